What follows belongs to an exercise in optimizing a design on an open flow for small area; a production flow would make more cautious choices.
Only simulation tests tie the RTL to the original design; equivalence was not proved.
The runs stand in the order in which they began. Some may have run side by side, so a run need not build on the results above it, and the first need not be the original design.
The series may have gaps, and a smaller design here may also do less where the tests do not look.
The clock port is modelled as an ideal driver, which makes a skipped or thinned clock tree look cheaper than it is; a real chip needs a root buffer or a tree.
No activity file was given, so power comes from the tool's default toggle rates.

`flow/run.sh`:
```
#!/bin/bash
# synth_recipe.tcl (not shown) runs the flow's synth.tcl, then flattens the netlist and writes it again
# the make line also repeats each setting of config.mk as NAME=value (left out here)
make -C /OpenROAD-flow-scripts/flow DESIGN_CONFIG=/design/flow/config.mk WORK_HOME=/design/flow/orfs CLKGATE_MAP_FILE= SYNTH_SCRIPT=/design/flow/synth_recipe.tcl finish
```
`flow/config.mk`:
```
export PLATFORM = sky130hd
export DESIGN_NAME = pintest
export DESIGN_NICKNAME = pintest
export VERILOG_FILES = /design/flow/design.v
export SDC_FILE = /design/flow/constraint.sdc
export NUM_CORES = 4
export LEC_CHECK = 0
export CAP_MARGIN = 20
export CORE_MARGIN = 2
export CORE_UTILIZATION = 40
export SLEW_MARGIN = 20
```
`flow/constraint.sdc`:
```
create_clock -name core_clock -period 10.0 [get_ports {CLK100_P}]
set_input_delay 2.0000 -clock core_clock [delete_from_list [all_inputs] [get_ports {CLK100_P}]]
set_output_delay 2.0000 -clock core_clock [all_outputs]
set_load 0.01 [all_outputs]
```
`flow/design.v`:
```
module pintest 
(
	input wire			CLK100_P,
	input wire			rst,  
	output wire[8:0]	D2IO_n,
	output wire[8:0]	D2IO_p,
	output wire[4:0]	D2I_n,
	output wire[4:0]	D2I_p,
	output wire[5:0]	D3IO_n,
	input wire			TestClock,
	output wire			D3IO_n7,  
	output wire[7:0]	D3IO_p,
	output wire[7:0]	D3I_n,
	output wire[7:0]	D3I_p,
	output wire[7:0]	D6IO_n,
	output wire[7:0]	D6IO_p,
	output wire[7:0]	D6I_n,
	output wire[7:0]	D6I_p,
	output wire[3:0]	LED,
	output wire[7:0]	S0,
	output wire[11:0]	S1,
	output wire[6:0]	S8,
	output wire[0:0]	S6
);
localparam PINCOUNT = 128;
localparam PINMAX = PINCOUNT - 1;
localparam RESETBITS = 20;  
localparam LEDBITS = 19;    
reg [PINMAX:0] shiftreg;
reg [PINMAX:0] shiftreg_r;
wire clk;
reg [5:0] porcount;
wire por_reset;
wire reset;
reg last_testclk;
reg [2:0] sync_testclk;
always @(posedge CLK100_P)
begin
	if (rst)
	begin
		porcount <= 6'b0;
	end
	else if (~&porcount)
	begin
		porcount <= porcount + 1'b1;
	end
end
assign por_reset = ~&porcount;
assign clk = CLK100_P;
reg[RESETBITS-1:0] resetcount;
always @(posedge clk or posedge por_reset)
begin
	if (por_reset) begin
		resetcount <= 'b0;
		sync_testclk <= 'b0;
		shiftreg <= 'b0;
	end else begin
		shiftreg <= shiftreg_r;
		sync_testclk <= {TestClock, sync_testclk[2:1]};
		if (sync_testclk[0] == 1'b1 ) begin
			resetcount <= 'b0;
		end else begin
			if (~&resetcount) begin
				resetcount <= resetcount + 1'b1;
			end 
		end
	end
end
assign reset = por_reset | &resetcount;
reg[LEDBITS-1:0] ledCount;
always @(posedge clk or posedge por_reset)
begin
	if (por_reset) begin
		ledCount <= 'b0;
	end else begin
		ledCount <= ledCount + 1'b1;
	end
end
reg flip;
assign LED[0] = por_reset;
assign LED[1] = ledCount[LEDBITS-1];
assign LED[2] = ~reset;
assign LED[3] = flip;
always @(posedge clk)
begin
	if (~reset) begin
		last_testclk <= sync_testclk[0];
	end
end
always @(posedge clk or posedge reset)
begin
	if (reset) begin
		shiftreg_r[PINMAX:1] <= {PINMAX{1'b0}};
		shiftreg_r[0] <= 1'b1;
		flip <= 1'b0;
	end else begin
		if (sync_testclk[0] == 1'b1 && last_testclk == 1'b0) begin
			shiftreg_r <={shiftreg_r[PINMAX-1:0], shiftreg_r[PINMAX]};
			flip <= ~flip;
		end
	end
end
assign S0[5]    = shiftreg[0];  
assign S1[3]    = shiftreg[1];  
assign S8[6]    = shiftreg[2];  
assign D6I_n[0]    = shiftreg[3];  
assign S1[4]    = shiftreg[4];  
assign S8[4]    = shiftreg[5];  
assign S6[0]    = shiftreg[6];  
assign D6I_p[3]    = shiftreg[7];  
assign D6I_p[2]    = shiftreg[8];  
assign D6I_p[5]    = shiftreg[9];  
assign D6I_p[0]    = shiftreg[10];  
assign D6I_n[3]    = shiftreg[11];  
assign D6I_n[5]    = shiftreg[12];  
assign D6I_n[2]    = shiftreg[13];  
assign D6I_n[1]    = shiftreg[14];  
assign D6I_p[1]    = shiftreg[15];  
assign S8[3]    = shiftreg[16];  
assign S1[5]    = shiftreg[17];  
assign S1[9]    = shiftreg[18];  
assign S1[0]    = shiftreg[19];  
assign S1[11]    = shiftreg[20];  
assign S8[5]    = shiftreg[21];  
assign S8[1]    = shiftreg[22];  
assign S0[7]    = shiftreg[24];  
assign S0[2]    = shiftreg[25];  
assign S0[0]    = shiftreg[26];  
assign S1[7]    = shiftreg[27];  
assign S0[1]    = shiftreg[28];  
assign S0[4]    = shiftreg[29];  
assign S0[6]    = shiftreg[30];  
assign S0[3]    = shiftreg[31];  
assign D6IO_n[6]    = shiftreg[32];  
assign D6IO_p[7]    = shiftreg[33];  
assign D6IO_n[7]    = shiftreg[34];  
assign D6I_n[6]    = shiftreg[35];  
assign D6I_p[6]    = shiftreg[36];  
assign D6I_p[7]    = shiftreg[37];  
assign D6I_p[4]    = shiftreg[38];  
assign D6I_n[7]    = shiftreg[39];  
assign S1[1]    = shiftreg[40];  
assign S1[2]    = shiftreg[41];  
assign D6I_n[4]    = shiftreg[42];  
assign S1[8]    = shiftreg[43];  
assign S8[0]    = shiftreg[44];  
assign S1[6]    = shiftreg[45];  
assign S1[10]    = shiftreg[46];  
assign S8[2]    = shiftreg[47];  
assign D6IO_n[3]    = shiftreg[50];  
assign D6IO_p[3]    = shiftreg[51];  
assign D6IO_p[0]    = shiftreg[52];  
assign D6IO_n[0]    = shiftreg[53];  
assign D6IO_p[1]    = shiftreg[54];  
assign D6IO_n[1]    = shiftreg[55];  
assign D6IO_p[4]    = shiftreg[56];  
assign D6IO_n[5]    = shiftreg[57];  
assign D6IO_p[5]    = shiftreg[58];  
assign D6IO_n[4]    = shiftreg[60];  
assign D6IO_p[2]    = shiftreg[61];  
assign D6IO_n[2]    = shiftreg[62];  
assign D6IO_p[6]    = shiftreg[63];  
assign D3IO_n[0]    = shiftreg[64];  
assign D3IO_p[0]    = shiftreg[65];  
assign D3I_n[3]    = shiftreg[66];  
assign D3I_p[3]    = shiftreg[67];  
assign D3I_n[4]    = shiftreg[68];  
assign D3I_p[4]    = shiftreg[69];  
assign D2IO_p[7]    = shiftreg[70];  
assign D2IO_n[7]    = shiftreg[71];  
assign D2IO_n[6]    = shiftreg[72];  
assign D2IO_p[6]    = shiftreg[73];  
assign D2IO_n[4]    = shiftreg[74];  
assign D2IO_p[4]    = shiftreg[75];  
assign D2I_n[1]    = shiftreg[76];  
assign D2I_p[1]    = shiftreg[77];  
assign D2I_n[0]    = shiftreg[78];  
assign D2I_p[0]    = shiftreg[79];  
assign D3IO_p[6]    = shiftreg[80];  
assign D3IO_n7    = shiftreg[81];  
assign D3IO_n[2]    = shiftreg[82];  
assign D3IO_p[2]    = shiftreg[83];  
assign D2IO_n[8]    = shiftreg[84];  
assign D2IO_p[8]    = shiftreg[85];  
assign D2IO_n[1]    = shiftreg[86];  
assign D2IO_n[2]    = shiftreg[87];  
assign D2IO_p[2]    = shiftreg[88];  
assign D2IO_n[0]    = shiftreg[89];  
assign D2IO_p[1]    = shiftreg[90];  
assign D3IO_n[4]    = shiftreg[91];  
assign D2IO_p[0]    = shiftreg[92];  
assign D3IO_p[4]    = shiftreg[93];  
assign D3IO_p[5]    = shiftreg[98];  
assign D3IO_n[5]    = shiftreg[99];  
assign D2IO_p[3]    = shiftreg[100];  
assign D2IO_n[3]    = shiftreg[101];  
assign D2IO_p[5]    = shiftreg[102];  
assign D3IO_p[1]    = shiftreg[104];  
assign D2IO_n[5]    = shiftreg[105];  
assign D3IO_n[1]    = shiftreg[106];  
assign D3IO_p[3]    = shiftreg[107];  
assign D3I_p[7]    = shiftreg[108];  
assign D3IO_p[7]    = shiftreg[109];  
assign D3IO_n[3]    = shiftreg[110];  
assign D3I_n[7]    = shiftreg[111];  
assign D2I_p[2]    = shiftreg[112];  
assign D2I_p[3]    = shiftreg[113];  
assign D3I_p[1]    = shiftreg[114];  
assign D2I_p[4]    = shiftreg[115];  
assign D2I_n[2]    = shiftreg[116];  
assign D2I_n[3]    = shiftreg[117];  
assign D3I_n[1]    = shiftreg[118];  
assign D2I_n[4]    = shiftreg[119];  
assign D3I_p[0]    = shiftreg[120];  
assign D3I_p[2]    = shiftreg[121];  
assign D3I_p[5]    = shiftreg[122];  
assign D3I_p[6]    = shiftreg[123];  
assign D3I_n[6]    = shiftreg[124];  
assign D3I_n[5]    = shiftreg[125];  
assign D3I_n[2]    = shiftreg[126];  
assign D3I_n[0]    = shiftreg[127];  
endmodule
```
==> run notes, run 1 <==
ROUTE
----------------------------------------------------------------------------------------
Count of routing violations after the opening detailed-route iteration               164
Post-detailed-route wirelength per cell                                         15.85 um
Final WL                                                                        17710 um
Remaining antenna violation count after routing                                        0
DR DRC count                                                                           0
Total iterations of the first detailed-routing run                                     4
Routed via count                                                                    5334
Per-cell via count in the routed design                                            4.775

GLOBAL ROUTING
----------------------------------------------------------------------------------------
Total overflow reported by the global router                                           0
Largest net degree at the start of global routing                                     93
Number of global-route vias before repair                                           5867
Antenna violations before repair                                                       0
Global-route wire length before repair                                          30060 um
Total global-route track usage                                                    13.85%

SETUP PATH
----------------------------------------------------------------------------------------
Kind of start point of the critical path                                        register
Startpoint-to-endpoint class of the critical path                                reg2out
Critical path peak fanout                                                             14
Critical path required time                                                      8.00 ns
Arrival time of data at the critical path endpoint                               2.67 ns
Worst Setup End Kind                                                        primary output

CTS
----------------------------------------------------------------------------------------
Insertion delay of the later-clocked pin in the worst-skew pair                  0.56 ns
Total of cells resized after clock tree synthesis                                      0
TritonCTS Buffers                                                                     31
Worst-case clock buffer depth                                                          3
H-tree depth                                                                           1
CTS tree                                                                            done
Clock Root Buffer                                                           sky130_fd_sc_hd__clkbuf_16
Post-CTS Setup Inserts                                                                 0
Worst-path clk slew                                                              0.06 ns
Quantity of hold-fixing buffers added after cts                                        0
Clock sink count                                                                     297

PLACEMENT
----------------------------------------------------------------------------------------
Weighted congestion at the end of routability-driven global placement             0.7283
Total half-perimeter wirelength after legalization and detailed placement       10750 um
Post-placement worst setup slack                                                5.936 ns
Port Buffers                                                                         125

HOLD PATH
----------------------------------------------------------------------------------------
Hold WC Path Type                                                                reg2reg

TIMING
----------------------------------------------------------------------------------------
Top achievable clock speed                                                     214.2 MHz
Setup repair after global routing missed its margin                                false
Hold WS                                                                        0.3604 ns
Sum Neg Setup Slack                                                                 0 ns
Clock period minus final worst setup slack                                      4.670 ns
Final Hold Violating Endpoints                                                         0
Worst setup skew after layout                                                0.009130 ns
Final setup fails                                                                      0
Final worst slack                                                               5.330 ns
Final worst-path cycle share                                                      46.70%
Tightest slew margin relative to the limit                                        35.98%
Slew @ Worst Pin                                                               0.9603 ns
Final count of pins violating max slew                                                 0

LOGIC SYNTHESIS
----------------------------------------------------------------------------------------
Syn Nets                                                                             628
Synthesized area                                                               10130 um2
Post-Syn Area per Cell                                                         16.28 um2
Number of warnings issued by yosys                                                     1
Share of the yosys chip area belonging to registers                               73.14%
Mapped Cells                                                                         622
Unique cell type count in the Yosys netlist                                           50
#FFs+latches synth                                                                   297

DIE
----------------------------------------------------------------------------------------
Core area                                                                      25040 um2
Row count                                                                             58
Die Span X                                                                      163.1 um
Number of top-level pins                                                             126
Initial Utilization                                                               40.45%
Die height                                                                      163.1 um
Floorplan die area                                                             26610 um2

POWER AND IR DROP
----------------------------------------------------------------------------------------
Power per cell area                                                         188.7 nW/um2
Maximum vdd ir drop                                                             121.0 uV
Total leakage power                                                             6.172 nW

FINAL LAYOUT
----------------------------------------------------------------------------------------
Area overhead of the layout relative to synthesis                                 26.45%
Antenna Diode Count                                                                    0
Proportion of layout cells with a drive suffix above 1                            25.54%
Final net count                                                                      768

OUTCOME
----------------------------------------------------------------------------------------
Result of the run                                                           finished clean

FLOW RUN
----------------------------------------------------------------------------------------
Maximum Capacitance Violations                                                         0

==> state kept, by name, summed over array words and instances, names as in the netlist <==
| register | flops |
|---|---|
| ledCount | 19 |
| porcount | 6 |
| shiftreg | 119 |
| last_testclk | 1 |
| resetcount | 20 |
| sync_testclk | 3 |
| shiftreg_r | 128 |
| flip | 1 |
==> final timing paths <==
kind / from / to / slack (ns) / cells after the start
worst max-delay path: resetcount[0]$_DFFE_PN0P_ / LED[2] / 5.33 / 5
worst min-delay path: sync_testclk[1]$_DFF_PN0_ / sync_testclk[0]$_DFF_PN0_ / 0.36 / 0
worst max register to register: sync_testclk[0]$_DFF_PN0_ / shiftreg_r[90]$_DFFE_PP0P_ / 7.23 / 4
worst min register to register: sync_testclk[1]$_DFF_PN0_ / sync_testclk[0]$_DFF_PN0_ / 0.36 / 0
max in group asynchronous: porcount[0]$_SDFFE_PP0N_ / sync_testclk[0]$_DFF_PN0_ / 7.34 / 5
min in group asynchronous: resetcount[7]$_DFFE_PN0P_ / shiftreg_r[57]$_DFFE_PP0P_ / 0.67 / 3
==> layer usage <==
| metal | vias up | wire length (um) | track usage [%] | part of all wire (%) |
|---|---|---|---|---|
| met3 | 33 | 1388 | 5.130 | 7.8 |
| met4 | 0 | 354 | 3.580 | 2.0 |
| li1 | 2441 | - | - | - |
| met5 | - | 0 | 0 | 0 |
| met2 | 109 | 8582 | 22.73 | 48 |
| met1 | 2751 | 7380 | 17.44 | 42 |
==> cells by family after synthesis <==
family          Yosys count  synth area share [%]
compound gates           36                 2.174
flops                   297                 73.14
fa+ha+maj                 3                0.3706
buf+inv                  28                 1.458
mux                     135                 15.03
xor+xnor                 21                 1.816
simple gates            102                 6.004
==> synth_stat cells, drive strengths merged <==
master  number  area (um2)
o21bai       1       7.510
o31ai        4       30.03
a211oi       1       7.510
dfrtp      289        7232
a21boi       1       7.510
nor3b        1       7.510
and4         3       28.78
nand3       24       142.6
o21ai        3       15.01
a21oi       17       88.84
or2          1       6.260
inv          5       18.77
edfxtp       1       30.03
buf         18       110.1
nand2b       1       6.260
and3         5       32.53
xor2        10       87.58
or4b         2       20.02
nor4         3       33.78
nor2        20       75.07
nor3        12       82.58
a31oi        6       37.54
mux2i        1       10.01
dfstp        1       26.28
xnor2       11       96.34
mux2       134        1513
nand4        7       56.30
o31a         1       8.760
nor2b        6       37.54
o21ba        1       10.01
or4          2       15.01
dfxtp        6       120.1
or3          3       18.77
o21a         1       7.510
ha           3       37.54
clkbuf       5       18.77
nand2       12       45.04
==> stage by stage <==
step,utilization [%],power (mW),area [um2],std cells
floorplan,-,1.253,10130,622
global placement,46.83,1.258,11730,1059
detailed placement,46.83,1.259,11730,1059
CTS,51.14,2.452,12800,1117
global route,51.15,2.510,12810,1117
finish,51.15,2.417,12810,1117
==> layout by cell type (no fill, tap or decap), types with 6 or more instances in the layout <==
| master | netlist | final |
|---|---|---|
| sky130_fd_sc_hd__nand2_1 | 12 | 12 |
| sky130_fd_sc_hd__clkbuf_8 | 0 | 6 |
| sky130_fd_sc_hd__dfrtp_1 | 289 | 289 |
| sky130_fd_sc_hd__a21oi_1 | 16 | 15 |
| sky130_fd_sc_hd__nor3_1 | 10 | 10 |
| sky130_fd_sc_hd__clkbuf_1 | 5 | 9 |
| sky130_fd_sc_hd__mux2_2 | 128 | 128 |
| sky130_fd_sc_hd__xnor2_1 | 11 | 11 |
| sky130_fd_sc_hd__clkdlybuf4s50_1 | 0 | 125 |
| sky130_fd_sc_hd__a31oi_1 | 6 | 6 |
| sky130_fd_sc_hd__nor2_1 | 20 | 20 |
| sky130_fd_sc_hd__xor2_1 | 10 | 10 |
| sky130_fd_sc_hd__nor2b_1 | 6 | 6 |
| sky130_fd_sc_hd__nand3_1 | 21 | 21 |
| sky130_fd_sc_hd__clkbuf_16 | 0 | 31 |
| sky130_fd_sc_hd__dfxtp_1 | 6 | 6 |
==> power breakdown <==
group | internal, mW | switching, mW | total (mW)
Sequential | 1.21 | 0.00625 | 1.21
Clock | 0.722 | 0.458 | 1.18
Combinational | 0.0125 | 0.0102 | 0.0226
Total | 1.94 | 0.474 | 2.42
==> worst max-delay path: stages, from the launching register on <==
cell and delay [ns]:
sky130_fd_sc_hd__dfrtp_1 0.43, sky130_fd_sc_hd__ha_1 0.25, sky130_fd_sc_hd__nand3_2 0.20, sky130_fd_sc_hd__nor3_4 0.55, sky130_fd_sc_hd__a21oi_1 0.17, sky130_fd_sc_hd__clkdlybuf4s50_1 0.52
==> final cells by class <==
type	count	area [um2]
clock buffer	46	892.1
inverter	5	23.77
sequential	297	7408
tap	330	412.9
fill	2086	12230
timing repair buffer	130	1292
clock inverter	12	186.4
multi-input combinational	297	2591
==> run 2: changes to the inputs <==
==> flow/design.v (replaced) <==
module pintest 
(
	input wire			CLK100_P,
	input wire			rst,  
	output wire[8:0]	D2IO_n,
	output wire[8:0]	D2IO_p,
	output wire[4:0]	D2I_n,
	output wire[4:0]	D2I_p,
	output wire[5:0]	D3IO_n,
	input wire			TestClock,
	output wire			D3IO_n7,  
	output wire[7:0]	D3IO_p,
	output wire[7:0]	D3I_n,
	output wire[7:0]	D3I_p,
	output wire[7:0]	D6IO_n,
	output wire[7:0]	D6IO_p,
	output wire[7:0]	D6I_n,
	output wire[7:0]	D6I_p,
	output wire[3:0]	LED,
	output wire[7:0]	S0,
	output wire[11:0]	S1,
	output wire[6:0]	S8,
	output wire[0:0]	S6
);
localparam GND = 7'd23;  
reg [6:0]  pos_out;      
reg        inc;          
reg [2:0]  sync_testclk;
reg        last_testclk;
reg        por;          
reg [19:0] tmo;          
reg [17:0] blink;        
reg        led1;
wire tmo_mid  = &tmo[18:1];
wire tmo_ones = tmo_mid & tmo[0];
wire timeout  = tmo_ones & tmo[19];
wire reset    = por | timeout;
wire clr      = rst | por;             
wire edge_tc  = sync_testclk[0] & ~last_testclk;
wire por_end  = tmo_mid & tmo[19] & ~tmo[0] & ~last_testclk;
wire [6:0] pos = (reset | por_end) ? 7'd0 : pos_out + {6'd0, inc};
always @(posedge CLK100_P)
begin
	por <= rst | (por & ~tmo_ones);
	if (rst)
		tmo <= 20'hDB6FF;              
	else if (sync_testclk[0])
		tmo <= 20'hFFFFE;              
	else
		tmo <= {tmo[18:0], ~(tmo[19] ^ tmo[2]) | (tmo_ones & ~por)};
	sync_testclk <= clr ? 3'b0 : {TestClock, sync_testclk[2:1]};
	last_testclk <= sync_testclk[0] & ~timeout;
	inc     <= edge_tc & ~reset;
	pos_out <= clr ? GND : pos;
	if (clr) begin
		blink <= 18'h3FFFE;
		led1  <= 1'b0;
	end else begin
		blink <= {blink[16:0], ~(blink[17] ^ blink[10]) ^ (&blink[16:0])};
		led1  <= led1 ^ (&blink);
	end
end
assign LED[0] = por;
assign LED[1] = led1;
assign LED[2] = ~reset;
assign LED[3] = pos[0];
wire [127:0] pins = 128'd1 << pos_out;
assign S0[5]    = pins[0];  
assign S1[3]    = pins[1];  
assign S8[6]    = pins[2];  
assign D6I_n[0]    = pins[3];  
assign S1[4]    = pins[4];  
assign S8[4]    = pins[5];  
assign S6[0]    = pins[6];  
assign D6I_p[3]    = pins[7];  
assign D6I_p[2]    = pins[8];  
assign D6I_p[5]    = pins[9];  
assign D6I_p[0]    = pins[10];  
assign D6I_n[3]    = pins[11];  
assign D6I_n[5]    = pins[12];  
assign D6I_n[2]    = pins[13];  
assign D6I_n[1]    = pins[14];  
assign D6I_p[1]    = pins[15];  
assign S8[3]    = pins[16];  
assign S1[5]    = pins[17];  
assign S1[9]    = pins[18];  
assign S1[0]    = pins[19];  
assign S1[11]    = pins[20];  
assign S8[5]    = pins[21];  
assign S8[1]    = pins[22];  
assign S0[7]    = pins[24];  
assign S0[2]    = pins[25];  
assign S0[0]    = pins[26];  
assign S1[7]    = pins[27];  
assign S0[1]    = pins[28];  
assign S0[4]    = pins[29];  
assign S0[6]    = pins[30];  
assign S0[3]    = pins[31];  
assign D6IO_n[6]    = pins[32];  
assign D6IO_p[7]    = pins[33];  
assign D6IO_n[7]    = pins[34];  
assign D6I_n[6]    = pins[35];  
assign D6I_p[6]    = pins[36];  
assign D6I_p[7]    = pins[37];  
assign D6I_p[4]    = pins[38];  
assign D6I_n[7]    = pins[39];  
assign S1[1]    = pins[40];  
assign S1[2]    = pins[41];  
assign D6I_n[4]    = pins[42];  
assign S1[8]    = pins[43];  
assign S8[0]    = pins[44];  
assign S1[6]    = pins[45];  
assign S1[10]    = pins[46];  
assign S8[2]    = pins[47];  
assign D6IO_n[3]    = pins[50];  
assign D6IO_p[3]    = pins[51];  
assign D6IO_p[0]    = pins[52];  
assign D6IO_n[0]    = pins[53];  
assign D6IO_p[1]    = pins[54];  
assign D6IO_n[1]    = pins[55];  
assign D6IO_p[4]    = pins[56];  
assign D6IO_n[5]    = pins[57];  
assign D6IO_p[5]    = pins[58];  
assign D6IO_n[4]    = pins[60];  
assign D6IO_p[2]    = pins[61];  
assign D6IO_n[2]    = pins[62];  
assign D6IO_p[6]    = pins[63];  
assign D3IO_n[0]    = pins[64];  
assign D3IO_p[0]    = pins[65];  
assign D3I_n[3]    = pins[66];  
assign D3I_p[3]    = pins[67];  
assign D3I_n[4]    = pins[68];  
assign D3I_p[4]    = pins[69];  
assign D2IO_p[7]    = pins[70];  
assign D2IO_n[7]    = pins[71];  
assign D2IO_n[6]    = pins[72];  
assign D2IO_p[6]    = pins[73];  
assign D2IO_n[4]    = pins[74];  
assign D2IO_p[4]    = pins[75];  
assign D2I_n[1]    = pins[76];  
assign D2I_p[1]    = pins[77];  
assign D2I_n[0]    = pins[78];  
assign D2I_p[0]    = pins[79];  
assign D3IO_p[6]    = pins[80];  
assign D3IO_n7    = pins[81];  
assign D3IO_n[2]    = pins[82];  
assign D3IO_p[2]    = pins[83];  
assign D2IO_n[8]    = pins[84];  
assign D2IO_p[8]    = pins[85];  
assign D2IO_n[1]    = pins[86];  
assign D2IO_n[2]    = pins[87];  
assign D2IO_p[2]    = pins[88];  
assign D2IO_n[0]    = pins[89];  
assign D2IO_p[1]    = pins[90];  
assign D3IO_n[4]    = pins[91];  
assign D2IO_p[0]    = pins[92];  
assign D3IO_p[4]    = pins[93];  
assign D3IO_p[5]    = pins[98];  
assign D3IO_n[5]    = pins[99];  
assign D2IO_p[3]    = pins[100];  
assign D2IO_n[3]    = pins[101];  
assign D2IO_p[5]    = pins[102];  
assign D3IO_p[1]    = pins[104];  
assign D2IO_n[5]    = pins[105];  
assign D3IO_n[1]    = pins[106];  
assign D3IO_p[3]    = pins[107];  
assign D3I_p[7]    = pins[108];  
assign D3IO_p[7]    = pins[109];  
assign D3IO_n[3]    = pins[110];  
assign D3I_n[7]    = pins[111];  
assign D2I_p[2]    = pins[112];  
assign D2I_p[3]    = pins[113];  
assign D3I_p[1]    = pins[114];  
assign D2I_p[4]    = pins[115];  
assign D2I_n[2]    = pins[116];  
assign D2I_n[3]    = pins[117];  
assign D3I_n[1]    = pins[118];  
assign D2I_n[4]    = pins[119];  
assign D3I_p[0]    = pins[120];  
assign D3I_p[2]    = pins[121];  
assign D3I_p[5]    = pins[122];  
assign D3I_p[6]    = pins[123];  
assign D3I_n[6]    = pins[124];  
assign D3I_n[5]    = pins[125];  
assign D3I_n[2]    = pins[126];  
assign D3I_n[0]    = pins[127];  
endmodule
==> run notes, run 2 <==
OUTCOME
----------------------------------------------------------------------------------------
Result of the run                                                           finished clean   unchanged

TIMING
----------------------------------------------------------------------------------------
Final count of pins violating max slew                                                 0   unchanged
Sum Neg Setup Slack                                                                 0 ns   unchanged
Clock period minus final worst setup slack                                      4.245 ns   was 4.670 ns
Tightest slew margin relative to the limit                                        26.54%   was 35.98%
Slew @ Worst Pin                                                                1.102 ns   was 0.9603 ns
Final setup fails                                                                      0   unchanged
Top achievable clock speed                                                     235.6 MHz   was 214.2 MHz
Final worst-path cycle share                                                      42.45%   was 46.70%
Worst setup skew after layout                                                0.003379 ns   was 0.009130 ns
Setup repair after global routing missed its margin                                false   unchanged
Final Hold Violating Endpoints                                                         0   unchanged

LOGIC SYNTHESIS
----------------------------------------------------------------------------------------
#FFs+latches synth                                                                    52   was 297
Top-area cell type share of the netlist area                                      42.64%   was 71.40%
Unique cell type count in the Yosys netlist                                           32   was 50
Top post-synthesis cells by area                                            sky130_fd_sc_hd__dfxtp_1 (43%), sky130_fd_sc_hd__nor2_1 (20%), sky130_fd_sc_hd__or3_1 (8.2%)   was sky130_fd_sc_hd__dfrtp_1 (71%), sky130_fd_sc_hd__mux2_2 (14%), sky130_fd_sc_hd__dfxtp_1 (1.2%)
Main flop type after synthesis                                              sky130_fd_sc_hd__dfxtp_1   was sky130_fd_sc_hd__dfrtp_1
Leading cell type by number of instances after synthesis                    sky130_fd_sc_hd__nor2_1   was sky130_fd_sc_hd__dfrtp_1
Post-Syn Area per Cell                                                         7.015 um2   was 16.28 um2
Async S/R FF share, synth                                                             0%   was 97.64%
Most frequent cells after synthesis                                         sky130_fd_sc_hd__nor2_1 (131), sky130_fd_sc_hd__dfxtp_1 (52), sky130_fd_sc_hd__nand2_1 (37), sky130_fd_sc_hd__or3_1 (32), sky130_fd_sc_hd__clkbuf_1 (23)   was sky130_fd_sc_hd__dfrtp_1 (289), sky130_fd_sc_hd__mux2_2 (128), sky130_fd_sc_hd__nand3_1 (21), sky130_fd_sc_hd__nor2_1 (20), sky130_fd_sc_hd__a21oi_1 (16)
Mapped Cells                                                                         348   was 622
Synthesized area                                                                2441 um2   was 10130 um2
Share of the yosys chip area belonging to registers                               42.64%   was 73.14%
Number of synthesized flops with an enable pin                                         0   was 1
Number of warnings issued by yosys                                                     1   unchanged
Yosys top cell by area                                                      sky130_fd_sc_hd__dfxtp_1   was sky130_fd_sc_hd__dfrtp_1
Syn Nets                                                                             353   was 628

DIE
----------------------------------------------------------------------------------------
Core area                                                                       5921 um2   was 25040 um2
Initial Utilization                                                               41.23%   was 40.45%
Die height                                                                      82.12 um   was 163.1 um
Floorplan die area                                                              6744 um2   was 26610 um2
Number of top-level pins                                                             126   unchanged
Row count                                                                             28   was 58
Die Span X                                                                      82.12 um   was 163.1 um

FINAL LAYOUT
----------------------------------------------------------------------------------------
# fillers                                                                            571   was 2086
Most common cell after layout, fill and taps aside                          sky130_fd_sc_hd__nor2_1   was sky130_fd_sc_hd__dfrtp_1
Proportion of layout cells with a drive suffix above 1                            2.655%   was 25.54%
Largest reg by FF count                                                              tmo   was shiftreg_r
Area overhead of the layout relative to synthesis                                 54.13%   was 26.45%
Area of the multi-input gates                                                   1267 um2   was 2591 um2
Final net count                                                                      456   was 768
Most used cells in the layout excluding fill and tap cells                  sky130_fd_sc_hd__nor2_1 (131), sky130_fd_sc_hd__clkdlybuf4s50_1 (125), sky130_fd_sc_hd__dfxtp_1 (52), sky130_fd_sc_hd__nand2_1 (37), sky130_fd_sc_hd__or3_1 (32)   was sky130_fd_sc_hd__dfrtp_1 (289), sky130_fd_sc_hd__mux2_2 (128), sky130_fd_sc_hd__clkdlybuf4s50_1 (125), sky130_fd_sc_hd__clkbuf_16 (31), sky130_fd_sc_hd__nand3_1 (21)
Largest registers                                                           tmo (20), blink (18), pos_out (7)   was shiftreg_r (128), shiftreg (119), resetcount (20)
Antenna Diode Count                                                                    0   unchanged
Largest register FFs                                                                  20   was 128
Sequential standard cell area                                                   1041 um2   was 7408 um2

ROUTE
----------------------------------------------------------------------------------------
Final WL                                                                         7461 um   was 17710 um
Remaining antenna violation count after routing                                        0   unchanged
DR DRC count                                                                           0   unchanged
Routed via count                                                                    2595   was 5334
Post-detailed-route wirelength per cell                                         14.16 um   was 15.85 um
Count of routing violations after the opening detailed-route iteration               102   was 164
Per-cell via count in the routed design                                            4.924   was 4.775
Total iterations of the first detailed-routing run                                     4   unchanged

CTS
----------------------------------------------------------------------------------------
Post-CTS Setup Inserts                                                                 0   unchanged
Total of cells resized after clock tree synthesis                                      0   unchanged
Quantity of hold-fixing buffers added after cts                                        0   unchanged
H-tree depth                                                                           2   was 1
Clock sink count                                                                      52   was 297
Clock Root Buffer                                                           sky130_fd_sc_hd__clkbuf_8   was sky130_fd_sc_hd__clkbuf_16
TritonCTS Buffers                                                                      5   was 31
Worst-case clock buffer depth                                                          2   was 3
CTS tree                                                                            done   unchanged
Insertion delay of the later-clocked pin in the worst-skew pair                  0.30 ns   was 0.56 ns
Worst-path clk slew                                                              0.08 ns   was 0.06 ns

SETUP PATH
----------------------------------------------------------------------------------------
Arrival time of data at the critical path endpoint                               2.25 ns   was 2.67 ns
Critical path required time                                                      8.00 ns   about the same
Worst Setup End Kind                                                        primary output   unchanged
Startpoint-to-endpoint class of the critical path                                reg2out   unchanged
Critical path peak fanout                                                             29   was 14
Kind of start point of the critical path                                        register   unchanged
Cells traversed along the worst timing path                                 nand2b_1 > nor2_1 > clkdlybuf4s50_1   was ha_1 > nand3_2 > nor3_4 > a21oi_1 > clkdlybuf4s50_1
Slowest library cell on the worst path                                      sky130_fd_sc_hd__nand2b_1   was sky130_fd_sc_hd__nor3_4
Setup slack of the worst register-to-register path                               8.37 ns   was 7.23 ns
Max incr delay on CP                                                             0.87 ns   was 0.55 ns

HOLD PATH
----------------------------------------------------------------------------------------
Hold WC Path Type                                                                reg2reg   unchanged

GLOBAL ROUTING
----------------------------------------------------------------------------------------
Antenna violations before repair                                                       0   unchanged
Global-route wire length before repair                                          11500 um   was 30060 um
Largest net degree at the start of global routing                                     41   was 93
Total global-route track usage                                                    22.04%   was 13.85%
Number of global-route vias before repair                                           2208   was 5867
Total overflow reported by the global router                                           0   unchanged

PLACEMENT
----------------------------------------------------------------------------------------
Port Buffers                                                                         125   unchanged
Weighted congestion at the end of routability-driven global placement             0.8123   was 0.7283
Total half-perimeter wirelength after legalization and detailed placement        5604 um   was 10750 um

FLOW RUN
----------------------------------------------------------------------------------------
Maximum Capacitance Violations                                                         0   unchanged

## run 2: cell types whose count changed in the layout (fill, tap and decap cells not counted), sizes merged, moves of 25 or more
cell,delta
dfxtp,+46
or3,+30
dfrtp,-289
mux2,-134
clkbuf,-39
nor2,+111
nand2,+25
## run 2: kinds of logic (layout without fill, tap and decap cells)
kind of cell    count (synthesis)  after routing  share of synthesized area, %
flops                          52             52                         42.64
xor+xnor                        7              7                         2.512
buf+inv                        33            137                         5.535
compound gates                 11             11                         2.973
fa+ha+maj                       2              2                         1.025
simple gates                  243            243                         45.31
## run 2: area by class of cell
class	count	share of cell area (%)
well taps	75	2.494
repair buffers	125	33.26
multi-input cells	263	33.69
flip-flops and latches	52	27.67
clock buffers	7	2.295
inverters	4	0.3991
clock inverters	1	0.1995
## run 2: final timing paths
path | depth (start not counted) | start | to
worst max register to register | 4 | blink[10]$_SDFF_PP1_ | led1$_SDFF_PP0_
worst min register to register | 1 | tmo[6]$_SDFF_PP1_ | tmo[7]$_SDFF_PP1_
worst min-delay path | 1 | tmo[6]$_SDFF_PP1_ | tmo[7]$_SDFF_PP1_
worst max-delay path | 3 | pos_out[6]$_SDFF_PP0_ | D6I_n[7]
## run 2: metrics by stage
stage               hold slack (ns)  area (um2)  setup slack, ns  utilization (%)  instances
finish                       0.4453        3762            5.755            63.55        527
global route                 0.4644        3762            5.503            63.55        527
CTS                          0.4467        3760            5.688            63.50        527
detailed placement           0.4236        3666            5.830            61.92        519
global placement             0.4112        3666            5.837            61.92        519
floorplan                    0.4057        2441            6.738                -        348
## run 2: critical path: cells and delay by family, from the launching register on
kind / cells / cell delay (ns)
buf+inv: 1 / 0.56
simple gates: 2 / 0.98
flops: 1 / 0.41
## run 2: per-layer routing
metal | GRT usage, % | share of wire (%)
met1 | 27.17 | 43
met2 | 37.40 | 48
met3 | 5.543 | 7.6
met4 | 7.667 | 1.7
met5 | 0 | 0
Power of run 2 is not shown: the default activity estimate is doubtful for this run.
==> run 3: changes to the inputs <==
==> flow/flow/run.sh (new file) <==
#!/bin/bash
set -euo pipefail
export BUFFER_PORTS_ARGS="-buffer_cell sky130_fd_sc_hd__buf_1"
export CTS_ARGS="-sink_clustering_enable -repair_clock_nets -dont_use_dummy_load -buf_list {sky130_fd_sc_hd__clkbuf_4 sky130_fd_sc_hd__clkbuf_8} -root_buf sky130_fd_sc_hd__clkbuf_8 -sink_clustering_size 30"
bash standard.sh > flow.log 2>&1
==> flow/standard.sh (new file) <==
#!/bin/bash
# synth_recipe.tcl (not shown) runs the flow's synth.tcl, then flattens the netlist and writes it again
# the make line also repeats each setting of config.mk as NAME=value (left out here)
make -C /OpenROAD-flow-scripts/flow DESIGN_CONFIG=/design/flow/config.mk WORK_HOME=/design/flow/orfs CLKGATE_MAP_FILE= SYNTH_SCRIPT=/design/flow/synth_recipe.tcl "${@:-finish}"
removed: flow/run.sh
==> run notes, run 3 <==
LOGIC SYNTHESIS
----------------------------------------------------------------------------------------
Mapped Cells                                                                         348   unchanged
Top-area cell type share of the netlist area                                      42.64%   unchanged
Number of warnings issued by yosys                                                     1   unchanged
Most frequent cells after synthesis                                         sky130_fd_sc_hd__nor2_1 (131), sky130_fd_sc_hd__dfxtp_1 (52), sky130_fd_sc_hd__nand2_1 (37), sky130_fd_sc_hd__or3_1 (32), sky130_fd_sc_hd__clkbuf_1 (23)   unchanged
Post-Syn Area per Cell                                                         7.015 um2   unchanged
Async S/R FF share, synth                                                             0%   unchanged
Share of the yosys chip area belonging to registers                               42.64%   unchanged
Leading cell type by number of instances after synthesis                    sky130_fd_sc_hd__nor2_1   unchanged
Yosys top cell by area                                                      sky130_fd_sc_hd__dfxtp_1   unchanged
Number of synthesized flops with an enable pin                                         0   unchanged
Main flop type after synthesis                                              sky130_fd_sc_hd__dfxtp_1   unchanged
#FFs+latches synth                                                                    52   unchanged
Syn Nets                                                                             353   unchanged
Synthesized area                                                                2441 um2   unchanged
Unique cell type count in the Yosys netlist                                           32   unchanged
Top post-synthesis cells by area                                            sky130_fd_sc_hd__dfxtp_1 (43%), sky130_fd_sc_hd__nor2_1 (20%), sky130_fd_sc_hd__or3_1 (8.2%)   unchanged

CTS
----------------------------------------------------------------------------------------
Insertion delay of the later-clocked pin in the worst-skew pair                  0.30 ns   about the same
TritonCTS Buffers                                                                      5   unchanged
Quantity of hold-fixing buffers added after cts                                        0   unchanged
CTS tree                                                                            done   unchanged
H-tree depth                                                                           2   unchanged
Clock sink count                                                                      52   unchanged
Clock Root Buffer                                                           sky130_fd_sc_hd__clkbuf_8   unchanged
Total of cells resized after clock tree synthesis                                      0   unchanged
Worst-case clock buffer depth                                                          2   unchanged
Worst-path clk slew                                                              0.09 ns   was 0.08 ns
Post-CTS Setup Inserts                                                                 0   unchanged

FINAL LAYOUT
----------------------------------------------------------------------------------------
Sequential standard cell area                                                   1041 um2   unchanged
Proportion of layout cells with a drive suffix above 1                            2.661%   was 2.655%
Share of the core filled with cells                                               50.23%   was 63.55%
Most used cells in the layout excluding fill and tap cells                  sky130_fd_sc_hd__nor2_1 (131), sky130_fd_sc_hd__buf_1 (125), sky130_fd_sc_hd__dfxtp_1 (52), sky130_fd_sc_hd__nand2_1 (37), sky130_fd_sc_hd__or3_1 (32)   was sky130_fd_sc_hd__nor2_1 (131), sky130_fd_sc_hd__clkdlybuf4s50_1 (125), sky130_fd_sc_hd__dfxtp_1 (52), sky130_fd_sc_hd__nand2_1 (37), sky130_fd_sc_hd__or3_1 (32)
Final Instance Area                                                             2974 um2   was 3762 um2
Largest register FFs                                                                  20   unchanged
Most common cell after layout, fill and taps aside                          sky130_fd_sc_hd__nor2_1   unchanged
Largest registers                                                           tmo (20), blink (18), pos_out (7)   unchanged
Area of the multi-input gates                                                   1267 um2   unchanged
Largest reg by FF count                                                              tmo   unchanged
Final net count                                                                      458   was 456
Area overhead of the layout relative to synthesis                                 21.83%   was 54.13%
Antenna Diode Count                                                                    0   unchanged
# fillers                                                                            625   was 571

ROUTE
----------------------------------------------------------------------------------------
DR DRC count                                                                           0   unchanged
Remaining antenna violation count after routing                                        0   unchanged
Routed via count                                                                    2552   was 2595
Count of routing violations after the opening detailed-route iteration               103   was 102
Final WL                                                                         6601 um   was 7461 um
Post-detailed-route wirelength per cell                                         12.55 um   was 14.16 um
Per-cell via count in the routed design                                            4.852   was 4.924
Total iterations of the first detailed-routing run                                     4   unchanged

SETUP PATH
----------------------------------------------------------------------------------------
Critical path required time                                                      8.00 ns   about the same
Worst Setup End Kind                                                        primary output   unchanged
Startpoint-to-endpoint class of the critical path                                reg2out   unchanged
Max incr delay on CP                                                             0.51 ns   was 0.87 ns
Launch point of the worst path                                              pos_out[1]$_SDFF_PP1_   was pos_out[6]$_SDFF_PP0_
FF-to-FF Start                                                              blink[10]$_SDFF_PP1_   unchanged
Cells traversed along the worst timing path                                 nor3b_1 > nand2_1 > nor2_1 > buf_1   was nand2b_1 > nor2_1 > clkdlybuf4s50_1
Arrival time of data at the critical path endpoint                               1.87 ns   was 2.25 ns
Kind of start point of the critical path                                        register   unchanged
Slowest library cell on the worst path                                      sky130_fd_sc_hd__dfxtp_1   was sky130_fd_sc_hd__nand2b_1
Critical path peak fanout                                                             11   was 29

DIE
----------------------------------------------------------------------------------------
Die Span X                                                                      82.12 um   unchanged
Die height                                                                      82.12 um   unchanged
Row count                                                                             28   unchanged
Floorplan die area                                                              6744 um2   unchanged
Initial Utilization                                                               41.23%   unchanged
Core area                                                                       5921 um2   unchanged
Number of top-level pins                                                             126   unchanged

PLACEMENT
----------------------------------------------------------------------------------------
Port Buffers                                                                         125   unchanged
Total cell area at the placement stage                                          2892 um2   was 3666 um2
Total half-perimeter wirelength after legalization and detailed placement        4755 um   was 5604 um
Weighted congestion at the end of routability-driven global placement             0.7275   was 0.8123

TIMING
----------------------------------------------------------------------------------------
Setup repair after global routing missed its margin                                false   unchanged
Slew @ Worst Pin                                                               0.9284 ns   was 1.102 ns
Final count of pins violating max slew                                                 0   unchanged
Top achievable clock speed                                                     258.4 MHz   was 235.6 MHz
Final worst-path cycle share                                                      38.70%   was 42.45%
Worst setup skew after layout                                                 0.01877 ns   was 0.003379 ns
Final Hold Violating Endpoints                                                         0   unchanged
Clock period minus final worst setup slack                                      3.870 ns   was 4.245 ns
Hold WS                                                                        0.4193 ns   was 0.4453 ns
Tightest slew margin relative to the limit                                        37.95%   was 26.54%
Sum Neg Setup Slack                                                                 0 ns   unchanged
Final setup fails                                                                      0   unchanged

GLOBAL ROUTING
----------------------------------------------------------------------------------------
Antenna violations before repair                                                       0   unchanged
Total overflow reported by the global router                                           0   unchanged
Largest net degree at the start of global routing                                     41   unchanged
Total global-route track usage                                                    18.60%   was 22.04%
Number of global-route vias before repair                                           1991   was 2208
Global-route wire length before repair                                           9729 um   was 11500 um

FLOW RUN
----------------------------------------------------------------------------------------
Maximum Capacitance Violations                                                         0   unchanged

HOLD PATH
----------------------------------------------------------------------------------------
Hold Startpoint                                                             sync_testclk[1]$_SDFF_PP0_   was tmo[6]$_SDFF_PP1_
Hold WC Path Type                                                                reg2reg   unchanged

OUTCOME
----------------------------------------------------------------------------------------
Result of the run                                                           finished clean   unchanged

[run 3: cell counts after synthesis]
Identical to the previous run, type by type.
[run 3: stage by stage]
stage                     setup WS (ns)  instances
after global routing              5.886        526
after global placement            6.441        520
after floorplan                   6.738        348
final                             6.130        526
after CTS                         6.061        525
after detailed placement          6.389        520
[run 3: routing by layer]
| metal | GRT usage, % | part of all wire, % | vias up |
|---|---|---|---|
| met5 | 0 | 0 | - |
| met1 | 22.39 | 44 | 1133 |
| met4 | 4.500 | 0.92 | 0 |
| li1 | - | - | 1320 |
| met2 | 34.15 | 48 | 92 |
| met3 | 3.370 | 6.4 | 7 |
[run 3: final cells by class]
type | count | area share [%]
repair buffers | 127 | 16.41
inverters | 4 | 0.5048
well taps | 75 | 3.155
flip-flops and latches | 52 | 35.00
multi-input cells | 263 | 42.62
clock buffers | 5 | 2.314
[run 3: path summary, 6_finish.rpt]
kind | to | slack, ns | cells after the start
setup / recovery | S0[0] | 6.13 | 4
hold / removal | sync_testclk[0]$_SDFF_PP0_ | 0.42 | 1
hold reg to reg | sync_testclk[0]$_SDFF_PP0_ | 0.42 | 1
setup reg to reg | led1$_SDFF_PP0_ | 8.37 | 4
[run 3: logic make-up (layout without fill, tap and decap cells)]
kind of cell / count (synthesis) / in the layout / synth area share (%)
XOR/XNOR: 7 / 7 / 2.512
AND/OR/NAND/NOR: 243 / 243 / 45.31
flip-flops: 52 / 52 / 42.64
adder cells (fa/ha/maj): 2 / 2 / 1.025
AO/OA/AOI/OAI: 11 / 11 / 2.973
buffers and inverters: 33 / 136 / 5.535
[run 3: worst max-delay path: cells and delay by family (launching register included)]
kind          cells  cell delay (ns)
buf+inv           1             0.17
flops             1             0.51
simple gates      3             0.90
Power of run 3 is not shown: the default activity estimate is doubtful for this run.
==> run 4: changes to the inputs <==
--- a/flow/design.v
+++ b/flow/design.v
@@ -23,14 +23,20 @@
 	output wire[0:0]	S6
 );
 localparam GND = 7'd23;  
+localparam [19:0] TMO_INV   = 20'h55555;
+localparam [17:0] BLINK_INV = 18'h15555;
+localparam [2:0]  SYNC_INV  = 3'b010;
 reg [6:0]  pos_out;      
 reg        inc;          
-reg [2:0]  sync_testclk;
+reg [2:0]  sync_q;
 reg        last_testclk;
 reg        por;          
-reg [19:0] tmo;          
-reg [17:0] blink;        
+reg [19:0] tmo_q;        
+reg [17:0] blink_q;      
 reg        led1;
+wire [2:0]  sync_testclk = sync_q ^ SYNC_INV;
+wire [19:0] tmo   = tmo_q ^ TMO_INV;
+wire [17:0] blink = blink_q ^ BLINK_INV;
 wire tmo_mid  = &tmo[18:1];
 wire tmo_ones = tmo_mid & tmo[0];
 wire timeout  = tmo_ones & tmo[19];
@@ -39,26 +45,26 @@
 wire edge_tc  = sync_testclk[0] & ~last_testclk;
 wire por_end  = tmo_mid & tmo[19] & ~tmo[0] & ~last_testclk;
 wire [6:0] pos = (reset | por_end) ? 7'd0 : pos_out + {6'd0, inc};
+reg [19:0] tmo_next;
+always @*
+begin
+	if (rst)
+		tmo_next = 20'hDB6FF;          
+	else if (sync_testclk[0])
+		tmo_next = 20'hFFFFE;          
+	else
+		tmo_next = {tmo[18:0], ~(tmo[19] ^ tmo[2]) | (tmo_ones & ~por)};
+end
 always @(posedge CLK100_P)
 begin
 	por <= rst | (por & ~tmo_ones);
-	if (rst)
-		tmo <= 20'hDB6FF;              
-	else if (sync_testclk[0])
-		tmo <= 20'hFFFFE;              
-	else
-		tmo <= {tmo[18:0], ~(tmo[19] ^ tmo[2]) | (tmo_ones & ~por)};
-	sync_testclk <= clr ? 3'b0 : {TestClock, sync_testclk[2:1]};
+	tmo_q <= tmo_next ^ TMO_INV;
+	sync_q <= (clr ? 3'b0 : {TestClock, sync_testclk[2:1]}) ^ SYNC_INV;
 	last_testclk <= sync_testclk[0] & ~timeout;
 	inc     <= edge_tc & ~reset;
 	pos_out <= clr ? GND : pos;
-	if (clr) begin
-		blink <= 18'h3FFFE;
-		led1  <= 1'b0;
-	end else begin
-		blink <= {blink[16:0], ~(blink[17] ^ blink[10]) ^ (&blink[16:0])};
-		led1  <= led1 ^ (&blink);
-	end
+	blink_q <= (clr ? 18'h3FFFE : {blink[16:0], ~(blink[17] ^ blink[10]) ^ (&blink[16:0])}) ^ BLINK_INV;
+	led1    <= ~clr & (led1 ^ (&blink));
 end
 assign LED[0] = por;
 assign LED[1] = led1;
==> run notes, run 4 <==
LOGIC SYNTHESIS
----------------------------------------------------------------------------------------
Leading cell type by number of instances after synthesis                    sky130_fd_sc_hd__nor2_1   unchanged
Number of warnings issued by yosys                                                     1   unchanged
Top post-synthesis cells by area                                            sky130_fd_sc_hd__dfxtp_1 (44%), sky130_fd_sc_hd__nor2_1 (22%), sky130_fd_sc_hd__nand2_1 (8.9%)   was sky130_fd_sc_hd__dfxtp_1 (43%), sky130_fd_sc_hd__nor2_1 (20%), sky130_fd_sc_hd__or3_1 (8.2%)
Top-area cell type share of the netlist area                                      44.23%   was 42.64%
Post-Syn Area per Cell                                                         6.862 um2   was 7.015 um2
Share of the yosys chip area belonging to registers                               44.23%   was 42.64%
Number of synthesized flops with an enable pin                                         0   unchanged
Most frequent cells after synthesis                                         sky130_fd_sc_hd__nor2_1 (141), sky130_fd_sc_hd__nand2_1 (56), sky130_fd_sc_hd__dfxtp_1 (52), sky130_fd_sc_hd__clkbuf_1 (18), sky130_fd_sc_hd__a21oi_1 (7)   was sky130_fd_sc_hd__nor2_1 (131), sky130_fd_sc_hd__dfxtp_1 (52), sky130_fd_sc_hd__nand2_1 (37), sky130_fd_sc_hd__or3_1 (32), sky130_fd_sc_hd__clkbuf_1 (23)
Yosys top cell by area                                                      sky130_fd_sc_hd__dfxtp_1   unchanged
Mapped Cells                                                                         343   was 348
Async S/R FF share, synth                                                             0%   unchanged
Main flop type after synthesis                                              sky130_fd_sc_hd__dfxtp_1   unchanged
Synthesized area                                                                2354 um2   was 2441 um2
Syn Nets                                                                             348   was 353
Unique cell type count in the Yosys netlist                                           34   was 32
#FFs+latches synth                                                                    52   unchanged

PLACEMENT
----------------------------------------------------------------------------------------
Total half-perimeter wirelength after legalization and detailed placement        4811 um   was 4755 um
Weighted congestion at the end of routability-driven global placement             0.7636   was 0.7275
Total cell area at the placement stage                                          2808 um2   was 2892 um2
Port Buffers                                                                         125   unchanged

TIMING
----------------------------------------------------------------------------------------
Hold WS                                                                        0.3821 ns   was 0.4193 ns
Final worst-path cycle share                                                      42.93%   was 38.70%
Slew @ Worst Pin                                                                1.089 ns   was 0.9284 ns
Final Hold Violating Endpoints                                                         0   unchanged
Tightest slew margin relative to the limit                                        27.43%   was 37.95%
Worst setup skew after layout                                                0.008953 ns   was 0.01877 ns
Final count of pins violating max slew                                                 0   unchanged
Setup repair after global routing missed its margin                                false   unchanged
Top achievable clock speed                                                     232.9 MHz   was 258.4 MHz
Sum Neg Setup Slack                                                                 0 ns   unchanged
Final setup fails                                                                      0   unchanged
Clock period minus final worst setup slack                                      4.293 ns   was 3.870 ns

CTS
----------------------------------------------------------------------------------------
Quantity of hold-fixing buffers added after cts                                        0   unchanged
Total of cells resized after clock tree synthesis                                      0   unchanged
H-tree depth                                                                           2   unchanged
CTS tree                                                                            done   unchanged
Worst-case clock buffer depth                                                          2   unchanged
Insertion delay of the later-clocked pin in the worst-skew pair                  0.30 ns   about the same
Clock Root Buffer                                                           sky130_fd_sc_hd__clkbuf_8   unchanged
Worst-path clk slew                                                              0.09 ns   about the same
Clock sink count                                                                      52   unchanged
TritonCTS Buffers                                                                      5   unchanged
Post-CTS Setup Inserts                                                                 0   unchanged

ROUTE
----------------------------------------------------------------------------------------
DR DRC count                                                                           0   unchanged
Count of routing violations after the opening detailed-route iteration                85   was 103
Routed via count                                                                    2492   was 2552
Remaining antenna violation count after routing                                        0   unchanged
Post-detailed-route wirelength per cell                                         12.53 um   was 12.55 um
Total iterations of the first detailed-routing run                                     4   unchanged
Final WL                                                                         6513 um   was 6601 um
Per-cell via count in the routed design                                            4.792   was 4.852

SETUP PATH
----------------------------------------------------------------------------------------
Kind of start point of the critical path                                        register   unchanged
Slowest library cell on the worst path                                      sky130_fd_sc_hd__or4_4   was sky130_fd_sc_hd__dfxtp_1
Startpoint-to-endpoint class of the critical path                                reg2out   unchanged
Max incr delay on CP                                                             0.53 ns   was 0.51 ns
Arrival time of data at the critical path endpoint                               2.29 ns   was 1.87 ns
Worst Setup End Kind                                                        primary output   unchanged
Critical path required time                                                      8.00 ns   about the same
Cells traversed along the worst timing path                                 or4_1 > or4_4 > nor3_1 > a21oi_1 > buf_1   was nor3b_1 > nand2_1 > nor2_1 > buf_1
Critical path peak fanout                                                              4   was 11

DIE
----------------------------------------------------------------------------------------
Core area                                                                       5608 um2   was 5921 um2
Initial Utilization                                                               41.97%   was 41.23%
Row count                                                                             27   was 28
Number of top-level pins                                                             126   unchanged
Floorplan die area                                                              6513 um2   was 6744 um2
Die height                                                                      80.71 um   was 82.12 um
Die Span X                                                                      80.71 um   was 82.12 um

HOLD PATH
----------------------------------------------------------------------------------------
Hold WC Path Type                                                                reg2reg   unchanged

FINAL LAYOUT
----------------------------------------------------------------------------------------
Largest reg by FF count                                                            tmo_q   was tmo
Final Instance Area                                                             2879 um2   was 2974 um2
Largest register FFs                                                                  20   unchanged
Largest registers                                                           tmo_q (20), blink_q (18), pos_out (7)   was tmo (20), blink (18), pos_out (7)
Most used cells in the layout excluding fill and tap cells                  sky130_fd_sc_hd__nor2_1 (141), sky130_fd_sc_hd__buf_1 (125), sky130_fd_sc_hd__nand2_1 (56), sky130_fd_sc_hd__dfxtp_1 (52), sky130_fd_sc_hd__a21oi_1 (7)   was sky130_fd_sc_hd__nor2_1 (131), sky130_fd_sc_hd__buf_1 (125), sky130_fd_sc_hd__dfxtp_1 (52), sky130_fd_sc_hd__nand2_1 (37), sky130_fd_sc_hd__or3_1 (32)
Area overhead of the layout relative to synthesis                                 22.33%   was 21.83%
Most common cell after layout, fill and taps aside                          sky130_fd_sc_hd__nor2_1   unchanged
Proportion of layout cells with a drive suffix above 1                            2.679%   was 2.661%
Antenna Diode Count                                                                    0   unchanged
Final net count                                                                      455   was 458

GLOBAL ROUTING
----------------------------------------------------------------------------------------
Number of global-route vias before repair                                           2020   was 1991
Total overflow reported by the global router                                           0   unchanged
Global-route wire length before repair                                           9791 um   was 9729 um
Total global-route track usage                                                    18.95%   was 18.60%
Antenna violations before repair                                                       0   unchanged
Largest net degree at the start of global routing                                     32   was 41

FLOW RUN
----------------------------------------------------------------------------------------
Maximum Capacitance Violations                                                         0   unchanged

OUTCOME
----------------------------------------------------------------------------------------
Result of the run                                                           finished clean   unchanged

==> run 4: changes by cell type in the layout (fill, tap and decap cells not counted), sizes merged, moves of 4 or more <==
| cell | change |
|---|---|
| or3 | -31 |
| nand2 | +19 |
| nor2 | +10 |
| nand4 | -8 |
| a21oi | +6 |
| and2 | -4 |
==> run 4: area by class of cell <==
class	count	area, um2
multi-input combinational	262	1195
inverter	4	15.01
fill	586	2729
tap	72	90.09
timing repair buffer	125	469.2
clock buffer	5	68.82
sequential	52	1041
==> run 4: critical path: cells and delay by family (launching register included) <==
family	cells	cell delay (ns)
AO/OA/AOI/OAI	1	0.12
AND/OR/NAND/NOR	3	1.41
flip-flops	1	0.32
buffers and inverters	1	0.14
==> run 4: logic make-up (layout without fill, tap and decap cells) <==
kind of cell	Yosys count	after routing	synth area share, %
adders and majority gates	2	2	1.063
DFF	52	52	44.23
AOI/OAI and AO/OA	17	17	4.200
buffers and inverters	29	134	5.103
and+or+nand+nor	236	236	42.80
xor gates and xnor gates	7	7	2.605
==> run 4: metal layers <==
| metal | wire, um | track usage (%) |
|---|---|---|
| met1 | 2832 | 23.08 |
| met2 | 3140 | 33.25 |
| met3 | 449 | 3.933 |
| met4 | 91 | 6.271 |
| met5 | 0 | 0 |
==> run 4: per-stage QoR <==
| stage | instances | setup WS [ns] | utilization [%] |
|---|---|---|---|
| floorplan | 343 | 6.233 | - |
| global placement | 515 | 6.087 | 50.07 |
| detailed placement | 515 | 6.052 | 50.07 |
| CTS | 520 | 5.705 | 51.29 |
| global route | 520 | 5.579 | 51.34 |
| finish | 520 | 5.707 | 51.34 |
==> run 4: final timing paths <==
kind,from,end,slack [ns],cells past startpoint
worst min-delay path,sync_q[2]$_SDFF_PN0_,sync_q[1]$_DFF_P_,0.38,1
worst max register to register,tmo_q[8]$_DFF_P_,inc$_DFF_P_,8.01,4
worst min register to register,sync_q[2]$_SDFF_PN0_,sync_q[1]$_DFF_P_,0.38,1
worst max-delay path,tmo_q[8]$_DFF_P_,LED[2],5.71,5
Power of run 4 is not shown: the default activity estimate is doubtful for this run.
==> run 5: changes to the inputs <==
==> flow/flow/run.sh (replaced) <==
#!/bin/bash
set -euo pipefail
here=$(pwd)
export BUFFER_PORTS_ARGS="-buffer_cell sky130_fd_sc_hd__buf_1"
export CTS_ARGS="-sink_clustering_enable -repair_clock_nets -dont_use_dummy_load -buf_list {sky130_fd_sc_hd__clkbuf_4} -root_buf sky130_fd_sc_hd__clkbuf_4"
export POST_CTS_TCL="$here/flow/post_cts.tcl"
bash standard.sh > flow.log 2>&1
==> flow/flow/post_cts.tcl (new file) <==
set block [ord::get_db_block]
set root [$block findInst clkbuf_0_CLK100_P]
set innet [[$root findITerm A] getNet]
set rootnet [[$root findITerm X] getNet]
set loads {}
foreach it [$rootnet getITerms] {
  if { [$it getInst] != $root } { lappend loads $it }
}
if { [llength $loads] <= 4 } {
  foreach it $loads { $it disconnect; $it connect $innet }
  [$root findITerm A] disconnect
  [$root findITerm X] disconnect
  odb::dbInst_destroy $root
  odb::dbNet_destroy $rootnet
  puts "post_cts: removed root clock buffer, port drives [llength $loads] buffers"
} else {
  puts "post_cts: root clock buffer kept, it drives [llength $loads] pins"
}
--- a/flow/config.mk
+++ b/flow/config.mk
@@ -7,5 +7,5 @@
 export LEC_CHECK = 0
 export CAP_MARGIN = 20
 export CORE_MARGIN = 2
-export CORE_UTILIZATION = 40
+export CORE_UTILIZATION = 75
 export SLEW_MARGIN = 20
==> run notes, run 5 <==
LOGIC SYNTHESIS
-----------------------------------------------------------------------
Unique cell type count in the Yosys netlist                          34   unchanged
Yosys top cell by area                                     sky130_fd_sc_hd__dfxtp_1   unchanged
Top post-synthesis cells by area                           sky130_fd_sc_hd__dfxtp_1 (44%), sky130_fd_sc_hd__nor2_1 (22%), sky130_fd_sc_hd__nand2_1 (8.9%)   unchanged
Syn Nets                                                            348   unchanged
Top-area cell type share of the netlist area                     44.23%   unchanged
Post-Syn Area per Cell                                        6.862 um2   unchanged
Async S/R FF share, synth                                            0%   unchanged
Share of the yosys chip area belonging to registers              44.23%   unchanged
#FFs+latches synth                                                   52   unchanged
Mapped Cells                                                        343   unchanged
Number of synthesized flops with an enable pin                        0   unchanged
Leading cell type by number of instances after synthesis   sky130_fd_sc_hd__nor2_1   unchanged
Synthesized area                                               2354 um2   unchanged
Main flop type after synthesis                             sky130_fd_sc_hd__dfxtp_1   unchanged
Most frequent cells after synthesis                        sky130_fd_sc_hd__nor2_1 (141), sky130_fd_sc_hd__nand2_1 (56), sky130_fd_sc_hd__dfxtp_1 (52), sky130_fd_sc_hd__clkbuf_1 (18), sky130_fd_sc_hd__a21oi_1 (7)   unchanged
Number of warnings issued by yosys                                    1   unchanged

DIE
-----------------------------------------------------------------------
Initial Utilization                                              77.73%   was 41.97%
Row count                                                            20   was 27
Die height                                                     60.02 um   was 80.71 um
Die Span X                                                     60.02 um   was 80.71 um
Number of top-level pins                                            126   unchanged

OUTCOME
-----------------------------------------------------------------------
First error                                                [ERROR GPL-0301] Utilization 101.823 % exceeds 100%.
Stage where the run ended                                  3_3_place_gp
Result of the run                                          stopped before the end   was finished clean

PLACEMENT
-----------------------------------------------------------------------
Port Buffers                                                        125   unchanged

==> run 5: cell families after synthesis <==
| logic type | Yosys count | synth area share, % |
|---|---|---|
| compound gates | 17 | 4.200 |
| xor+xnor | 7 | 2.605 |
| fa+ha+maj | 2 | 1.063 |
| buf+inv | 29 | 5.103 |
| flops | 52 | 44.23 |
| simple gates | 236 | 42.80 |
==> run 6: changes to the inputs <==
==> flow/flow/run.sh (replaced) <==
#!/bin/bash
set -euo pipefail
here=$(pwd)
export BUFFER_PORTS_ARGS="-buffer_cell sky130_fd_sc_hd__buf_1"
export CTS_ARGS="-sink_clustering_enable -repair_clock_nets -dont_use_dummy_load -buf_list {sky130_fd_sc_hd__clkbuf_4} -root_buf sky130_fd_sc_hd__clkbuf_4"
export POST_CTS_TCL="$here/flow/post_cts.tcl"
export POST_CTS_SLEW=0.100
bash standard.sh > flow.log 2>&1
--- a/flow/flow/post_cts.tcl
+++ b/flow/flow/post_cts.tcl
@@ -16,3 +16,24 @@
 } else {
   puts "post_cts: root clock buffer kept, it drives [llength $loads] pins"
 }
+
+estimate_parasitics -placement
+foreach it [$innet getITerms] {
+  set inst [$it getInst]
+  if { ![string match "sky130_fd_sc_hd__clkbuf_*" [[$inst getMaster] getName]] } { continue }
+  set leafnet [[$inst findITerm X] getNet]
+  set worst 0
+  foreach sink [$leafnet getITerms] {
+    if { [$sink getInst] == $inst } { continue }
+    set pin [get_pins [[$sink getInst] getName]/[[$sink getMTerm] getName]]
+    foreach rf {rise fall} {
+      set s [get_property $pin slew_max_$rf]
+      if { $s > $worst } { set worst $s }
+    }
+  }
+  puts "post_cts: [$inst getName] [[$inst getMaster] getName] worst sink slew $worst"
+  if { $worst > $::env(POST_CTS_SLEW) } {
+    $inst swapMaster [[ord::get_db] findMaster sky130_fd_sc_hd__clkbuf_8]
+    puts "post_cts: [$inst getName] upsized to clkbuf_8"
+  }
+}
--- a/flow/config.mk
+++ b/flow/config.mk
@@ -7,5 +7,5 @@
 export LEC_CHECK = 0
 export CAP_MARGIN = 20
 export CORE_MARGIN = 2
-export CORE_UTILIZATION = 75
+export CORE_UTILIZATION = 65
 export SLEW_MARGIN = 20
==> run notes, run 6 <==
DIE
----------------------------------------------------------------------------------------
Die Span X                                                                      64.17 um   was 60.02 um
Die height                                                                      64.17 um   was 60.02 um
Core area                                                                       3416 um2
Floorplan die area                                                              4118 um2
Initial Utilization                                                               68.90%   was 77.73%
Number of top-level pins                                                             126   unchanged
Row count                                                                             21   was 20

ROUTE
----------------------------------------------------------------------------------------
Routed via count                                                                    2550
Post-detailed-route wirelength per cell                                         12.62 um
Total iterations of the first detailed-routing run                                     4
Final WL                                                                         6220 um
Count of routing violations after the opening detailed-route iteration               204
Per-cell via count in the routed design                                            5.172
DR DRC count                                                                           0
Remaining antenna violation count after routing                                        0

SETUP PATH
----------------------------------------------------------------------------------------
Kind of start point of the critical path                                        register
Critical path required time                                                      8.00 ns
Slowest library cell on the worst path                                      sky130_fd_sc_hd__or4_4
Startpoint-to-endpoint class of the critical path                                reg2out
Critical path peak fanout                                                              4
Arrival time of data at the critical path endpoint                               2.08 ns
Worst Setup End Kind                                                        primary output
Max incr delay on CP                                                             0.52 ns
Cells traversed along the worst timing path                                 or4_1 > or4_4 > nor3_1 > a21oi_1 > buf_1

FINAL LAYOUT
----------------------------------------------------------------------------------------
Most common cell after layout, fill and taps aside                          sky130_fd_sc_hd__nor2_1
Largest reg by FF count                                                            tmo_q
Area overhead of the layout relative to synthesis                                 20.36%
Largest registers                                                           tmo_q (20), blink_q (18), pos_out (7)
Sequential standard cell area                                                   1041 um2
Proportion of layout cells with a drive suffix above 1                            2.461%
Antenna Diode Count                                                                    0
Area of the multi-input gates                                                   1195 um2
Share of the core filled with cells                                               82.93%
Final net count                                                                      454
Most used cells in the layout excluding fill and tap cells                  sky130_fd_sc_hd__nor2_1 (141), sky130_fd_sc_hd__buf_1 (125), sky130_fd_sc_hd__nand2_1 (56), sky130_fd_sc_hd__dfxtp_1 (52), sky130_fd_sc_hd__a21oi_1 (7)
Largest register FFs                                                                  20
# fillers                                                                            244

LOGIC SYNTHESIS
----------------------------------------------------------------------------------------
Number of synthesized flops with an enable pin                                         0   unchanged
Post-Syn Area per Cell                                                         6.862 um2   unchanged
Share of the yosys chip area belonging to registers                               44.23%   unchanged
Synthesized area                                                                2354 um2   unchanged
Top-area cell type share of the netlist area                                      44.23%   unchanged
Mapped Cells                                                                         343   unchanged
Syn Nets                                                                             348   unchanged
Async S/R FF share, synth                                                             0%   unchanged
Most frequent cells after synthesis                                         sky130_fd_sc_hd__nor2_1 (141), sky130_fd_sc_hd__nand2_1 (56), sky130_fd_sc_hd__dfxtp_1 (52), sky130_fd_sc_hd__clkbuf_1 (18), sky130_fd_sc_hd__a21oi_1 (7)   unchanged
#FFs+latches synth                                                                    52   unchanged
Leading cell type by number of instances after synthesis                    sky130_fd_sc_hd__nor2_1   unchanged
Main flop type after synthesis                                              sky130_fd_sc_hd__dfxtp_1   unchanged
Top post-synthesis cells by area                                            sky130_fd_sc_hd__dfxtp_1 (44%), sky130_fd_sc_hd__nor2_1 (22%), sky130_fd_sc_hd__nand2_1 (8.9%)   unchanged
Unique cell type count in the Yosys netlist                                           34   unchanged
Yosys top cell by area                                                      sky130_fd_sc_hd__dfxtp_1   unchanged
Number of warnings issued by yosys                                                     1   unchanged

PLACEMENT
----------------------------------------------------------------------------------------
Weighted congestion at the end of routability-driven global placement             0.7983
Port Buffers                                                                         125   unchanged
Total half-perimeter wirelength after legalization and detailed placement        4655 um

TIMING
----------------------------------------------------------------------------------------
Slew @ Worst Pin                                                                1.086 ns
Final worst-path cycle share                                                      40.77%
Setup repair after global routing missed its margin                                false
Clock period minus final worst setup slack                                      4.077 ns
Final setup fails                                                                      0
Final Hold Violating Endpoints                                                         0
Tightest slew margin relative to the limit                                        27.62%
Sum Neg Setup Slack                                                                 0 ns
Hold WS                                                                        0.3859 ns
Top achievable clock speed                                                     245.3 MHz
Worst setup skew after layout                                                0.008519 ns
Final count of pins violating max slew                                                 0

GLOBAL ROUTING
----------------------------------------------------------------------------------------
Number of global-route vias before repair                                           2161
Total overflow reported by the global router                                           0
Largest net degree at the start of global routing                                     32
Antenna violations before repair                                                       0
Total global-route track usage                                                    28.88%
Global-route wire length before repair                                           9515 um

CTS
----------------------------------------------------------------------------------------
Insertion delay of the later-clocked pin in the worst-skew pair                  0.14 ns
Clock sink count                                                                      52
Worst-path clk slew                                                              0.08 ns

FLOW RUN
----------------------------------------------------------------------------------------
Maximum Capacitance Violations                                                         0

HOLD PATH
----------------------------------------------------------------------------------------
Hold WC Path Type                                                                reg2reg

OUTCOME
----------------------------------------------------------------------------------------
Result of the run                                                           finished clean   was stopped before the end

==> run 6: logic make-up after synthesis <==
logic type	share of synthesized area, %
XOR/XNOR	2.605
AO/OA/AOI/OAI	4.200
flip-flops	44.23
AND/OR/NAND/NOR	42.80
adder cells (fa/ha/maj)	1.063
buffers and inverters	5.103
==> run 6: metal layers <==
layer  GRT usage [%]  share of wire (%)
met1           32.17                 40
met2           54.43                 52
met3           5.458                5.8
met4           9.840                1.8
met5               0                  0
==> run 6: cell type report <==
type | instances | area share [%]
multi-input combinational | 262 | 42.18
sequential | 52 | 36.75
timing repair buffer | 125 | 16.56
tap | 46 | 2.032
clock buffer | 4 | 1.943
inverter | 4 | 0.5300
==> run 6: through the flow <==
step	instance area, um2	setup WS (ns)	std cells
6_report	2833	5.923	493
5_1_grt	2833	5.800	493
3_5_place_dp	2775	6.098	489
3_3_place_gp	2775	6.098	489
2_1_floorplan	2354	6.233	343
==> run 6: worst max-delay path, delay by kind of cell (launching register included) <==
family,cells,cell delay [ns]
AO/OA/AOI/OAI,1,0.12
buffers and inverters,1,0.14
AND/OR/NAND/NOR,3,1.36
flip-flops,1,0.31
==> run 6: path summary, 6_finish.rpt <==
| check | from | end | slack (ns) | cells after the start |
|---|---|---|---|---|
| min reg2reg | blink_q[14]$_DFF_P_ | blink_q[15]$_SDFF_PN1_ | 0.39 | 1 |
| max reg2reg | tmo_q[8]$_DFF_P_ | pos_out[2]$_SDFF_PN1_ | 8.03 | 4 |
| min | blink_q[14]$_DFF_P_ | blink_q[15]$_SDFF_PN1_ | 0.39 | 1 |
| max | tmo_q[8]$_DFF_P_ | LED[2] | 5.92 | 5 |
Power of run 6 is not shown: the default activity estimate is doubtful for this run.
==> run 7: changes to the inputs <==
==> flow/flow/run.sh (replaced) <==
#!/bin/bash
set -euo pipefail
here=$(pwd)
cat > "$here/flow_synth.tcl" <<EOF
proc abc {args} {
  set i [lsearch -exact \$args -script]
  if { \$i >= 0 } { set args [lreplace \$args [expr {\$i + 1}] [expr {\$i + 1}] $here/flow/abc_area.script] }
  yosys abc {*}\$args
}
source $here/synth_recipe.tcl
EOF
sed "s|SYNTH_SCRIPT=[^ ]*|SYNTH_SCRIPT=$here/flow_synth.tcl|" standard.sh > flow_standard.sh
export BUFFER_PORTS_ARGS="-buffer_cell sky130_fd_sc_hd__buf_1"
export CTS_ARGS="-sink_clustering_enable -repair_clock_nets -dont_use_dummy_load -buf_list {sky130_fd_sc_hd__clkbuf_4} -root_buf sky130_fd_sc_hd__clkbuf_4"
export POST_CTS_TCL="$here/flow/post_cts.tcl"
export POST_CTS_SLEW=0.100
bash flow_standard.sh > flow.log 2>&1
==> flow/flow/abc_area.script (new file) <==
&get -n
&deepsyn -I 4 -J 50
&put
map -a
topo
==> run notes, run 7 <==
PLACEMENT
----------------------------------------------------------------------------------------
Post-placement worst setup slack                                                6.148 ns   was 6.098 ns
Port Buffers                                                                         125   unchanged
Weighted congestion at the end of routability-driven global placement             0.9062   was 0.7983
Total half-perimeter wirelength after legalization and detailed placement        5402 um   was 4655 um

LOGIC SYNTHESIS
----------------------------------------------------------------------------------------
Most frequent cells after synthesis                                         sky130_fd_sc_hd__nor2_1 (158), sky130_fd_sc_hd__dfxtp_1 (52), sky130_fd_sc_hd__nand2_1 (37), sky130_fd_sc_hd__clkinv_1 (18), sky130_fd_sc_hd__nand3_1 (17)   was sky130_fd_sc_hd__nor2_1 (141), sky130_fd_sc_hd__nand2_1 (56), sky130_fd_sc_hd__dfxtp_1 (52), sky130_fd_sc_hd__clkbuf_1 (18), sky130_fd_sc_hd__a21oi_1 (7)
Synthesized area                                                                2172 um2   was 2354 um2
Mapped Cells                                                                         319   was 343
#FFs+latches synth                                                                    52   unchanged
Number of warnings issued by yosys                                                     1   unchanged
Number of synthesized flops with an enable pin                                         0   unchanged
Syn Nets                                                                             324   was 348
Main flop type after synthesis                                              sky130_fd_sc_hd__dfxtp_1   unchanged
Leading cell type by number of instances after synthesis                    sky130_fd_sc_hd__nor2_1   unchanged
Yosys top cell by area                                                      sky130_fd_sc_hd__dfxtp_1   unchanged
Top-area cell type share of the netlist area                                      47.93%   was 44.23%
Async S/R FF share, synth                                                             0%   unchanged
Top post-synthesis cells by area                                            sky130_fd_sc_hd__dfxtp_1 (48%), sky130_fd_sc_hd__nor2_1 (27%), sky130_fd_sc_hd__nand2_1 (6.4%)   was sky130_fd_sc_hd__dfxtp_1 (44%), sky130_fd_sc_hd__nor2_1 (22%), sky130_fd_sc_hd__nand2_1 (8.9%)
Share of the yosys chip area belonging to registers                               47.93%   was 44.23%
Unique cell type count in the Yosys netlist                                           19   was 34
Post-Syn Area per Cell                                                         6.809 um2   was 6.862 um2

TIMING
----------------------------------------------------------------------------------------
Final setup fails                                                                      0   unchanged
Tightest slew margin relative to the limit                                        32.54%   was 27.62%
Final Hold Violating Endpoints                                                         0   unchanged
Worst setup skew after layout                                                0.002957 ns   was 0.008519 ns
Top achievable clock speed                                                     260.8 MHz   was 245.3 MHz
Clock period minus final worst setup slack                                      3.835 ns   was 4.077 ns
Final count of pins violating max slew                                                 0   unchanged
Setup repair after global routing missed its margin                                false   unchanged
Sum Neg Setup Slack                                                                 0 ns   unchanged
Final worst slack                                                               6.165 ns   was 5.923 ns
Final worst-path cycle share                                                      38.35%   was 40.77%
Hold WS                                                                        0.3972 ns   was 0.3859 ns
Slew @ Worst Pin                                                                1.008 ns   was 1.086 ns

ROUTE
----------------------------------------------------------------------------------------
Count of routing violations after the opening detailed-route iteration               281   was 204
Total iterations of the first detailed-routing run                                     6   was 4
Per-cell via count in the routed design                                            5.489   was 5.172
Final WL                                                                         7399 um   was 6220 um
Routed via count                                                                    2684   was 2550
Remaining antenna violation count after routing                                        0   unchanged
DR DRC count                                                                           0   unchanged
Post-detailed-route wirelength per cell                                         15.13 um   was 12.62 um

FLOW RUN
----------------------------------------------------------------------------------------
Maximum Capacitance Violations                                                         0   unchanged

DIE
----------------------------------------------------------------------------------------
Core area                                                                       3128 um2   was 3416 um2
Number of top-level pins                                                             126   unchanged
Row count                                                                             20   was 21
Floorplan die area                                                              3820 um2   was 4118 um2
Die height                                                                      61.81 um   was 64.17 um
Initial Utilization                                                               69.44%   was 68.90%
Die Span X                                                                      61.81 um   was 64.17 um

GLOBAL ROUTING
----------------------------------------------------------------------------------------
Number of global-route vias before repair                                           2017   was 2161
Total global-route track usage                                                    35.21%   was 28.88%
Met2 GRT Util                                                                     60.75%   was 54.43%
Most congested layer reported by global routing                                     met2   unchanged
Met1 GRT Util                                                                     44.01%   was 32.17%
Largest net degree at the start of global routing                                     17   was 32
Total overflow reported by the global router                                           0   unchanged
Met3 Use GR                                                                       4.348%   was 5.458%
Antenna violations before repair                                                       0   unchanged
Global-route wire length before repair                                           9777 um   was 9515 um

HOLD PATH
----------------------------------------------------------------------------------------
Hold Startpoint                                                             sync_q[1]$_DFF_P_   was blink_q[14]$_DFF_P_
Hold WC Path Type                                                                reg2reg   unchanged

SETUP PATH
----------------------------------------------------------------------------------------
Reg2reg path depth                                                                     4   unchanged
FF-to-FF Start                                                               por$_DFF_P_   was tmo_q[8]$_DFF_P_
Critical path required time                                                      8.00 ns   about the same
Launch point of the worst path                                              tmo_q[15]$_SDFF_PP1_   was tmo_q[8]$_DFF_P_
Kind of start point of the critical path                                        register   unchanged
Critical path peak fanout                                                              4   unchanged
Worst setup path end                                                              LED[3]   was LED[2]
Arrival time of data at the critical path endpoint                               1.83 ns   was 2.08 ns
Worst R2R End                                                               blink_q[0]$_DFF_P_   was pos_out[2]$_SDFF_PN1_
Setup slack of the worst register-to-register path                               7.87 ns   was 8.03 ns
Worst Setup End Kind                                                        primary output   unchanged
Startpoint-to-endpoint class of the critical path                                reg2out   unchanged

FINAL LAYOUT
----------------------------------------------------------------------------------------
Antenna Diode Count                                                                    0   unchanged
Most common cell after layout, fill and taps aside                          sky130_fd_sc_hd__nor2_1   unchanged
Most used cells in the layout excluding fill and tap cells                  sky130_fd_sc_hd__nor2_1 (158), sky130_fd_sc_hd__buf_1 (125), sky130_fd_sc_hd__dfxtp_1 (52), sky130_fd_sc_hd__nand2_1 (37), sky130_fd_sc_hd__clkinv_1 (18)   was sky130_fd_sc_hd__nor2_1 (141), sky130_fd_sc_hd__buf_1 (125), sky130_fd_sc_hd__nand2_1 (56), sky130_fd_sc_hd__dfxtp_1 (52), sky130_fd_sc_hd__a21oi_1 (7)
Area of the multi-input gates                                                   1041 um2   was 1195 um2
Largest registers                                                           tmo_q (20), blink_q (18), pos_out (7)   unchanged
Share of the core filled with cells                                               87.24%   was 82.93%
Area overhead of the layout relative to synthesis                                 25.63%   was 20.36%
Sequential standard cell area                                                   1041 um2   unchanged
Largest reg by FF count                                                            tmo_q   unchanged
Proportion of layout cells with a drive suffix above 1                            1.573%   was 2.461%
# fillers                                                                            197   was 244
Final net count                                                                      452   was 454
Largest register FFs                                                                  20   unchanged

OUTCOME
----------------------------------------------------------------------------------------
Result of the run                                                           finished clean   unchanged

CTS
----------------------------------------------------------------------------------------
Clock sink count                                                                      52   unchanged
Insertion delay of the later-clocked pin in the worst-skew pair                  0.14 ns   about the same
Worst-path clk slew                                                              0.08 ns   about the same

## run 7: final cells by class
cell class / instances / share of cell area (%)
inverters: 18 / 2.476
flip-flops and latches: 52 / 38.15
repair buffers: 125 / 17.19
multi-input cells: 246 / 38.15
well taps: 44 / 2.017
clock buffers: 4 / 2.017
## run 7: worst min-delay path by stage
| stage | cells past startpoint | end |
|---|---|---|
| 2_1_floorplan | 1 | sync_q[1]$_DFF_P_ |
| 3_3_place_gp | 1 | sync_q[0]$_SDFF_PN0_ |
| 3_5_place_dp | 1 | blink_q[9]$_SDFF_PN1_ |
| 5_1_grt | 1 | sync_q[0]$_SDFF_PN0_ |
| 6_report | 1 | sync_q[0]$_SDFF_PN0_ |
## run 7: logic make-up after synthesis
logic type               count (synthesis)  synth area share, %
flip-flops                              52                47.93
AND/OR/NAND/NOR                        226                41.59
adder cells (fa/ha/maj)                  2                1.152
buffers and inverters                   21                4.147
AO/OA/AOI/OAI                           14                3.572
XOR/XNOR                                 4                1.613
## run 7: routing by layer
layer | wire length (um) | up-vias
met4 | 208 | 0
met3 | 648 | 28
met5 | 0 | -
met2 | 3781 | 182
li1 | - | 1264
met1 | 2760 | 1210
## run 7: worst max-delay path, stage by stage, from the launching register on
cell,delay [ns]
sky130_fd_sc_hd__dfxtp_1,0.35
sky130_fd_sc_hd__nand4_1,0.11
sky130_fd_sc_hd__nor4_1,0.23
sky130_fd_sc_hd__nand3_1,0.12
sky130_fd_sc_hd__nor2_1,0.12
sky130_fd_sc_hd__clkinv_1,0.10
sky130_fd_sc_hd__nor2_1,0.20
sky130_fd_sc_hd__nor2_1,0.12
sky130_fd_sc_hd__nand2_1,0.14
sky130_fd_sc_hd__nor2_1,0.07
sky130_fd_sc_hd__buf_1,0.13
## run 7: stage by stage
step,instances,instance area (um2)
5_1_grt,489,2729
6_report,489,2729
2_1_floorplan,319,2172
3_3_place_gp,485,2674
3_5_place_dp,485,2674
Power of run 7 is not shown: the default activity estimate is doubtful for this run.
==> run 8: changes to the inputs <==
--- a/flow/design.v
+++ b/flow/design.v
@@ -22,21 +22,21 @@
 	output wire[6:0]	S8,
 	output wire[0:0]	S6
 );
-localparam GND = 7'd23;  
+localparam GND = 7'd96;  
 localparam [19:0] TMO_INV   = 20'h55555;
-localparam [17:0] BLINK_INV = 18'h15555;
+localparam [17:0] BLINK_INV = 18'h00000;
 localparam [2:0]  SYNC_INV  = 3'b010;
 reg [6:0]  pos_out;      
 reg        inc;          
 reg [2:0]  sync_q;
 reg        last_testclk;
-reg        por;          
 reg [19:0] tmo_q;        
 reg [17:0] blink_q;      
 reg        led1;
 wire [2:0]  sync_testclk = sync_q ^ SYNC_INV;
 wire [19:0] tmo   = tmo_q ^ TMO_INV;
 wire [17:0] blink = blink_q ^ BLINK_INV;
+wire por      = inc & ~last_testclk;
 wire tmo_mid  = &tmo[18:1];
 wire tmo_ones = tmo_mid & tmo[0];
 wire timeout  = tmo_ones & tmo[19];
@@ -57,14 +57,13 @@
 end
 always @(posedge CLK100_P)
 begin
-	por <= rst | (por & ~tmo_ones);
 	tmo_q <= tmo_next ^ TMO_INV;
 	sync_q <= (clr ? 3'b0 : {TestClock, sync_testclk[2:1]}) ^ SYNC_INV;
-	last_testclk <= sync_testclk[0] & ~timeout;
-	inc     <= edge_tc & ~reset;
+	last_testclk <= ~rst & sync_testclk[0] & ~timeout;
+	inc     <= rst | (por & ~tmo_ones) | (edge_tc & ~reset);
 	pos_out <= clr ? GND : pos;
-	blink_q <= (clr ? 18'h3FFFE : {blink[16:0], ~(blink[17] ^ blink[10]) ^ (&blink[16:0])}) ^ BLINK_INV;
-	led1    <= ~clr & (led1 ^ (&blink));
+	blink_q <= {blink[16:0], clr | (~(blink[17] ^ blink[10]) ^ (&blink[16:0]))} ^ BLINK_INV;
+	led1    <= ~clr & (led1 ^ (~blink[17] & (&blink[16:0])));
 end
 assign LED[0] = por;
 assign LED[1] = led1;
==> run notes, run 8 <==
OUTCOME
-----------------------------------------------------------------------------------------------------
Result of the run                                                                        finished clean   unchanged

TIMING
-----------------------------------------------------------------------------------------------------
Final worst slack                                                                            6.176 ns   was 6.165 ns
Worst setup skew after layout                                                             0.007723 ns   was 0.002957 ns
Final count of pins violating max slew                                                              0   unchanged
Slew @ Worst Pin                                                                            0.7767 ns   was 1.008 ns
Top achievable clock speed                                                                  261.5 MHz   was 260.8 MHz
Final worst-path cycle share                                                                   38.24%   was 38.35%
Final Hold Violating Endpoints                                                                      0   unchanged
Hold WS                                                                                     0.3608 ns   was 0.3972 ns
Final setup fails                                                                                   0   unchanged
Tightest slew margin relative to the limit                                                     48.07%   was 32.54%
Clock period minus final worst setup slack                                                   3.824 ns   was 3.835 ns
Setup repair after global routing missed its margin                                             false   unchanged
Sum Neg Setup Slack                                                                              0 ns   unchanged

ROUTE
-----------------------------------------------------------------------------------------------------
Final WL                                                                                      8327 um   was 7399 um
DR DRC count                                                                                        0   unchanged
Total iterations of the first detailed-routing run                                                 10   was 6
Routed via count                                                                                 2716   was 2684
Count of routing violations after the opening detailed-route iteration                            371   was 281
Per-cell via count in the routed design                                                         5.754   was 5.489
Post-detailed-route wirelength per cell                                                      17.64 um   was 15.13 um
Remaining antenna violation count after routing                                                     0   unchanged

LOGIC SYNTHESIS
-----------------------------------------------------------------------------------------------------
Fraction of synthesized cell area in xor and xnor cells                                        2.098%   was 1.613%
Dominant combinational cell family by area after synthesis                               simple AND/OR/NAND/NOR gates   unchanged
Async S/R FF share, synth                                                                          0%   unchanged
Unique cell type count in the Yosys netlist                                                        20   was 19
Yosys top cell by area                                                                   sky130_fd_sc_hd__dfxtp_1   unchanged
Share of the synthesized area in compound gates (AO/OA/AOI/OAI)                                3.477%   was 3.571%
Leading cell type by number of instances after synthesis                                 sky130_fd_sc_hd__nor2_1   unchanged
Post-Syn Area per Cell                                                                      6.911 um2   was 6.809 um2
#FFs+latches synth                                                                                 51   was 52
Top post-synthesis cells by area                                                         sky130_fd_sc_hd__dfxtp_1 (49%), sky130_fd_sc_hd__nor2_1 (28%), sky130_fd_sc_hd__nand2_1 (5.8%)   was sky130_fd_sc_hd__dfxtp_1 (48%), sky130_fd_sc_hd__nor2_1 (27%), sky130_fd_sc_hd__nand2_1 (6.4%)
Share of the yosys chip area belonging to registers                                            48.92%   was 47.93%
Share of synthesized area spent on multiplexers                                                    0%   unchanged
Top-area cell type share of the netlist area                                                   48.92%   was 47.93%
Most frequent cells after synthesis                                                      sky130_fd_sc_hd__nor2_1 (153), sky130_fd_sc_hd__dfxtp_1 (51), sky130_fd_sc_hd__nand2_1 (32), sky130_fd_sc_hd__clkinv_1 (19), sky130_fd_sc_hd__nand3_1 (12)   was sky130_fd_sc_hd__nor2_1 (158), sky130_fd_sc_hd__dfxtp_1 (52), sky130_fd_sc_hd__nand2_1 (37), sky130_fd_sc_hd__clkinv_1 (18), sky130_fd_sc_hd__nand3_1 (17)
Fraction of the mapped netlist area in simple logic gates                                      39.81%   was 41.59%
Main flop type after synthesis                                                           sky130_fd_sc_hd__dfxtp_1   unchanged
Synthesized area                                                                             2087 um2   was 2172 um2
Number of synthesized flops with an enable pin                                                      0   unchanged
Syn Nets                                                                                          307   was 324
Mapped Cells                                                                                      302   was 319
Number of warnings issued by yosys                                                                  1   unchanged
Post-synthesis share of cell area spent on full adders, half adders and majority gates         1.199%   was 1.152%

GLOBAL ROUTING
-----------------------------------------------------------------------------------------------------
Met3 Use GR                                                                                    13.01%   was 4.348%
Met1 GRT Util                                                                                  46.65%   was 44.01%
Most congested layer reported by global routing                                                  met2   unchanged
Number of global-route vias before repair                                                        2193   was 2017
Total overflow reported by the global router                                                        0   unchanged
Met2 GRT Util                                                                                  63.90%   was 60.75%
Global-route wire length before repair                                                       10560 um   was 9777 um
Largest net degree at the start of global routing                                                  17   unchanged
Total global-route track usage                                                                 40.04%   was 35.21%
Antenna violations before repair                                                                    0   unchanged

SETUP PATH
-----------------------------------------------------------------------------------------------------
Critical path peak fanout                                                                           4   unchanged
Setup slack of the worst register-to-register path                                            8.27 ns   was 7.87 ns
Kind of start point of the critical path                                                     register   unchanged
Startpoint-to-endpoint class of the critical path                                             reg2out   unchanged
Worst Setup End Kind                                                                     primary output   unchanged
Arrival time of data at the critical path endpoint                                            1.82 ns   was 1.83 ns
Critical path required time                                                                   8.00 ns   about the same

FINAL LAYOUT
-----------------------------------------------------------------------------------------------------
Most used cells in the layout excluding fill and tap cells                               sky130_fd_sc_hd__nor2_1 (153), sky130_fd_sc_hd__buf_1 (125), sky130_fd_sc_hd__dfxtp_1 (51), sky130_fd_sc_hd__nand2_1 (32), sky130_fd_sc_hd__clkinv_1 (19)   was sky130_fd_sc_hd__nor2_1 (158), sky130_fd_sc_hd__buf_1 (125), sky130_fd_sc_hd__dfxtp_1 (52), sky130_fd_sc_hd__nand2_1 (37), sky130_fd_sc_hd__clkinv_1 (18)
Area overhead of the layout relative to synthesis                                              26.68%   was 25.63%
Final non-filler cell total                                                                       472   was 489
Most common cell after layout, fill and taps aside                                       sky130_fd_sc_hd__nor2_1   unchanged
Largest reg by FF count                                                                         tmo_q   unchanged
Largest registers                                                                        tmo_q (20), blink_q (18), pos_out (7)   unchanged
Largest register FFs                                                                               20   unchanged
Final net count                                                                                   435   was 452
# fillers                                                                                         203   was 197
Antenna Diode Count                                                                                 0   unchanged
Area of the multi-input gates                                                               972.2 um2   was 1041 um2
Proportion of layout cells with a drive suffix above 1                                         1.402%   was 1.573%
Sequential standard cell area                                                                1021 um2   was 1041 um2

CTS
-----------------------------------------------------------------------------------------------------
Worst-path clk slew                                                                           0.09 ns   was 0.08 ns
Insertion delay of the later-clocked pin in the worst-skew pair                               0.15 ns   was 0.14 ns
Clock sink count                                                                                   51   was 52

PLACEMENT
-----------------------------------------------------------------------------------------------------
Weighted congestion at the end of routability-driven global placement                          0.8895   was 0.9062
Port Buffers                                                                                      125   unchanged
Total half-perimeter wirelength after legalization and detailed placement                     4962 um   was 5402 um
Number of cells after detailed placement                                                          468   was 485
Post-placement worst setup slack                                                             6.464 ns   was 6.148 ns

DIE
-----------------------------------------------------------------------------------------------------
Initial Utilization                                                                            68.36%   was 69.44%
Die height                                                                                   60.67 um   was 61.81 um
Number of top-level pins                                                                          126   unchanged
Core area                                                                                    3053 um2   was 3128 um2
Floorplan die area                                                                           3680 um2   was 3820 um2
Row count                                                                                          20   unchanged
Die Span X                                                                                   60.67 um   was 61.81 um

POWER AND IR DROP
-----------------------------------------------------------------------------------------------------
Net switching fraction of the power                                                            19.10%
Clk network pwr share                                                                           28.6%
Switching power summed over all nets                                                       0.05798 mW
Combinational Power Share                                                                        2.4%
Total leakage power                                                                         0.9076 nW
Power share of the sequential group                                                             68.9%
Internal power component                                                                    0.2456 mW
Maximum vdd ir drop                                                                          131.3 uV
Power per cell area                                                                      114.8 nW/um2

FLOW RUN
-----------------------------------------------------------------------------------------------------
Maximum Capacitance Violations                                                                      0   unchanged

HOLD PATH
-----------------------------------------------------------------------------------------------------
Hold WC Path Type                                                                             reg2reg   unchanged

run 8: cell count changes in the layout (fill, tap and decap cells not counted), moves of 2 or more:
cell,change
sky130_fd_sc_hd__nand2_1,-5
sky130_fd_sc_hd__nand3_1,-5
sky130_fd_sc_hd__nor2_1,-5
sky130_fd_sc_hd__nor3_1,-3
sky130_fd_sc_hd__nand4_1,+2
sky130_fd_sc_hd__xnor2_1,+2
run 8: worst paths after layout:
kind	from	endpoint	depth (start not counted)
worst max-delay path	tmo_q[8]$_DFF_P_	LED[3]	6
worst min-delay path	blink_q[8]$_DFF_P_	blink_q[9]$_DFF_P_	0
worst max register to register	tmo_q[8]$_DFF_P_	pos_out[5]$_SDFF_PP1_	5
worst min register to register	blink_q[8]$_DFF_P_	blink_q[9]$_DFF_P_	0
run 8: cells by family (layout without fill, tap and decap cells):
family	count (synthesis)	after routing
fa+ha+maj	2	2
simple gates	209	209
xor+xnor	5	5
compound gates	13	13
flops	51	51
buf+inv	22	148
run 8: area by class of cell:
class	count	area share (%)
Tap cell	44	2.082
Clock buffer	4	2.082
Multi-Input combinational cell	229	36.77
Timing Repair Buffer	125	17.75
Inverter	19	2.698
Sequential cell	51	38.62
run 8: critical path, cell delays in order, from the launching register on:
cell	delay (ns)
sky130_fd_sc_hd__dfxtp_1	0.33
sky130_fd_sc_hd__nor4_1	0.37
sky130_fd_sc_hd__nand3_1	0.17
sky130_fd_sc_hd__or3_2	0.45
sky130_fd_sc_hd__nand2_1	0.15
sky130_fd_sc_hd__nor2_1	0.08
sky130_fd_sc_hd__buf_1	0.13
run 8: metrics by stage:
step                area [um2]  power [mW]  util [%]
floorplan                 2087      0.2175         -
global placement          2589      0.2197     84.80
detailed placement        2589      0.2202     84.80
global route              2644      0.3095     86.60
finish                    2644      0.3036     86.60
run 8: metal layers:
| layer | share of wire (%) | up-vias |
|---|---|---|
| met5 | 0 | - |
| met4 | 7.7 | 0 |
| met3 | 12 | 72 |
| met2 | 47 | 257 |
| met1 | 34 | 1188 |
| li1 | - | 1199 |
run 8: power groups by stage:
| stage | Sequential (mW) | Clock [mW] | Combinational [mW] |
|---|---|---|---|
| 2_1_floorplan | 0.213 | 0 | 0.00486 |
| 3_3_place_gp | 0.213 | 0 | 0.00661 |
| 3_5_place_dp | 0.213 | 0 | 0.00677 |
| 5_1_grt | 0.209 | 0.0921 | 0.00811 |
| 6_report | 0.209 | 0.0870 | 0.00740 |
==> run 9: changes to the inputs <==
--- a/flow/flow/run.sh
+++ b/flow/flow/run.sh
@@ -13,5 +13,5 @@
 export BUFFER_PORTS_ARGS="-buffer_cell sky130_fd_sc_hd__buf_1"
 export CTS_ARGS="-sink_clustering_enable -repair_clock_nets -dont_use_dummy_load -buf_list {sky130_fd_sc_hd__clkbuf_4} -root_buf sky130_fd_sc_hd__clkbuf_4"
 export POST_CTS_TCL="$here/flow/post_cts.tcl"
-export POST_CTS_SLEW=0.100
+export POST_CTS_SLEW=0.105
 bash flow_standard.sh > flow.log 2>&1
==> flow/flow/post_cts.tcl (replaced) <==
# Runs at the end of ORFS's CTS step (POST_CTS_TCL).
set block [ord::get_db_block]
set root [$block findInst clkbuf_0_CLK100_P]
set innet [[$root findITerm A] getNet]
set rootnet [[$root findITerm X] getNet]
set loads {}
foreach it [$rootnet getITerms] {
  if { [$it getInst] != $root } { lappend loads $it }
}
if { [llength $loads] <= 4 } {
  foreach it $loads { $it disconnect; $it connect $innet }
  [$root findITerm A] disconnect
  [$root findITerm X] disconnect
  odb::dbInst_destroy $root
  odb::dbNet_destroy $rootnet
  puts "post_cts: removed root clock buffer, port drives [llength $loads] buffers"
} else {
  puts "post_cts: root clock buffer kept, it drives [llength $loads] pins"
  return
}

proc leaf_worst_slew { inst } {
  set worst 0
  set leafnet [[$inst findITerm X] getNet]
  foreach sink [$leafnet getITerms] {
    if { [$sink getInst] == $inst } { continue }
    set pin [get_pins [[$sink getInst] getName]/[[$sink getMTerm] getName]]
    foreach rf {rise fall} {
      set s [get_property $pin slew_max_$rf]
      if { $s > $worst } { set worst $s }
    }
  }
  return $worst
}

set leaves {}
foreach it [$innet getITerms] {
  set inst [$it getInst]
  if { [string match "sky130_fd_sc_hd__*buf_*" [[$inst getMaster] getName]] } { lappend leaves $inst }
}
foreach inst $leaves { $inst swapMaster [[ord::get_db] findMaster sky130_fd_sc_hd__buf_4] }
estimate_parasitics -placement
foreach inst $leaves {
  set w [leaf_worst_slew $inst]
  if { $w > $::env(POST_CTS_SLEW) } {
    $inst swapMaster [[ord::get_db] findMaster sky130_fd_sc_hd__buf_6]
  }
  puts "post_cts: [$inst getName] estimated sink slew with buf_4 $w, now [[$inst getMaster] getName]"
}
estimate_parasitics -placement
foreach inst $leaves {
  puts "post_cts: [$inst getName] [[$inst getMaster] getName] estimated sink slew [leaf_worst_slew $inst]"
}
==> run notes, run 9 <==
OUTCOME
----------------------------------------------------------------------------------------
Result of the run                                                           finished clean   unchanged

LOGIC SYNTHESIS
----------------------------------------------------------------------------------------
Synthesized area                                                                2087 um2   unchanged
Share of the yosys chip area belonging to registers                               48.92%   unchanged
Mapped Cells                                                                         302   unchanged
Post-Syn Area per Cell                                                         6.911 um2   unchanged
Async S/R FF share, synth                                                             0%   unchanged
Top post-synthesis cells by area                                            sky130_fd_sc_hd__dfxtp_1 (49%), sky130_fd_sc_hd__nor2_1 (28%), sky130_fd_sc_hd__nand2_1 (5.8%)   unchanged
Unique cell type count in the Yosys netlist                                           20   unchanged
Leading cell type by number of instances after synthesis                    sky130_fd_sc_hd__nor2_1   unchanged
Number of warnings issued by yosys                                                     1   unchanged
Most frequent cells after synthesis                                         sky130_fd_sc_hd__nor2_1 (153), sky130_fd_sc_hd__dfxtp_1 (51), sky130_fd_sc_hd__nand2_1 (32), sky130_fd_sc_hd__clkinv_1 (19), sky130_fd_sc_hd__nand3_1 (12)   unchanged
Syn Nets                                                                             307   unchanged
Top-area cell type share of the netlist area                                      48.92%   unchanged
Yosys top cell by area                                                      sky130_fd_sc_hd__dfxtp_1   unchanged
Number of synthesized flops with an enable pin                                         0   unchanged
#FFs+latches synth                                                                    51   unchanged
Main flop type after synthesis                                              sky130_fd_sc_hd__dfxtp_1   unchanged

SETUP PATH
----------------------------------------------------------------------------------------
Kind of start point of the critical path                                        register   unchanged
Cells traversed along the worst timing path                                 nand3_1 > nor2_1 > buf_1   was nor4_1 > nand3_1 > or3_2 > nand2_1 > nor2_1 > buf_1
Slowest library cell on the worst path                                      sky130_fd_sc_hd__nand3_1   was sky130_fd_sc_hd__or3_2
Critical path peak fanout                                                             16   was 4
Critical path required time                                                      8.00 ns   about the same
Number of buffers and inverters on the critical path                                   1   unchanged
Arrival time of data at the critical path endpoint                               1.78 ns   was 1.82 ns
Startpoint-to-endpoint class of the critical path                                reg2out   unchanged
Crit path max-delay family                                                  simple AND/OR/NAND/NOR gates   unchanged
Worst Setup End Kind                                                        primary output   unchanged
Max incr delay on CP                                                             0.58 ns   was 0.45 ns

DIE
----------------------------------------------------------------------------------------
Core area                                                                       3053 um2   unchanged
Die height                                                                      60.67 um   unchanged
Die Span X                                                                      60.67 um   unchanged
Number of top-level pins                                                             126   unchanged
Row count                                                                             20   unchanged
Floorplan die area                                                              3680 um2   unchanged
Initial Utilization                                                               68.36%   unchanged

GLOBAL ROUTING
----------------------------------------------------------------------------------------
Global-route wire length before repair                                          10560 um   unchanged
Largest net degree at the start of global routing                                     17   unchanged
Number of global-route vias before repair                                           2193   unchanged
Total global-route track usage                                                    40.04%   unchanged
Total overflow reported by the global router                                           0   unchanged
Antenna violations before repair                                                       0   unchanged

ROUTE
----------------------------------------------------------------------------------------
Per-cell via count in the routed design                                            5.625   was 5.754
Total iterations of the first detailed-routing run                                     6   was 10
Remaining antenna violation count after routing                                        0   unchanged
Count of routing violations after the opening detailed-route iteration               401   was 371
Routed via count                                                                    2655   was 2716
Final WL                                                                         7909 um   was 8327 um
Post-detailed-route wirelength per cell                                         16.76 um   was 17.64 um
DR DRC count                                                                           0   unchanged

FINAL LAYOUT
----------------------------------------------------------------------------------------
Largest registers                                                           tmo_q (20), blink_q (18), pos_out (7)   unchanged
Most common cell after layout, fill and taps aside                          sky130_fd_sc_hd__nor2_1   unchanged
Largest reg by FF count                                                            tmo_q   unchanged
Most used cells in the layout excluding fill and tap cells                  sky130_fd_sc_hd__nor2_1 (153), sky130_fd_sc_hd__buf_1 (125), sky130_fd_sc_hd__dfxtp_1 (51), sky130_fd_sc_hd__nand2_1 (32), sky130_fd_sc_hd__clkinv_1 (19)   unchanged
Final non-filler cell total                                                          472   unchanged
Area overhead of the layout relative to synthesis                                 26.02%   was 26.68%
# fillers                                                                            207   was 203
Antenna Diode Count                                                                    0   unchanged
Largest register FFs                                                                  20   unchanged
Final net count                                                                      435   unchanged
Proportion of layout cells with a drive suffix above 1                            1.402%   unchanged

POWER AND IR DROP
----------------------------------------------------------------------------------------
Maximum vdd ir drop                                                             136.5 uV   was 131.3 uV
Total leakage power                                                            0.9018 nW   was 0.9076 nW
Power per cell area                                                         112.4 nW/um2   was 114.8 nW/um2

TIMING
----------------------------------------------------------------------------------------
Final count of pins violating max slew                                                 0   unchanged
Setup repair after global routing missed its margin                                false   unchanged
Top achievable clock speed                                                     264.4 MHz   was 261.5 MHz
Tightest slew margin relative to the limit                                        49.16%   was 48.07%
Hold WS                                                                        0.3536 ns   was 0.3608 ns
Slew @ Worst Pin                                                               0.7605 ns   was 0.7767 ns
Final setup fails                                                                      0   unchanged
Final worst-path cycle share                                                      37.82%   was 38.24%
Sum Neg Setup Slack                                                                 0 ns   unchanged
Final Hold Violating Endpoints                                                         0   unchanged
Clock period minus final worst setup slack                                      3.782 ns   was 3.824 ns
Worst setup skew after layout                                                 0.02956 ns   was 0.007723 ns

PLACEMENT
----------------------------------------------------------------------------------------
Port Buffers                                                                         125   unchanged
Number of cells after detailed placement                                             468   unchanged
Total half-perimeter wirelength after legalization and detailed placement        4962 um   unchanged
Weighted congestion at the end of routability-driven global placement             0.8895   unchanged

CTS
----------------------------------------------------------------------------------------
Insertion delay of the later-clocked pin in the worst-skew pair                  0.14 ns   was 0.15 ns
Clock sink count                                                                      51   unchanged
Worst-path clk slew                                                              0.11 ns   was 0.09 ns

FLOW RUN
----------------------------------------------------------------------------------------
Maximum Capacitance Violations                                                         0   unchanged

HOLD PATH
----------------------------------------------------------------------------------------
Hold WC Path Type                                                                reg2reg   unchanged

-- run 9: cell counts after synthesis --
No cell type changed its count.
-- run 9: area by class of cell --
type	instances	area, um2	area share, %
inverters	19	71.32	2.712
flip-flops and latches	51	1021	38.82
repair buffers	125	469.2	17.84
multi-input cells	229	972.2	36.96
well taps	44	55.05	2.093
clock buffers	4	41.29	1.570
-- run 9: worst paths after layout --
check / slack [ns] / start / endpoint / cells past startpoint
setup / recovery: 6.22 / pos_out[2]$_SDFF_PP0_ / S1[6] / 3
hold / removal: 0.35 / blink_q[7]$_DFF_P_ / blink_q[8]$_DFF_P_ / 0
setup reg to reg: 8.35 / tmo_q[8]$_DFF_P_ / pos_out[5]$_SDFF_PP1_ / 5
hold reg to reg: 0.35 / blink_q[7]$_DFF_P_ / blink_q[8]$_DFF_P_ / 0
-- run 9: kinds of logic (layout without fill, tap and decap cells) --
| family | count (synthesis) | after routing | synth area share (%) |
|---|---|---|---|
| compound gates | 13 | 13 | 3.477 |
| xor+xnor | 5 | 5 | 2.099 |
| fa+ha+maj | 2 | 2 | 1.199 |
| buf+inv | 22 | 148 | 4.496 |
| flops | 51 | 51 | 48.92 |
| simple gates | 209 | 209 | 39.81 |
-- run 9: routing by layer --
metal / share of wire (%) / vias up / GRT usage, % / wire (um)
met5: 0 / - / 0 / 0
met4: 4.7 / 0 / 24.84 / 368
met3: 11 / 56 / 13.01 / 856
met2: 50 / 234 / 63.90 / 3952
met1: 35 / 1168 / 46.65 / 2732
li1: - / 1197 / - / -
-- run 9: power by group --
part	total, mW	switching (mW)	leakage (nW)	internal (mW)
Combinational	0.00721	0.00478	0.463	0.00243
Sequential	0.209	0.00249	0.416	0.207
Clock	0.0791	0.0498	0.0230	0.0293
-- run 9: worst register-to-register path: stages (launching register included) --
cell and delay (ns):
sky130_fd_sc_hd__dfxtp_1 0.33, sky130_fd_sc_hd__nor4_1 0.36, sky130_fd_sc_hd__nand3_1 0.16, sky130_fd_sc_hd__or3_2 0.45, sky130_fd_sc_hd__nand2_1 0.14, sky130_fd_sc_hd__o21ai_0 0.12
-- run 9: metrics by stage --
stage / cell area, um2 / util, % / power (mW) / setup slack, ns
global route: 2630 / 86.15 / 0.3021 / 6.048
global placement: 2589 / 84.80 / 0.2197 / 6.517
finish: 2630 / 86.15 / 0.2956 / 6.218
floorplan: 2087 / - / 0.2175 / 6.586
detailed placement: 2589 / 84.80 / 0.2202 / 6.464
==> run 10: changes to the inputs <==
--- a/flow/design.v
+++ b/flow/design.v
@@ -25,15 +25,19 @@
 localparam GND = 7'd96;  
 localparam [19:0] TMO_INV   = 20'h55555;
 localparam [17:0] BLINK_INV = 18'h00000;
-localparam [2:0]  SYNC_INV  = 3'b010;
+localparam [2:0]  SYNC_INV  = 3'b111;
+localparam        INC_INV   = 1'b0;
+localparam        LAST_INV  = 1'b0;
 reg [6:0]  pos_out;      
-reg        inc;          
+reg        inc_q;        
 reg [2:0]  sync_q;
-reg        last_testclk;
+reg        last_q;
 reg [19:0] tmo_q;        
 reg [17:0] blink_q;      
 reg        led1;
 wire [2:0]  sync_testclk = sync_q ^ SYNC_INV;
+wire        inc          = inc_q ^ INC_INV;
+wire        last_testclk = last_q ^ LAST_INV;
 wire [19:0] tmo   = tmo_q ^ TMO_INV;
 wire [17:0] blink = blink_q ^ BLINK_INV;
 wire por      = inc & ~last_testclk;
@@ -50,7 +54,7 @@
 begin
 	if (rst)
 		tmo_next = 20'hDB6FF;          
-	else if (sync_testclk[0])
+	else if (sync_testclk[0] & ~por)
 		tmo_next = 20'hFFFFE;          
 	else
 		tmo_next = {tmo[18:0], ~(tmo[19] ^ tmo[2]) | (tmo_ones & ~por)};
@@ -58,9 +62,9 @@
 always @(posedge CLK100_P)
 begin
 	tmo_q <= tmo_next ^ TMO_INV;
-	sync_q <= (clr ? 3'b0 : {TestClock, sync_testclk[2:1]}) ^ SYNC_INV;
-	last_testclk <= ~rst & sync_testclk[0] & ~timeout;
-	inc     <= rst | (por & ~tmo_ones) | (edge_tc & ~reset);
+	sync_q <= {~clr & TestClock, sync_testclk[2:1]} ^ SYNC_INV;
+	last_q <= (~clr & sync_testclk[0] & ~timeout) ^ LAST_INV;
+	inc_q  <= (rst | (por & ~tmo_ones) | (edge_tc & ~reset)) ^ INC_INV;
 	pos_out <= clr ? GND : pos;
 	blink_q <= {blink[16:0], clr | (~(blink[17] ^ blink[10]) ^ (&blink[16:0]))} ^ BLINK_INV;
 	led1    <= ~clr & (led1 ^ (~blink[17] & (&blink[16:0])));
==> run notes, run 10 <==
GLOBAL ROUTING
----------------------------------------------------------------------------------------
Number of global-route vias before repair                                           1921   was 2193
Antenna violations before repair                                                       0   unchanged
Met1 GRT Util                                                                     41.79%   was 46.65%
Global-route wire length before repair                                           9121 um   was 10560 um
Total overflow reported by the global router                                           0   unchanged
Total global-route track usage                                                    33.41%   was 40.04%
Most congested layer reported by global routing                                     met2   unchanged
Met2 GRT Util                                                                     59.32%   was 63.90%
Met3 Use GR                                                                       4.051%   was 13.01%
Largest net degree at the start of global routing                                     17   unchanged

ROUTE
----------------------------------------------------------------------------------------
Post-detailed-route wirelength per cell                                         13.90 um   was 16.76 um
Remaining antenna violation count after routing                                        0   unchanged
DR DRC count                                                                           0   unchanged
Count of routing violations after the opening detailed-route iteration               250   was 401
Final WL                                                                         6507 um   was 7909 um
Per-cell via count in the routed design                                            5.372   was 5.625
Total iterations of the first detailed-routing run                                     5   was 6
Routed via count                                                                    2514   was 2655

SETUP PATH
----------------------------------------------------------------------------------------
FF-to-FF Start                                                              tmo_q[15]$_SDFF_PP1_   was tmo_q[8]$_DFF_P_
Kind of start point of the critical path                                        register   unchanged
Critical path required time                                                      8.00 ns   about the same
Critical path peak fanout                                                              4   was 16
Reg2reg path depth                                                                     6   was 5
Setup slack of the worst register-to-register path                               8.12 ns   was 8.35 ns
Worst Setup End Kind                                                        primary output   unchanged
Worst R2R End                                                               pos_out[4]$_SDFF_PP0_   was pos_out[5]$_SDFF_PP1_
Arrival time of data at the critical path endpoint                               1.92 ns   was 1.78 ns
Startpoint-to-endpoint class of the critical path                                reg2out   unchanged

OUTCOME
----------------------------------------------------------------------------------------
Result of the run                                                           finished clean   unchanged

DIE
----------------------------------------------------------------------------------------
Number of top-level pins                                                             126   unchanged
Core area                                                                       3053 um2   unchanged
Floorplan die area                                                              3661 um2   was 3680 um2
Row count                                                                             20   unchanged
Die height                                                                      60.51 um   was 60.67 um
Die Span X                                                                      60.51 um   was 60.67 um
Initial Utilization                                                               67.99%   was 68.36%

TIMING
----------------------------------------------------------------------------------------
Final setup fails                                                                      0   unchanged
Top achievable clock speed                                                     255.2 MHz   was 264.4 MHz
Setup repair after global routing missed its margin                                false   unchanged
Clock period minus final worst setup slack                                      3.919 ns   was 3.782 ns
Tightest slew margin relative to the limit                                        51.00%   was 49.16%
Final Hold Violating Endpoints                                                         0   unchanged
Final worst-path cycle share                                                      39.19%   was 37.82%
Worst setup skew after layout                                                 0.02322 ns   was 0.02956 ns
Slew @ Worst Pin                                                               0.7330 ns   was 0.7605 ns
Hold WS                                                                        0.3368 ns   was 0.3536 ns
Sum Neg Setup Slack                                                                 0 ns   unchanged
Final count of pins violating max slew                                                 0   unchanged

LOGIC SYNTHESIS
----------------------------------------------------------------------------------------
Number of warnings issued by yosys                                                     1   unchanged
Number of synthesized flops with an enable pin                                         0   unchanged
Main flop type after synthesis                                              sky130_fd_sc_hd__dfxtp_1   unchanged
Async S/R FF share, synth                                                             0%   unchanged
Top post-synthesis cells by area                                            sky130_fd_sc_hd__dfxtp_1 (49%), sky130_fd_sc_hd__nor2_1 (27%), sky130_fd_sc_hd__nand2_1 (6.1%)   was sky130_fd_sc_hd__dfxtp_1 (49%), sky130_fd_sc_hd__nor2_1 (28%), sky130_fd_sc_hd__nand2_1 (5.8%)
Leading cell type by number of instances after synthesis                    sky130_fd_sc_hd__nor2_1   unchanged
Mapped Cells                                                                         298   was 302
Top-area cell type share of the netlist area                                      49.19%   was 48.92%
#FFs+latches synth                                                                    51   unchanged
Most frequent cells after synthesis                                         sky130_fd_sc_hd__nor2_1 (149), sky130_fd_sc_hd__dfxtp_1 (51), sky130_fd_sc_hd__nand2_1 (34), sky130_fd_sc_hd__clkinv_1 (15), sky130_fd_sc_hd__nand3_1 (12)   was sky130_fd_sc_hd__nor2_1 (153), sky130_fd_sc_hd__dfxtp_1 (51), sky130_fd_sc_hd__nand2_1 (32), sky130_fd_sc_hd__clkinv_1 (19), sky130_fd_sc_hd__nand3_1 (12)
Share of the yosys chip area belonging to registers                               49.19%   was 48.92%
Synthesized area                                                                2076 um2   was 2087 um2
Unique cell type count in the Yosys netlist                                           20   unchanged
Yosys top cell by area                                                      sky130_fd_sc_hd__dfxtp_1   unchanged
Post-Syn Area per Cell                                                         6.966 um2   was 6.911 um2
Syn Nets                                                                             303   was 307

FLOW RUN
----------------------------------------------------------------------------------------
Maximum Capacitance Violations                                                         0   unchanged

FINAL LAYOUT
----------------------------------------------------------------------------------------
Largest register FFs                                                                  20   unchanged
Area overhead of the layout relative to synthesis                                 26.16%   was 26.02%
Proportion of layout cells with a drive suffix above 1                            1.651%   was 1.402%
Most used cells in the layout excluding fill and tap cells                  sky130_fd_sc_hd__nor2_1 (149), sky130_fd_sc_hd__buf_1 (125), sky130_fd_sc_hd__dfxtp_1 (51), sky130_fd_sc_hd__nand2_1 (34), sky130_fd_sc_hd__clkinv_1 (15)   was sky130_fd_sc_hd__nor2_1 (153), sky130_fd_sc_hd__buf_1 (125), sky130_fd_sc_hd__dfxtp_1 (51), sky130_fd_sc_hd__nand2_1 (32), sky130_fd_sc_hd__clkinv_1 (19)
Antenna Diode Count                                                                    0   unchanged
Largest reg by FF count                                                            tmo_q   unchanged
Final net count                                                                      431   was 435
Final Instance Area                                                             2619 um2   was 2630 um2
Most common cell after layout, fill and taps aside                          sky130_fd_sc_hd__nor2_1   unchanged
# fillers                                                                            218   was 207
Largest registers                                                           tmo_q (20), blink_q (18), pos_out (7)   unchanged

PLACEMENT
----------------------------------------------------------------------------------------
Port Buffers                                                                         125   unchanged
Total cell area at the placement stage                                          2577 um2   was 2589 um2
Total half-perimeter wirelength after legalization and detailed placement        4833 um   was 4962 um
Weighted congestion at the end of routability-driven global placement             0.9167   was 0.8895

CTS
----------------------------------------------------------------------------------------
Worst-path clk slew                                                              0.10 ns   was 0.11 ns
Insertion delay of the later-clocked pin in the worst-skew pair                  0.14 ns   about the same
Clock sink count                                                                      51   unchanged

POWER AND IR DROP
----------------------------------------------------------------------------------------
Power per cell area                                                         112.0 nW/um2   was 112.4 nW/um2
Switching power summed over all nets                                          0.05475 mW   was 0.05709 mW
Net switching fraction of the power                                               18.66%   was 19.31%
Combinational Power Share                                                           2.6%   was 2.4%
Maximum vdd ir drop                                                             139.7 uV   was 136.5 uV
Total chip power                                                               0.2934 mW   was 0.2956 mW
Power share of the sequential group                                                71.3%   was 70.8%
Clk network pwr share                                                              26.1%   was 26.8%
Total leakage power                                                            0.9059 nW   was 0.9018 nW
Internal power component                                                       0.2387 mW   was 0.2385 mW

HOLD PATH
----------------------------------------------------------------------------------------
Hold Startpoint                                                             sync_q[1]$_DFF_P_   was blink_q[7]$_DFF_P_
Hold-critical path endpoint                                                 sync_q[0]$_DFF_P_   was blink_q[8]$_DFF_P_
Cells on Worst Hold Path                                                               0   unchanged
Hold WC Path Type                                                                reg2reg   unchanged

[run 10: cell types whose count changed in the layout (fill, tap and decap cells not counted), sizes merged]
cell / delta
nor2: -4
a21oi: +2
o21ai: -1
or2: +1
o22ai: -1
or3b: +1
nor3: +1
or3: -1
nand2: +2
clkinv: -4
[run 10: metal layers]
metal	vias up	part of all wire, %	routed length (um)
met3	18	8.3	539
li1	1195	-	-
met2	159	50	3249
met5	-	0	0
met4	0	2.4	159
met1	1142	39	2559
[run 10: final cells by class]
cell class	count	area (um2)	share of cell area, %
Sequential cell	51	1021	38.99
Tap cell	44	55.05	2.102
Multi-Input combinational cell	229	975.9	37.27
Timing Repair Buffer	125	469.2	17.92
Inverter	15	56.30	2.150
Clock buffer	4	41.29	1.577
[run 10: worst max path at each step]
stage | start | endpoint | slack (ns) | depth (start not counted)
6_report | tmo_q[15]$_SDFF_PP1_ | LED[3] | 6.08 | 7
5_1_grt | tmo_q[15]$_SDFF_PP1_ | LED[3] | 5.98 | 7
3_5_place_dp | tmo_q[15]$_SDFF_PP1_ | LED[3] | 6.28 | 7
3_3_place_gp | tmo_q[15]$_SDFF_PP1_ | LED[3] | 6.42 | 7
2_1_floorplan | tmo_q[15]$_SDFF_PP1_ | LED[3] | 6.53 | 7
[run 10: logic make-up (layout without fill, tap and decap cells)]
| family | Yosys count | after routing | share of synthesized area (%) |
|---|---|---|---|
| DFF | 51 | 51 | 49.19 |
| buffers and inverters | 18 | 144 | 3.797 |
| adders and majority gates | 2 | 2 | 1.205 |
| AOI/OAI and AO/OA | 13 | 13 | 3.436 |
| xor gates and xnor gates | 5 | 5 | 2.110 |
| and+or+nand+nor | 209 | 209 | 40.27 |
[run 10: power by group through the flow]
stage / registers (mW) / clock network, mW / logic (mW)
finish: 0.209 / 0.0767 / 0.00760
global route: 0.209 / 0.0853 / 0.00841
detailed placement: 0.213 / 0 / 0.00743
global placement: 0.213 / 0 / 0.00721
floorplan: 0.213 / 0 / 0.00519
[run 10: critical path, cell delays in order (launching register included)]
cell,delay (ns)
sky130_fd_sc_hd__dfxtp_1,0.38
sky130_fd_sc_hd__nand4_1,0.12
sky130_fd_sc_hd__nor4_1,0.29
sky130_fd_sc_hd__nand3_1,0.18
sky130_fd_sc_hd__or3b_2,0.50
sky130_fd_sc_hd__nand2_1,0.13
sky130_fd_sc_hd__nor2_1,0.05
sky130_fd_sc_hd__buf_1,0.12
[run 10: through the flow]
step	instances	setup slack, ns	util [%]
2_1_floorplan	298	6.534	-
3_3_place_gp	464	6.424	84.43
3_5_place_dp	464	6.275	84.43
5_1_grt	468	5.979	85.78
6_report	468	6.081	85.78
==> run 11: changes to the inputs <==
--- a/flow/config.mk
+++ b/flow/config.mk
@@ -7,5 +7,5 @@
 export LEC_CHECK = 0
 export CAP_MARGIN = 20
 export CORE_MARGIN = 2
-export CORE_UTILIZATION = 65
+export CORE_UTILIZATION = 75
 export SLEW_MARGIN = 20
==> run notes, run 11 <==
OUTCOME
-----------------------------------------------------------------------
Result of the run                                          stopped before the end   was finished clean
Stage where the run ended                                  3_3_place_gp
First error                                                [ERROR GPL-0301] Utilization 105.922 % exceeds 100%.

PLACEMENT
-----------------------------------------------------------------------
Port Buffers                                                        125   unchanged

LOGIC SYNTHESIS
-----------------------------------------------------------------------
Leading cell type by number of instances after synthesis   sky130_fd_sc_hd__nor2_1   unchanged
#FFs+latches synth                                                   51   unchanged
Async S/R FF share, synth                                            0%   unchanged
Post-Syn Area per Cell                                        6.966 um2   unchanged
Unique cell type count in the Yosys netlist                          20   unchanged
Mapped Cells                                                        298   unchanged
Synthesized area                                               2076 um2   unchanged
Syn Nets                                                            303   unchanged
Share of the yosys chip area belonging to registers              49.19%   unchanged
Most frequent cells after synthesis                        sky130_fd_sc_hd__nor2_1 (149), sky130_fd_sc_hd__dfxtp_1 (51), sky130_fd_sc_hd__nand2_1 (34), sky130_fd_sc_hd__clkinv_1 (15), sky130_fd_sc_hd__nand3_1 (12)   unchanged
Top post-synthesis cells by area                           sky130_fd_sc_hd__dfxtp_1 (49%), sky130_fd_sc_hd__nor2_1 (27%), sky130_fd_sc_hd__nand2_1 (6.1%)   unchanged
Main flop type after synthesis                             sky130_fd_sc_hd__dfxtp_1   unchanged
Top-area cell type share of the netlist area                     49.19%   unchanged
Number of warnings issued by yosys                                    1   unchanged
Yosys top cell by area                                     sky130_fd_sc_hd__dfxtp_1   unchanged
Number of synthesized flops with an enable pin                        0   unchanged

DIE
-----------------------------------------------------------------------
Initial Utilization                                              77.27%   was 67.99%
Row count                                                            19   was 20
Number of top-level pins                                            126   unchanged
Die height                                                     56.61 um   was 60.51 um
Die Span X                                                     56.61 um   was 60.51 um

-- run 11: cells by family after synthesis --
kind of cell / share of synthesized area [%]
buffers and inverters: 3.797
DFF: 49.19
adders and majority gates: 1.205
xor gates and xnor gates: 2.110
and+or+nand+nor: 40.27
AOI/OAI and AO/OA: 3.436
==> run 12: changes to the inputs <==
--- a/flow/config.mk
+++ b/flow/config.mk
@@ -7,5 +7,5 @@
 export LEC_CHECK = 0
 export CAP_MARGIN = 20
 export CORE_MARGIN = 2
-export CORE_UTILIZATION = 75
+export CORE_UTILIZATION = 82
 export SLEW_MARGIN = 20
==> run notes, run 12 <==
LOGIC SYNTHESIS
-----------------------------------------------------------------------
Synthesized area                                               2076 um2   unchanged
Number of warnings issued by yosys                                    1   unchanged
Top-area cell type share of the netlist area                     49.19%   unchanged
Number of synthesized flops with an enable pin                        0   unchanged
Share of the yosys chip area belonging to registers              49.19%   unchanged
Yosys top cell by area                                     sky130_fd_sc_hd__dfxtp_1   unchanged
Post-Syn Area per Cell                                        6.966 um2   unchanged
Syn Nets                                                            303   unchanged
Most frequent cells after synthesis                        sky130_fd_sc_hd__nor2_1 (149), sky130_fd_sc_hd__dfxtp_1 (51), sky130_fd_sc_hd__nand2_1 (34), sky130_fd_sc_hd__clkinv_1 (15), sky130_fd_sc_hd__nand3_1 (12)   unchanged
Mapped Cells                                                        298   unchanged
Unique cell type count in the Yosys netlist                          20   unchanged
Main flop type after synthesis                             sky130_fd_sc_hd__dfxtp_1   unchanged
#FFs+latches synth                                                   51   unchanged
Async S/R FF share, synth                                            0%   unchanged
Leading cell type by number of instances after synthesis   sky130_fd_sc_hd__nor2_1   unchanged
Top post-synthesis cells by area                           sky130_fd_sc_hd__dfxtp_1 (49%), sky130_fd_sc_hd__nor2_1 (27%), sky130_fd_sc_hd__nand2_1 (6.1%)   unchanged

DIE
-----------------------------------------------------------------------
Die Span X                                                     54.31 um   was 56.61 um
Row count                                                            18   was 19
Number of top-level pins                                            126   unchanged
Die height                                                     54.31 um   was 56.61 um
Initial Utilization                                              85.34%   was 77.27%

OUTCOME
-----------------------------------------------------------------------
Result of the run                                          stopped before the end   unchanged
Stage where the run ended                                  3_3_place_gp   unchanged
First error                                                [ERROR GPL-0301] Utilization 117.101 % exceeds 100%.   was [ERROR GPL-0301] Utilization 105.922 % exceeds 100%.

PLACEMENT
-----------------------------------------------------------------------
Port Buffers                                                        125   unchanged

run 12: kinds of logic after synthesis:
kind of cell / Yosys count / synth area share, %
AO/OA/AOI/OAI: 13 / 3.436
XOR/XNOR: 5 / 2.110
adder cells (fa/ha/maj): 2 / 1.205
buffers and inverters: 18 / 3.797
flip-flops: 51 / 49.19
AND/OR/NAND/NOR: 209 / 40.27
==> run 13: changes to the inputs <==
--- a/flow/config.mk
+++ b/flow/config.mk
@@ -6,6 +6,9 @@
 export NUM_CORES = 4
 export LEC_CHECK = 0
 export CAP_MARGIN = 20
+export CELL_PAD_IN_SITES_DETAIL_PLACEMENT = 0
+export CELL_PAD_IN_SITES_GLOBAL_PLACEMENT = 1
 export CORE_MARGIN = 2
-export CORE_UTILIZATION = 82
+export CORE_UTILIZATION = 65
+export PLACE_DENSITY = 0.9
 export SLEW_MARGIN = 20
==> run notes, run 13 <==
LOGIC SYNTHESIS
-----------------------------------------------------------------------------------------------------
Number of synthesized flops with an enable pin                                                      0   unchanged
Main flop type after synthesis                                                           sky130_fd_sc_hd__dfxtp_1   unchanged
Async S/R FF share, synth                                                                          0%   unchanged
Synthesized area                                                                             2076 um2   unchanged
Dominant combinational cell family by area after synthesis                               simple AND/OR/NAND/NOR gates   unchanged
Most frequent cells after synthesis                                                      sky130_fd_sc_hd__nor2_1 (149), sky130_fd_sc_hd__dfxtp_1 (51), sky130_fd_sc_hd__nand2_1 (34), sky130_fd_sc_hd__clkinv_1 (15), sky130_fd_sc_hd__nand3_1 (12)   unchanged
Yosys top cell by area                                                                   sky130_fd_sc_hd__dfxtp_1   unchanged
Post-synthesis share of cell area spent on full adders, half adders and majority gates         1.206%   unchanged
Leading cell type by number of instances after synthesis                                 sky130_fd_sc_hd__nor2_1   unchanged
Number of warnings issued by yosys                                                                  1   unchanged
Top-area cell type share of the netlist area                                                   49.19%   unchanged
Syn Nets                                                                                          303   unchanged
Share of the yosys chip area belonging to registers                                            49.19%   unchanged
Share of the synthesized area in compound gates (AO/OA/AOI/OAI)                                3.436%   unchanged
Fraction of the mapped netlist area in simple logic gates                                      40.27%   unchanged
Top post-synthesis cells by area                                                         sky130_fd_sc_hd__dfxtp_1 (49%), sky130_fd_sc_hd__nor2_1 (27%), sky130_fd_sc_hd__nand2_1 (6.1%)   unchanged
#FFs+latches synth                                                                                 51   unchanged
Mapped Cells                                                                                      298   unchanged
Unique cell type count in the Yosys netlist                                                        20   unchanged
Post-Syn Area per Cell                                                                      6.966 um2   unchanged
Share of synthesized area spent on multiplexers                                                    0%   unchanged
Fraction of synthesized cell area in xor and xnor cells                                        2.110%   unchanged

OUTCOME
-----------------------------------------------------------------------------------------------------
Result of the run                                                                        stopped before the end   unchanged
First error                                                                              [ERROR GPL-0301] Utilization 111.166 % exceeds 100%.   was [ERROR GPL-0301] Utilization 117.101 % exceeds 100%.
Stage where the run ended                                                                3_1_place_gp_skip_io   was 3_3_place_gp

DIE
-----------------------------------------------------------------------------------------------------
Die height                                                                                   60.51 um   was 54.31 um
Initial Utilization                                                                            67.99%   was 85.34%
Row count                                                                                          20   was 18
Die Span X                                                                                   60.51 um   was 54.31 um

-- run 13: cell counts after synthesis --
No cell type changed its count.
-- run 13: logic make-up after synthesis --
group                    count (synthesis)
flip-flops                              51
buffers and inverters                   18
XOR/XNOR                                 5
AO/OA/AOI/OAI                           13
AND/OR/NAND/NOR                        209
adder cells (fa/ha/maj)                  2
==> run 14: changes to the inputs <==
--- a/flow/config.mk
+++ b/flow/config.mk
@@ -9,6 +9,5 @@
 export CELL_PAD_IN_SITES_DETAIL_PLACEMENT = 0
 export CELL_PAD_IN_SITES_GLOBAL_PLACEMENT = 1
 export CORE_MARGIN = 2
-export CORE_UTILIZATION = 65
-export PLACE_DENSITY = 0.9
+export CORE_UTILIZATION = 75
 export SLEW_MARGIN = 20
==> run notes, run 14 <==
OUTCOME
-----------------------------------------------------------------------------------------------------
Result of the run                                                                        stopped before the end   unchanged
Stage where the run ended                                                                3_1_place_gp_skip_io   unchanged
First error                                                                              [ERROR GPL-0301] Utilization 125.876 % exceeds 100%.   was [ERROR GPL-0301] Utilization 111.166 % exceeds 100%.

DIE
-----------------------------------------------------------------------------------------------------
Die Span X                                                                                   56.61 um   was 60.51 um
Initial Utilization                                                                            77.27%   was 67.99%
Row count                                                                                          19   was 20
Die height                                                                                   56.61 um   was 60.51 um

LOGIC SYNTHESIS
-----------------------------------------------------------------------------------------------------
Top-area cell type share of the netlist area                                                   49.19%   unchanged
Main flop type after synthesis                                                           sky130_fd_sc_hd__dfxtp_1   unchanged
Async S/R FF share, synth                                                                          0%   unchanged
Number of warnings issued by yosys                                                                  1   unchanged
Synthesized area                                                                             2076 um2   unchanged
Share of the yosys chip area belonging to registers                                            49.19%   unchanged
Fraction of the mapped netlist area in simple logic gates                                      40.27%   unchanged
Unique cell type count in the Yosys netlist                                                        20   unchanged
#FFs+latches synth                                                                                 51   unchanged
Share of the synthesized area in compound gates (AO/OA/AOI/OAI)                                3.436%   unchanged
Syn Nets                                                                                          303   unchanged
Number of synthesized flops with an enable pin                                                      0   unchanged
Top post-synthesis cells by area                                                         sky130_fd_sc_hd__dfxtp_1 (49%), sky130_fd_sc_hd__nor2_1 (27%), sky130_fd_sc_hd__nand2_1 (6.1%)   unchanged
Mapped Cells                                                                                      298   unchanged
Share of synthesized area spent on multiplexers                                                    0%   unchanged
Dominant combinational cell family by area after synthesis                               simple AND/OR/NAND/NOR gates   unchanged
Most frequent cells after synthesis                                                      sky130_fd_sc_hd__nor2_1 (149), sky130_fd_sc_hd__dfxtp_1 (51), sky130_fd_sc_hd__nand2_1 (34), sky130_fd_sc_hd__clkinv_1 (15), sky130_fd_sc_hd__nand3_1 (12)   unchanged
Leading cell type by number of instances after synthesis                                 sky130_fd_sc_hd__nor2_1   unchanged
Post-Syn Area per Cell                                                                      6.966 um2   unchanged
Fraction of synthesized cell area in xor and xnor cells                                        2.110%   unchanged
Yosys top cell by area                                                                   sky130_fd_sc_hd__dfxtp_1   unchanged
Post-synthesis share of cell area spent on full adders, half adders and majority gates         1.206%   unchanged

## run 14: cell counts after synthesis
Identical to the previous run, type by type.
## run 14: cells by family after synthesis
group,after synthesis
fa+ha+maj,2
compound gates,13
buf+inv,18
xor+xnor,5
flops,51
simple gates,209
==> run 15: changes to the inputs <==
--- a/flow/flow/run.sh
+++ b/flow/flow/run.sh
@@ -13,5 +13,5 @@
 export BUFFER_PORTS_ARGS="-buffer_cell sky130_fd_sc_hd__buf_1"
 export CTS_ARGS="-sink_clustering_enable -repair_clock_nets -dont_use_dummy_load -buf_list {sky130_fd_sc_hd__clkbuf_4} -root_buf sky130_fd_sc_hd__clkbuf_4"
 export POST_CTS_TCL="$here/flow/post_cts.tcl"
-export POST_CTS_SLEW=0.105
+export POST_CTS_SLEW=0.110
 bash flow_standard.sh > flow.log 2>&1
==> flow/config.mk (replaced) <==
export PLATFORM = sky130hd
export DESIGN_NAME = pintest
export DESIGN_NICKNAME = pintest
export VERILOG_FILES = /design/flow/design.v
export SDC_FILE = /design/flow/constraint.sdc
export NUM_CORES = 4
export LEC_CHECK = 0
export CAP_MARGIN = 20
export CORE_MARGIN = 2
export CORE_UTILIZATION = 65
export SLEW_MARGIN = 20
==> run notes, run 15 <==
OUTCOME
-----------------------------------------------------------------------------------------------------
Result of the run                                                                        finished clean   was stopped before the end

POWER AND IR DROP
-----------------------------------------------------------------------------------------------------
Clk network pwr share                                                                           25.5%
Internal power component                                                                    0.2359 mW
Power per cell area                                                                      111.2 nW/um2
Total leakage power                                                                         0.9047 nW
Net switching fraction of the power                                                            18.86%
Maximum vdd ir drop                                                                          139.4 uV
Combinational Power Share                                                                        2.6%
Power share of the sequential group                                                             71.9%
Switching power summed over all nets                                                       0.05483 mW
Total chip power                                                                            0.2907 mW

LOGIC SYNTHESIS
-----------------------------------------------------------------------------------------------------
Post-synthesis share of cell area spent on full adders, half adders and majority gates         1.206%   unchanged
Synthesized area                                                                             2076 um2   unchanged
Number of warnings issued by yosys                                                                  1   unchanged
Post-Syn Area per Cell                                                                      6.966 um2   unchanged
#FFs+latches synth                                                                                 51   unchanged
Fraction of the mapped netlist area in simple logic gates                                      40.27%   unchanged
Fraction of synthesized cell area in xor and xnor cells                                        2.110%   unchanged
Top-area cell type share of the netlist area                                                   49.19%   unchanged
Mapped Cells                                                                                      298   unchanged
Main flop type after synthesis                                                           sky130_fd_sc_hd__dfxtp_1   unchanged
Unique cell type count in the Yosys netlist                                                        20   unchanged
Top post-synthesis cells by area                                                         sky130_fd_sc_hd__dfxtp_1 (49%), sky130_fd_sc_hd__nor2_1 (27%), sky130_fd_sc_hd__nand2_1 (6.1%)   unchanged
Number of synthesized flops with an enable pin                                                      0   unchanged
Leading cell type by number of instances after synthesis                                 sky130_fd_sc_hd__nor2_1   unchanged
Share of the synthesized area in compound gates (AO/OA/AOI/OAI)                                3.436%   unchanged
Most frequent cells after synthesis                                                      sky130_fd_sc_hd__nor2_1 (149), sky130_fd_sc_hd__dfxtp_1 (51), sky130_fd_sc_hd__nand2_1 (34), sky130_fd_sc_hd__clkinv_1 (15), sky130_fd_sc_hd__nand3_1 (12)   unchanged
Syn Nets                                                                                          303   unchanged
Share of synthesized area spent on multiplexers                                                    0%   unchanged
Dominant combinational cell family by area after synthesis                               simple AND/OR/NAND/NOR gates   unchanged
Async S/R FF share, synth                                                                          0%   unchanged
Yosys top cell by area                                                                   sky130_fd_sc_hd__dfxtp_1   unchanged
Share of the yosys chip area belonging to registers                                            49.19%   unchanged

TIMING
-----------------------------------------------------------------------------------------------------
Final Hold Violating Endpoints                                                                      0
Tightest slew margin relative to the limit                                                     52.39%
Final worst-path cycle share                                                                   39.22%
Clock period minus final worst setup slack                                                   3.922 ns
Worst setup skew after layout                                                              0.03279 ns
Final count of pins violating max slew                                                              0
Slew @ Worst Pin                                                                            0.7122 ns
Final setup fails                                                                                   0
Setup repair after global routing missed its margin                                             false
Final worst slack                                                                            6.078 ns
Top achievable clock speed                                                                  255.0 MHz
Hold WS                                                                                     0.3177 ns
Sum Neg Setup Slack                                                                              0 ns

ROUTE
-----------------------------------------------------------------------------------------------------
Per-cell via count in the routed design                                                         5.400
Post-detailed-route wirelength per cell                                                      13.90 um
Total iterations of the first detailed-routing run                                                  5
Routed via count                                                                                 2527
Remaining antenna violation count after routing                                                     0
Final WL                                                                                      6504 um
DR DRC count                                                                                        0
Count of routing violations after the opening detailed-route iteration                            273

DIE
-----------------------------------------------------------------------------------------------------
Floorplan die area                                                                           3661 um2
Die Span X                                                                                   60.51 um   was 56.61 um
Core area                                                                                    3053 um2
Initial Utilization                                                                            67.99%   was 77.27%
Die height                                                                                   60.51 um   was 56.61 um
Number of top-level pins                                                                          126
Row count                                                                                          20   was 19

PLACEMENT
-----------------------------------------------------------------------------------------------------
Number of cells after detailed placement                                                          464
Post-placement worst setup slack                                                             6.275 ns
Total half-perimeter wirelength after legalization and detailed placement                     4833 um
Total cell area at the placement stage                                                       2577 um2
Weighted congestion at the end of routability-driven global placement                          0.9167
Port Buffers                                                                                      125

FINAL LAYOUT
-----------------------------------------------------------------------------------------------------
Largest register FFs                                                                               20
Area overhead of the layout relative to synthesis                                              25.98%
Largest registers                                                                        tmo_q (20), blink_q (18), pos_out (7)
Final Instance Area                                                                          2615 um2
Antenna Diode Count                                                                                 0
Share of the core filled with cells                                                            85.66%
Most used cells in the layout excluding fill and tap cells                               sky130_fd_sc_hd__nor2_1 (149), sky130_fd_sc_hd__buf_1 (125), sky130_fd_sc_hd__dfxtp_1 (51), sky130_fd_sc_hd__nand2_1 (34), sky130_fd_sc_hd__clkinv_1 (15)
Most common cell after layout, fill and taps aside                                       sky130_fd_sc_hd__nor2_1
# fillers                                                                                         220
Final net count                                                                                   431
Final non-filler cell total                                                                       468
Proportion of layout cells with a drive suffix above 1                                         1.651%
Largest reg by FF count                                                                         tmo_q

SETUP PATH
-----------------------------------------------------------------------------------------------------
Kind of start point of the critical path                                                     register
Critical path peak fanout                                                                           4
Cells traversed along the worst timing path                                              nand4_1 > nor4_1 > nand3_1 > or3b_2 > nand2_1 > nor2_1 > buf_1
Worst Setup End Kind                                                                     primary output
Startpoint-to-endpoint class of the critical path                                             reg2out
Arrival time of data at the critical path endpoint                                            1.92 ns
Max incr delay on CP                                                                          0.50 ns
Critical path required time                                                                   8.00 ns
Slowest library cell on the worst path                                                   sky130_fd_sc_hd__or3b_2

GLOBAL ROUTING
-----------------------------------------------------------------------------------------------------
Number of global-route vias before repair                                                        1917
Largest net degree at the start of global routing                                                  17
Total overflow reported by the global router                                                        0
Antenna violations before repair                                                                    0
Global-route wire length before repair                                                        9135 um
Total global-route track usage                                                                 33.41%

CTS
-----------------------------------------------------------------------------------------------------
Clock sink count                                                                                   51
Worst-path clk slew                                                                           0.11 ns
Insertion delay of the later-clocked pin in the worst-skew pair                               0.15 ns

FLOW RUN
-----------------------------------------------------------------------------------------------------
Maximum Capacitance Violations                                                                      0

HOLD PATH
-----------------------------------------------------------------------------------------------------
Hold WC Path Type                                                                             reg2reg

-- run 15: cell counts after synthesis --
Identical to the previous run, type by type.
-- run 15: critical path: cells and delay by family (launching register included) --
| kind | cells | cell delay (ns) |
|---|---|---|
| buffers and inverters | 1 | 0.12 |
| flip-flops | 1 | 0.38 |
| AND/OR/NAND/NOR | 6 | 1.28 |
-- run 15: path summary, 6_finish.rpt --
| kind | start | endpoint | slack (ns) | depth (start not counted) |
|---|---|---|---|---|
| worst max-delay path | tmo_q[15]$_SDFF_PP1_ | LED[3] | 6.08 | 7 |
| worst min-delay path | sync_q[2]$_DFF_P_ | sync_q[1]$_DFF_P_ | 0.32 | 0 |
| worst max register to register | tmo_q[15]$_SDFF_PP1_ | pos_out[5]$_SDFF_PP1_ | 8.16 | 6 |
| worst min register to register | sync_q[2]$_DFF_P_ | sync_q[1]$_DFF_P_ | 0.32 | 0 |
-- run 15: cells by family after synthesis --
group | count (synthesis)
and+or+nand+nor | 209
DFF | 51
buffers and inverters | 18
AOI/OAI and AO/OA | 13
xor gates and xnor gates | 5
adders and majority gates | 2
-- run 15: routing by layer --
layer | global-route usage (%) | part of all wire, % | up-vias
li1 | - | - | 1199
met1 | 41.79 | 38 | 1136
met2 | 59.32 | 50 | 172
met3 | 4.051 | 8.8 | 20
met4 | 12.42 | 2.8 | 0
met5 | 0 | 0 | -
-- run 15: area by class of cell --
| cell class | count | area (um2) | share of cell area (%) |
|---|---|---|---|
| Multi-Input combinational cell | 229 | 975.9 | 37.32 |
| Timing Repair Buffer | 125 | 469.2 | 17.94 |
| Clock buffer | 4 | 37.54 | 1.435 |
| Inverter | 15 | 56.30 | 2.153 |
| Sequential cell | 51 | 1021 | 39.04 |
| Tap cell | 44 | 55.05 | 2.105 |
-- run 15: power groups by stage --
stage / Sequential [mW] / Combinational [mW] / Clock (mW)
floorplan: 0.213 / 0.00519 / 0
detailed placement: 0.213 / 0.00743 / 0
global placement: 0.213 / 0.00721 / 0
global route: 0.209 / 0.00841 / 0.0825
finish: 0.209 / 0.00756 / 0.0741
==> run 16: changes to the inputs <==
--- a/flow/design.v
+++ b/flow/design.v
@@ -48,7 +48,9 @@
 wire clr      = rst | por;             
 wire edge_tc  = sync_testclk[0] & ~last_testclk;
 wire por_end  = tmo_mid & tmo[19] & ~tmo[0] & ~last_testclk;
-wire [6:0] pos = (reset | por_end) ? 7'd0 : pos_out + {6'd0, inc};
+wire [6:0] carry = {inc & (&pos_out[5:0]), inc & (&pos_out[4:0]), inc & (&pos_out[3:0]),
+                    inc & (&pos_out[2:0]), inc & (&pos_out[1:0]), inc & pos_out[0], inc};
+wire [6:0] pos = (reset | por_end) ? 7'd0 : pos_out ^ carry;
 reg [19:0] tmo_next;
 always @*
 begin
--- a/flow/flow/run.sh
+++ b/flow/flow/run.sh
@@ -9,7 +9,7 @@
 }
 source $here/synth_recipe.tcl
 EOF
-sed "s|SYNTH_SCRIPT=[^ ]*|SYNTH_SCRIPT=$here/flow_synth.tcl|" standard.sh > flow_standard.sh
+sed "s|SYNTH_SCRIPT=[^ ]*|SYNTH_SCRIPT=$here/flow_synth.tcl ADDER_MAP_FILE=|" standard.sh > flow_standard.sh
 export BUFFER_PORTS_ARGS="-buffer_cell sky130_fd_sc_hd__buf_1"
 export CTS_ARGS="-sink_clustering_enable -repair_clock_nets -dont_use_dummy_load -buf_list {sky130_fd_sc_hd__clkbuf_4} -root_buf sky130_fd_sc_hd__clkbuf_4"
 export POST_CTS_TCL="$here/flow/post_cts.tcl"
==> run notes, run 16 <==
FINAL LAYOUT
-----------------------------------------------------------------------------------------------------
Final non-filler cell total                                                                       473   was 468
Final net count                                                                                   434   was 431
Largest reg by FF count                                                                         tmo_q   unchanged
Most used cells in the layout excluding fill and tap cells                               sky130_fd_sc_hd__nor2_1 (149), sky130_fd_sc_hd__buf_1 (125), sky130_fd_sc_hd__dfxtp_1 (51), sky130_fd_sc_hd__nand2_1 (31), sky130_fd_sc_hd__clkinv_1 (20)   was sky130_fd_sc_hd__nor2_1 (149), sky130_fd_sc_hd__buf_1 (125), sky130_fd_sc_hd__dfxtp_1 (51), sky130_fd_sc_hd__nand2_1 (34), sky130_fd_sc_hd__clkinv_1 (15)
# fillers                                                                                         203   was 220
Proportion of layout cells with a drive suffix above 1                                         1.865%   was 1.651%
Area overhead of the layout relative to synthesis                                              25.85%   was 25.98%
Largest register FFs                                                                               20   unchanged
Most common cell after layout, fill and taps aside                                       sky130_fd_sc_hd__nor2_1   unchanged
Antenna Diode Count                                                                                 0   unchanged
Final Instance Area                                                                          2608 um2   was 2615 um2
Largest registers                                                                        tmo_q (20), blink_q (18), pos_out (7)   unchanged

DIE
-----------------------------------------------------------------------------------------------------
Row count                                                                                          20   unchanged
Number of top-level pins                                                                          126   unchanged
Initial Utilization                                                                            67.87%   was 67.99%
Die height                                                                                   60.46 um   was 60.51 um
Floorplan die area                                                                           3655 um2   was 3661 um2
Die Span X                                                                                   60.46 um   was 60.51 um
Core area                                                                                    3053 um2   unchanged

SETUP PATH
-----------------------------------------------------------------------------------------------------
Worst R2R End                                                                            pos_out[6]$_SDFF_PP1_   was pos_out[5]$_SDFF_PP1_
Slowest library cell on the worst path                                                   sky130_fd_sc_hd__dfxtp_1   was sky130_fd_sc_hd__or3b_2
Max incr delay on CP                                                                          0.41 ns   was 0.50 ns
Reg2reg path depth                                                                                 11   was 6
Launch point of the worst path                                                           pos_out[1]$_SDFF_PP0_   was tmo_q[15]$_SDFF_PP1_
Number of cells on the critical path                                                                5   was 7
Cells traversed along the worst timing path                                              clkinv_1 > nor3_1 > clkinv_1 > nor2_1 > buf_1   was nand4_1 > nor4_1 > nand3_1 > or3b_2 > nand2_1 > nor2_1 > buf_1
Number of buffers and inverters on the critical path                                                3   was 1
Worst Setup End Kind                                                                     primary output   unchanged
Arrival time of data at the critical path endpoint                                            1.85 ns   was 1.92 ns
FF-to-FF Start                                                                           pos_out[1]$_SDFF_PP0_   was tmo_q[15]$_SDFF_PP1_
Kind of start point of the critical path                                                     register   unchanged
Startpoint-to-endpoint class of the critical path                                             reg2out   unchanged
Setup slack of the worst register-to-register path                                            7.52 ns   was 8.16 ns
Critical path peak fanout                                                                          14   was 4
CP dominant cell by count                                                                sky130_fd_sc_hd__clkinv_1
Crit path max-delay family                                                               buffers and inverters   was simple AND/OR/NAND/NOR gates
Critical path required time                                                                   8.00 ns   about the same

GLOBAL ROUTING
-----------------------------------------------------------------------------------------------------
Number of global-route vias before repair                                                        2027   was 1917
Total global-route track usage                                                                 35.84%   was 33.41%
Global-route wire length before repair                                                        9646 um   was 9135 um
Total overflow reported by the global router                                                        0   unchanged
Largest net degree at the start of global routing                                                  18   was 17
Antenna violations before repair                                                                    0   unchanged

LOGIC SYNTHESIS
-----------------------------------------------------------------------------------------------------
Async S/R FF share, synth                                                                          0%   unchanged
Top-area cell type share of the netlist area                                                   49.28%   was 49.19%
Yosys top cell by area                                                                   sky130_fd_sc_hd__dfxtp_1   unchanged
Leading cell type by number of instances after synthesis                                 sky130_fd_sc_hd__nor2_1   unchanged
Dominant combinational cell family by area after synthesis                               simple AND/OR/NAND/NOR gates   unchanged
Post-synthesis share of cell area spent on full adders, half adders and majority gates             0%   was 1.206%
Unique cell type count in the Yosys netlist                                                        20   unchanged
Syn Nets                                                                                          306   was 303
Top post-synthesis cells by area                                                         sky130_fd_sc_hd__dfxtp_1 (49%), sky130_fd_sc_hd__nor2_1 (27%), sky130_fd_sc_hd__nand2_1 (5.6%)   was sky130_fd_sc_hd__dfxtp_1 (49%), sky130_fd_sc_hd__nor2_1 (27%), sky130_fd_sc_hd__nand2_1 (6.1%)
Number of synthesized flops with an enable pin                                                      0   unchanged
Share of synthesized area spent on multiplexers                                                    0%   unchanged
Share of the synthesized area in compound gates (AO/OA/AOI/OAI)                                4.046%   was 3.436%
#FFs+latches synth                                                                                 51   unchanged
Mapped Cells                                                                                      303   was 298
Number of warnings issued by yosys                                                                  1   unchanged
Main flop type after synthesis                                                           sky130_fd_sc_hd__dfxtp_1   unchanged
Share of the yosys chip area belonging to registers                                            49.28%   was 49.19%
Fraction of the mapped netlist area in simple logic gates                                      41.55%   was 40.27%
Post-Syn Area per Cell                                                                      6.838 um2   was 6.966 um2
Fraction of synthesized cell area in xor and xnor cells                                       0.4227%   was 2.110%
Synthesized area                                                                             2072 um2   was 2076 um2
Most frequent cells after synthesis                                                      sky130_fd_sc_hd__nor2_1 (149), sky130_fd_sc_hd__dfxtp_1 (51), sky130_fd_sc_hd__nand2_1 (31), sky130_fd_sc_hd__clkinv_1 (20), sky130_fd_sc_hd__nand3_1 (14)   was sky130_fd_sc_hd__nor2_1 (149), sky130_fd_sc_hd__dfxtp_1 (51), sky130_fd_sc_hd__nand2_1 (34), sky130_fd_sc_hd__clkinv_1 (15), sky130_fd_sc_hd__nand3_1 (12)

ROUTE
-----------------------------------------------------------------------------------------------------
Per-cell via count in the routed design                                                         5.412   was 5.400
Final WL                                                                                      6808 um   was 6504 um
DR DRC count                                                                                        0   unchanged
Total iterations of the first detailed-routing run                                                  5   unchanged
Remaining antenna violation count after routing                                                     0   unchanged
Routed via count                                                                                 2560   was 2527
Post-detailed-route wirelength per cell                                                      14.39 um   was 13.90 um
Count of routing violations after the opening detailed-route iteration                            323   was 273

TIMING
-----------------------------------------------------------------------------------------------------
Final worst-path cycle share                                                                   38.53%   was 39.22%
Sum Neg Setup Slack                                                                              0 ns   unchanged
Slew @ Worst Pin                                                                            0.6926 ns   was 0.7122 ns
Clock period minus final worst setup slack                                                   3.853 ns   was 3.922 ns
Top achievable clock speed                                                                  259.5 MHz   was 255.0 MHz
Final count of pins violating max slew                                                              0   unchanged
Final Hold Violating Endpoints                                                                      0   unchanged
Hold WS                                                                                     0.3478 ns   was 0.3177 ns
Tightest slew margin relative to the limit                                                     53.70%   was 52.39%
Setup repair after global routing missed its margin                                             false   unchanged
Final setup fails                                                                                   0   unchanged
Worst setup skew after layout                                                              0.02007 ns   was 0.03279 ns

PLACEMENT
-----------------------------------------------------------------------------------------------------
Port Buffers                                                                                      125   unchanged
Weighted congestion at the end of routability-driven global placement                          0.8826   was 0.9167
Total cell area at the placement stage                                                       2574 um2   was 2577 um2
Number of cells after detailed placement                                                          469   was 464
Total half-perimeter wirelength after legalization and detailed placement                     5185 um   was 4833 um

HOLD PATH
-----------------------------------------------------------------------------------------------------
Hold-critical path endpoint                                                              sync_q[1]$_DFF_P_   unchanged
Cells on Worst Hold Path                                                                            0   unchanged
Hold WC Path Type                                                                             reg2reg   unchanged
Hold Startpoint                                                                          sync_q[2]$_DFF_P_   unchanged

OUTCOME
-----------------------------------------------------------------------------------------------------
Result of the run                                                                        finished clean   unchanged

CTS
-----------------------------------------------------------------------------------------------------
Insertion delay of the later-clocked pin in the worst-skew pair                               0.15 ns   about the same
Clock sink count                                                                                   51   unchanged
Worst-path clk slew                                                                           0.11 ns   about the same

POWER AND IR DROP
-----------------------------------------------------------------------------------------------------
Power per cell area                                                                      110.1 nW/um2   was 111.2 nW/um2
Maximum vdd ir drop                                                                          158.2 uV   was 139.4 uV
Total leakage power                                                                         0.8841 nW   was 0.9047 nW

FLOW RUN
-----------------------------------------------------------------------------------------------------
Maximum Capacitance Violations                                                                      0   unchanged

-- run 16: report_power, final --
group	total (mW)	switching, mW	internal (mW)
Sequential	0.209	0.00258	0.207
Clock	0.0708	0.0469	0.0239
Combinational	0.00705	0.00465	0.00240
-- run 16: worst max path at each step --
stage                     to  slack (ns)
floorplan             LED[3]        6.64
global placement    D2I_n[4]        6.52
detailed placement  D6I_p[1]        6.39
global route        D6I_p[1]        5.97
finish              D6I_p[1]        6.15
-- run 16: cell type report --
type | instances | area (um2) | area share, %
Tap cell | 44 | 55.05 | 2.111
Timing Repair Buffer | 125 | 469.2 | 17.99
Multi-Input combinational cell | 229 | 953.4 | 36.56
Sequential cell | 51 | 1021 | 39.16
Clock buffer | 4 | 33.78 | 1.296
Inverter | 20 | 75.07 | 2.879
-- run 16: routing by layer --
metal	global-route usage, %	up-vias	routed length (um)
met1	42.56	1154	2528
met3	7.036	24	608
met2	64.13	172	3514
li1	-	1210	-
met4	13.66	0	155
met5	0	-	0
-- run 16: kinds of logic after synthesis --
group                  after synthesis
AND/OR/NAND/NOR                    213
flip-flops                          51
XOR/XNOR                             1
buffers and inverters               23
AO/OA/AOI/OAI                       15
-- run 16: through the flow --
stage	utilization, %	total power [mW]	setup slack (ns)
global route	85.41	0.2938	5.967
floorplan	-	0.2175	6.637
global placement	84.30	0.2195	6.525
finish	85.41	0.2870	6.147
detailed placement	84.30	0.2206	6.385
==> run 17: changes to the inputs <==
--- a/flow/config.mk
+++ b/flow/config.mk
@@ -7,5 +7,5 @@
 export LEC_CHECK = 0
 export CAP_MARGIN = 20
 export CORE_MARGIN = 2
-export CORE_UTILIZATION = 65
+export CORE_UTILIZATION = 70
 export SLEW_MARGIN = 20
==> run notes, run 17 <==
OUTCOME
-----------------------------------------------------------------------
Result of the run                                          stopped before the end   was finished clean
Stage where the run ended                                  3_3_place_gp
First error                                                [ERROR GPL-0301] Utilization 102.796 % exceeds 100%.

LOGIC SYNTHESIS
-----------------------------------------------------------------------
Yosys top cell by area                                     sky130_fd_sc_hd__dfxtp_1   unchanged
Main flop type after synthesis                             sky130_fd_sc_hd__dfxtp_1   unchanged
#FFs+latches synth                                                   51   unchanged
Most frequent cells after synthesis                        sky130_fd_sc_hd__nor2_1 (149), sky130_fd_sc_hd__dfxtp_1 (51), sky130_fd_sc_hd__nand2_1 (31), sky130_fd_sc_hd__clkinv_1 (20), sky130_fd_sc_hd__nand3_1 (14)   unchanged
Number of warnings issued by yosys                                    1   unchanged
Number of synthesized flops with an enable pin                        0   unchanged
Share of the yosys chip area belonging to registers              49.28%   unchanged
Top post-synthesis cells by area                           sky130_fd_sc_hd__dfxtp_1 (49%), sky130_fd_sc_hd__nor2_1 (27%), sky130_fd_sc_hd__nand2_1 (5.6%)   unchanged
Top-area cell type share of the netlist area                     49.28%   unchanged
Syn Nets                                                            306   unchanged
Unique cell type count in the Yosys netlist                          20   unchanged
Mapped Cells                                                        303   unchanged
Leading cell type by number of instances after synthesis   sky130_fd_sc_hd__nor2_1   unchanged
Async S/R FF share, synth                                            0%   unchanged
Post-Syn Area per Cell                                        6.838 um2   unchanged
Synthesized area                                               2072 um2   unchanged

DIE
-----------------------------------------------------------------------
Die Span X                                                     58.41 um   was 60.46 um
Row count                                                            19   was 20
Die height                                                     58.41 um   was 60.46 um
Number of top-level pins                                            126   unchanged
Initial Utilization                                              74.49%   was 67.87%

PLACEMENT
-----------------------------------------------------------------------
Port Buffers                                                        125   unchanged

-- run 17: cells by family after synthesis --
kind of cell	count (synthesis)	share of synthesized area, %
buffers and inverters	23	4.710
XOR/XNOR	1	0.4228
flip-flops	51	49.28
AO/OA/AOI/OAI	15	4.046
AND/OR/NAND/NOR	213	41.55
==> run 18: changes to the inputs <==
==> flow/flow/run.sh (replaced) <==
#!/bin/bash
set -euo pipefail
here=$(pwd)
cat > "$here/flow_synth.tcl" <<EOF
source $here/flow/synth_abc.tcl
source $here/synth_recipe.tcl
EOF
export FLOW_ABC_DIR="$here/flow"
sed "s|SYNTH_SCRIPT=[^ ]*|SYNTH_SCRIPT=$here/flow_synth.tcl ADDER_MAP_FILE=|" standard.sh > flow_standard.sh
export BUFFER_PORTS_ARGS="-buffer_cell sky130_fd_sc_hd__buf_1"
export CTS_ARGS="-sink_clustering_enable -repair_clock_nets -dont_use_dummy_load -buf_list {sky130_fd_sc_hd__clkbuf_4} -root_buf sky130_fd_sc_hd__clkbuf_4"
export POST_CTS_TCL="$here/flow/post_cts.tcl"
export POST_CTS_SLEW=0.110
bash flow_standard.sh > flow.log 2>&1
==> flow/flow/abc_area1.script (new file) <==
strash
&get -n
&deepsyn -I 4 -J 50
&put
map -a
topo
==> flow/flow/abc_area2.script (new file) <==
strash
dc2
&get -n
&deepsyn -I 4 -J 50
&put
map -a
topo
==> flow/flow/abc_area3.script (new file) <==
strash
&get -n
&deepsyn -I 4 -J 50
&put
balance
map -a
topo
==> flow/flow/abc_area4.script (new file) <==
strash
&get -n
&deepsyn -I 4 -J 50 -t
&put
map -a
topo
==> flow/flow/abc_area5.script (new file) <==
strash
&get -n
&deepsyn -I 4 -J 50
&put
rewrite -z
map -a
topo
==> flow/flow/abc_area6.script (new file) <==
strash
&get -n
&deepsyn -I 4 -J 50 -t
&put
dc2
map -a
topo
==> flow/flow/synth_abc.tcl (new file) <==
# Sourced by the flow's synthesis script before synth_recipe.tcl. Replaces the
# abc call of ORFS's synthesis: each area-oriented abc script in flow/ is
# tried on the same netlist, and the one giving the smallest cell area is
# kept. Registers are not touched by abc.
proc abc {args} {
  set i [lsearch -exact $args -script]
  set lib [lindex $args [expr {[lsearch -exact $args -liberty] + 1}]]
  set scripts [lsort [glob $::env(FLOW_ABC_DIR)/abc_area*.script]]
  yosys design -save flow_pre_abc
  set best ""; set best_area 1e30
  foreach s $scripts {
    yosys design -load flow_pre_abc
    yosys abc {*}[lreplace $args [expr {$i + 1}] [expr {$i + 1}] $s]
    yosys tee -q -o $::env(FLOW_ABC_DIR)/../abc_stat.txt stat -liberty $lib
    set f [open $::env(FLOW_ABC_DIR)/../abc_stat.txt]; set t [read $f]; close $f
    regexp {Chip area for (?:top )?module[^:]*:\s*([0-9.]+)} $t -> area
    puts "flow abc: [file tail $s] gives cell area $area"
    if { $area < $best_area } { set best_area $area; set best $s }
  }
  yosys design -load flow_pre_abc
  yosys abc {*}[lreplace $args [expr {$i + 1}] [expr {$i + 1}] $best]
  puts "flow abc: kept [file tail $best] (cell area $best_area)"
}
--- a/flow/config.mk
+++ b/flow/config.mk
@@ -7,5 +7,5 @@
 export LEC_CHECK = 0
 export CAP_MARGIN = 20
 export CORE_MARGIN = 2
-export CORE_UTILIZATION = 70
+export CORE_UTILIZATION = 65
 export SLEW_MARGIN = 20
removed: flow/flow/abc_area.script
==> run notes, run 18 <==
TIMING
-----------------------------------------------------------------------------------------------------
Slew @ Worst Pin                                                                            0.7252 ns
Final worst slack                                                                            6.156 ns
Sum Neg Setup Slack                                                                              0 ns
Tightest slew margin relative to the limit                                                     51.52%
Final setup fails                                                                                   0
Setup repair after global routing missed its margin                                             false
Final worst-path cycle share                                                                   38.44%
Clock period minus final worst setup slack                                                   3.844 ns
Final count of pins violating max slew                                                              0
Top achievable clock speed                                                                  260.1 MHz
Final Hold Violating Endpoints                                                                      0
Worst setup skew after layout                                                              0.03228 ns

SETUP PATH
-----------------------------------------------------------------------------------------------------
Arrival time of data at the critical path endpoint                                            1.84 ns
Cells traversed along the worst timing path                                              nand4_1 > nor4_1 > nand3_1 > or3b_2 > nand2_1 > nor3_1 > buf_1
Max incr delay on CP                                                                          0.46 ns
Critical path required time                                                                   8.00 ns
Slowest library cell on the worst path                                                   sky130_fd_sc_hd__or3b_2
Startpoint-to-endpoint class of the critical path                                             reg2out
Setup slack of the worst register-to-register path                                            7.57 ns
Kind of start point of the critical path                                                     register
Critical path peak fanout                                                                           4
Worst Setup End Kind                                                                     primary output

LOGIC SYNTHESIS
-----------------------------------------------------------------------------------------------------
Number of synthesized flops with an enable pin                                                      0   unchanged
Top post-synthesis cells by area                                                         sky130_fd_sc_hd__dfxtp_1 (50%), sky130_fd_sc_hd__nor2_1 (28%), sky130_fd_sc_hd__nand2_1 (5.7%)   was sky130_fd_sc_hd__dfxtp_1 (49%), sky130_fd_sc_hd__nor2_1 (27%), sky130_fd_sc_hd__nand2_1 (5.6%)
#FFs+latches synth                                                                                 51   unchanged
Post-synthesis share of cell area spent on full adders, half adders and majority gates             0%   unchanged
Share of synthesized area spent on multiplexers                                                    0%   unchanged
Synthesized area                                                                             2058 um2   was 2072 um2
Dominant combinational cell family by area after synthesis                               simple AND/OR/NAND/NOR gates   unchanged
Top-area cell type share of the netlist area                                                   49.60%   was 49.28%
Mapped Cells                                                                                      301   was 303
Fraction of the mapped netlist area in simple logic gates                                      41.40%   was 41.55%
Fraction of synthesized cell area in xor and xnor cells                                            0%   was 0.4227%
Leading cell type by number of instances after synthesis                                 sky130_fd_sc_hd__nor2_1   unchanged
Number of warnings issued by yosys                                                                  1   unchanged
Most frequent cells after synthesis                                                      sky130_fd_sc_hd__nor2_1 (152), sky130_fd_sc_hd__dfxtp_1 (51), sky130_fd_sc_hd__nand2_1 (31), sky130_fd_sc_hd__clkinv_1 (17), sky130_fd_sc_hd__nand3_1 (12)   was sky130_fd_sc_hd__nor2_1 (149), sky130_fd_sc_hd__dfxtp_1 (51), sky130_fd_sc_hd__nand2_1 (31), sky130_fd_sc_hd__clkinv_1 (20), sky130_fd_sc_hd__nand3_1 (14)
Post-Syn Area per Cell                                                                      6.838 um2   about the same
Main flop type after synthesis                                                           sky130_fd_sc_hd__dfxtp_1   unchanged
Yosys top cell by area                                                                   sky130_fd_sc_hd__dfxtp_1   unchanged
Unique cell type count in the Yosys netlist                                                        18   was 20
Async S/R FF share, synth                                                                          0%   unchanged
Share of the synthesized area in compound gates (AO/OA/AOI/OAI)                                4.802%   was 4.046%
Share of the yosys chip area belonging to registers                                            49.60%   was 49.28%
Syn Nets                                                                                          304   was 306

ROUTE
-----------------------------------------------------------------------------------------------------
Remaining antenna violation count after routing                                                     0
Post-detailed-route wirelength per cell                                                      13.90 um
Final WL                                                                                      6548 um
Count of routing violations after the opening detailed-route iteration                            229
Total iterations of the first detailed-routing run                                                  5
Per-cell via count in the routed design                                                         5.225
DR DRC count                                                                                        0
Routed via count                                                                                 2461

FINAL LAYOUT
-----------------------------------------------------------------------------------------------------
Largest register FFs                                                                               20
Proportion of layout cells with a drive suffix above 1                                         1.874%
Antenna Diode Count                                                                                 0
Final net count                                                                                   432
Largest registers                                                                        tmo_q (20), blink_q (18), pos_out (7)
Most common cell after layout, fill and taps aside                                       sky130_fd_sc_hd__nor2_1
Largest reg by FF count                                                                         tmo_q
Area overhead of the layout relative to synthesis                                              26.02%
Most used cells in the layout excluding fill and tap cells                               sky130_fd_sc_hd__nor2_1 (152), sky130_fd_sc_hd__buf_1 (125), sky130_fd_sc_hd__dfxtp_1 (51), sky130_fd_sc_hd__nand2_1 (31), sky130_fd_sc_hd__clkinv_1 (17)

POWER AND IR DROP
-----------------------------------------------------------------------------------------------------
Power per cell area                                                                      111.4 nW/um2
Internal power component                                                                    0.2331 mW
Maximum vdd ir drop                                                                          138.9 uV
Total leakage power                                                                         0.8870 nW
Clk network pwr share                                                                           25.1%
Net switching fraction of the power                                                            19.32%
Switching power summed over all nets                                                       0.05584 mW
Power share of the sequential group                                                             72.4%
Combinational Power Share                                                                        2.6%

GLOBAL ROUTING
-----------------------------------------------------------------------------------------------------
Number of global-route vias before repair                                                        1925
Total overflow reported by the global router                                                        0
Antenna violations before repair                                                                    0
Global-route wire length before repair                                                        9032 um
Total global-route track usage                                                                 34.01%
Largest net degree at the start of global routing                                                  17

CTS
-----------------------------------------------------------------------------------------------------
Clock sink count                                                                                   51
Worst-path clk slew                                                                           0.12 ns
Insertion delay of the later-clocked pin in the worst-skew pair                               0.15 ns

DIE
-----------------------------------------------------------------------------------------------------
Initial Utilization                                                                            67.98%   was 74.49%
Row count                                                                                          20   was 19
Number of top-level pins                                                                          126   unchanged
Die height                                                                                   60.27 um   was 58.41 um
Floorplan die area                                                                           3632 um2
Core area                                                                                    3028 um2
Die Span X                                                                                   60.27 um   was 58.41 um

PLACEMENT
-----------------------------------------------------------------------------------------------------
Port Buffers                                                                                      125   unchanged
Weighted congestion at the end of routability-driven global placement                          0.9136
Total half-perimeter wirelength after legalization and detailed placement                     4940 um
Post-placement worst setup slack                                                             6.346 ns

HOLD PATH
-----------------------------------------------------------------------------------------------------
Hold WC Path Type                                                                             reg2reg

OUTCOME
-----------------------------------------------------------------------------------------------------
Result of the run                                                                        finished clean   was stopped before the end

FLOW RUN
-----------------------------------------------------------------------------------------------------
Maximum Capacitance Violations                                                                      0

[run 18: cell types whose count changed after synthesis, moves of 2 or more]
cell and delta:
sky130_fd_sc_hd__clkinv_1 -3, sky130_fd_sc_hd__o21ai_0 +2, sky130_fd_sc_hd__nor2_1 +3, sky130_fd_sc_hd__nand3_1 -2
[run 18: logic make-up (layout without fill, tap and decap cells)]
family                 after synthesis  count (layout)
buffers and inverters               20             146
AOI/OAI and AO/OA                   18              18
DFF                                 51              51
and+or+nand+nor                    212             212
[run 18: path summary, 6_finish.rpt]
path                                       startpoint               endpoint  cells past startpoint
worst max-delay path             tmo_q[11]$_SDFF_PP0_                 LED[3]                      7
worst min-delay path              blink_q[15]$_DFF_P_    blink_q[16]$_DFF_P_                      0
worst max register to register  pos_out[0]$_SDFF_PP0_  pos_out[6]$_SDFF_PP1_                     11
worst min register to register    blink_q[15]$_DFF_P_    blink_q[16]$_DFF_P_                      0
[run 18: layer usage]
| layer | wire, um | track usage (%) |
|---|---|---|
| met2 | 3255 | 60.09 |
| met5 | 0 | 0 |
| met4 | 136 | 11.43 |
| met3 | 504 | 6.494 |
| met1 | 2652 | 41.10 |
[run 18: power by group through the flow]
stage / logic [mW] / registers, mW / clock network (mW)
after floorplan: 0.00499 / 0.213 / 0
after global placement: 0.00666 / 0.213 / 0
after detailed placement: 0.00696 / 0.214 / 0
after global routing: 0.00816 / 0.209 / 0.0783
final: 0.00739 / 0.209 / 0.0724
[run 18: critical path, delay by kind of cell, from the launching register on]
kind | cells | cell delay [ns]
buffers and inverters | 1 | 0.13
DFF | 1 | 0.37
and+or+nand+nor | 6 | 1.23
[run 18: cell type report]
class                      count  area [um2]
inverter                      17       63.81
fill                         196       434.2
clock buffer                   4       33.78
multi-input combinational    230       950.9
tap                           44       55.05
sequential                    51        1021
timing repair buffer         125       469.2
[run 18: per-stage QoR]
step,hold WS [ns],cell area [um2],util (%),instances,total power [mW]
2_1_floorplan,0.3096,2058,-,301,0.2178
3_3_place_gp,0.3122,2560,84.55,467,0.2200
6_report,0.3546,2594,85.66,471,0.2890
5_1_grt,0.3439,2594,85.66,471,0.2959
3_5_place_dp,0.3143,2560,84.55,467,0.2206
==> run 19: changes to the inputs <==
==> flow/flow/abc_area7.script (new file) <==
strash
&get -n
&deepsyn -I 4 -J 50 -t
&put
balance
map -a
topo
==> flow/flow/abc_area8.script (new file) <==
strash
dc2
&get -n
&deepsyn -I 4 -J 50 -t
&put
map -a
topo
==> flow/flow/abc_area9.script (new file) <==
strash
&get -n
&deepsyn -I 4 -J 50
&put
balance
rewrite -z
map -a
topo
==> flow/flow/abc_areaA.script (new file) <==
strash
&get -n
&deepsyn -I 4 -J 50 -t
&put
rewrite -z
map -a
topo
==> flow/flow/abc_areaB.script (new file) <==
strash
dc2
&get -n
&deepsyn -I 4 -J 50
&put
balance
map -a
topo
==> flow/flow/abc_areaC.script (new file) <==
strash
&get -n
&deepsyn -I 4 -J 50 -t
&put
balance
map -a
mfs2
strash
balance
map -a
topo
==> run notes, run 19 <==
DIE
----------------------------------------------------------------------------------------
Floorplan die area                                                              3622 um2   was 3632 um2
Row count                                                                             20   unchanged
Initial Utilization                                                               67.77%   was 67.98%
Die Span X                                                                      60.19 um   was 60.27 um
Number of top-level pins                                                             126   unchanged
Die height                                                                      60.19 um   was 60.27 um
Core area                                                                       3028 um2   unchanged

ROUTE
----------------------------------------------------------------------------------------
Post-detailed-route wirelength per cell                                         15.73 um   was 13.90 um
Count of routing violations after the opening detailed-route iteration               335   was 229
DR DRC count                                                                           0   unchanged
Total iterations of the first detailed-routing run                                     5   unchanged
Final WL                                                                         7377 um   was 6548 um
Routed via count                                                                    2581   was 2461
Per-cell via count in the routed design                                            5.503   was 5.225
Remaining antenna violation count after routing                                        0   unchanged

FINAL LAYOUT
----------------------------------------------------------------------------------------
Most common cell after layout, fill and taps aside                          sky130_fd_sc_hd__nor2_1   unchanged
Final net count                                                                      430   was 432
# fillers                                                                            197   was 196
Proportion of layout cells with a drive suffix above 1                            1.412%   was 1.874%
Most used cells in the layout excluding fill and tap cells                  sky130_fd_sc_hd__nor2_1 (154), sky130_fd_sc_hd__buf_1 (125), sky130_fd_sc_hd__dfxtp_1 (51), sky130_fd_sc_hd__nand2_1 (28), sky130_fd_sc_hd__clkinv_1 (16)   was sky130_fd_sc_hd__nor2_1 (152), sky130_fd_sc_hd__buf_1 (125), sky130_fd_sc_hd__dfxtp_1 (51), sky130_fd_sc_hd__nand2_1 (31), sky130_fd_sc_hd__clkinv_1 (17)
Largest reg by FF count                                                            tmo_q   unchanged
Largest register FFs                                                                  20   unchanged
Largest registers                                                           tmo_q (20), blink_q (18), pos_out (7)   unchanged
Antenna Diode Count                                                                    0   unchanged
Area overhead of the layout relative to synthesis                                 26.46%   was 26.02%

LOGIC SYNTHESIS
----------------------------------------------------------------------------------------
Top post-synthesis cells by area                                            sky130_fd_sc_hd__dfxtp_1 (50%), sky130_fd_sc_hd__nor2_1 (28%), sky130_fd_sc_hd__nand2_1 (5.1%)   was sky130_fd_sc_hd__dfxtp_1 (50%), sky130_fd_sc_hd__nor2_1 (28%), sky130_fd_sc_hd__nand2_1 (5.7%)
Async S/R FF share, synth                                                             0%   unchanged
Most frequent cells after synthesis                                         sky130_fd_sc_hd__nor2_1 (154), sky130_fd_sc_hd__dfxtp_1 (51), sky130_fd_sc_hd__nand2_1 (28), sky130_fd_sc_hd__clkinv_1 (16), sky130_fd_sc_hd__nand3_1 (14)   was sky130_fd_sc_hd__nor2_1 (152), sky130_fd_sc_hd__dfxtp_1 (51), sky130_fd_sc_hd__nand2_1 (31), sky130_fd_sc_hd__clkinv_1 (17), sky130_fd_sc_hd__nand3_1 (12)
Mapped Cells                                                                         299   was 301
Unique cell type count in the Yosys netlist                                           17   was 18
Main flop type after synthesis                                              sky130_fd_sc_hd__dfxtp_1   unchanged
Leading cell type by number of instances after synthesis                    sky130_fd_sc_hd__nor2_1   unchanged
Number of warnings issued by yosys                                                     1   unchanged
Post-Syn Area per Cell                                                         6.863 um2   was 6.838 um2
Top-area cell type share of the netlist area                                      49.76%   was 49.60%
Share of the yosys chip area belonging to registers                               49.76%   was 49.60%
#FFs+latches synth                                                                    51   unchanged
Syn Nets                                                                             302   was 304
Number of synthesized flops with an enable pin                                         0   unchanged
Yosys top cell by area                                                      sky130_fd_sc_hd__dfxtp_1   unchanged
Synthesized area                                                                2052 um2   was 2058 um2

POWER AND IR DROP
----------------------------------------------------------------------------------------
Power per cell area                                                         114.0 nW/um2   was 111.4 nW/um2
Total chip power                                                               0.2958 mW   was 0.2890 mW
Total leakage power                                                            0.8912 nW   was 0.8870 nW
Maximum vdd ir drop                                                             153.5 uV   was 138.9 uV

CTS
----------------------------------------------------------------------------------------
Insertion delay of the later-clocked pin in the worst-skew pair                  0.13 ns   was 0.15 ns
Worst-path clk slew                                                              0.09 ns   was 0.12 ns
Clock sink count                                                                      51   unchanged

SETUP PATH
----------------------------------------------------------------------------------------
Worst R2R End                                                               pos_out[6]$_SDFF_PP1_   unchanged
Launch point of the worst path                                              tmo_q[11]$_SDFF_PP0_   unchanged
Critical path required time                                                      8.00 ns   about the same
Arrival time of data at the critical path endpoint                               1.89 ns   was 1.84 ns
Reg2reg path depth                                                                     8   was 11
Worst Setup End Kind                                                        primary output   unchanged
Critical path peak fanout                                                              4   unchanged
Kind of start point of the critical path                                        register   unchanged
Startpoint-to-endpoint class of the critical path                                reg2out   unchanged
Setup slack of the worst register-to-register path                               7.58 ns   was 7.57 ns
FF-to-FF Start                                                              pos_out[0]$_SDFF_PP0_   unchanged
Worst setup path end                                                              LED[3]   unchanged

PLACEMENT
----------------------------------------------------------------------------------------
Weighted congestion at the end of routability-driven global placement             0.9453   was 0.9136
Port Buffers                                                                         125   unchanged
Total half-perimeter wirelength after legalization and detailed placement        5308 um   was 4940 um

TIMING
----------------------------------------------------------------------------------------
Final worst-path cycle share                                                      38.86%   was 38.44%
Slew @ Worst Pin                                                               0.7542 ns   was 0.7252 ns
Setup repair after global routing missed its margin                                false   unchanged
Tightest slew margin relative to the limit                                        49.58%   was 51.52%
Final setup fails                                                                      0   unchanged
Final count of pins violating max slew                                                 0   unchanged
Final Hold Violating Endpoints                                                         0   unchanged
Sum Neg Setup Slack                                                                 0 ns   unchanged
Clock period minus final worst setup slack                                      3.886 ns   was 3.844 ns
Top achievable clock speed                                                     257.4 MHz   was 260.1 MHz
Worst setup skew after layout                                                 0.01819 ns   was 0.03228 ns

GLOBAL ROUTING
----------------------------------------------------------------------------------------
Antenna violations before repair                                                       0   unchanged
Total global-route track usage                                                    36.93%   was 34.01%
Number of global-route vias before repair                                           2033   was 1925
Largest net degree at the start of global routing                                     17   unchanged
Global-route wire length before repair                                           9853 um   was 9032 um
Total overflow reported by the global router                                           0   unchanged

HOLD PATH
----------------------------------------------------------------------------------------
Hold WC Path Type                                                                reg2reg   unchanged
Hold Startpoint                                                             sync_q[1]$_DFF_P_   was blink_q[15]$_DFF_P_

OUTCOME
----------------------------------------------------------------------------------------
Result of the run                                                           finished clean   unchanged

FLOW RUN
----------------------------------------------------------------------------------------
Maximum Capacitance Violations                                                         0   unchanged

==> run 19: cell types whose count changed after synthesis, sizes merged <==
cell    before  now
nand3       12   14
clkinv      17   16
nand2       31   28
a21oi        8    7
xnor2        0    1
nor3         5    6
or3          0    1
or3b         1    0
xor2         0    1
o21ai        6    5
nor2       152  154
o22ai        1    0
and2         1    0
or2          1    0
==> run 19: area by class of cell <==
cell class                 instances  area (um2)  share of cell area (%)
tap                               44       55.05                   2.122
timing repair buffer             125       469.2                   18.08
inverter                          16       60.06                   2.314
multi-input combinational        229       948.4                   36.55
sequential                        51        1021                   39.34
clock buffer                       4       41.29                   1.591
==> run 19: cells by family (layout without fill, tap and decap cells) <==
group / Yosys count / in the layout / synth area share, %
AND/OR/NAND/NOR: 212 / 212 / 41.34
XOR/XNOR: 2 / 2 / 0.8538
AO/OA/AOI/OAI: 15 / 15 / 4.024
flip-flops: 51 / 51 / 49.76
buffers and inverters: 19 / 145 / 4.024
==> run 19: metal layers <==
layer | GRT usage (%) | vias up | wire length (um)
met1 | 42.10 | 1154 | 2602
met2 | 64.60 | 194 | 3735
met5 | 0 | - | 0
met3 | 8.009 | 35 | 723
li1 | - | 1198 | -
met4 | 18.10 | 0 | 316
==> run 19: report_power, final <==
| part | internal, mW | switching, mW | leakage, nW |
|---|---|---|---|
| Sequential | 0.207 | 0.00288 | 0.416 |
| Clock | 0.0293 | 0.0490 | 0.0230 |
| Combinational | 0.00228 | 0.00551 | 0.453 |
| Total | 0.238 | 0.0574 | 0.891 |
==> run 19: critical path: stages (launching register included) <==
cell                      delay [ns]
sky130_fd_sc_hd__dfxtp_1        0.38
sky130_fd_sc_hd__nand4_1        0.14
sky130_fd_sc_hd__nor4_1         0.25
sky130_fd_sc_hd__nand3_1        0.15
sky130_fd_sc_hd__or3_2          0.47
sky130_fd_sc_hd__nand2_1        0.17
sky130_fd_sc_hd__nor3_1         0.07
sky130_fd_sc_hd__buf_1          0.13
==> run 19: metrics by stage <==
stage | util [%] | setup slack, ns | hold WS (ns) | instance area, um2 | instances
floorplan | - | 6.567 | 0.3096 | 2052 | 299
global placement | 84.34 | 6.472 | 0.3113 | 2554 | 465
detailed placement | 84.34 | 6.325 | 0.3143 | 2554 | 465
global route | 85.70 | 6.029 | 0.3404 | 2595 | 469
finish | 85.70 | 6.114 | 0.3243 | 2595 | 469
==> run 19: how the worst min path moves through the flow <==
| stage | endpoint | slack (ns) | depth (start not counted) |
|---|---|---|---|
| 3_3_place_gp | sync_q[0]$_DFF_P_ | 0.31 | 0 |
| 3_5_place_dp | sync_q[0]$_DFF_P_ | 0.31 | 0 |
| 2_1_floorplan | sync_q[0]$_DFF_P_ | 0.31 | 0 |
| 6_report | sync_q[0]$_DFF_P_ | 0.32 | 0 |
| 5_1_grt | sync_q[0]$_DFF_P_ | 0.34 | 0 |

-- static timing again, ports no longer ideal --
No port has a modelled driver above. Below, the same layouts with a new extraction and two added sets of constraints. Step 1: set_driving_cell puts a clkbuf_16 on CLK100_P and a buf_2 on each other input, an assumption about the parent block. Step 2 times the ports against the registers' clock, not the clock port: input delays grow and output delays shrink by t, the midpoint of the rising clock arrivals with the driver on. a / b / c = ideal / step 1 / step 2; a / b = the first two.
| run | t (ns) | setup slack, ns | clock arrival spread, ns | worst slew at a driven data input, ns |
|---|---|---|---|---|
| run 1 | 0.593 | 5.330 / 5.290 / 5.883 | 0.010 / 0.009 | 0.03 |
| run 2 | 0.329 | 5.755 / 5.729 / 5.789 | 0.004 / 0.004 | 0.03 |
| run 3 | 0.319 | 6.130 / 6.105 / 6.424 | 0.019 / 0.019 | 0.03 |
| run 4 | 0.322 | 5.707 / 5.683 / 6.005 | 0.010 / 0.010 | 0.03 |
| run 6 | 0.183 | 5.923 / 5.876 / 6.059 | 0.009 / 0.008 | 0.03 |
| run 7 | 0.191 | 6.165 / 6.112 / 6.084 | 0.004 / 0.004 | 0.03 |
| run 8 | 0.194 | 6.176 / 6.125 / 6.319 | 0.009 / 0.009 | 0.05 |
| run 9 | 0.182 | 6.218 / 6.164 / 6.346 | 0.029 / 0.030 | 0.05 |
| run 10 | 0.172 | 6.081 / 6.033 / 6.205 | 0.024 / 0.024 | 0.03 |
| run 15 | 0.174 | 6.078 / 6.033 / 6.207 | 0.034 / 0.034 | 0.03 |
| run 16 | 0.180 | 6.147 / 6.101 / 6.282 | 0.020 / 0.021 | 0.03 |
| run 18 | 0.178 | 6.156 / 6.111 / 6.289 | 0.033 / 0.034 | 0.03 |
| run 19 | 0.173 | 6.114 / 6.064 / 6.224 | 0.018 / 0.020 | 0.05 |
After both steps setup and hold are still met in every run listed. For run 7, which loses most, drivers alone change the setup slack by -0.053 ns; drivers and shift together by -0.081 ns.
